From an optimization exercise on the open Yosys and OpenROAD flow, aimed at small area; shortcuts taken in it are not production practice.
The RTL was checked by simulation tests, not by an equivalence proof against the original design.
Runs are listed by start time; runs that overlapped did not see each other's results, and the first one shown may already differ from the original design.
Not every run is shown, and edits may drop behaviour that the tests do not exercise.
The clock cells of runs 5 to 10 come from the design's own scripts or RTL, not from TritonCTS.
The clock input has no modelled driver; a real chip could not lean on it and would need a root buffer or a full tree.
Power figures rest on the tool's default switching activity, not on a simulated workload.

$ cat flow/config.mk
export PLATFORM = sky130hd
export DESIGN_NAME = rc_receiver
export DESIGN_NICKNAME = rc_receiver
export VERILOG_FILES = /design/flow/design.v
export SDC_FILE = /design/flow/constraint.sdc
export NUM_CORES = 4
export LEC_CHECK = 0
export CAP_MARGIN = 20
export CORE_MARGIN = 2
export CORE_UTILIZATION = 40
export SLEW_MARGIN = 20
$ cat flow/run.sh
#!/bin/bash
# synth_recipe.tcl (not shown) runs the flow's synth.tcl, then flattens the netlist and writes it again
# the make line also repeats each setting of config.mk as NAME=value (left out here)
make -C /OpenROAD-flow-scripts/flow DESIGN_CONFIG=/design/flow/config.mk WORK_HOME=/design/flow/orfs CLKGATE_MAP_FILE= SYNTH_SCRIPT=/design/flow/synth_recipe.tcl finish
$ cat flow/design.v
module YS_PWM#(parameter HZ= 50)(   
  input clk, rstn,
  input [7:0] val,  
  output reg out   
);
reg [32:0] clk_cnt;
localparam [32:0] clks_per_cycle = 1000/HZ*48000;  
reg [16:0] clks_high_dur;   
always @(posedge clk, negedge rstn) begin
	if (!rstn) begin clk_cnt = 0; out <= 0; end
	else if (clk_cnt < clks_per_cycle) 	begin
		clks_high_dur = 60000+val*120;   
		out <= clk_cnt<clks_high_dur ? 1 : 0;  
		clk_cnt = clk_cnt+1;
	end
	else clk_cnt=0;  
end
endmodule
module ReadRF #(parameter CLKS_PER_BIT= 4992, IDLE=300)(   
  input clk, rstn, in,												 
  output reg out_led,
  output reg [7:0] servo_out,
  output reg [7:0] esc_out
);
reg [9:0] data_all;   
reg [7:0] data_temp, data[0:4];  
reg start_bit, end_bit;
reg [4:0] data_bits_cnt;  
reg [3:0] data_cnt;  
reg [16:0] high_cnt;  
reg [32:0] clk_cnt;   
reg in_prev;
always @(posedge clk, negedge rstn) begin
	if (!rstn) begin
		clk_cnt = CLKS_PER_BIT;
		in_prev <= 1;
		data_bits_cnt = 0;   
		data_cnt = 0;			 
		servo_out <= 'h64; esc_out <= 'h64;  
		out_led <= 0;
		high_cnt = 0;
		data_all = 0;
		data[0] = 0; data[1] = 0; data[2] = 0; data[3] = 0; data[4] = 0;
		start_bit = 0; end_bit = 0;
	end
	else if (clk_cnt==0) 	begin
		clk_cnt=CLKS_PER_BIT;  
		if(in) begin
			if(high_cnt<10000) high_cnt=high_cnt+1;  
			else begin servo_out<='h64; esc_out<='h64; data_bits_cnt=0; data_cnt=0; end  
		end
		else high_cnt=0; 
		if(high_cnt>IDLE) begin
			data_cnt=0;
			data_bits_cnt=0;
		end
		else begin
			data_all[data_bits_cnt]=in;
			data_bits_cnt=data_bits_cnt+1;
			if(data_bits_cnt>=10) begin
				data_bits_cnt=0;
				{end_bit, data[data_cnt], start_bit} = data_all;
				if(start_bit || !end_bit) data[data_cnt]='h64;  
				data_cnt = data_cnt+1;
				if(data_cnt>=5) begin   
					if( data[0]=='hff && data[1]=='hff && data[2]+data[3]==data[4]) begin  
						out_led<=~out_led;  
						servo_out<=data[2];  
						esc_out<=data[3];  
					end 
					else begin  
						servo_out<='h64;  
						esc_out<='h64;
					end
					data_cnt=0;
				end
			end
		end
	end  
	else begin
		clk_cnt = clk_cnt-1;
		if(!in && high_cnt>IDLE && in!=in_prev) 	 
			clk_cnt = CLKS_PER_BIT>>1;
		in_prev<=in;
	end
end
endmodule
module rc_receiver (
  input  iCLK,        
  input  iRESETn,     
  input  rf_in,       
  output led,         
  output servo_pwm,   
  output esc_pwm      
);
wire [7:0] servo_val, esc_val;
ReadRF rf(iCLK, iRESETn, rf_in, led, servo_val, esc_val);
YS_PWM servo_pwm_gen(iCLK, iRESETn, servo_val, servo_pwm);
YS_PWM esc_pwm_gen(iCLK, iRESETn, esc_val, esc_pwm);
endmodule
$ cat flow/constraint.sdc
create_clock -name core_clock -period 20.8 [get_ports {iCLK}]
set_input_delay 4.1600 -clock core_clock [delete_from_list [all_inputs] [get_ports {iCLK}]]
set_output_delay 4.1600 -clock core_clock [all_outputs]
set_load 0.01 [all_outputs]
==> reports/metrics.json, run 1 <==
{
  "criticalPathCategory": {"value": "primary input to register"},
  "power.density_cell_area": {"value": 57.54, "unit": "nW/um^2"},
  "route.detailed.vias_per_inst": {"value": 5.392},
  "timing.clock.skew": {"value": 0.01196, "unit": "ns"},
  "yosys_warnings": {"value": 3},
  "timing_hold_violations_final": {"value": 0},
  "synth-main-ff-cell": {"value": "sky130_fd_sc_hd__dfrtp_1"},
  "num_antenna_cells": {"value": 0},
  "ys_ff_latch": {"value": 195},
  "cts_max_path_buffers": {"value": 2},
  "synth_enable_flop_cells": {"value": 0},
  "rsz0062_at_grt": {"value": "false"},
  "placed_cells": {"value": 1699},
  "post-cts-setup-buffers": {"value": 0},
  "ant_nets": {"value": 0},
  "finish.net_count": {"value": 1432},
  "tightestPinTransition": {"value": 1.005, "unit": "ns"},
  "vias": {"value": 9339},
  "final_period_minus_worst_setup_slack": {"value": 11.54, "unit": "ns"},
  "timing.final.ws_setup": {"value": 9.257, "unit": "ns"},
  "syn_to_final_growth": {"value": 9.063, "unit": "%"},
  "worst-r2r-cell-count": {"value": 25},
  "final_common_cell": {"value": "sky130_fd_sc_hd__dfrtp_1"},
  "dr.first_iter.drc_count": {"value": 742},
  "timing_max_transition_violations_final": {"value": 0},
  "fmaxAchievable": {"value": 86.64, "unit": "MHz"},
  "die_area": {"value": 32100, "unit": "um^2"},
  "area_share_of_the_leading_cell_type_in_the_synthesized_netlist": {"value": 37.52, "unit": "%"},
  "cpLargestDelayFamily": {"value": "compound AO/OA/AOI/OAI gates"},
  "setup_viol": {"value": 0},
  "power.static_leakage": {"value": 6.023, "unit": "nW"},
  "synth_area_leader": {"value": "sky130_fd_sc_hd__dfrtp_1"},
  "routedWlPerCell": {"value": 15.74, "unit": "um"},
  "critPathBufInv": {"value": 5},
  "fp.coreArea": {"value": 30430, "unit": "um^2"},
  "overflow": {"value": 0},
  "worstPathMaxFanout": {"value": 21},
  "floorplan.die.width": {"value": 179.2, "unit": "um"},
  "grt_pass1_vias": {"value": 9144},
  "floorplan.initialDensity": {"value": 40.33, "unit": "%"},
  "fp.dieH": {"value": 179.2, "unit": "um"},
  "groute.usage.overall": {"value": 18.49, "unit": "%"},
  "cts_tree": {"value": "built"},
  "place.port_buffers": {"value": 5},
  "netlist-cell-type-count": {"value": 74},
  "fin_crit_sh": {"value": 55.49, "unit": "%"},
  "setup_tns_final": {"value": 0, "unit": "ns"},
  "mostFrequentLayoutCells": {"value": "sky130_fd_sc_hd__dfrtp_1, sky130_fd_sc_hd__nor2_1, sky130_fd_sc_hd__nand2_1"},
  "cts.repair.resized": {"value": 0},
  "grt_antenna_before_repair": {"value": 0},
  "whs_path_depth": {"value": 2},
  "maxCapViolations": {"value": 0},
  "timing.critical_path.from_type": {"value": "primary input"},
  "synth-async-reset-ratio": {"value": 100.0, "unit": "%"},
  "timing.hold.worst.class": {"value": "register to register"},
  "detailedRoute.firstPassIterationCount": {"value": 5},
  "ys_top_cells_by_area": {"value": "sky130_fd_sc_hd__dfrtp_1, sky130_fd_sc_hd__ha_1, sky130_fd_sc_hd__xnor2_1"},
  "status": {"value": "no timing/DRC/antenna violations"},
  "placementRows": {"value": 64},
  "grt_max_degree": {"value": 121},
  "postCtsHoldBufs": {"value": 0},
  "proportion_of_synthesized_chip_area_in_sequential_cells": {"value": 39.87, "unit": "%"},
  "cts_inserted_buffers": {"value": 17},
  "clk_pin_slew_worst_setup_hold_paths": {"value": 0.08, "unit": "ns"},
  "crit_required": {"value": 21.18, "unit": "ns"},
  "endpoint_kind": {"value": "register"},
  "cell_count_after_synthesis": {"value": 1316},
  "finish.cell_count_without_fillers": {"value": 1732},
  "gp_routability_congestion": {"value": 0.8992},
  "top_level_ports": {"value": 6},
  "layout_cells_sized_above_1": {"value": 5.838, "unit": "%"},
  "clock_tree.root_cell": {"value": "sky130_fd_sc_hd__clkbuf_16"},
  "crit_path_top_delay_cell": {"value": "sky130_fd_sc_hd__clkdlybuf4s50_1"},
  "power.total": {"value": 770.2, "unit": "uW"},
  "worst-path-stages": {"value": 26},
  "clkLatencyLatePin": {"value": 0.44, "unit": "ns"},
  "final_util": {"value": 43.99, "unit": "%"},
  "cp_data_arrival_time": {"value": 11.92, "unit": "ns"},
  "slew-limit-headroom": {"value": 32.84, "unit": "%"},
  "mappedNetlistArea": {"value": 12270, "unit": "um^2"},
  "grt_pass1_wl": {"value": 47.02, "unit": "mm"},
  "wl": {"value": 27.26, "unit": "mm"},
  "clock_sink_count": {"value": 195},
  "drc_errors": {"value": 0},
  "postSynthAreaPerCell": {"value": 9.326, "unit": "um^2"},
  "place_ws": {"value": 8.917, "unit": "ns"},
  "htree_num_levels": {"value": 4},
  "peakVddDrop": {"value": 0.05588, "unit": "mV"},
  "dpl.hpwl": {"value": 19.44, "unit": "mm"},
  "cpPeakStageDelay": {"value": 1.00, "unit": "ns"}
}
## final cells by class
type / count / area (um^2)
Fill cell: 2962 / 17040
Multi-Input combinational cell: 1031 / 7036
Sequential cell: 195 / 4893
Tap cell: 396 / 495.5
Clock buffer: 19 / 452.9
Inverter: 65 / 244.0
Clock inverter: 13 / 137.6
Timing Repair Buffer: 13 / 126.4
## state kept, by name, summed over array words and instances, names as in the netlist, 4 cells and up
signal and cells:
rf.data_bits_cnt 5, rf.esc_out 8, rf.clk_cnt 33, servo_pwm_gen.clk_cnt 33
rf.high_cnt 17, rf.data 40, rf.servo_out 8, esc_pwm_gen.clk_cnt 33
rf.data_cnt 4, rf.data_all 10
## power by group
group | internal [mW] | total [mW] | leakage [nW] | switching (mW)
Clock | 0.176 | 0.335 | 0.291 | 0.159
Sequential | 0.388 | 0.395 | 2.50 | 0.00751
Combinational | 0.0135 | 0.0396 | 3.23 | 0.0261
Total | 0.577 | 0.770 | 6.02 | 0.193
## path summary, 6_finish.rpt
kind / endpoint / from / slack [ns]
max: rf.servo_out[2] / rf_in / 9.26
max reg2reg: rf.servo_out[2] / rf.high_cnt[7] / 13.14
max in group asynchronous: rf.in_prev / iRESETn / 15.50
min reg2reg: rf.data[0][3] / rf.data[0][3] / 0.48
min: rf.data[0][3] / rf.data[0][3] / 0.48
min in group asynchronous: esc_pwm_gen.clk_cnt[6] / iRESETn / 3.82
## worst register-to-register path, cell delays in order, from the launching register on
cell	delay (ns)
sky130_fd_sc_hd__dfrtp_1	0.46
sky130_fd_sc_hd__or4_4	0.61
sky130_fd_sc_hd__a2111o_1	0.51
sky130_fd_sc_hd__nand2_1	0.37
sky130_fd_sc_hd__and2_1	0.28
sky130_fd_sc_hd__inv_1	0.06
sky130_fd_sc_hd__ha_1	0.43
sky130_fd_sc_hd__inv_1	0.13
sky130_fd_sc_hd__or4b_2	0.71
sky130_fd_sc_hd__a211oi_1	0.22
sky130_fd_sc_hd__mux2_2	0.44
sky130_fd_sc_hd__nand2_1	0.23
sky130_fd_sc_hd__nor2_1	0.07
sky130_fd_sc_hd__a21oi_1	0.32
sky130_fd_sc_hd__inv_1	0.09
sky130_fd_sc_hd__ha_1	0.31
sky130_fd_sc_hd__a21o_1	0.18
sky130_fd_sc_hd__a21oi_1	0.18
sky130_fd_sc_hd__xnor2_1	0.24
sky130_fd_sc_hd__xnor2_1	0.17
sky130_fd_sc_hd__o211ai_1	0.11
sky130_fd_sc_hd__a21oi_1	0.20
sky130_fd_sc_hd__nand4_1	0.17
sky130_fd_sc_hd__a2111oi_4	0.41
sky130_fd_sc_hd__o2111ai_4	0.40
sky130_fd_sc_hd__o22a_1	0.30
## layer usage
| metal | up-vias | share of wire [%] | global-route usage (%) |
|---|---|---|---|
| li1 | 4621 | - | - |
| met1 | 4509 | 48 | 25.80 |
| met2 | 163 | 46 | 29.23 |
| met3 | 46 | 3.2 | 3.181 |
| met4 | 0 | 2.4 | 5.981 |
| met5 | - | 0 | 0 |
## through the flow
stage | hold WS [ns] | area (um^2)
2_1_floorplan | 0.4418 | 12370
4_1_cts | 0.4810 | 13370
5_1_grt | 0.4937 | 13390
3_5_place_dp | 0.4640 | 12770
3_3_place_gp | 0.4599 | 12770
6_report | 0.4774 | 13390
## cell usage after synthesis (all sizes together) (11+ instances only)
library cell / number
o2bb2ai: 11
nand4: 22
ha: 79
mux2: 11
nand3: 41
nor3: 41
a21oi: 79
dfrtp: 184
clkbuf: 43
and3: 13
o21ai: 88
or4: 11
nor2: 140
fa: 27
dfstp: 11
and2: 11
nor4: 21
nor2b: 15
inv: 64
or3: 15
xor2: 46
o2111ai: 11
o21bai: 12
a21o: 18
xnor2: 62
nand2: 112
## cells by family after synthesis
| family | share of synthesized area [%] |
|---|---|
| fa+ha+maj | 12.46 |
| compound gates | 15.89 |
| mux | 1.662 |
| xor+xnor | 7.707 |
| simple gates | 18.71 |
| other cells | 0.03055 |
| buf+inv | 3.670 |
| flops | 39.87 |
==> run 2: changes to the inputs <==
==> flow/design.v (replaced) <==
module YS_PWM (
  input        clk, rstn,
  input  [7:0] val_a, val_b,
  output       out_a, out_b
);
localparam [6:0] R0 = 7'b0111110;    
localparam [6:0] RX = 7'b0011111;    
reg [6:0]  r;
reg [12:0] q;
wire tick = (r == RX);
wire wrap = &{q[12:8], q[6], q[3], q[2]};
wire lo   = (q[12:9] == 4'd0);
wire mid  = (q[12:8] == 5'd2);
always @(posedge clk) begin
  if (!rstn) begin
    r <= R0; q <= 13'd8012;
  end else if (wrap) begin
    r <= R0; q <= 13'd12;
  end else begin
    r <= {r[5:0], ~(r[6] ^ r[5]) ^ tick};
    q <= q + {12'd0, tick};
  end
end
assign out_a = rstn & ~wrap & (lo | (mid & (q[7:0] < val_a)));
assign out_b = rstn & ~wrap & (lo | (mid & (q[7:0] < val_b)));
endmodule
module rc_receiver (
  input  iCLK,        
  input  iRESETn,     
  input  rf_in,       
  output led,         
  output servo_pwm,   
  output esc_pwm      
);
localparam [7:0] DEF = 8'h64;
localparam [12:0] T0 = 13'h0800, TH = 13'h0036, TX = 13'h0400;
localparam [13:0] H0 = 14'b10001001110101, H300 = 14'b11010010101010;
reg [12:0] tc;
reg        in_prev;
reg [13:0] hc;
reg        idle;       
reg [3:0]  b;          
reg [2:0]  n;          
reg [7:0]  d2, d3;     
reg        err;        
reg        bad;        
reg        cy;         
reg        m;          
reg        m64;        
reg        ld;         
reg [7:0]  servo_val, esc_val;
reg        led_r;
wire samp = (tc == TX);
wire hmax = &hc[12:0];
wire sat  = hmax & hc[13];
wire fail = rf_in & sat;                        
wire idle_new = rf_in & (idle | (hc == H300));
wire act  = samp & ~idle_new;                   
wire sum_bit = d2[0] ^ d3[0] ^ cy;
wire k64 = (b == 4'd3) | (b == 4'd6) | (b == 4'd7);    
wire data_bit = (b != 4'd0) & (b != 4'd9);
wire stop = act & (b == 4'd9);
wire e9 = err | ~rf_in;                         
wire fend = stop & (n == 3'd4);
wire ok = ~bad & ~(e9 ? m64 : m);
wire set64_2 = (stop & e9 & (n == 3'd2)) | (fend & ~ok) | (samp & fail);
wire set64_3 = (stop & e9 & (n == 3'd3)) | (fend & ~ok) | (samp & fail);
wire sh2 = act & data_bit & ((n == 3'd2) | (n == 3'd4));
wire sh3 = act & data_bit & ((n == 3'd3) | (n == 3'd4));
always @(posedge iCLK) begin
  if (!iRESETn) begin
    tc <= T0;
    in_prev <= 1'b1;
    hc <= H0;
    idle <= 1'b0;
    b <= 4'd0;
    n <= 3'd0;
    ld <= 1'b0;
    servo_val <= DEF;
    esc_val <= DEF;
    led_r <= 1'b0;
  end else begin
    ld <= samp & (fail | fend);
    if (ld) begin
      servo_val <= d2;
      esc_val <= d3;
    end
    if (!samp) begin
      tc <= (~rf_in & in_prev & idle) ? TH : {tc[11:0], ~(tc[12] ^ tc[5])};
      in_prev <= rf_in;
    end else begin
      tc <= {tc[11:0], tc[12] ^ tc[5]};
      hc <= rf_in ? (hmax ? hc : {hc[12:0], ~(hc[13] ^ hc[0])}) : H0;
      idle <= idle_new;
      if (idle_new) begin
        b <= 4'd0;
        n <= 3'd0;
      end else begin
        b <= (b == 4'd9) ? 4'd0 : b + 4'd1;
        if (b == 4'd9) n <= (n == 3'd4) ? 3'd0 : n + 3'd1;
      end
      if (fend & ok) led_r <= ~led_r;
    end
  end
end
always @(posedge iCLK) begin
  if (set64_2) d2 <= DEF;
  else if (sh2) d2 <= {(n == 3'd4) ? d2[0] : rf_in, d2[7:1]};
  if (set64_3) d3 <= DEF;
  else if (sh3) d3 <= {(n == 3'd4) ? d3[0] : rf_in, d3[7:1]};
  if (act) begin
    if (b == 4'd0) err <= rf_in;
    if (n[2:1] == 2'd0) begin
      if (b == 4'd0) bad <= (n[0] & bad) | rf_in;
      else bad <= bad | ~rf_in;
    end
    if (n == 3'd4) begin
      if (b == 4'd0) begin
        cy <= 1'b0; m <= 1'b0; m64 <= 1'b0;
      end else if (data_bit) begin
        cy <= (d2[0] & d3[0]) | (cy & (d2[0] ^ d3[0]));
        m <= m | (sum_bit ^ rf_in);
        m64 <= m64 | (sum_bit ^ k64);
      end
    end
  end
end
assign led = led_r & iRESETn;
YS_PWM pwm(.clk(iCLK), .rstn(iRESETn), .val_a(servo_val), .val_b(esc_val),
           .out_a(servo_pwm), .out_b(esc_pwm));
endmodule
==> run 2 against run 1 <==
  * Still clean
  * Via count fell by 66%
  * Die area fell by 64%
  * Critical path depth fell by 20
  * Total power decreased by 55%
  * Critical path type is now primary input to output pin
  * Largest cell class unchanged
  * Highest routed layer unchanged
==> reports/metrics.json, run 2 <==
{
  "finish.net_count": {"value": 483, "change": "was 1432"},
  "yosys_warnings": {"value": 2, "change": "was 3"},
  "whs_path_depth": {"value": 1, "change": "was 2"},
  "dominant_combinational_cell_family_by_area_after_synthesis": {"value": "simple AND/OR/NAND/NOR gates", "change": "unchanged"},
  "compound_gate_fraction_of_synth_area": {"value": 11.05, "unit": "%", "change": "was 15.89%"},
  "fillers": {"value": 1054, "change": "was 2962"},
  "grt_pass1_wl": {"value": 14.30, "unit": "mm", "change": "was 47.02 mm"},
  "clkLatencyLatePin": {"value": 0.37, "unit": "ns", "change": "was 0.44 ns"},
  "drc_errors": {"value": 0, "change": "unchanged"},
  "ys_ff_latch": {"value": 95, "change": "was 195"},
  "postCtsHoldBufs": {"value": 0, "change": "unchanged"},
  "final_period_minus_worst_setup_slack": {"value": 10.27, "unit": "ns", "change": "was 11.54 ns"},
  "dr.first_iter.drc_count": {"value": 136, "change": "was 742"},
  "dpl.hpwl": {"value": 5.834, "unit": "mm", "change": "was 19.44 mm"},
  "ant_nets": {"value": 0, "change": "unchanged"},
  "netlist-cell-type-count": {"value": 56, "change": "was 74"},
  "multiInputGateArea": {"value": 2165, "unit": "um^2", "change": "was 7036 um^2"},
  "ys_top_cells_by_area": {"value": "sky130_fd_sc_hd__dfxtp_1, sky130_fd_sc_hd__mux2i_1, sky130_fd_sc_hd__ha_1", "change": "was sky130_fd_sc_hd__dfrtp_1, sky130_fd_sc_hd__ha_1, sky130_fd_sc_hd__xnor2_1"},
  "top_regs": {"value": "hc (14), pwm.q (13), tc (13)"},
  "final_common_cell": {"value": "sky130_fd_sc_hd__dfxtp_1", "change": "was sky130_fd_sc_hd__dfrtp_1"},
  "power.density_cell_area": {"value": 74.26, "unit": "nW/um^2", "change": "was 57.54 nW/um^2"},
  "fin_crit_sh": {"value": 49.38, "unit": "%", "change": "was 55.49%"},
  "cts_inserted_buffers": {"value": 9, "change": "was 17"},
  "groute.usage.overall": {"value": 15.38, "unit": "%", "change": "was 18.49%"},
  "peakVddDrop": {"value": 0.05337, "unit": "mV", "change": "was 0.05588 mV"},
  "timing.hold.worst.class": {"value": "register to register", "change": "unchanged"},
  "worst_reg2reg_path_startpoint": {"value": "tc[0]", "change": "was rf.high_cnt[7]"},
  "htree_num_levels": {"value": 3, "change": "was 4"},
  "whs_endpoint": {"value": "pwm.r[2]", "change": "was rf.data[0][3]"},
  "wl": {"value": 8.138, "unit": "mm", "change": "was 27.26 mm"},
  "largest_register_ffs": {"value": 14, "change": "was 40"},
  "fp.coreArea": {"value": 10370, "unit": "um^2", "change": "was 30430 um^2"},
  "clk_pin_slew_worst_setup_hold_paths": {"value": 0.09, "unit": "ns", "change": "was 0.08 ns"},
  "floorplan.initialDensity": {"value": 41.28, "unit": "%", "change": "was 40.33%"},
  "fin_hold_ws": {"value": 0.4423, "unit": "ns", "change": "was 0.4774 ns"},
  "fmaxAchievable": {"value": 97.36, "unit": "MHz", "change": "was 86.64 MHz"},
  "clock_tree.root_cell": {"value": "sky130_fd_sc_hd__clkbuf_8", "change": "was sky130_fd_sc_hd__clkbuf_16"},
  "top_level_ports": {"value": 6, "change": "unchanged"},
  "regArea": {"value": 1952, "unit": "um^2", "change": "was 4893 um^2"},
  "worst-r2r-cell-count": {"value": 4, "change": "was 25"},
  "cp_data_arrival_time": {"value": 6.11, "unit": "ns", "change": "was 11.92 ns"},
  "status": {"value": "no timing/DRC/antenna violations", "change": "unchanged"},
  "syn_to_final_growth": {"value": 7.922, "unit": "%", "change": "was 9.063%"},
  "finish.cell_count_without_fillers": {"value": 600, "change": "was 1732"},
  "power.total": {"value": 343.0, "unit": "uW", "change": "was 770.2 uW"},
  "placed_cells": {"value": 584, "change": "was 1699"},
  "timing_hold_violations_final": {"value": 0, "change": "unchanged"},
  "cts_max_path_buffers": {"value": 2, "change": "unchanged"},
  "tightestPinTransition": {"value": 0.9020, "unit": "ns", "change": "was 1.005 ns"},
  "layout_cells_sized_above_1": {"value": 6.897, "unit": "%", "change": "was 5.838%"},
  "r2r-end": {"value": "m", "change": "was rf.servo_out[2]"},
  "cts_tree": {"value": "built", "change": "unchanged"},
  "mostFrequentLayoutCells": {"value": "sky130_fd_sc_hd__dfxtp_1, sky130_fd_sc_hd__nor2_1, sky130_fd_sc_hd__nand2_1", "change": "was sky130_fd_sc_hd__dfrtp_1, sky130_fd_sc_hd__nor2_1, sky130_fd_sc_hd__nand2_1"},
  "fp.dieH": {"value": 107.4, "unit": "um", "change": "was 179.2 um"},
  "routedWlPerCell": {"value": 13.56, "unit": "um", "change": "was 15.74 um"},
  "slew-limit-headroom": {"value": 39.78, "unit": "%", "change": "was 32.84%"},
  "rsz0062_at_grt": {"value": "false", "change": "unchanged"},
  "synth_most_common_cell": {"value": "sky130_fd_sc_hd__dfxtp_1", "change": "was sky130_fd_sc_hd__dfrtp_1"},
  "grt_antenna_before_repair": {"value": 0, "change": "unchanged"},
  "grt_max_degree": {"value": 33, "change": "was 121"},
  "area_share_of_the_leading_cell_type_in_the_synthesized_netlist": {"value": 42.09, "unit": "%", "change": "was 37.52%"},
  "postSynthAreaPerCell": {"value": 9.265, "unit": "um^2", "change": "was 9.326 um^2"},
  "maxCapViolations": {"value": 0, "change": "unchanged"},
  "post-cts-setup-buffers": {"value": 0, "change": "unchanged"},
  "overflow": {"value": 0, "change": "unchanged"},
  "setup_tns_final": {"value": 0, "unit": "ns", "change": "unchanged"},
  "cts.repair.resized": {"value": 0, "change": "unchanged"},
  "regToRegSetupSlack": {"value": 18.19, "unit": "ns", "change": "was 13.14 ns"},
  "floorplan.die.width": {"value": 107.4, "unit": "um", "change": "was 179.2 um"},
  "route.detailed.vias_per_inst": {"value": 5.242, "change": "was 5.392"},
  "timing_max_transition_violations_final": {"value": 0, "change": "unchanged"},
  "synthAdderAreaFrac": {"value": 6.314, "unit": "%", "change": "was 12.46%"},
  "synth_enable_flop_cells": {"value": 5, "change": "was 0"},
  "gp_routability_congestion": {"value": 0.7523, "change": "was 0.8992"},
  "num_antenna_cells": {"value": 0, "change": "unchanged"},
  "vias": {"value": 3145, "change": "was 9339"},
  "proportion_of_synthesized_chip_area_in_sequential_cells": {"value": 45.60, "unit": "%", "change": "was 39.87%"},
  "synth_area_leader": {"value": "sky130_fd_sc_hd__dfxtp_1", "change": "was sky130_fd_sc_hd__dfrtp_1"},
  "detailedRoute.firstPassIterationCount": {"value": 6, "change": "was 5"},
  "power.static_leakage": {"value": 1.819, "unit": "nW", "change": "was 6.023 nW"},
  "synth_xor_area_share": {"value": 2.660, "unit": "%", "change": "was 7.707%"},
  "holdCritStartpoint": {"value": "pwm.r[1]", "change": "was rf.data[0][3]"},
  "cell_count_after_synthesis": {"value": 462, "change": "was 1316"},
  "synth-async-reset-ratio": {"value": 0, "unit": "%", "change": "was 100.0%"},
  "worstPathMaxFanout": {"value": 32, "change": "was 21"},
  "place.port_buffers": {"value": 5, "change": "unchanged"},
  "criticalPathCategory": {"value": "primary input to output pin", "change": "was primary input to register"},
  "timing.critical_path.from_type": {"value": "primary input", "change": "unchanged"},
  "crit_required": {"value": 16.64, "unit": "ns", "change": "was 21.18 ns"},
  "setup_viol": {"value": 0, "change": "unchanged"},
  "die_area": {"value": 11540, "unit": "um^2", "change": "was 32100 um^2"},
  "synth_mux_area_share": {"value": 6.343, "unit": "%", "change": "was 1.662%"},
  "timing.clock.skew": {"value": 0.01116, "unit": "ns", "change": "was 0.01196 ns"},
  "endpoint_kind": {"value": "output pin", "change": "was register"},
  "synth_top_cells_by_count": {"value": "sky130_fd_sc_hd__dfxtp_1, sky130_fd_sc_hd__nor2_1, sky130_fd_sc_hd__nand2_1, sky130_fd_sc_hd__mux2i_1, sky130_fd_sc_hd__inv_1", "change": "was sky130_fd_sc_hd__dfrtp_1, sky130_fd_sc_hd__nor2_1, sky130_fd_sc_hd__nand2_1, sky130_fd_sc_hd__o21ai_0"},
  "mappedNetlistArea": {"value": 4280, "unit": "um^2", "change": "was 12270 um^2"},
  "grt_pass1_vias": {"value": 3035, "change": "was 9144"},
  "clock_sink_count": {"value": 95, "change": "was 195"},
  "synth-simple-area-share": {"value": 23.85, "unit": "%", "change": "was 18.71%"},
  "synth-main-ff-cell": {"value": "sky130_fd_sc_hd__dfxtp_1", "change": "was sky130_fd_sc_hd__dfrtp_1"},
  "placementRows": {"value": 37, "change": "was 64"}
}
[run 2: worst max path at each step]
stage,startpoint,endpoint,slack [ns],cells past startpoint
finish,iRESETn,esc_pwm,10.53,6
global route,iRESETn,servo_pwm,10.38,6
CTS,iRESETn,esc_pwm,10.50,6
detailed placement,iRESETn,esc_pwm,10.50,6
global placement,iRESETn,servo_pwm,10.57,6
floorplan,iRESETn,esc_pwm,11.82,4
[run 2: cell type report]
type,instances,area share (%)
multi-input combinational,322,46.86
sequential,95,42.25
tap,136,3.684
clock buffer,9,2.681
inverter,24,1.950
timing repair buffer,7,1.408
clock inverter,7,1.165
[run 2: logic make-up (layout without fill, tap and decap cells)]
kind of cell | count (synthesis) | in the layout
AO/OA/AOI/OAI | 69 | 69
XOR/XNOR | 13 | 13
adder cells (fa/ha/maj) | 21 | 21
buffers and inverters | 45 | 47
flip-flops | 95 | 95
multiplexers | 27 | 27
AND/OR/NAND/NOR | 192 | 192
[run 2: routing by layer]
metal	up-vias	routed length [um]	part of all wire (%)	global-route usage, %
li1	1624	-	-	-
met1	1478	3922	48	19.36
met2	37	3873	48	25.77
met3	6	271	3.3	4.661
met4	0	70	0.86	3.846
met5	-	0	0	0
[run 2: where the power goes]
group | total, mW | leakage, nW | switching (mW) | internal, mW
Combinational | 0.0305 | 0.955 | 0.0179 | 0.0126
Sequential | 0.202 | 0.774 | 0.00928 | 0.193
Clock | 0.111 | 0.0909 | 0.0660 | 0.0447
Total | 0.343 | 1.82 | 0.0931 | 0.250
[run 2: per-stage QoR]
step	setup WS [ns]	instance area, um^2	util (%)
CTS	10.50	4611	44.46
global route	10.38	4619	44.55
finish	10.53	4619	44.55
detailed placement	10.50	4433	42.75
floorplan	11.82	4280	-
global placement	10.57	4433	42.75
[run 2: critical path: stages]
cell and delay (ns):
sky130_fd_sc_hd__clkdlybuf4s50_1 0.45, sky130_fd_sc_hd__buf_4 0.29, sky130_fd_sc_hd__and2_1 0.35, sky130_fd_sc_hd__o21ai_0 0.14
sky130_fd_sc_hd__a21oi_1 0.15, sky130_fd_sc_hd__clkdlybuf4s50_1 0.55
==> run 3: changes to the inputs <==
==> flow/design.v (replaced) <==
module YS_PWM (
  input        clk, rstn,
  input  [7:0] val_a, val_b,
  output       out_a, out_b
);
localparam [6:0] R0 = 7'b0111110;    
localparam [6:0] RX = 7'b0011111;    
reg [6:0]  r;
reg [12:0] q;
wire tick = (r == RX);
wire wrap = &{q[12:8], q[6], q[3], q[2]};
wire lo   = (q[12:9] == 4'd0);
wire mid  = (q[12:8] == 5'd2);
always @(posedge clk) begin
  if (!rstn) begin
    r <= R0; q <= 13'd8012;
  end else if (wrap) begin
    r <= R0; q <= 13'd12;
  end else begin
    r <= {r[5:0], ~(r[6] ^ r[5]) ^ tick};
    q <= q + {12'd0, tick};
  end
end
assign out_a = rstn & ~wrap & (lo | (mid & (q[7:0] < val_a)));
assign out_b = rstn & ~wrap & (lo | (mid & (q[7:0] < val_b)));
endmodule
module rc_receiver (
  input  iCLK,        
  input  iRESETn,     
  input  rf_in,       
  output led,         
  output servo_pwm,   
  output esc_pwm      
);
localparam [7:0] DEF = 8'h64;
localparam [12:0] T0 = 13'h0800;     
localparam [12:0] TH = 13'h0036;     
localparam [8:0]  L0 = 9'd19;     
wire rst = ~iRESETn;
reg [12:0] tc;         
reg        in_prev;
reg [8:0]  lc;         
reg        idle;       
reg        sat;        
reg [3:0]  b;          
reg [2:0]  n;          
reg [7:0]  d2, d3;     
reg        err;        
reg        bad;        
reg        cy;         
reg        m;          
reg        m64;        
reg        ld;         
reg [7:0]  servo_val, esc_val;
reg        led_r;
wire [15:0] dd = {d3, d2};
wire samp  = &{~tc[11], tc[10], ~tc[9], ~tc[8], ~tc[7], ~tc[6], ~tc[5], ~tc[4], ~tc[3], ~tc[2], ~tc[1], ~tc[0]};                   
wire l300  = &{~lc[7], ~lc[5], ~lc[4], ~lc[3], ~lc[2], ~lc[0]};                   
wire esat  = &{~dd[13], ~dd[12], dd[11], ~dd[10], dd[9], ~dd[8], ~dd[6], dd[5], dd[3], dd[1], ~dd[0]};                   
wire fail  = rf_in & idle & (sat | esat);         
wire enter = rf_in & ~idle & l300;                
wire idle_new = rf_in & (idle | l300);
wire act   = samp & ~idle_new;                    
wire count = samp & rf_in & idle & ~fail;         
wire sum_bit  = d2[0] ^ d3[0] ^ cy;
wire b0 = ~|b;                                    
wire b9 = b[3] & b[0];                            
wire k64      = b[1] & (b[2] | b[0]);             
wire data_bit = ~b0 & ~b9;
wire n01 = ~n[2] & ~n[1];                         
wire n2  = n[1] & ~n[0];
wire n3  = n[1] & n[0];
wire n4  = n[2];
wire stop = act & b9;
wire e9   = err | ~rf_in;                         
wire fend = stop & n4;
wire ok   = ~bad & ~(e9 ? m64 : m);
wire set64_all = rst | samp & (fail | enter) | (fend & ~ok);
wire set64_2 = set64_all | (stop & e9 & n2);
wire set64_3 = set64_all | (stop & e9 & n3);
wire sh2 = act & data_bit & (n2 | n4);
wire sh3 = act & data_bit & (n3 | n4);
always @(posedge iCLK) begin
  if (rst) begin
    tc <= T0;
    lc <= L0;
    idle <= 1'b0;
    b <= 4'd0;
    n <= 3'd0;
    ld <= 1'b1;
    led_r <= 1'b0;
  end else begin
    ld <= samp & (fail | fend);
    if (!samp) begin
      tc <= (~rf_in & in_prev & idle) ? TH : {tc[11:0], ~(tc[12] ^ tc[5])};
      in_prev <= rf_in;
    end else begin
      tc <= {tc[11:0], tc[12] ^ tc[5]};
      lc <= rf_in ? {lc[7:0], lc[8] ^ lc[1]} : L0;
      idle <= idle_new;
      if (idle_new) begin
        b <= 4'd0;
        n <= 3'd0;
      end else begin
        b <= b9 ? 4'd0 : b + 4'd1;
        if (b9) n <= n4 ? 3'd0 : n + 3'd1;
      end
      if (fend & ok) led_r <= ~led_r;
    end
  end
end
always @(posedge iCLK) begin
  if (ld) begin
    servo_val <= d2;
    esc_val <= d3;
  end
  if (samp) sat <= fail;
  if (set64_2) d2 <= DEF;
  else if (count) d2 <= {d3[0], d2[7:1]};
  else if (sh2) d2 <= {n4 ? d2[0] : rf_in, d2[7:1]};
  if (set64_3) d3 <= DEF;
  else if (count) d3 <= {d2[0] ^ d2[3], d3[7:1]};
  else if (sh3) d3 <= {n4 ? d3[0] : rf_in, d3[7:1]};
  if (act) begin
    if (b0) err <= rf_in;
    if (n01) begin
      if (b0) bad <= (n[0] & bad) | rf_in;
      else bad <= bad | ~rf_in;
    end
    if (n4) begin
      if (b0) begin
        cy <= 1'b0; m <= 1'b0; m64 <= 1'b0;
      end else if (data_bit) begin
        cy <= (d2[0] & d3[0]) | (cy & (d2[0] ^ d3[0]));
        m <= m | (sum_bit ^ rf_in);
        m64 <= m64 | (sum_bit ^ k64);
      end
    end
  end
end
assign led = led_r & iRESETn;
YS_PWM pwm(.clk(iCLK), .rstn(iRESETn), .val_a(servo_val), .val_b(esc_val),
           .out_a(servo_pwm), .out_b(esc_pwm));
endmodule
==> flow/flow/run.sh (new file) <==
#!/bin/bash
# Layout flow: the standard layout (standard.sh, ORFS from synthesis to
# the final layout) with these changes:
#  - synthesis maps the combinational logic with an area-oriented ABC script
#    (flow/area.abc, through flow/synth.tcl) and leaves adders to ABC instead
#    of mapping them to the library's adder cells (ADDER_MAP_FILE empty);
#    neither step touches the registers, which stay the standard synthesis's;
#  - clock tree synthesis uses small clock buffers and adds no dummy loads.
# Each tool's output goes to ORFS's logs under orfs/logs/; make's own output
# goes to flow.log in the work folder.
set -euo pipefail
W=$(pwd)
export MY_ABC_SCRIPT="$W/flow/area.abc"
export FLOW_SYNTH_TCL="$W/synth_recipe.tcl"
bash standard.sh SYNTH_SCRIPT="$W/flow/synth.tcl" ADDER_MAP_FILE= \
  CTS_ARGS="-sink_clustering_enable -repair_clock_nets -dont_use_dummy_load -buf_list sky130_fd_sc_hd__clkbuf_8" \
  finish > "$W/flow.log" 2>&1
==> flow/flow/area.abc (new file) <==
strash; ifraig; dc2; dc2; dch -f; amap; topo; dnsize
==> flow/flow/synth.tcl (new file) <==
# The standard flow's synthesis script (synth_recipe.tcl, which runs ORFS's synth.tcl) with
# one change: each abc call keeps its liberty, dont_use and constraint
# arguments, but maps with flow/area.abc instead of ORFS's delay-oriented
# script. ABC only maps the combinational logic, so the registers are those
# of the standard synthesis.
proc abc {args} {
  set i [lsearch -exact $args -script]
  if {$i >= 0} {
    set args [lreplace $args [expr {$i + 1}] [expr {$i + 1}] $::env(MY_ABC_SCRIPT)]
  }
  yosys abc {*}$args
}
source $::env(FLOW_SYNTH_TCL)
==> flow/standard.sh (new file) <==
#!/bin/bash
# synth_recipe.tcl (not shown) runs the flow's synth.tcl, then flattens the netlist and writes it again
# the make line also repeats each setting of config.mk as NAME=value (left out here)
make -C /OpenROAD-flow-scripts/flow DESIGN_CONFIG=/design/flow/config.mk WORK_HOME=/design/flow/orfs CLKGATE_MAP_FILE= SYNTH_SCRIPT=/design/flow/synth_recipe.tcl "${@:-finish}"
removed: flow/run.sh
==> run 3 against run 2 <==
  * Critical endpoint unchanged
  * Non-clock buffer count is 2 lower
  * Via count decreased by 15%
  * Final area fell by 17%
  * Combinational power shrank 66%
  * Clock skew rose by 0.016 ns
  * Maximum frequency shrank 8.3%
  * Worst setup slack worse by 0.93 ns
  * Synthesized cell count fell by 16%
  * Die area down 17%
  * Still clean
  * Core utilization rose by 0.078 points
  * Final cell count decreased by 15%
==> reports/metrics.json, run 3 <==
{
  "status": {"value": "no timing/DRC/antenna violations", "change": "unchanged"},
  "routedWlPerCell": {"value": 13.28, "unit": "um", "change": "was 13.56 um"},
  "place_area": {"value": 3730, "unit": "um^2", "change": "was 4433 um^2"},
  "cts.repair.resized": {"value": 0, "change": "unchanged"},
  "final_common_cell": {"value": "sky130_fd_sc_hd__nor2_1", "change": "was sky130_fd_sc_hd__dfxtp_1"},
  "dpl.hpwl": {"value": 4.918, "unit": "mm", "change": "was 5.834 mm"},
  "synth_most_common_cell": {"value": "sky130_fd_sc_hd__nor2_1", "change": "was sky130_fd_sc_hd__dfxtp_1"},
  "grt_pass1_vias": {"value": 2514, "change": "was 3035"},
  "peakVddDrop": {"value": 0.03885, "unit": "mV", "change": "was 0.05337 mV"},
  "synth-main-ff-cell": {"value": "sky130_fd_sc_hd__dfxtp_1", "change": "unchanged"},
  "place.port_buffers": {"value": 5, "change": "unchanged"},
  "floorplan.initialDensity": {"value": 41.05, "unit": "%", "change": "was 41.28%"},
  "clock_tree.root_cell": {"value": "sky130_fd_sc_hd__clkbuf_8", "change": "unchanged"},
  "tightestPinTransition": {"value": 0.9266, "unit": "ns", "change": "was 0.9020 ns"},
  "post-cts-setup-buffers": {"value": 0, "change": "unchanged"},
  "dominant_combinational_cell_family_by_area_after_synthesis": {"value": "simple AND/OR/NAND/NOR gates", "change": "unchanged"},
  "detailedRoute.firstPassIterationCount": {"value": 5, "change": "was 6"},
  "layout_cells_sized_above_1": {"value": 2.228, "unit": "%", "change": "was 6.897%"},
  "compound_gate_fraction_of_synth_area": {"value": 16.38, "unit": "%", "change": "was 11.05%"},
  "regArea": {"value": 2052, "unit": "um^2", "change": "was 1952 um^2"},
  "clkLatencyLatePin": {"value": 0.35, "unit": "ns", "change": "was 0.37 ns"},
  "htree_num_levels": {"value": 3, "change": "unchanged"},
  "gp_routability_congestion": {"value": 0.8736, "change": "was 0.7523"},
  "synth-simple-area-share": {"value": 20.12, "unit": "%", "change": "was 23.85%"},
  "mappedNetlistArea": {"value": 3545, "unit": "um^2", "change": "was 4280 um^2"},
  "synth-async-reset-ratio": {"value": 0, "unit": "%", "change": "unchanged"},
  "setup_viol": {"value": 0, "change": "unchanged"},
  "fp.coreArea": {"value": 8636, "unit": "um^2", "change": "was 10370 um^2"},
  "final_period_minus_worst_setup_slack": {"value": 11.21, "unit": "ns", "change": "was 10.27 ns"},
  "drc_errors": {"value": 0, "change": "unchanged"},
  "synthAdderAreaFrac": {"value": 0, "unit": "%", "change": "was 6.314%"},
  "fillers": {"value": 844, "change": "was 1054"},
  "ant_nets": {"value": 0, "change": "unchanged"},
  "cts_tree": {"value": "built", "change": "unchanged"},
  "rsz0062_at_grt": {"value": "false", "change": "unchanged"},
  "worstPathMaxFanout": {"value": 21, "change": "was 32"},
  "synth_mux_area_share": {"value": 0, "unit": "%", "change": "was 6.343%"},
  "timing.hold.worst.class": {"value": "register to register", "change": "unchanged"},
  "area_share_of_the_leading_cell_type_in_the_synthesized_netlist": {"value": 38.40, "unit": "%", "change": "was 42.09%"},
  "cts_max_path_buffers": {"value": 2, "change": "unchanged"},
  "route.detailed.vias_per_inst": {"value": 5.227, "change": "was 5.242"},
  "mostFrequentLayoutCells": {"value": "sky130_fd_sc_hd__nor2_1, sky130_fd_sc_hd__dfxtp_1, sky130_fd_sc_hd__clkinv_1", "change": "was sky130_fd_sc_hd__dfxtp_1, sky130_fd_sc_hd__nor2_1, sky130_fd_sc_hd__nand2_1"},
  "vias": {"value": 2676, "change": "was 3145"},
  "grt_antenna_before_repair": {"value": 0, "change": "unchanged"},
  "clk_pin_slew_worst_setup_hold_paths": {"value": 0.09, "unit": "ns", "change": "about the same"},
  "maxCapViolations": {"value": 0, "change": "unchanged"},
  "ys_top_cells_by_area": {"value": "sky130_fd_sc_hd__dfxtp_1, sky130_fd_sc_hd__edfxtp_1, sky130_fd_sc_hd__nor2_1", "change": "was sky130_fd_sc_hd__dfxtp_1, sky130_fd_sc_hd__mux2i_1, sky130_fd_sc_hd__ha_1"},
  "timing.clock.skew": {"value": 0.02678, "unit": "ns", "change": "was 0.01116 ns"},
  "proportion_of_synthesized_chip_area_in_sequential_cells": {"value": 57.89, "unit": "%", "change": "was 45.60%"},
  "setup_tns_final": {"value": 0, "unit": "ns", "change": "unchanged"},
  "synth_area_leader": {"value": "sky130_fd_sc_hd__dfxtp_1", "change": "unchanged"},
  "crit_required": {"value": 16.64, "unit": "ns", "change": "about the same"},
  "dr.first_iter.drc_count": {"value": 150, "change": "was 136"},
  "multiInputGateArea": {"value": 1294, "unit": "um^2", "change": "was 2165 um^2"},
  "overflow": {"value": 0, "change": "unchanged"},
  "endpoint_kind": {"value": "output pin", "change": "unchanged"},
  "power.static_leakage": {"value": 1.269, "unit": "nW", "change": "was 1.819 nW"},
  "synth_top_cells_by_count": {"value": "sky130_fd_sc_hd__nor2_1, sky130_fd_sc_hd__dfxtp_1, sky130_fd_sc_hd__clkinv_1, sky130_fd_sc_hd__nand2_1, sky130_fd_sc_hd__edfxtp_1", "change": "was sky130_fd_sc_hd__dfxtp_1, sky130_fd_sc_hd__nor2_1, sky130_fd_sc_hd__nand2_1, sky130_fd_sc_hd__mux2i_1, sky130_fd_sc_hd__inv_1"},
  "slew-limit-headroom": {"value": 37.70, "unit": "%", "change": "was 39.78%"},
  "fmaxAchievable": {"value": 89.24, "unit": "MHz", "change": "was 97.36 MHz"},
  "netlist-cell-type-count": {"value": 29, "change": "was 56"},
  "cell_count_after_synthesis": {"value": 390, "change": "was 462"},
  "fp.dieH": {"value": 98.14, "unit": "um", "change": "was 107.4 um"},
  "ys_ff_latch": {"value": 91, "change": "was 95"},
  "postCtsHoldBufs": {"value": 0, "change": "unchanged"},
  "grt_max_degree": {"value": 22, "change": "was 33"},
  "fin_crit_sh": {"value": 53.87, "unit": "%", "change": "was 49.38%"},
  "finish.net_count": {"value": 409, "change": "was 483"},
  "top_level_ports": {"value": 6, "change": "unchanged"},
  "final_cell_area": {"value": 3854, "unit": "um^2", "change": "was 4619 um^2"},
  "top_regs": {"value": "pwm.q (13), tc (13), lc (9)", "change": "was hc (14), pwm.q (13), tc (13)"},
  "synth_xor_area_share": {"value": 0, "unit": "%", "change": "was 2.660%"},
  "floorplan.die.width": {"value": 98.14, "unit": "um", "change": "was 107.4 um"},
  "placementRows": {"value": 34, "change": "was 37"},
  "wl": {"value": 6.800, "unit": "mm", "change": "was 8.138 mm"},
  "cp_data_arrival_time": {"value": 7.05, "unit": "ns", "change": "was 6.11 ns"},
  "power.density_cell_area": {"value": 74.98, "unit": "nW/um^2", "change": "was 74.26 nW/um^2"},
  "cts_inserted_buffers": {"value": 9, "change": "unchanged"},
  "syn_to_final_growth": {"value": 8.719, "unit": "%", "change": "was 7.922%"},
  "postSynthAreaPerCell": {"value": 9.089, "unit": "um^2", "change": "was 9.265 um^2"},
  "criticalPathCategory": {"value": "primary input to output pin", "change": "unchanged"},
  "grt_pass1_wl": {"value": 11.84, "unit": "mm", "change": "was 14.30 mm"},
  "timing_max_transition_violations_final": {"value": 0, "change": "unchanged"},
  "timing.critical_path.from_type": {"value": "primary input", "change": "unchanged"},
  "yosys_warnings": {"value": 2, "change": "unchanged"},
  "timing_hold_violations_final": {"value": 0, "change": "unchanged"},
  "groute.usage.overall": {"value": 15.27, "unit": "%", "change": "was 15.38%"},
  "die_area": {"value": 9630, "unit": "um^2", "change": "was 11540 um^2"},
  "num_antenna_cells": {"value": 0, "change": "unchanged"},
  "clock_sink_count": {"value": 91, "change": "was 95"},
  "synth_enable_flop_cells": {"value": 23, "change": "was 5"}
}
run 3: cell types whose count changed in the layout (fill, tap and decap cells not counted), moves of 12 or more:
| cell | previous run | this run |
|---|---|---|
| sky130_fd_sc_hd__clkinv_1 | 0 | 53 |
| sky130_fd_sc_hd__mux2i_1 | 26 | 0 |
| sky130_fd_sc_hd__inv_1 | 24 | 0 |
| sky130_fd_sc_hd__dfxtp_1 | 90 | 68 |
| sky130_fd_sc_hd__ha_1 | 20 | 0 |
| sky130_fd_sc_hd__edfxtp_1 | 5 | 23 |
| sky130_fd_sc_hd__nor2_1 | 62 | 74 |
| sky130_fd_sc_hd__o211ai_1 | 13 | 1 |
run 3: logic make-up after synthesis:
family	after synthesis
buf+inv	53
simple gates	159
flops	91
compound gates	87
run 3: power by group:
part           internal (mW)  total, mW  switching [mW]
logic                0.00361     0.0103         0.00668
clock network         0.0389     0.0913          0.0525
registers              0.184      0.187         0.00284
run 3: worst max-delay path: stages:
cell                              delay [ns]
sky130_fd_sc_hd__clkdlybuf4s50_1        0.76
sky130_fd_sc_hd__clkinv_1               0.57
sky130_fd_sc_hd__nor2_1                 0.56
sky130_fd_sc_hd__clkinv_1               0.30
sky130_fd_sc_hd__nor2_1                 0.15
sky130_fd_sc_hd__clkdlybuf4s50_1        0.54
run 3: final timing paths:
path	depth (start not counted)	start	slack, ns	to
worst max register to register	7	tc[10]	16.94	d2[5]
worst min-delay path	2	tc[11]	0.42	tc[12]
worst max-delay path	6	iRESETn	9.59	esc_pwm
worst min register to register	2	tc[11]	0.42	tc[12]
run 3: metal layers:
| layer | global-route usage [%] | vias up | share of wire [%] |
|---|---|---|---|
| li1 | - | 1409 | - |
| met1 | 20.75 | 1226 | 49 |
| met2 | 24.29 | 37 | 47 |
| met3 | 2.863 | 4 | 3.5 |
| met4 | 6.006 | 0 | 0.76 |
| met5 | 0 | - | 0 |
run 3: metrics by stage:
stage / worst slack [ns] / hold slack [ns] / std cells / total power [mW] / utilization [%]
floorplan: 11.39 / 0.4002 / 390 / 0.1980 / -
global placement: 9.628 / 0.4155 / 503 / 0.2015 / 43.19
detailed placement: 9.531 / 0.4179 / 503 / 0.2016 / 43.19
CTS: 9.522 / 0.4206 / 512 / 0.2929 / 44.62
global route: 9.226 / 0.4362 / 512 / 0.3022 / 44.62
finish: 9.594 / 0.4250 / 512 / 0.2889 / 44.62
run 3: final cells by class:
cell class | instances | area share [%]
Clock buffer | 9 | 3.214
Inverter | 53 | 5.162
Multi-Input combinational cell | 246 | 33.57
Sequential cell | 91 | 53.25
Tap cell | 108 | 3.507
Timing Repair Buffer | 5 | 1.299
==> run 4: changes to the inputs <==
--- a/flow/design.v
+++ b/flow/design.v
@@ -41,7 +41,6 @@
 reg        in_prev;
 reg [8:0]  lc;         
 reg        idle;       
-reg        sat;        
 reg [3:0]  b;          
 reg [2:0]  n;          
 reg [7:0]  d2, d3;     
@@ -57,7 +56,7 @@
 wire samp  = &{~tc[11], tc[10], ~tc[9], ~tc[8], ~tc[7], ~tc[6], ~tc[5], ~tc[4], ~tc[3], ~tc[2], ~tc[1], ~tc[0]};                   
 wire l300  = &{~lc[7], ~lc[5], ~lc[4], ~lc[3], ~lc[2], ~lc[0]};                   
 wire esat  = &{~dd[13], ~dd[12], dd[11], ~dd[10], dd[9], ~dd[8], ~dd[6], dd[5], dd[3], dd[1], ~dd[0]};                   
-wire fail  = rf_in & idle & (sat | esat);         
+wire fail  = rf_in & idle & (cy | esat);          
 wire enter = rf_in & ~idle & l300;                
 wire idle_new = rf_in & (idle | l300);
 wire act   = samp & ~idle_new;                    
@@ -114,7 +113,7 @@
     servo_val <= d2;
     esc_val <= d3;
   end
-  if (samp) sat <= fail;
+  if (samp & idle_new) cy <= fail;
   if (set64_2) d2 <= DEF;
   else if (count) d2 <= {d3[0], d2[7:1]};
   else if (sh2) d2 <= {n4 ? d2[0] : rf_in, d2[7:1]};
==> flow/flow/run.sh (replaced) <==
#!/bin/bash
# Layout flow: the standard layout (standard.sh, ORFS from synthesis to
# the final layout) with these changes:
#  - synthesis maps the combinational logic with area-oriented ABC scripts
#    (flow/abc_scripts.txt, through flow/synth.tcl, keeping the smallest
#    result) and leaves adders to ABC instead of mapping them to the library's
#    adder cells (ADDER_MAP_FILE empty); neither step touches the registers,
#    which stay the standard synthesis's;
#  - clock tree synthesis uses clkbuf_8 buffers and adds no dummy loads.
# Each tool's output goes to ORFS's logs under orfs/logs/; make's own output
# goes to flow.log in the work folder.
set -euo pipefail
W=$(pwd)
export MY_ABC_SCRIPTS="$W/flow/abc_scripts.txt"
export FLOW_SYNTH_TCL="$W/synth_recipe.tcl"
bash standard.sh SYNTH_SCRIPT="$W/flow/synth.tcl" ADDER_MAP_FILE= \
  CTS_ARGS="-sink_clustering_enable -repair_clock_nets -dont_use_dummy_load -buf_list sky130_fd_sc_hd__clkbuf_8" \
  finish > "$W/flow.log" 2>&1
==> flow/flow/abc_scripts.txt (new file) <==
strash; dch -f; map -a; strash; dch -f; map -a; strash; dch -f; map -a; strash; dch -f; map -a; strash; dch -f; amap; topo
strash; dch -f; amap; strash; dch -f; amap; topo
strash; strash; dch -f; amap; strash; dch -f; amap; topo
strash; ifraig; dc2; strash; dch -f; amap; strash; dch -f; amap; strash; dch -f; amap; strash; dch -f; amap; topo
strash; dch -f; map -a; strash; dch -f; map -a; strash; dch -f; map -a; strash; dch -f; amap; topo
strash; ifraig; dc2; balance; rewrite; refactor; balance; rewrite -z; refactor -z; balance; dch; amap; topo
strash; ifraig; dc2; balance; rewrite; refactor; balance; rewrite -z; refactor -z; balance; dch -f; amap; strash; dch -f; amap; topo
strash; ifraig; dc2; strash; dch -f; amap; strash; dch -f; amap; strash; dch -f; amap; topo
strash; ifraig; dc2; dch; amap; topo
strash; &get -n; &fraig -x; &put; dc2; dch; amap; topo
strash; strash; dch -f; amap; strash; dch -f; amap; strash; dch -f; amap; topo
strash; ifraig; dc2; dch -f; amap; strash; dch -f; amap; topo; dnsize
strash; dc2; amap; topo
strash; ifraig; dc2; dch -f; amap; strash; dch -f; amap; topo
strash; ifraig; dc2; dc2; amap; topo
strash; &get -n; &fraig -x; &put; dc2; dch -f; amap; strash; dch -f; amap; topo
strash; ifraig; dc2; balance; rewrite; refactor; balance; rewrite -z; refactor -z; balance; dch -f; amap; topo
strash; ifraig; dc2; strash; dch -f; amap; strash; dch -f; amap; topo
strash; ifraig; dc2; balance; rewrite; refactor; balance; rewrite -z; refactor -z; balance; amap; topo
strash; ifraig; dc2; dc2; dch -f; amap; strash; dch -f; amap; topo
strash; ifraig; dc2; strash; dch -f; amap; strash; dch -f; amap; strash; dch -f; amap; strash; dch -f; amap; strash; dch -f; amap; topo
strash; ifraig; dc2; amap; topo
strash; &get -n; &fraig -x; &put; dc2; amap; topo
strash; strash; dch -f; amap; strash; dch -f; amap; strash; dch -f; amap; strash; dch -f; amap; strash; dch -f; amap; topo
strash; ifraig; dc2; dc2; dch -f; amap; topo; dnsize
strash; ifraig; dc2; dch -f; amap; topo; dnsize
==> flow/flow/synth.tcl (replaced) <==
# The standard flow's synthesis script (synth_recipe.tcl, which runs ORFS's synth.tcl) with
# one change: each abc call keeps its liberty, dont_use and constraint
# arguments, but maps the logic with each area-oriented ABC script in
# flow/abc_scripts.txt (one per line) and keeps the smallest result. ABC only
# maps the combinational logic, so the registers are the standard synthesis's.
proc abc {args} {
  set i [lsearch -exact $args -script]
  set libargs {}
  foreach j [lsearch -all -exact $args -liberty] {
    lappend libargs -liberty [lindex $args [expr {$j + 1}]]
  }
  set fh [open $::env(MY_ABC_SCRIPTS) r]
  set lines [split [string trim [read $fh]] "\n"]
  close $fh
  yosys design -save my_pre_abc
  set best ""
  set best_area 1e18
  set k 0
  foreach line $lines {
    incr k
    set s [file join $::env(OBJECTS_DIR) "area_$k.abc"]
    set fh [open $s w]
    puts $fh $line
    close $fh
    yosys design -load my_pre_abc
    if {[catch {yosys abc {*}[lreplace $args [expr {$i + 1}] [expr {$i + 1}] $s]}]} {
      puts "abc script $k ($line): failed"
      continue
    }
    set st [tee -q -s result.string stat {*}$libargs]
    if {[regexp {Chip area for module '[^']*': ([0-9.]+)} $st -> area]} {
      puts "abc script $k ($line): area $area"
      if {$area < $best_area} {
        set best_area $area
        set best $s
      }
    }
  }
  puts "abc script chosen: $best ($best_area)"
  yosys design -load my_pre_abc
  yosys abc {*}[lreplace $args [expr {$i + 1}] [expr {$i + 1}] $best]
}
source $::env(FLOW_SYNTH_TCL)
removed: flow/flow/area.abc
==> run 4 against run 3 <==
  * Final cell count shrank 0.98%
  * Still clean
  * Total power grew 1.1%
  * Critical path type unchanged
  * Critical path depth is the same
  * Maximum frequency grew 0.67%
==> reports/metrics.json, run 4 <==
{
  "floorplan.die.width": {"value": 97.25, "unit": "um", "change": "was 98.14 um"},
  "fp.dieH": {"value": 97.25, "unit": "um", "change": "was 98.14 um"},
  "routedWlPerCell": {"value": 12.84, "unit": "um", "change": "was 13.28 um"},
  "cpPeakStageDelay": {"value": 0.81, "unit": "ns", "change": "was 0.76 ns"},
  "synth_enable_flop_cells": {"value": 21, "change": "was 23"},
  "floorplan.initialDensity": {"value": 40.48, "unit": "%", "change": "was 41.05%"},
  "worstPathMaxFanout": {"value": 23, "change": "was 21"},
  "final_common_cell": {"value": "sky130_fd_sc_hd__dfxtp_1", "change": "was sky130_fd_sc_hd__nor2_1"},
  "ordered_list_of_cells_on_the_worst_path": {"value": "clkdlybuf4s50_1, clkinv_1, nor2_1, clkinv_1, nor2_1, clkdlybuf4s50_1", "change": "unchanged"},
  "ys_ff_latch": {"value": 90, "change": "was 91"},
  "gp_routability_congestion": {"value": 0.8104, "change": "was 0.8736"},
  "critPathBufInv": {"value": 4, "change": "unchanged"},
  "cts_inserted_buffers": {"value": 9, "change": "unchanged"},
  "vias": {"value": 2658, "change": "was 2676"},
  "die_area": {"value": 9458, "unit": "um^2", "change": "was 9630 um^2"},
  "cts_max_path_buffers": {"value": 2, "change": "unchanged"},
  "mappedNetlistArea": {"value": 3478, "unit": "um^2", "change": "was 3545 um^2"},
  "p_seq_share": {"value": 64.3, "unit": "%", "change": "was 64.8%"},
  "overflow": {"value": 0, "change": "unchanged"},
  "area_share_of_the_leading_cell_type_in_the_synthesized_netlist": {"value": 39.71, "unit": "%", "change": "was 38.40%"},
  "grt_pass1_wl": {"value": 11.46, "unit": "mm", "change": "was 11.84 mm"},
  "cpLargestDelayFamily": {"value": "buffers and inverters", "change": "unchanged"},
  "peakVddDrop": {"value": 0.02748, "unit": "mV", "change": "was 0.03885 mV"},
  "rsz0062_at_grt": {"value": "false", "change": "unchanged"},
  "mostFrequentLayoutCells": {"value": "sky130_fd_sc_hd__dfxtp_1, sky130_fd_sc_hd__nor2_1, sky130_fd_sc_hd__clkinv_1", "change": "was sky130_fd_sc_hd__nor2_1, sky130_fd_sc_hd__dfxtp_1, sky130_fd_sc_hd__clkinv_1"},
  "grt_max_degree": {"value": 24, "change": "was 22"},
  "netlist-cell-type-count": {"value": 29, "change": "unchanged"},
  "route.detailed.vias_per_inst": {"value": 5.243, "change": "was 5.227"},
  "slew-limit-headroom": {"value": 39.32, "unit": "%", "change": "was 37.70%"},
  "dr.first_iter.drc_count": {"value": 122, "change": "was 150"},
  "synth_mux_area_share": {"value": 0, "unit": "%", "change": "unchanged"},
  "p_sw_share": {"value": 22.07, "unit": "%", "change": "was 21.46%"},
  "multiInputGateArea": {"value": 1267, "unit": "um^2", "change": "was 1294 um^2"},
  "synth_most_common_cell": {"value": "sky130_fd_sc_hd__dfxtp_1", "change": "was sky130_fd_sc_hd__nor2_1"},
  "finish.net_count": {"value": 404, "change": "was 409"},
  "synthAdderAreaFrac": {"value": 0, "unit": "%", "change": "unchanged"},
  "power.density_cell_area": {"value": 76.96, "unit": "nW/um^2", "change": "was 74.98 nW/um^2"},
  "yosys_warnings": {"value": 2, "change": "unchanged"},
  "dominant_combinational_cell_family_by_area_after_synthesis": {"value": "simple AND/OR/NAND/NOR gates", "change": "unchanged"},
  "timing.final.ws_setup": {"value": 9.669, "unit": "ns", "change": "was 9.594 ns"},
  "postSynthAreaPerCell": {"value": 9.058, "unit": "um^2", "change": "was 9.089 um^2"},
  "clock_tree.root_cell": {"value": "sky130_fd_sc_hd__clkbuf_8", "change": "unchanged"},
  "dpl.hpwl": {"value": 4.752, "unit": "mm", "change": "was 4.918 mm"},
  "maxCapViolations": {"value": 0, "change": "unchanged"},
  "final_util": {"value": 44.16, "unit": "%", "change": "was 44.62%"},
  "fp.coreArea": {"value": 8593, "unit": "um^2", "change": "was 8636 um^2"},
  "setup_tns_final": {"value": 0, "unit": "ns", "change": "unchanged"},
  "ant_nets": {"value": 0, "change": "unchanged"},
  "proportion_of_synthesized_chip_area_in_sequential_cells": {"value": 57.84, "unit": "%", "change": "was 57.89%"},
  "synth-main-ff-cell": {"value": "sky130_fd_sc_hd__dfxtp_1", "change": "unchanged"},
  "endpoint_kind": {"value": "output pin", "change": "unchanged"},
  "setup_viol": {"value": 0, "change": "unchanged"},
  "syn_to_final_growth": {"value": 9.101, "unit": "%", "change": "was 8.719%"},
  "final_period_minus_worst_setup_slack": {"value": 11.13, "unit": "ns", "change": "was 11.21 ns"},
  "wl": {"value": 6.510, "unit": "mm", "change": "was 6.800 mm"},
  "timing.clock.skew": {"value": 0.02855, "unit": "ns", "change": "was 0.02678 ns"},
  "cts_tree": {"value": "built", "change": "unchanged"},
  "share_comb_of_total_power": {"value": 4.9, "unit": "%", "change": "was 3.6%"},
  "power.static_leakage": {"value": 1.274, "unit": "nW", "change": "was 1.269 nW"},
  "fin_crit_sh": {"value": 53.51, "unit": "%", "change": "was 53.87%"},
  "place_ws": {"value": 9.692, "unit": "ns", "change": "was 9.531 ns"},
  "cp_data_arrival_time": {"value": 6.97, "unit": "ns", "change": "was 7.05 ns"},
  "switching_power": {"value": 64.44, "unit": "uW", "change": "was 62.00 uW"},
  "num_antenna_cells": {"value": 0, "change": "unchanged"},
  "cts.repair.resized": {"value": 0, "change": "unchanged"},
  "criticalPathCategory": {"value": "primary input to output pin", "change": "unchanged"},
  "timing_hold_violations_final": {"value": 0, "change": "unchanged"},
  "placementRows": {"value": 34, "change": "unchanged"},
  "synth_xor_area_share": {"value": 0, "unit": "%", "change": "unchanged"},
  "cell_count_after_synthesis": {"value": 384, "change": "was 390"},
  "grt_pass1_vias": {"value": 2568, "change": "was 2514"},
  "grt_antenna_before_repair": {"value": 0, "change": "unchanged"},
  "groute.usage.overall": {"value": 14.76, "unit": "%", "change": "was 15.27%"},
  "fmaxAchievable": {"value": 89.84, "unit": "MHz", "change": "was 89.24 MHz"},
  "timing.critical_path.from_type": {"value": "primary input", "change": "unchanged"},
  "synth-simple-area-share": {"value": 19.06, "unit": "%", "change": "was 20.12%"},
  "synth_top_cells_by_count": {"value": "sky130_fd_sc_hd__dfxtp_1, sky130_fd_sc_hd__nor2_1, sky130_fd_sc_hd__clkinv_1, sky130_fd_sc_hd__nand2_1, sky130_fd_sc_hd__o21ai_0", "change": "was sky130_fd_sc_hd__nor2_1, sky130_fd_sc_hd__dfxtp_1, sky130_fd_sc_hd__clkinv_1, sky130_fd_sc_hd__nand2_1, sky130_fd_sc_hd__edfxtp_1"},
  "synth-async-reset-ratio": {"value": 0, "unit": "%", "change": "unchanged"},
  "crit_path_top_delay_cell": {"value": "sky130_fd_sc_hd__clkdlybuf4s50_1", "change": "unchanged"},
  "power.total": {"value": 292.1, "unit": "uW", "change": "was 288.9 uW"},
  "fillers": {"value": 844, "change": "unchanged"},
  "top_level_ports": {"value": 6, "change": "unchanged"},
  "p_int": {"value": 227.6, "unit": "uW", "change": "was 226.9 uW"},
  "timing_max_transition_violations_final": {"value": 0, "change": "unchanged"},
  "timing.hold.worst.class": {"value": "register to register", "change": "unchanged"},
  "top_regs": {"value": "pwm.q (13), tc (13), lc (9)", "change": "unchanged"},
  "crit_required": {"value": 16.64, "unit": "ns", "change": "about the same"},
  "postCtsHoldBufs": {"value": 0, "change": "unchanged"},
  "ys_top_cells_by_area": {"value": "sky130_fd_sc_hd__dfxtp_1, sky130_fd_sc_hd__edfxtp_1, sky130_fd_sc_hd__nor2_1", "change": "unchanged"},
  "clkPwrFrac": {"value": 30.8, "unit": "%", "change": "was 31.6%"},
  "layout_cells_sized_above_1": {"value": 2.506, "unit": "%", "change": "was 2.228%"},
  "synth_area_leader": {"value": "sky130_fd_sc_hd__dfxtp_1", "change": "unchanged"},
  "drc_errors": {"value": 0, "change": "unchanged"},
  "clk_pin_slew_worst_setup_hold_paths": {"value": 0.09, "unit": "ns", "change": "about the same"},
  "clkLatencyLatePin": {"value": 0.35, "unit": "ns", "change": "about the same"},
  "place.port_buffers": {"value": 5, "change": "unchanged"},
  "clock_sink_count": {"value": 90, "change": "was 91"},
  "tightestPinTransition": {"value": 0.9007, "unit": "ns", "change": "was 0.9266 ns"},
  "regArea": {"value": 2012, "unit": "um^2", "change": "was 2052 um^2"},
  "status": {"value": "no timing/DRC/antenna violations", "change": "unchanged"},
  "htree_num_levels": {"value": 3, "change": "unchanged"},
  "detailedRoute.firstPassIterationCount": {"value": 5, "change": "unchanged"},
  "compound_gate_fraction_of_synth_area": {"value": 17.37, "unit": "%", "change": "was 16.38%"},
  "post-cts-setup-buffers": {"value": 0, "change": "unchanged"}
}
[run 4: cell count changes in the layout (fill, tap and decap cells not counted), moves of 3 or more]
| cell | delta |
|---|---|
| sky130_fd_sc_hd__nor2b_1 | +4 |
| sky130_fd_sc_hd__or4_1 | -3 |
| sky130_fd_sc_hd__o22ai_1 | +13 |
| sky130_fd_sc_hd__nor2_1 | -13 |
| sky130_fd_sc_hd__nand3_1 | +3 |
| sky130_fd_sc_hd__o21ai_0 | +5 |
| sky130_fd_sc_hd__a22oi_1 | -11 |
| sky130_fd_sc_hd__nand2_1 | -4 |
[run 4: metal layers]
layer / GRT usage, % / vias up / wire length (um)
met3: 4.245 / 9 / 241
met2: 23.77 / 37 / 3000
met4: 5.342 / 0 / 102
li1: - / 1400 / -
met5: 0 / - / 0
met1: 19.02 / 1212 / 3166
[run 4: stage by stage]
| step | instances | hold slack [ns] | instance area [um^2] |
|---|---|---|---|
| global route | 507 | 0.4636 | 3795 |
| CTS | 507 | 0.4373 | 3795 |
| floorplan | 384 | 0.4089 | 3478 |
| global placement | 498 | 0.4215 | 3671 |
| finish | 507 | 0.4385 | 3795 |
| detailed placement | 498 | 0.4205 | 3671 |
[run 4: cell families after synthesis]
logic type | Yosys count
flip-flops | 90
buffers and inverters | 53
AO/OA/AOI/OAI | 95
AND/OR/NAND/NOR | 146
[run 4: layout make-up]
cell class              count  area share, %
clock buffers               9          3.264
well taps                 108          3.561
inverters                  53          5.242
flip-flops and latches     90          53.02
repair buffers              6          1.517
multi-input cells         241          33.40
[run 4: power groups by stage]
stage	combinational, mW	sequential, mW	clock, mW
after global routing	0.0161	0.189	0.101
after global placement	0.0139	0.192	0
after CTS	0.0143	0.188	0.0935
after floorplan	0.0105	0.191	0
final	0.0142	0.188	0.0900
after detailed placement	0.0142	0.192	0
[run 4: final timing paths]
check,start,end,slack [ns],cells past startpoint
worst min register to register,tc[11],tc[12],0.44,2
worst min-delay path,tc[11],tc[12],0.44,2
worst max register to register,tc[10],d3[5],17.21,10
worst max-delay path,iRESETn,esc_pwm,9.67,6
[run 4: worst reg2reg max path, delay by kind of cell (launching register included)]
family          cells  cell delay (ns)
compound gates      2             1.16
simple gates        4             1.09
buf+inv             4             0.88
flops               1             0.33
==> run 5: changes to the inputs <==
--- a/flow/flow/run.sh
+++ b/flow/flow/run.sh
@@ -6,13 +6,17 @@
 #    result) and leaves adders to ABC instead of mapping them to the library's
 #    adder cells (ADDER_MAP_FILE empty); neither step touches the registers,
 #    which stay the standard synthesis's;
-#  - clock tree synthesis uses clkbuf_8 buffers and adds no dummy loads.
+#  - the clock tree is rebuilt after CTS by flow/clock_tree.tcl: a few large
+#    leaf buffers driven from the clock port, one level for every flip-flop.
 # Each tool's output goes to ORFS's logs under orfs/logs/; make's own output
 # goes to flow.log in the work folder.
 set -euo pipefail
 W=$(pwd)
 export MY_ABC_SCRIPTS="$W/flow/abc_scripts.txt"
 export FLOW_SYNTH_TCL="$W/synth_recipe.tcl"
+export MY_CLK_LEAVES=3
+export MY_CLK_BUF=sky130_fd_sc_hd__clkbuf_16
 bash standard.sh SYNTH_SCRIPT="$W/flow/synth.tcl" ADDER_MAP_FILE= \
   CTS_ARGS="-sink_clustering_enable -repair_clock_nets -dont_use_dummy_load -buf_list sky130_fd_sc_hd__clkbuf_8" \
+  POST_CTS_TCL="$W/flow/clock_tree.tcl" \
   finish > "$W/flow.log" 2>&1
==> flow/flow/clock_tree.tcl (new file) <==
# Runs after ORFS's CTS step (POST_CTS_TCL): replaces TritonCTS's clock tree
# (a root buffer and leaf buffers) with MY_CLK_LEAVES leaf buffers of type
# MY_CLK_BUF, all driven straight from the clock port, each feeding the
# flip-flops of one cluster (k-means on the flip-flop locations) from the
# cluster's centre. Every flip-flop is one buffer away from the port.
set block [ord::get_db_block]
set db [ord::get_db]
set clk_net [$block findNet iCLK]
set nleaf $::env(MY_CLK_LEAVES)
set bufm [$db findMaster $::env(MY_CLK_BUF)]

set olds {}
foreach inst [$block getInsts] {
  if {[string match "clkbuf_*_iCLK" [$inst getName]]} { lappend olds $inst }
}
foreach inst $olds {
  set n [[$inst findITerm X] getNet]
  odb::dbInst_destroy $inst
  if {$n ne "NULL" && [$n getName] ne "iCLK"} { odb::dbNet_destroy $n }
}
puts "clock_tree.tcl: removed [llength $olds] CTS buffers"

set sinks {}
set xs {}
set ys {}
foreach inst [$block getInsts] {
  set it [$inst findITerm CLK]
  if {$it eq "NULL" || $it eq ""} { continue }
  set bb [$inst getBBox]
  lappend sinks $it
  lappend xs [expr {([$bb xMin] + [$bb xMax]) / 2.0}]
  lappend ys [expr {([$bb yMin] + [$bb yMax]) / 2.0}]
}
set ns [llength $sinks]
puts "clock_tree.tcl: $ns clock sinks"

# k-means, started from sinks spread along x
set order [lsort -real -indices $xs]
set cx {}
set cy {}
for {set k 0} {$k < $nleaf} {incr k} {
  set j [lindex $order [expr {int(($k + 0.5) * $ns / $nleaf)}]]
  lappend cx [lindex $xs $j]
  lappend cy [lindex $ys $j]
}
for {set iter 0} {$iter < 50} {incr iter} {
  set asg {}
  for {set i 0} {$i < $ns} {incr i} {
    set best 0
    set bd 1e30
    for {set k 0} {$k < $nleaf} {incr k} {
      set d [expr {abs([lindex $xs $i] - [lindex $cx $k]) + abs([lindex $ys $i] - [lindex $cy $k])}]
      if {$d < $bd} { set bd $d; set best $k }
    }
    lappend asg $best
  }
  set ncx {}
  set ncy {}
  for {set k 0} {$k < $nleaf} {incr k} {
    set sx 0.0; set sy 0.0; set c 0
    for {set i 0} {$i < $ns} {incr i} {
      if {[lindex $asg $i] == $k} {
        set sx [expr {$sx + [lindex $xs $i]}]
        set sy [expr {$sy + [lindex $ys $i]}]
        incr c
      }
    }
    if {$c > 0} {
      lappend ncx [expr {$sx / $c}]
      lappend ncy [expr {$sy / $c}]
    } else {
      lappend ncx [lindex $cx $k]
      lappend ncy [lindex $cy $k]
    }
  }
  set cx $ncx
  set cy $ncy
}

for {set k 0} {$k < $nleaf} {incr k} {
  set buf [odb::dbInst_create $block $bufm "myclkbuf_$k"]
  set net [odb::dbNet_create $block "myclknet_$k"]
  $net setSigType CLOCK
  [$buf findITerm A] connect $clk_net
  [$buf findITerm X] connect $net
  set c 0
  for {set i 0} {$i < $ns} {incr i} {
    if {[lindex $asg $i] == $k} {
      set it [lindex $sinks $i]
      $it disconnect
      $it connect $net
      incr c
    }
  }
  $buf setLocation [expr {int([lindex $cx $k])}] [expr {int([lindex $cy $k])}]
  $buf setPlacementStatus PLACED
  puts "clock_tree.tcl: buffer $k at ([lindex $cx $k], [lindex $cy $k]) drives $c flip-flops"
}

detailed_placement
check_placement -verbose
estimate_parasitics -placement
report_clock_skew
report_checks -path_delay min -format end
==> run 5 against run 4 <==
  * Final cell count is 1.2% lower
  * Final area shrank 1.3%
  * Global-route usage down 0.60 points
  * Sequential cell count stayed put
  * Combinational power is essentially flat
  * Maximum frequency grew 0.19%
  * Largest power group unchanged
==> reports/metrics.json, run 5 <==
{
  "top_level_ports": {"value": 6, "change": "unchanged"},
  "ant_nets": {"value": 0, "change": "unchanged"},
  "final_period_minus_worst_setup_slack": {"value": 11.11, "unit": "ns", "change": "was 11.13 ns"},
  "clk_pin_slew_worst_setup_hold_paths": {"value": 0.12, "unit": "ns", "change": "was 0.09 ns"},
  "criticalPathCategory": {"value": "primary input to output pin", "change": "unchanged"},
  "final_util": {"value": 43.59, "unit": "%", "change": "was 44.16%"},
  "placementRows": {"value": 34, "change": "unchanged"},
  "fp.coreArea": {"value": 8593, "unit": "um^2", "change": "unchanged"},
  "place.port_buffers": {"value": 5, "change": "unchanged"},
  "p_seq_share": {"value": 69.4, "unit": "%", "change": "was 64.3%"},
  "ordered_list_of_cells_on_the_worst_path": {"value": "clkdlybuf4s50_1, clkinv_1, nor2_1, clkinv_1, nor2_1, clkdlybuf4s50_1", "change": "unchanged"},
  "routedWlPerCell": {"value": 12.67, "unit": "um", "change": "was 12.84 um"},
  "postSynthAreaPerCell": {"value": 9.058, "unit": "um^2", "change": "unchanged"},
  "fin_crit_sh": {"value": 53.42, "unit": "%", "change": "was 53.51%"},
  "multiInputGateArea": {"value": 1267, "unit": "um^2", "change": "unchanged"},
  "drc_errors": {"value": 0, "change": "unchanged"},
  "gp_routability_congestion": {"value": 0.8104, "change": "unchanged"},
  "worstPathMaxFanout": {"value": 23, "change": "unchanged"},
  "mostFrequentLayoutCells": {"value": "sky130_fd_sc_hd__dfxtp_1, sky130_fd_sc_hd__nor2_1, sky130_fd_sc_hd__clkinv_1", "change": "unchanged"},
  "ys_ff_latch": {"value": 90, "change": "unchanged"},
  "fmaxAchievable": {"value": 90.01, "unit": "MHz", "change": "was 89.84 MHz"},
  "netlist-cell-type-count": {"value": 29, "change": "unchanged"},
  "vias": {"value": 2598, "change": "was 2658"},
  "p_int": {"value": 215.6, "unit": "uW", "change": "was 227.6 uW"},
  "setup_tns_final": {"value": 0, "unit": "ns", "change": "unchanged"},
  "synth_most_common_cell": {"value": "sky130_fd_sc_hd__dfxtp_1", "change": "unchanged"},
  "final_common_cell": {"value": "sky130_fd_sc_hd__dfxtp_1", "change": "unchanged"},
  "timing_hold_violations_final": {"value": 0, "change": "unchanged"},
  "timing.clock.skew": {"value": 0.02860, "unit": "ns", "change": "was 0.02855 ns"},
  "dpl.hpwl": {"value": 4.752, "unit": "mm", "change": "unchanged"},
  "finish.net_count": {"value": 398, "change": "was 404"},
  "dr.first_iter.drc_count": {"value": 142, "change": "was 122"},
  "timing_max_transition_violations_final": {"value": 0, "change": "unchanged"},
  "clkPwrFrac": {"value": 25.4, "unit": "%", "change": "was 30.8%"},
  "wl": {"value": 6.346, "unit": "mm", "change": "was 6.510 mm"},
  "tightestPinTransition": {"value": 0.9120, "unit": "ns", "change": "was 0.9007 ns"},
  "endpoint_kind": {"value": "output pin", "change": "unchanged"},
  "synth_enable_flop_cells": {"value": 21, "change": "unchanged"},
  "mappedNetlistArea": {"value": 3478, "unit": "um^2", "change": "unchanged"},
  "fp.dieH": {"value": 97.25, "unit": "um", "change": "unchanged"},
  "grt_max_degree": {"value": 36, "change": "was 24"},
  "cell_count_after_synthesis": {"value": 384, "change": "unchanged"},
  "switching_power": {"value": 55.02, "unit": "uW", "change": "was 64.44 uW"},
  "rsz0062_at_grt": {"value": "false", "change": "unchanged"},
  "synth-main-ff-cell": {"value": "sky130_fd_sc_hd__dfxtp_1", "change": "unchanged"},
  "groute.usage.overall": {"value": 14.17, "unit": "%", "change": "was 14.76%"},
  "cpPeakStageDelay": {"value": 0.81, "unit": "ns", "change": "about the same"},
  "setup_viol": {"value": 0, "change": "unchanged"},
  "ys_top_cells_by_area": {"value": "sky130_fd_sc_hd__dfxtp_1, sky130_fd_sc_hd__edfxtp_1, sky130_fd_sc_hd__nor2_1", "change": "unchanged"},
  "fillers": {"value": 842, "change": "was 844"},
  "grt_antenna_before_repair": {"value": 0, "change": "unchanged"},
  "share_comb_of_total_power": {"value": 5.2, "unit": "%", "change": "was 4.9%"},
  "yosys_warnings": {"value": 2, "change": "unchanged"},
  "power.density_cell_area": {"value": 72.24, "unit": "nW/um^2", "change": "was 76.96 nW/um^2"},
  "clock_sink_count": {"value": 90, "change": "unchanged"},
  "power.static_leakage": {"value": 1.246, "unit": "nW", "change": "was 1.274 nW"},
  "peakVddDrop": {"value": 0.04012, "unit": "mV", "change": "was 0.02748 mV"},
  "floorplan.initialDensity": {"value": 40.48, "unit": "%", "change": "unchanged"},
  "die_area": {"value": 9458, "unit": "um^2", "change": "unchanged"},
  "num_antenna_cells": {"value": 0, "change": "unchanged"},
  "status": {"value": "no timing/DRC/antenna violations", "change": "unchanged"},
  "layout_cells_sized_above_1": {"value": 1.018, "unit": "%", "change": "was 2.506%"},
  "crit_required": {"value": 16.64, "unit": "ns", "change": "about the same"},
  "cp_data_arrival_time": {"value": 6.95, "unit": "ns", "change": "was 6.97 ns"},
  "crit_path_top_delay_cell": {"value": "sky130_fd_sc_hd__clkdlybuf4s50_1", "change": "unchanged"},
  "synth_area_leader": {"value": "sky130_fd_sc_hd__dfxtp_1", "change": "unchanged"},
  "clkLatencyLatePin": {"value": 0.18, "unit": "ns", "change": "was 0.35 ns"},
  "synth_top_cells_by_count": {"value": "sky130_fd_sc_hd__dfxtp_1, sky130_fd_sc_hd__nor2_1, sky130_fd_sc_hd__clkinv_1, sky130_fd_sc_hd__nand2_1, sky130_fd_sc_hd__o21ai_0", "change": "unchanged"},
  "overflow": {"value": 0, "change": "unchanged"},
  "slew-limit-headroom": {"value": 38.56, "unit": "%", "change": "was 39.32%"},
  "area_share_of_the_leading_cell_type_in_the_synthesized_netlist": {"value": 39.71, "unit": "%", "change": "unchanged"},
  "regArea": {"value": 2012, "unit": "um^2", "change": "unchanged"},
  "grt_pass1_vias": {"value": 2510, "change": "was 2568"},
  "p_sw_share": {"value": 20.33, "unit": "%", "change": "was 22.07%"},
  "detailedRoute.firstPassIterationCount": {"value": 4, "change": "was 5"},
  "floorplan.die.width": {"value": 97.25, "unit": "um", "change": "unchanged"},
  "syn_to_final_growth": {"value": 7.698, "unit": "%", "change": "was 9.101%"},
  "timing.hold.worst.class": {"value": "register to register", "change": "unchanged"},
  "proportion_of_synthesized_chip_area_in_sequential_cells": {"value": 57.84, "unit": "%", "change": "unchanged"},
  "maxCapViolations": {"value": 0, "change": "unchanged"},
  "power.total": {"value": 270.6, "unit": "uW", "change": "was 292.1 uW"},
  "synth-async-reset-ratio": {"value": 0, "unit": "%", "change": "unchanged"},
  "route.detailed.vias_per_inst": {"value": 5.186, "change": "was 5.243"},
  "top_regs": {"value": "pwm.q (13), tc (13), lc (9)", "change": "unchanged"},
  "timing.critical_path.from_type": {"value": "primary input", "change": "unchanged"},
  "grt_pass1_wl": {"value": 11.30, "unit": "mm", "change": "was 11.46 mm"}
}
-- run 5: power by group through the flow --
stage | registers (mW) | logic (mW) | clock network (mW)
6_report | 0.188 | 0.0141 | 0.0687
3_5_place_dp | 0.192 | 0.0142 | 0
2_1_floorplan | 0.191 | 0.0105 | 0
5_1_grt | 0.189 | 0.0161 | 0.0769
3_3_place_gp | 0.192 | 0.0139 | 0
-- run 5: final timing paths --
| check | start | endpoint | slack, ns | cells after the start |
|---|---|---|---|---|
| setup reg to reg | tc[10] | d3[5] | 17.21 | 10 |
| setup / recovery | iRESETn | esc_pwm | 9.69 | 6 |
| hold / removal | tc[11] | tc[12] | 0.44 | 2 |
| hold reg to reg | tc[11] | tc[12] | 0.44 | 2 |
-- run 5: cell type report --
cell class                 instances  share of cell area [%]
timing repair buffer               6                   1.536
multi-input combinational        241                   33.83
sequential                        90                   53.71
inverter                          53                   5.311
tap                              108                   3.607
buffer                             3                   2.004
-- run 5: critical path, delay by kind of cell --
| family | cells | cell delay (ns) |
|---|---|---|
| simple gates | 2 | 0.51 |
| buf+inv | 4 | 2.28 |
-- run 5: logic make-up after synthesis --
logic type / synth area share (%)
AOI/OAI and AO/OA: 17.37
DFF: 57.84
and+or+nand+nor: 19.06
buffers and inverters: 5.719
-- run 5: metrics by stage --
| stage | hold WS, ns | setup slack, ns | cells | instance area, um^2 |
|---|---|---|---|---|
| after floorplan | 0.4089 | 11.50 | 384 | 3478 |
| final | 0.4427 | 9.690 | 501 | 3746 |
| after global routing | 0.4694 | 9.412 | 501 | 3746 |
| after detailed placement | 0.4205 | 9.692 | 498 | 3671 |
| after global placement | 0.4215 | 9.775 | 498 | 3671 |
-- run 5: layer usage --
metal | global-route usage (%) | routed length (um)
met3 | 2.518 | 157
met5 | 0 | 0
met2 | 24.04 | 2990
met4 | 4.060 | 89
met1 | 18.65 | 3108
==> run 6: changes to the inputs <==
--- a/flow/flow/run.sh
+++ b/flow/flow/run.sh
@@ -6,6 +6,7 @@
 #    result) and leaves adders to ABC instead of mapping them to the library's
 #    adder cells (ADDER_MAP_FILE empty); neither step touches the registers,
 #    which stay the standard synthesis's;
+#  - the input and output ports get buf_1 buffers;
 #  - the clock tree is rebuilt after CTS by flow/clock_tree.tcl: a few large
 #    leaf buffers driven from the clock port, one level for every flip-flop.
 # Each tool's output goes to ORFS's logs under orfs/logs/; make's own output
@@ -17,6 +18,7 @@
 export MY_CLK_LEAVES=3
 export MY_CLK_BUF=sky130_fd_sc_hd__clkbuf_16
 bash standard.sh SYNTH_SCRIPT="$W/flow/synth.tcl" ADDER_MAP_FILE= \
+  BUFFER_PORTS_ARGS="-inputs -outputs -buffer_cell sky130_fd_sc_hd__buf_1" \
   CTS_ARGS="-sink_clustering_enable -repair_clock_nets -dont_use_dummy_load -buf_list sky130_fd_sc_hd__clkbuf_8" \
   POST_CTS_TCL="$W/flow/clock_tree.tcl" \
   finish > "$W/flow.log" 2>&1
--- a/flow/flow/clock_tree.tcl
+++ b/flow/flow/clock_tree.tcl
@@ -1,7 +1,7 @@
 # Runs after ORFS's CTS step (POST_CTS_TCL): replaces TritonCTS's clock tree
 # (a root buffer and leaf buffers) with MY_CLK_LEAVES leaf buffers of type
 # MY_CLK_BUF, all driven straight from the clock port, each feeding the
-# flip-flops of one cluster (k-means on the flip-flop locations) from the
+# flip-flops of one cluster (balanced k-means on the flip-flop locations) from the
 # cluster's centre. Every flip-flop is one buffer away from the port.
 set block [ord::get_db_block]
 set db [ord::get_db]
@@ -43,16 +43,24 @@
   lappend cx [lindex $xs $j]
   lappend cy [lindex $ys $j]
 }
-for {set iter 0} {$iter < 50} {incr iter} {
-  set asg {}
+# balanced k-means: each round assigns sink-centre pairs in order of distance,
+# filling each cluster up to ceil(sinks / leaves), then moves the centres
+set cap [expr {($ns + $nleaf - 1) / $nleaf}]
+for {set iter 0} {$iter < 30} {incr iter} {
+  set pairs {}
   for {set i 0} {$i < $ns} {incr i} {
-    set best 0
-    set bd 1e30
     for {set k 0} {$k < $nleaf} {incr k} {
-      set d [expr {abs([lindex $xs $i] - [lindex $cx $k]) + abs([lindex $ys $i] - [lindex $cy $k])}]
-      if {$d < $bd} { set bd $d; set best $k }
+      lappend pairs [list [expr {abs([lindex $xs $i] - [lindex $cx $k]) + abs([lindex $ys $i] - [lindex $cy $k])}] $i $k]
     }
-    lappend asg $best
+  }
+  set pairs [lsort -real -index 0 $pairs]
+  set asg [lrepeat $ns -1]
+  set fill [lrepeat $nleaf 0]
+  foreach p $pairs {
+    lassign $p d i k
+    if {[lindex $asg $i] >= 0 || [lindex $fill $k] >= $cap} { continue }
+    lset asg $i $k
+    lset fill $k [expr {[lindex $fill $k] + 1}]
   }
   set ncx {}
   set ncy {}
--- a/flow/config.mk
+++ b/flow/config.mk
@@ -7,5 +7,5 @@
 export LEC_CHECK = 0
 export CAP_MARGIN = 20
 export CORE_MARGIN = 2
-export CORE_UTILIZATION = 40
+export CORE_UTILIZATION = 65
 export SLEW_MARGIN = 20
==> run 6 against run 5 <==
  * Wire length up 0.84%
  * Sequential cell count unchanged
  * Total power barely moved
  * Maximum frequency is 6.9% higher
  * Synthesized cell count did not move
  * First-iteration DRC count is 11% higher
  * Die area is 37% lower
  * Hold slack better by 0.0030 ns
  * Critical path type unchanged
  * Largest cell class unchanged
==> reports/metrics.json, run 6 <==
{
  "num_antenna_cells": {"value": 0, "change": "unchanged"},
  "setup_tns_final": {"value": 0, "unit": "ns", "change": "unchanged"},
  "synthAdderAreaFrac": {"value": 0, "unit": "%", "change": "unchanged"},
  "route.detailed.vias_per_inst": {"value": 5.717, "change": "was 5.186"},
  "ant_nets": {"value": 0, "change": "unchanged"},
  "gp_routability_congestion": {"value": 0.8401, "change": "was 0.8104"},
  "ys_top_cells_by_area": {"value": "sky130_fd_sc_hd__dfxtp_1, sky130_fd_sc_hd__edfxtp_1, sky130_fd_sc_hd__nor2_1", "change": "unchanged"},
  "clkPwrFrac": {"value": 25.5, "unit": "%", "change": "was 25.4%"},
  "top_regs": {"value": "pwm.q (13), tc (13), lc (9)", "change": "unchanged"},
  "p_sw_share": {"value": 20.40, "unit": "%", "change": "was 20.33%"},
  "compound_gate_fraction_of_synth_area": {"value": 17.37, "unit": "%", "change": "unchanged"},
  "clock_sink_count": {"value": 90, "change": "unchanged"},
  "top_level_ports": {"value": 6, "change": "unchanged"},
  "fmaxAchievable": {"value": 96.22, "unit": "MHz", "change": "was 90.01 MHz"},
  "synth_most_common_cell": {"value": "sky130_fd_sc_hd__dfxtp_1", "change": "unchanged"},
  "fp.dieH": {"value": 77.15, "unit": "um", "change": "was 97.25 um"},
  "maxCapViolations": {"value": 0, "change": "unchanged"},
  "critPathBufInv": {"value": 4, "change": "unchanged"},
  "finish.net_count": {"value": 398, "change": "unchanged"},
  "floorplan.die.width": {"value": 77.15, "unit": "um", "change": "was 97.25 um"},
  "grt_max_degree": {"value": 31, "change": "was 36"},
  "area_share_of_the_leading_cell_type_in_the_synthesized_netlist": {"value": 39.71, "unit": "%", "change": "unchanged"},
  "mappedNetlistArea": {"value": 3478, "unit": "um^2", "change": "unchanged"},
  "final_cell_area": {"value": 3667, "unit": "um^2", "change": "was 3746 um^2"},
  "overflow": {"value": 0, "change": "unchanged"},
  "timing_max_transition_violations_final": {"value": 0, "change": "unchanged"},
  "grt_antenna_before_repair": {"value": 0, "change": "unchanged"},
  "grt_pass1_wl": {"value": 11.24, "unit": "mm", "change": "was 11.30 mm"},
  "synth_xor_area_share": {"value": 0, "unit": "%", "change": "unchanged"},
  "synth_mux_area_share": {"value": 0, "unit": "%", "change": "unchanged"},
  "fin_crit_sh": {"value": 49.97, "unit": "%", "change": "was 53.42%"},
  "switching_power": {"value": 55.18, "unit": "uW", "change": "was 55.02 uW"},
  "timing.hold.worst.class": {"value": "register to register", "change": "unchanged"},
  "synth-simple-area-share": {"value": 19.06, "unit": "%", "change": "unchanged"},
  "p_seq_share": {"value": 69.5, "unit": "%", "change": "was 69.4%"},
  "p_int": {"value": 215.3, "unit": "uW", "change": "was 215.6 uW"},
  "die_area": {"value": 5952, "unit": "um^2", "change": "was 9458 um^2"},
  "power.static_leakage": {"value": 1.234, "unit": "nW", "change": "was 1.246 nW"},
  "clkLatencyLatePin": {"value": 0.17, "unit": "ns", "change": "was 0.18 ns"},
  "fin_hold_ws": {"value": 0.4456, "unit": "ns", "change": "was 0.4427 ns"},
  "syn_to_final_growth": {"value": 5.432, "unit": "%", "change": "was 7.698%"},
  "postSynthAreaPerCell": {"value": 9.058, "unit": "um^2", "change": "unchanged"},
  "ordered_list_of_cells_on_the_worst_path": {"value": "buf_1, clkinv_1, nor2_1, clkinv_1, nor2_1, buf_1", "change": "was clkdlybuf4s50_1, clkinv_1, nor2_1, clkinv_1, nor2_1, clkdlybuf4s50_1"},
  "worstPathMaxFanout": {"value": 23, "change": "unchanged"},
  "final_common_cell": {"value": "sky130_fd_sc_hd__dfxtp_1", "change": "unchanged"},
  "routedWlPerCell": {"value": 13.82, "unit": "um", "change": "was 12.67 um"},
  "timing.critical_path.from_type": {"value": "primary input", "change": "unchanged"},
  "placementRows": {"value": 26, "change": "was 34"},
  "groute.usage.overall": {"value": 23.33, "unit": "%", "change": "was 14.17%"},
  "synth-async-reset-ratio": {"value": 0, "unit": "%", "change": "unchanged"},
  "vias": {"value": 2647, "change": "was 2598"},
  "status": {"value": "no timing/DRC/antenna violations", "change": "unchanged"},
  "synth-main-ff-cell": {"value": "sky130_fd_sc_hd__dfxtp_1", "change": "unchanged"},
  "mostFrequentLayoutCells": {"value": "sky130_fd_sc_hd__dfxtp_1, sky130_fd_sc_hd__nor2_1, sky130_fd_sc_hd__clkinv_1", "change": "unchanged"},
  "share_comb_of_total_power": {"value": 5.1, "unit": "%", "change": "was 5.2%"},
  "final_period_minus_worst_setup_slack": {"value": 10.39, "unit": "ns", "change": "was 11.11 ns"},
  "dpl.hpwl": {"value": 4.582, "unit": "mm", "change": "was 4.752 mm"},
  "timing.clock.skew": {"value": 0.01383, "unit": "ns", "change": "was 0.02860 ns"},
  "grt_pass1_vias": {"value": 2437, "change": "was 2510"},
  "timing_hold_violations_final": {"value": 0, "change": "unchanged"},
  "regToRegSetupSlack": {"value": 16.61, "unit": "ns", "change": "was 17.21 ns"},
  "proportion_of_synthesized_chip_area_in_sequential_cells": {"value": 57.84, "unit": "%", "change": "unchanged"},
  "peakVddDrop": {"value": 0.08485, "unit": "mV", "change": "was 0.04012 mV"},
  "slew-limit-headroom": {"value": 33.36, "unit": "%", "change": "was 38.56%"},
  "setup_viol": {"value": 0, "change": "unchanged"},
  "crit_path_top_delay_cell": {"value": "sky130_fd_sc_hd__clkinv_1", "change": "was sky130_fd_sc_hd__clkdlybuf4s50_1"},
  "cp_data_arrival_time": {"value": 6.23, "unit": "ns", "change": "was 6.95 ns"},
  "layout_cells_sized_above_1": {"value": 1.018, "unit": "%", "change": "unchanged"},
  "place_area": {"value": 3592, "unit": "um^2", "change": "was 3671 um^2"},
  "cell_count_after_synthesis": {"value": 384, "change": "unchanged"},
  "detailedRoute.firstPassIterationCount": {"value": 4, "change": "unchanged"},
  "tightestPinTransition": {"value": 0.9892, "unit": "ns", "change": "was 0.9120 ns"},
  "wl": {"value": 6.399, "unit": "mm", "change": "was 6.346 mm"},
  "cpLargestDelayFamily": {"value": "buffers and inverters", "change": "unchanged"},
  "rsz0062_at_grt": {"value": "false", "change": "unchanged"},
  "drc_errors": {"value": 0, "change": "unchanged"},
  "place.port_buffers": {"value": 5, "change": "unchanged"},
  "yosys_warnings": {"value": 2, "change": "unchanged"},
  "dr.first_iter.drc_count": {"value": 157, "change": "was 142"},
  "endpoint_kind": {"value": "output pin", "change": "unchanged"},
  "cpPeakStageDelay": {"value": 0.66, "unit": "ns", "change": "was 0.81 ns"},
  "power.total": {"value": 270.5, "unit": "uW", "change": "was 270.6 uW"},
  "synth_enable_flop_cells": {"value": 21, "change": "unchanged"},
  "criticalPathCategory": {"value": "primary input to output pin", "change": "unchanged"},
  "fp.coreArea": {"value": 5140, "unit": "um^2", "change": "was 8593 um^2"},
  "dominant_combinational_cell_family_by_area_after_synthesis": {"value": "simple AND/OR/NAND/NOR gates", "change": "unchanged"},
  "clk_pin_slew_worst_setup_hold_paths": {"value": 0.11, "unit": "ns", "change": "was 0.12 ns"},
  "power.density_cell_area": {"value": 73.76, "unit": "nW/um^2", "change": "was 72.24 nW/um^2"},
  "ys_ff_latch": {"value": 90, "change": "unchanged"},
  "synth_area_leader": {"value": "sky130_fd_sc_hd__dfxtp_1", "change": "unchanged"},
  "crit_required": {"value": 16.64, "unit": "ns", "change": "about the same"},
  "synth_top_cells_by_count": {"value": "sky130_fd_sc_hd__dfxtp_1, sky130_fd_sc_hd__nor2_1, sky130_fd_sc_hd__clkinv_1, sky130_fd_sc_hd__nand2_1, sky130_fd_sc_hd__o21ai_0", "change": "unchanged"},
  "netlist-cell-type-count": {"value": 29, "change": "unchanged"},
  "floorplan.initialDensity": {"value": 67.67, "unit": "%", "change": "was 40.48%"}
}
==> run 6: cell counts after synthesis <==
Identical to the previous run, type by type.
==> run 6: tightest hold or removal path: stages (launching register included) <==
cell                       delay [ns]
sky130_fd_sc_hd__dfxtp_1         0.32
sky130_fd_sc_hd__clkinv_1        0.05
sky130_fd_sc_hd__nor3_1          0.04
==> run 6: kinds of logic (layout without fill, tap and decap cells) <==
group           after synthesis  count (layout)
simple gates                146             146
flops                        90              90
compound gates               95              95
buf+inv                      53              62
==> run 6: final cells by class <==
class	instances	area [um^2]
plain buffers	3	75.07
fillers	401	1473
inverters	53	198.9
multi-input cells	241	1267
flip-flops and latches	90	2012
well taps	70	87.58
repair buffers	6	26.28
==> run 6: metal layers <==
layer / vias up / global-route usage [%] / wire length [um]
met2: 36 / 36.70 / 2996
li1: 1382 / - / -
met3: 4 / 4.588 / 232
met4: 0 / 3.571 / 40
met1: 1225 / 34.29 / 3129
met5: - / 0 / 0
==> run 6: path summary, 6_finish.rpt <==
| path | from | to | depth (start not counted) |
|---|---|---|---|
| setup / recovery | iRESETn | esc_pwm | 6 |
| setup reg to reg | tc[10] | d2[6] | 9 |
| hold / removal | tc[8] | tc[9] | 2 |
| hold reg to reg | tc[8] | tc[9] | 2 |
==> run 6: power by group through the flow <==
stage               Clock (mW)  Combinational, mW  Sequential (mW)
finish                  0.0689             0.0137            0.188
detailed placement           0             0.0137            0.192
global route            0.0754             0.0163            0.189
floorplan                    0             0.0105            0.191
global placement             0             0.0133            0.192
==> run 6: metrics by stage <==
step                      util (%)  setup slack (ns)  instances
final                        71.35             10.41        463
after global routing         71.35             9.981        463
after detailed placement     69.89             10.40        460
after global placement       69.89             10.48        460
after floorplan                  -             11.50        384
==> run 7: changes to the inputs <==
--- a/flow/config.mk
+++ b/flow/config.mk
@@ -7,5 +7,5 @@
 export LEC_CHECK = 0
 export CAP_MARGIN = 20
 export CORE_MARGIN = 2
-export CORE_UTILIZATION = 65
+export CORE_UTILIZATION = 40
 export SLEW_MARGIN = 20
==> run 7 against run 6 <==
  * Still clean on timing, DRC and antenna
  * Combinational power hardly changed
  * Hold slack got worse by 0.0076 ns
  * Worst setup slack worse by 0.047 ns
  * Critical path type unchanged
  * Largest power group unchanged
==> reports/metrics.json, run 7 <==
{
  "maxCapViolations": {"value": 0, "change": "unchanged"},
  "r2r-end": {"value": "d2[5]", "change": "was d2[6]"},
  "top_regs": {"value": "pwm.q (13), tc (13), lc (9)", "change": "unchanged"},
  "synth_top_cells_by_count": {"value": "sky130_fd_sc_hd__dfxtp_1, sky130_fd_sc_hd__nor2_1, sky130_fd_sc_hd__clkinv_1, sky130_fd_sc_hd__nand2_1, sky130_fd_sc_hd__o21ai_0", "change": "unchanged"},
  "fillers": {"value": 849, "change": "was 401"},
  "grt_pass1_wl": {"value": 11.40, "unit": "mm", "change": "was 11.24 mm"},
  "detailedRoute.firstPassIterationCount": {"value": 4, "change": "unchanged"},
  "whs_path_depth": {"value": 2, "change": "unchanged"},
  "synth-async-reset-ratio": {"value": 0, "unit": "%", "change": "unchanged"},
  "timing.critical_path.from_type": {"value": "primary input", "change": "unchanged"},
  "grt_max_degree": {"value": 31, "change": "unchanged"},
  "num_antenna_cells": {"value": 0, "change": "unchanged"},
  "worst-r2r-cell-count": {"value": 10, "change": "was 9"},
  "final_period_minus_worst_setup_slack": {"value": 10.44, "unit": "ns", "change": "was 10.39 ns"},
  "fin_crit_sh": {"value": 50.19, "unit": "%", "change": "was 49.97%"},
  "setup_viol": {"value": 0, "change": "unchanged"},
  "holdCritStartpoint": {"value": "tc[11]", "change": "was tc[8]"},
  "fp.coreArea": {"value": 8593, "unit": "um^2", "change": "was 5140 um^2"},
  "final_common_cell": {"value": "sky130_fd_sc_hd__dfxtp_1", "change": "unchanged"},
  "power.total": {"value": 272.1, "unit": "uW", "change": "was 270.5 uW"},
  "overflow": {"value": 0, "change": "unchanged"},
  "clkLatencyLatePin": {"value": 0.17, "unit": "ns", "change": "about the same"},
  "regToRegSetupSlack": {"value": 17.13, "unit": "ns", "change": "was 16.61 ns"},
  "rsz0062_at_grt": {"value": "false", "change": "unchanged"},
  "p_sw_share": {"value": 20.82, "unit": "%", "change": "was 20.40%"},
  "drc_errors": {"value": 0, "change": "unchanged"},
  "crit_required": {"value": 16.64, "unit": "ns", "change": "about the same"},
  "wl": {"value": 6.517, "unit": "mm", "change": "was 6.399 mm"},
  "slew-limit-headroom": {"value": 37.40, "unit": "%", "change": "was 33.36%"},
  "p_seq_share": {"value": 69.0, "unit": "%", "change": "was 69.5%"},
  "worstPathMaxFanout": {"value": 23, "change": "unchanged"},
  "fmaxAchievable": {"value": 95.78, "unit": "MHz", "change": "was 96.22 MHz"},
  "groute.usage.overall": {"value": 14.38, "unit": "%", "change": "was 23.33%"},
  "mostFrequentLayoutCells": {"value": "sky130_fd_sc_hd__dfxtp_1, sky130_fd_sc_hd__nor2_1, sky130_fd_sc_hd__clkinv_1", "change": "unchanged"},
  "cp_data_arrival_time": {"value": 6.28, "unit": "ns", "change": "was 6.23 ns"},
  "vias": {"value": 2660, "change": "was 2647"},
  "yosys_warnings": {"value": 2, "change": "unchanged"},
  "top_level_ports": {"value": 6, "change": "unchanged"},
  "placed_cells": {"value": 498, "change": "was 460"},
  "ys_top_cells_by_area": {"value": "sky130_fd_sc_hd__dfxtp_1, sky130_fd_sc_hd__edfxtp_1, sky130_fd_sc_hd__nor2_1", "change": "unchanged"},
  "routedWlPerCell": {"value": 13.01, "unit": "um", "change": "was 13.82 um"},
  "dpl.hpwl": {"value": 4.812, "unit": "mm", "change": "was 4.582 mm"},
  "placementRows": {"value": 34, "change": "was 26"},
  "timing.hold.worst.class": {"value": "register to register", "change": "unchanged"},
  "ys_ff_latch": {"value": 90, "change": "unchanged"},
  "endpoint_kind": {"value": "output pin", "change": "unchanged"},
  "synth_most_common_cell": {"value": "sky130_fd_sc_hd__dfxtp_1", "change": "unchanged"},
  "setup_tns_final": {"value": 0, "unit": "ns", "change": "unchanged"},
  "peakVddDrop": {"value": 0.04128, "unit": "mV", "change": "was 0.08485 mV"},
  "timing_hold_violations_final": {"value": 0, "change": "unchanged"},
  "mappedNetlistArea": {"value": 3478, "unit": "um^2", "change": "unchanged"},
  "timing_max_transition_violations_final": {"value": 0, "change": "unchanged"},
  "floorplan.die.width": {"value": 97.25, "unit": "um", "change": "was 77.15 um"},
  "status": {"value": "no timing/DRC/antenna violations", "change": "unchanged"},
  "power.static_leakage": {"value": 1.234, "unit": "nW", "change": "unchanged"},
  "netlist-cell-type-count": {"value": 29, "change": "unchanged"},
  "layout_cells_sized_above_1": {"value": 1.018, "unit": "%", "change": "unchanged"},
  "cell_count_after_synthesis": {"value": 384, "change": "unchanged"},
  "share_comb_of_total_power": {"value": 5.1, "unit": "%", "change": "about the same"},
  "place.port_buffers": {"value": 5, "change": "unchanged"},
  "worst_reg2reg_path_startpoint": {"value": "tc[10]", "change": "unchanged"},
  "synth-main-ff-cell": {"value": "sky130_fd_sc_hd__dfxtp_1", "change": "unchanged"},
  "synth_enable_flop_cells": {"value": 21, "change": "unchanged"},
  "clkPwrFrac": {"value": 25.9, "unit": "%", "change": "was 25.5%"},
  "gp_routability_congestion": {"value": 0.8114, "change": "was 0.8401"},
  "tightestPinTransition": {"value": 0.9292, "unit": "ns", "change": "was 0.9892 ns"},
  "syn_to_final_growth": {"value": 6.798, "unit": "%", "change": "was 5.432%"},
  "dr.first_iter.drc_count": {"value": 123, "change": "was 157"},
  "fp.dieH": {"value": 97.25, "unit": "um", "change": "was 77.15 um"},
  "die_area": {"value": 9458, "unit": "um^2", "change": "was 5952 um^2"},
  "place_area": {"value": 3640, "unit": "um^2", "change": "was 3592 um^2"},
  "switching_power": {"value": 56.65, "unit": "uW", "change": "was 55.18 uW"},
  "timing.clock.skew": {"value": 0.009742, "unit": "ns", "change": "was 0.01383 ns"},
  "route.detailed.vias_per_inst": {"value": 5.309, "change": "was 5.717"},
  "p_int": {"value": 215.4, "unit": "uW", "change": "was 215.3 uW"},
  "criticalPathCategory": {"value": "primary input to output pin", "change": "unchanged"},
  "final_cell_area": {"value": 3715, "unit": "um^2", "change": "was 3667 um^2"},
  "whs_endpoint": {"value": "tc[12]", "change": "was tc[9]"},
  "power.density_cell_area": {"value": 73.24, "unit": "nW/um^2", "change": "was 73.76 nW/um^2"},
  "proportion_of_synthesized_chip_area_in_sequential_cells": {"value": 57.84, "unit": "%", "change": "unchanged"},
  "postSynthAreaPerCell": {"value": 9.058, "unit": "um^2", "change": "unchanged"},
  "floorplan.initialDensity": {"value": 40.48, "unit": "%", "change": "was 67.67%"},
  "clock_sink_count": {"value": 90, "change": "unchanged"},
  "finish.cell_count_without_fillers": {"value": 501, "change": "was 463"},
  "ant_nets": {"value": 0, "change": "unchanged"},
  "area_share_of_the_leading_cell_type_in_the_synthesized_netlist": {"value": 39.71, "unit": "%", "change": "unchanged"},
  "grt_pass1_vias": {"value": 2499, "change": "was 2437"},
  "grt_antenna_before_repair": {"value": 0, "change": "unchanged"},
  "synth_area_leader": {"value": "sky130_fd_sc_hd__dfxtp_1", "change": "unchanged"},
  "finish.net_count": {"value": 398, "change": "unchanged"},
  "clk_pin_slew_worst_setup_hold_paths": {"value": 0.11, "unit": "ns", "change": "about the same"}
}
## run 7: cell counts in the layout (fill, tap and decap cells not counted)
Identical to the previous run, type by type.
## run 7: how the worst max path moves through the flow
stage	cells after the start	endpoint	slack [ns]	start
after floorplan	4	esc_pwm	11.50	iRESETn
after global placement	6	esc_pwm	10.46	iRESETn
after detailed placement	6	servo_pwm	10.37	iRESETn
after global routing	6	servo_pwm	10.11	iRESETn
final	6	servo_pwm	10.36	iRESETn
## run 7: layout make-up
cell class | count | area (um^2) | area share, %
Multi-Input combinational cell | 241 | 1267 | 34.12
Tap cell | 108 | 135.1 | 3.638
Sequential cell | 90 | 2012 | 54.16
Inverter | 53 | 198.9 | 5.355
Buffer | 3 | 75.07 | 2.021
Timing Repair Buffer | 6 | 26.28 | 0.7073
## run 7: stage by stage
stage | utilization [%] | worst slack, ns | hold slack (ns)
global placement | 42.36 | 10.46 | 0.4232
finish | 43.23 | 10.36 | 0.4381
detailed placement | 42.36 | 10.37 | 0.4194
floorplan | - | 11.50 | 0.4089
global route | 43.23 | 10.11 | 0.4666
## run 7: per-layer routing
layer,GRT usage (%),share of wire [%],vias to the layer above
met2,24.09,47,22
met4,4.701,1.4,0
li1,-,-,1390
met1,19.28,49,1243
met3,2.014,2.1,5
met5,0,0,-
## run 7: cells by family (layout without fill, tap and decap cells)
kind of cell           Yosys count  count (layout)  share of synthesized area [%]
AOI/OAI and AO/OA               95              95                          17.37
buffers and inverters           53              62                          5.719
DFF                             90              90                          57.84
and+or+nand+nor                146             146                          19.06
## run 7: power by group through the flow
stage                     clock network, mW  logic [mW]  registers [mW]
after floorplan                           0      0.0105           0.191
after global placement                    0      0.0137           0.192
after detailed placement                  0      0.0140           0.192
after global routing                 0.0782      0.0161           0.189
final                                0.0704      0.0140           0.188
## run 7: worst max-delay path, cell delays in order
cell and delay (ns):
sky130_fd_sc_hd__buf_1 0.47, sky130_fd_sc_hd__clkinv_1 0.68, sky130_fd_sc_hd__nor2_1 0.36, sky130_fd_sc_hd__clkinv_1 0.28
sky130_fd_sc_hd__nor2_1 0.16, sky130_fd_sc_hd__buf_1 0.16
==> run 8: changes to the inputs <==
--- a/flow/config.mk
+++ b/flow/config.mk
@@ -8,4 +8,5 @@
 export CAP_MARGIN = 20
 export CORE_MARGIN = 2
 export CORE_UTILIZATION = 40
+export GPL_TIMING_DRIVEN = 0
 export SLEW_MARGIN = 20
==> run 8 against run 7 <==
  * Final cell count is 0.20% lower
  * Total power shrank 0.45%
  * Global-route usage down 0.11 points
  * Still clean
  * Register-to-register slack worse by 0.70 ns
  * Clock skew fell by 0.0032 ns
  * Maximum frequency is 1.6% lower
  * Worst setup slack got worse by 0.17 ns
  * Final area is 0.20% lower
==> reports/metrics.json, run 8 <==
{
  "slew-limit-headroom": {"value": 36.00, "unit": "%", "change": "was 37.40%"},
  "floorplan.initialDensity": {"value": 40.48, "unit": "%", "change": "unchanged"},
  "setup_tns_final": {"value": 0, "unit": "ns", "change": "unchanged"},
  "r2r-end": {"value": "d2[5]", "change": "unchanged"},
  "placed_cells": {"value": 497, "change": "was 498"},
  "timing.clock.skew": {"value": 0.006556, "unit": "ns", "change": "was 0.009742 ns"},
  "mappedNetlistArea": {"value": 3478, "unit": "um^2", "change": "unchanged"},
  "vias": {"value": 2675, "change": "was 2660"},
  "timing.final.ws_setup": {"value": 10.19, "unit": "ns", "change": "was 10.36 ns"},
  "ant_nets": {"value": 0, "change": "unchanged"},
  "regToRegSetupSlack": {"value": 16.43, "unit": "ns", "change": "was 17.13 ns"},
  "syn_to_final_growth": {"value": 6.583, "unit": "%", "change": "was 6.798%"},
  "worstPathMaxFanout": {"value": 23, "change": "unchanged"},
  "placementRows": {"value": 34, "change": "unchanged"},
  "setup_viol": {"value": 0, "change": "unchanged"},
  "top_regs": {"value": "pwm.q (13), tc (13), lc (9)", "change": "unchanged"},
  "maxCapViolations": {"value": 0, "change": "unchanged"},
  "final_util": {"value": 43.14, "unit": "%", "change": "was 43.23%"},
  "status": {"value": "no timing/DRC/antenna violations", "change": "unchanged"},
  "mostFrequentLayoutCells": {"value": "sky130_fd_sc_hd__dfxtp_1, sky130_fd_sc_hd__nor2_1, sky130_fd_sc_hd__clkinv_1", "change": "unchanged"},
  "finish.cell_count_without_fillers": {"value": 500, "change": "was 501"},
  "gp_routability_congestion": {"value": 0.8282, "change": "was 0.8114"},
  "groute.usage.overall": {"value": 14.27, "unit": "%", "change": "was 14.38%"},
  "grt_max_degree": {"value": 31, "change": "unchanged"},
  "worst-r2r-cell-count": {"value": 9, "change": "was 10"},
  "synth-async-reset-ratio": {"value": 0, "unit": "%", "change": "unchanged"},
  "yosys_warnings": {"value": 2, "change": "unchanged"},
  "timing.critical_path.from_type": {"value": "primary input", "change": "unchanged"},
  "ys_ff_latch": {"value": 90, "change": "unchanged"},
  "synth-main-ff-cell": {"value": "sky130_fd_sc_hd__dfxtp_1", "change": "unchanged"},
  "ys_top_cells_by_area": {"value": "sky130_fd_sc_hd__dfxtp_1, sky130_fd_sc_hd__edfxtp_1, sky130_fd_sc_hd__nor2_1", "change": "unchanged"},
  "floorplan.die.width": {"value": 97.25, "unit": "um", "change": "unchanged"},
  "die_area": {"value": 9458, "unit": "um^2", "change": "unchanged"},
  "power.density_cell_area": {"value": 73.06, "unit": "nW/um^2", "change": "was 73.24 nW/um^2"},
  "worst_reg2reg_path_startpoint": {"value": "tc[10]", "change": "unchanged"},
  "rsz0062_at_grt": {"value": "false", "change": "unchanged"},
  "top_level_ports": {"value": 6, "change": "unchanged"},
  "routedWlPerCell": {"value": 13.09, "unit": "um", "change": "was 13.01 um"},
  "grt_antenna_before_repair": {"value": 0, "change": "unchanged"},
  "routing_layer_with_the_top_usage_in_global_route": {"value": "met2", "change": "unchanged"},
  "cp_data_arrival_time": {"value": 6.45, "unit": "ns", "change": "was 6.28 ns"},
  "fmaxAchievable": {"value": 94.28, "unit": "MHz", "change": "was 95.78 MHz"},
  "area_share_of_the_leading_cell_type_in_the_synthesized_netlist": {"value": 39.71, "unit": "%", "change": "unchanged"},
  "clock_sink_count": {"value": 90, "change": "unchanged"},
  "num_antenna_cells": {"value": 0, "change": "unchanged"},
  "synth_top_cells_by_count": {"value": "sky130_fd_sc_hd__dfxtp_1, sky130_fd_sc_hd__nor2_1, sky130_fd_sc_hd__clkinv_1, sky130_fd_sc_hd__nand2_1, sky130_fd_sc_hd__o21ai_0", "change": "unchanged"},
  "wl": {"value": 6.544, "unit": "mm", "change": "was 6.517 mm"},
  "proportion_of_synthesized_chip_area_in_sequential_cells": {"value": 57.84, "unit": "%", "change": "unchanged"},
  "endpoint_kind": {"value": "output pin", "change": "unchanged"},
  "clk_pin_slew_worst_setup_hold_paths": {"value": 0.10, "unit": "ns", "change": "was 0.11 ns"},
  "synth_most_common_cell": {"value": "sky130_fd_sc_hd__dfxtp_1", "change": "unchanged"},
  "cell_count_after_synthesis": {"value": 384, "change": "unchanged"},
  "final_common_cell": {"value": "sky130_fd_sc_hd__dfxtp_1", "change": "unchanged"},
  "power.static_leakage": {"value": 1.229, "unit": "nW", "change": "was 1.234 nW"},
  "final_cell_area": {"value": 3707, "unit": "um^2", "change": "was 3715 um^2"},
  "route.detailed.vias_per_inst": {"value": 5.350, "change": "was 5.309"},
  "peakVddDrop": {"value": 0.04452, "unit": "mV", "change": "was 0.04128 mV"},
  "postSynthAreaPerCell": {"value": 9.058, "unit": "um^2", "change": "unchanged"},
  "place_ws": {"value": 10.08, "unit": "ns", "change": "was 10.37 ns"},
  "drc_errors": {"value": 0, "change": "unchanged"},
  "timing_hold_violations_final": {"value": 0, "change": "unchanged"},
  "fin_crit_sh": {"value": 50.99, "unit": "%", "change": "was 50.19%"},
  "whs_endpoint": {"value": "tc[12]", "change": "unchanged"},
  "whs_path_depth": {"value": 2, "change": "unchanged"},
  "fin_hold_ws": {"value": 0.4358, "unit": "ns", "change": "was 0.4381 ns"},
  "grtUsageMet3": {"value": 3.165, "unit": "%", "change": "was 2.014%"},
  "place_area": {"value": 3632, "unit": "um^2", "change": "was 3640 um^2"},
  "synth_area_leader": {"value": "sky130_fd_sc_hd__dfxtp_1", "change": "unchanged"},
  "detailedRoute.firstPassIterationCount": {"value": 4, "change": "unchanged"},
  "timing.hold.worst.class": {"value": "register to register", "change": "unchanged"},
  "met2_track_usage_gr": {"value": 23.72, "unit": "%", "change": "was 24.09%"},
  "criticalPathCategory": {"value": "primary input to output pin", "change": "unchanged"},
  "holdCritStartpoint": {"value": "tc[11]", "change": "unchanged"},
  "clkLatencyLatePin": {"value": 0.17, "unit": "ns", "change": "about the same"},
  "power.total": {"value": 270.9, "unit": "uW", "change": "was 272.1 uW"},
  "tightestPinTransition": {"value": 0.9500, "unit": "ns", "change": "was 0.9292 ns"},
  "place.port_buffers": {"value": 5, "change": "unchanged"},
  "finish.net_count": {"value": 397, "change": "was 398"},
  "fp.coreArea": {"value": 8593, "unit": "um^2", "change": "unchanged"},
  "overflow": {"value": 0, "change": "unchanged"},
  "grt.met1_usage": {"value": 18.40, "unit": "%", "change": "was 19.28%"},
  "dr.first_iter.drc_count": {"value": 182, "change": "was 123"},
  "netlist-cell-type-count": {"value": 29, "change": "unchanged"},
  "crit_required": {"value": 16.64, "unit": "ns", "change": "about the same"},
  "timing_max_transition_violations_final": {"value": 0, "change": "unchanged"},
  "grt_pass1_wl": {"value": 11.18, "unit": "mm", "change": "was 11.40 mm"},
  "layout_cells_sized_above_1": {"value": 0.7653, "unit": "%", "change": "was 1.018%"},
  "synth_enable_flop_cells": {"value": 21, "change": "unchanged"},
  "dpl.hpwl": {"value": 4.771, "unit": "mm", "change": "was 4.812 mm"},
  "fp.dieH": {"value": 97.25, "unit": "um", "change": "unchanged"},
  "grt_pass1_vias": {"value": 2466, "change": "was 2499"},
  "final_period_minus_worst_setup_slack": {"value": 10.61, "unit": "ns", "change": "was 10.44 ns"}
}
-- run 8: cell types whose count changed in the layout (fill, tap and decap cells not counted), sizes merged --
cell,change
buf,-1
-- run 8: worst max path at each step --
stage	cells past startpoint	endpoint	startpoint
2_1_floorplan	4	esc_pwm	iRESETn
3_3_place_gp	6	esc_pwm	iRESETn
3_5_place_dp	6	servo_pwm	iRESETn
5_1_grt	6	esc_pwm	iRESETn
6_report	6	servo_pwm	iRESETn
-- run 8: kinds of logic after synthesis --
group	synth area share [%]
flip-flops	57.84
AO/OA/AOI/OAI	17.37
AND/OR/NAND/NOR	19.06
buffers and inverters	5.719
-- run 8: cell type report --
| type | instances | area (um^2) |
|---|---|---|
| multi-input cells | 241 | 1267 |
| plain buffers | 3 | 75.07 |
| fillers | 850 | 4886 |
| well taps | 108 | 135.1 |
| repair buffers | 5 | 18.77 |
| inverters | 53 | 198.9 |
| flip-flops and latches | 90 | 2012 |
-- run 8: worst max-delay path: stages --
cell and delay (ns):
sky130_fd_sc_hd__buf_1 0.50, sky130_fd_sc_hd__clkinv_1 0.75, sky130_fd_sc_hd__nor2_1 0.40, sky130_fd_sc_hd__clkinv_1 0.31, sky130_fd_sc_hd__nor2_1 0.16, sky130_fd_sc_hd__buf_1 0.15
-- run 8: report_power, final --
part	total [mW]	leakage (nW)	internal [mW]	switching (mW)
clock	0.0692	0.0370	0.0268	0.0423
combinational	0.0140	0.441	0.00469	0.00927
sequential	0.188	0.751	0.184	0.00392
total	0.271	1.23	0.215	0.0555
-- run 8: metal layers --
metal | vias to the layer above | routed length (um)
li1 | 1391 | -
met1 | 1211 | 2973
met2 | 57 | 3110
met3 | 16 | 269
met4 | 0 | 191
met5 | - | 0
==> run 9: changes to the inputs <==
--- a/flow/design.v
+++ b/flow/design.v
@@ -35,17 +35,15 @@
 localparam [7:0] DEF = 8'h64;
 localparam [12:0] T0 = 13'h0800;     
 localparam [12:0] TH = 13'h0036;     
-localparam [8:0]  L0 = 9'd19;     
+localparam [8:0]  L0 = 9'd124;     
 wire rst = ~iRESETn;
 reg [12:0] tc;         
 reg        in_prev;
 reg [8:0]  lc;         
-reg        idle;       
 reg [3:0]  b;          
 reg [2:0]  n;          
 reg [7:0]  d2, d3;     
 reg        err;        
-reg        bad;        
 reg        cy;         
 reg        m;          
 reg        m64;        
@@ -54,7 +52,8 @@
 reg        led_r;
 wire [15:0] dd = {d3, d2};
 wire samp  = &{~tc[11], tc[10], ~tc[9], ~tc[8], ~tc[7], ~tc[6], ~tc[5], ~tc[4], ~tc[3], ~tc[2], ~tc[1], ~tc[0]};                   
-wire l300  = &{~lc[7], ~lc[5], ~lc[4], ~lc[3], ~lc[2], ~lc[0]};                   
+wire l300  = &{lc[8], ~lc[7], ~lc[6], ~lc[5], ~lc[4], ~lc[3], ~lc[2], ~lc[1], ~lc[0]};                   
+wire idle  = &{~lc[8], ~lc[7], ~lc[6], ~lc[5], ~lc[4], ~lc[3], ~lc[2], ~lc[0]};                   
 wire esat  = &{~dd[13], ~dd[12], dd[11], ~dd[10], dd[9], ~dd[8], ~dd[6], dd[5], dd[3], dd[1], ~dd[0]};                   
 wire fail  = rf_in & idle & (cy | esat);          
 wire enter = rf_in & ~idle & l300;                
@@ -73,7 +72,7 @@
 wire stop = act & b9;
 wire e9   = err | ~rf_in;                         
 wire fend = stop & n4;
-wire ok   = ~bad & ~(e9 ? m64 : m);
+wire ok   = ~(e9 ? m64 : m);
 wire set64_all = rst | samp & (fail | enter) | (fend & ~ok);
 wire set64_2 = set64_all | (stop & e9 & n2);
 wire set64_3 = set64_all | (stop & e9 & n3);
@@ -83,7 +82,6 @@
   if (rst) begin
     tc <= T0;
     lc <= L0;
-    idle <= 1'b0;
     b <= 4'd0;
     n <= 3'd0;
     ld <= 1'b1;
@@ -95,8 +93,7 @@
       in_prev <= rf_in;
     end else begin
       tc <= {tc[11:0], tc[12] ^ tc[5]};
-      lc <= rf_in ? {lc[7:0], lc[8] ^ lc[1]} : L0;
-      idle <= idle_new;
+      lc <= rf_in ? {lc[7:0], lc[8] ^ lc[1] ^ l300} : L0;
       if (idle_new) begin
         b <= 4'd0;
         n <= 3'd0;
@@ -123,12 +120,12 @@
   if (act) begin
     if (b0) err <= rf_in;
     if (n01) begin
-      if (b0) bad <= (n[0] & bad) | rf_in;
-      else bad <= bad | ~rf_in;
+      if (b0) m <= (n[0] & m) | rf_in;
+      else m <= m | ~rf_in;
     end
     if (n4) begin
       if (b0) begin
-        cy <= 1'b0; m <= 1'b0; m64 <= 1'b0;
+        cy <= 1'b0; m64 <= m;
       end else if (data_bit) begin
         cy <= (d2[0] & d3[0]) | (cy & (d2[0] ^ d3[0]));
         m <= m | (sum_bit ^ rf_in);
==> run 9 against run 8 <==
  * First-iteration DRC count decreased by 25%
  * Sequential power down 4%
  * Die area fell by 0.86%
==> reports/metrics.json, run 9 <==
{
  "postSynthAreaPerCell": {"value": 9.095, "unit": "um^2", "change": "was 9.058 um^2"},
  "finish.net_count": {"value": 392, "change": "was 397"},
  "ant_nets": {"value": 0, "change": "unchanged"},
  "floorplan.initialDensity": {"value": 41.53, "unit": "%", "change": "was 40.48%"},
  "timing_max_transition_violations_final": {"value": 0, "change": "unchanged"},
  "grt_antenna_before_repair": {"value": 0, "change": "unchanged"},
  "area_share_of_the_leading_cell_type_in_the_synthesized_netlist": {"value": 39.49, "unit": "%", "change": "was 39.71%"},
  "cpLargestDelayFamily": {"value": "buffers and inverters", "change": "unchanged"},
  "timing_hold_violations_final": {"value": 0, "change": "unchanged"},
  "regArea": {"value": 1962, "unit": "um^2", "change": "was 2012 um^2"},
  "timing.final.ws_setup": {"value": 10.64, "unit": "ns", "change": "was 10.19 ns"},
  "synthAdderAreaFrac": {"value": 0, "unit": "%", "change": "unchanged"},
  "finish.cell_count_without_fillers": {"value": 492, "change": "was 500"},
  "placed_cells": {"value": 489, "change": "was 497"},
  "dominant_combinational_cell_family_by_area_after_synthesis": {"value": "simple AND/OR/NAND/NOR gates", "change": "unchanged"},
  "gp_routability_congestion": {"value": 0.9353, "change": "was 0.8282"},
  "synth-async-reset-ratio": {"value": 0, "unit": "%", "change": "unchanged"},
  "placementRows": {"value": 33, "change": "was 34"},
  "cpPeakStageDelay": {"value": 0.41, "unit": "ns", "change": "was 0.75 ns"},
  "setup_viol": {"value": 0, "change": "unchanged"},
  "dpl.hpwl": {"value": 4.824, "unit": "mm", "change": "was 4.771 mm"},
  "vias": {"value": 2593, "change": "was 2675"},
  "peakVddDrop": {"value": 0.04207, "unit": "mV", "change": "was 0.04452 mV"},
  "synth_area_leader": {"value": "sky130_fd_sc_hd__dfxtp_1", "change": "unchanged"},
  "clock_sink_count": {"value": 88, "change": "was 90"},
  "worstPathMaxFanout": {"value": 16, "change": "was 23"},
  "critPathBufInv": {"value": 4, "change": "unchanged"},
  "synth-main-ff-cell": {"value": "sky130_fd_sc_hd__dfxtp_1", "change": "unchanged"},
  "power.static_leakage": {"value": 1.183, "unit": "nW", "change": "was 1.229 nW"},
  "num_antenna_cells": {"value": 0, "change": "unchanged"},
  "power.density_cell_area": {"value": 70.18, "unit": "nW/um^2", "change": "was 73.06 nW/um^2"},
  "netlist-cell-type-count": {"value": 32, "change": "was 29"},
  "power.total": {"value": 257.7, "unit": "uW", "change": "was 270.9 uW"},
  "timing.clock.skew": {"value": 0.009740, "unit": "ns", "change": "was 0.006556 ns"},
  "place.port_buffers": {"value": 5, "change": "unchanged"},
  "synth_mux_area_share": {"value": 0, "unit": "%", "change": "unchanged"},
  "mostFrequentLayoutCells": {"value": "sky130_fd_sc_hd__nor2_1, sky130_fd_sc_hd__dfxtp_1, sky130_fd_sc_hd__clkinv_1", "change": "was sky130_fd_sc_hd__dfxtp_1, sky130_fd_sc_hd__nor2_1, sky130_fd_sc_hd__clkinv_1"},
  "cp_data_arrival_time": {"value": 6.00, "unit": "ns", "change": "was 6.45 ns"},
  "fin_hold_ws": {"value": 0.4241, "unit": "ns", "change": "was 0.4358 ns"},
  "clkLatencyLatePin": {"value": 0.17, "unit": "ns", "change": "about the same"},
  "clk_pin_slew_worst_setup_hold_paths": {"value": 0.11, "unit": "ns", "change": "was 0.10 ns"},
  "maxCapViolations": {"value": 0, "change": "unchanged"},
  "synth_xor_area_share": {"value": 0, "unit": "%", "change": "unchanged"},
  "grt_pass1_wl": {"value": 11.17, "unit": "mm", "change": "was 11.18 mm"},
  "top_regs": {"value": "pwm.q (13), tc (13), lc (9)", "change": "unchanged"},
  "drc_errors": {"value": 0, "change": "unchanged"},
  "grt_max_degree": {"value": 31, "change": "unchanged"},
  "fillers": {"value": 820, "change": "was 850"},
  "syn_to_final_growth": {"value": 6.534, "unit": "%", "change": "was 6.583%"},
  "detailedRoute.firstPassIterationCount": {"value": 4, "change": "unchanged"},
  "groute.usage.overall": {"value": 14.10, "unit": "%", "change": "was 14.27%"},
  "synth_enable_flop_cells": {"value": 20, "change": "was 21"},
  "endpoint_kind": {"value": "output pin", "change": "unchanged"},
  "place_ws": {"value": 10.63, "unit": "ns", "change": "was 10.08 ns"},
  "overflow": {"value": 0, "change": "unchanged"},
  "mappedNetlistArea": {"value": 3447, "unit": "um^2", "change": "was 3478 um^2"},
  "yosys_warnings": {"value": 2, "change": "unchanged"},
  "status": {"value": "no timing/DRC/antenna violations", "change": "unchanged"},
  "criticalPathCategory": {"value": "primary input to output pin", "change": "unchanged"},
  "proportion_of_synthesized_chip_area_in_sequential_cells": {"value": 56.91, "unit": "%", "change": "was 57.84%"},
  "wl": {"value": 6.536, "unit": "mm", "change": "was 6.544 mm"},
  "layout_cells_sized_above_1": {"value": 0.7752, "unit": "%", "change": "was 0.7653%"},
  "compound_gate_fraction_of_synth_area": {"value": 18.95, "unit": "%", "change": "was 17.37%"},
  "fp.coreArea": {"value": 8299, "unit": "um^2", "change": "was 8593 um^2"},
  "synth_top_cells_by_count": {"value": "sky130_fd_sc_hd__nor2_1, sky130_fd_sc_hd__dfxtp_1, sky130_fd_sc_hd__clkinv_1, sky130_fd_sc_hd__nand2_1, sky130_fd_sc_hd__o21ai_0", "change": "was sky130_fd_sc_hd__dfxtp_1, sky130_fd_sc_hd__nor2_1, sky130_fd_sc_hd__clkinv_1, sky130_fd_sc_hd__nand2_1, sky130_fd_sc_hd__o21ai_0"},
  "timing.critical_path.from_type": {"value": "primary input", "change": "unchanged"},
  "floorplan.die.width": {"value": 96.83, "unit": "um", "change": "was 97.25 um"},
  "fp.dieH": {"value": 96.83, "unit": "um", "change": "was 97.25 um"},
  "ys_ff_latch": {"value": 88, "change": "was 90"},
  "tightestPinTransition": {"value": 0.9498, "unit": "ns", "change": "was 0.9500 ns"},
  "fin_crit_sh": {"value": 48.85, "unit": "%", "change": "was 50.99%"},
  "timing.hold.worst.class": {"value": "register to register", "change": "unchanged"},
  "die_area": {"value": 9376, "unit": "um^2", "change": "was 9458 um^2"},
  "top_level_ports": {"value": 6, "change": "unchanged"},
  "route.detailed.vias_per_inst": {"value": 5.270, "change": "was 5.350"},
  "grt_pass1_vias": {"value": 2423, "change": "was 2466"},
  "cell_count_after_synthesis": {"value": 379, "change": "was 384"},
  "synth_most_common_cell": {"value": "sky130_fd_sc_hd__nor2_1", "change": "was sky130_fd_sc_hd__dfxtp_1"},
  "multiInputGateArea": {"value": 1313, "unit": "um^2", "change": "was 1267 um^2"},
  "dr.first_iter.drc_count": {"value": 137, "change": "was 182"},
  "routedWlPerCell": {"value": 13.28, "unit": "um", "change": "was 13.09 um"},
  "rsz0062_at_grt": {"value": "false", "change": "unchanged"},
  "crit_required": {"value": 16.64, "unit": "ns", "change": "about the same"},
  "final_period_minus_worst_setup_slack": {"value": 10.16, "unit": "ns", "change": "was 10.61 ns"},
  "crit_path_top_delay_cell": {"value": "sky130_fd_sc_hd__clkinv_1", "change": "unchanged"},
  "final_common_cell": {"value": "sky130_fd_sc_hd__nor2_1", "change": "was sky130_fd_sc_hd__dfxtp_1"},
  "regToRegSetupSlack": {"value": 16.95, "unit": "ns", "change": "was 16.43 ns"},
  "fmaxAchievable": {"value": 98.42, "unit": "MHz", "change": "was 94.28 MHz"},
  "setup_tns_final": {"value": 0, "unit": "ns", "change": "unchanged"},
  "ys_top_cells_by_area": {"value": "sky130_fd_sc_hd__dfxtp_1, sky130_fd_sc_hd__edfxtp_1, sky130_fd_sc_hd__nor2_1", "change": "unchanged"},
  "slew-limit-headroom": {"value": 36.01, "unit": "%", "change": "was 36.00%"},
  "synth-simple-area-share": {"value": 19.13, "unit": "%", "change": "was 19.06%"},
  "ordered_list_of_cells_on_the_worst_path": {"value": "buf_1, clkinv_1, nor2_1, clkinv_1, nor2_1, buf_1", "change": "unchanged"}
}
==> run 9: tightest hold or removal path, stage by stage (launching register included) <==
cell,delay (ns)
sky130_fd_sc_hd__dfxtp_1,0.32
sky130_fd_sc_hd__clkinv_1,0.05
sky130_fd_sc_hd__nor2_1,0.03
==> run 9: cell families after synthesis <==
logic type / after synthesis
compound gates: 97
flops: 88
simple gates: 148
buf+inv: 46
==> run 9: routing by layer <==
layer  GRT usage (%)  up-vias  wire length, um
met3           2.168        5              215
li1                -     1366                -
met5               0        -                0
met4           4.009        0               66
met1           20.47     1187             3408
met2           21.85       35             2846
==> run 9: layout make-up <==
cell class	instances	area share, %
sequential	88	53.42
multi-input combinational	245	35.74
inverter	46	4.702
tap	105	3.578
buffer	3	2.044
timing repair buffer	5	0.5111
==> run 9: per-stage QoR <==
| step | instance area, um^2 | utilization [%] |
|---|---|---|
| after floorplan | 3447 | - |
| after global placement | 3597 | 43.34 |
| after detailed placement | 3597 | 43.34 |
| after global routing | 3672 | 44.25 |
| final | 3672 | 44.25 |
==> run 9: worst paths after layout <==
path / start / endpoint / cells after the start
max: iRESETn / servo_pwm / 6
min: tc[7] / tc[8] / 2
max reg2reg: tc[10] / d3[2] / 8
min reg2reg: tc[7] / tc[8] / 2
==> run 9: power breakdown <==
group | switching [mW] | total, mW | internal [mW]
Sequential | 0.00253 | 0.180 | 0.178
Clock | 0.0413 | 0.0680 | 0.0268
Combinational | 0.00613 | 0.00929 | 0.00316
Total | 0.0499 | 0.258 | 0.208
==> run 10: changes to the inputs <==
--- a/flow/design.v
+++ b/flow/design.v
@@ -107,16 +107,16 @@
 end
 always @(posedge iCLK) begin
   if (ld) begin
-    servo_val <= d2;
-    esc_val <= d3;
+    servo_val <= d3;
+    esc_val <= d2;
   end
   if (samp & idle_new) cy <= fail;
   if (set64_2) d2 <= DEF;
   else if (count) d2 <= {d3[0], d2[7:1]};
-  else if (sh2) d2 <= {n4 ? d2[0] : rf_in, d2[7:1]};
+  else if (sh2) d2 <= {n4 ? d3[0] : rf_in, d2[7:1]};
   if (set64_3) d3 <= DEF;
   else if (count) d3 <= {d2[0] ^ d2[3], d3[7:1]};
-  else if (sh3) d3 <= {n4 ? d3[0] : rf_in, d3[7:1]};
+  else if (sh3) d3 <= {n4 ? d2[0] : rf_in, d3[7:1]};
   if (act) begin
     if (b0) err <= rf_in;
     if (n01) begin
==> run 10 against run 9 <==
  * Combinational power up 15%
  * Clock skew up 0.0033 ns
  * Via count up 0.23%
  * Hold slack better by 0.012 ns
  * Sequential cell count unchanged
  * Wire length down 0.67%
  * Worst setup slack worse by 0.45 ns
  * Global-route usage up 1.2 points
  * First-iteration DRC count down 5.8%
  * Final area down 0.41%
  * Still clean
==> reports/metrics.json, run 10 <==
{
  "yosys_warnings": {"value": 2, "change": "unchanged"},
  "final_period_minus_worst_setup_slack": {"value": 10.61, "unit": "ns", "change": "was 10.16 ns"},
  "worst-r2r-cell-count": {"value": 9, "change": "was 8"},
  "grt_max_degree": {"value": 31, "change": "unchanged"},
  "groute.usage.overall": {"value": 15.29, "unit": "%", "change": "was 14.10%"},
  "regToRegSetupSlack": {"value": 16.97, "unit": "ns", "change": "was 16.95 ns"},
  "fp.dieH": {"value": 96.55, "unit": "um", "change": "was 96.83 um"},
  "peakVddDrop": {"value": 0.04120, "unit": "mV", "change": "was 0.04207 mV"},
  "finish.net_count": {"value": 386, "change": "was 392"},
  "dr.first_iter.drc_count": {"value": 129, "change": "was 137"},
  "power.total": {"value": 262.2, "unit": "uW", "change": "was 257.7 uW"},
  "r2r-end": {"value": "d3[7]", "change": "was d3[2]"},
  "power.density_cell_area": {"value": 71.68, "unit": "nW/um^2", "change": "was 70.18 nW/um^2"},
  "power.static_leakage": {"value": 1.203, "unit": "nW", "change": "was 1.183 nW"},
  "floorplan.initialDensity": {"value": 41.48, "unit": "%", "change": "was 41.53%"},
  "drc_errors": {"value": 0, "change": "unchanged"},
  "synth_enable_flop_cells": {"value": 20, "change": "unchanged"},
  "dpl.hpwl": {"value": 4.689, "unit": "mm", "change": "was 4.824 mm"},
  "final_cell_area": {"value": 3657, "unit": "um^2", "change": "was 3672 um^2"},
  "worst_reg2reg_path_startpoint": {"value": "tc[10]", "change": "unchanged"},
  "syn_to_final_growth": {"value": 6.757, "unit": "%", "change": "was 6.534%"},
  "vias": {"value": 2599, "change": "was 2593"},
  "floorplan.die.width": {"value": 96.55, "unit": "um", "change": "was 96.83 um"},
  "ys_top_cells_by_area": {"value": "sky130_fd_sc_hd__dfxtp_1, sky130_fd_sc_hd__edfxtp_1, sky130_fd_sc_hd__nor2_1", "change": "unchanged"},
  "top_level_ports": {"value": 6, "change": "unchanged"},
  "place.port_buffers": {"value": 5, "change": "unchanged"},
  "mappedNetlistArea": {"value": 3426, "unit": "um^2", "change": "was 3447 um^2"},
  "ys_ff_latch": {"value": 88, "change": "unchanged"},
  "crit_required": {"value": 16.64, "unit": "ns", "change": "about the same"},
  "netlist-cell-type-count": {"value": 32, "change": "unchanged"},
  "grt_pass1_vias": {"value": 2391, "change": "was 2423"},
  "grt_pass1_wl": {"value": 11.13, "unit": "mm", "change": "was 11.17 mm"},
  "slew-limit-headroom": {"value": 48.02, "unit": "%", "change": "was 36.01%"},
  "mostFrequentLayoutCells": {"value": "sky130_fd_sc_hd__dfxtp_1, sky130_fd_sc_hd__nor2_1, sky130_fd_sc_hd__clkinv_1", "change": "was sky130_fd_sc_hd__nor2_1, sky130_fd_sc_hd__dfxtp_1, sky130_fd_sc_hd__clkinv_1"},
  "timing_max_transition_violations_final": {"value": 0, "change": "unchanged"},
  "regArea": {"value": 1962, "unit": "um^2", "change": "unchanged"},
  "timing.critical_path.from_type": {"value": "primary input", "change": "unchanged"},
  "setup_viol": {"value": 0, "change": "unchanged"},
  "whs_endpoint": {"value": "tc[9]", "change": "was tc[8]"},
  "timing.hold.worst.class": {"value": "register to register", "change": "unchanged"},
  "synth_top_cells_by_count": {"value": "sky130_fd_sc_hd__dfxtp_1, sky130_fd_sc_hd__nor2_1, sky130_fd_sc_hd__clkinv_1, sky130_fd_sc_hd__nand2_1, sky130_fd_sc_hd__o21ai_0", "change": "was sky130_fd_sc_hd__nor2_1, sky130_fd_sc_hd__dfxtp_1, sky130_fd_sc_hd__clkinv_1, sky130_fd_sc_hd__nand2_1, sky130_fd_sc_hd__o21ai_0"},
  "synth-async-reset-ratio": {"value": 0, "unit": "%", "change": "unchanged"},
  "wl": {"value": 6.492, "unit": "mm", "change": "was 6.536 mm"},
  "endpoint_kind": {"value": "output pin", "change": "unchanged"},
  "area_share_of_the_leading_cell_type_in_the_synthesized_netlist": {"value": 39.74, "unit": "%", "change": "was 39.49%"},
  "placementRows": {"value": 33, "change": "unchanged"},
  "route.detailed.vias_per_inst": {"value": 5.348, "change": "was 5.270"},
  "maxCapViolations": {"value": 0, "change": "unchanged"},
  "fmaxAchievable": {"value": 94.28, "unit": "MHz", "change": "was 98.42 MHz"},
  "synth_most_common_cell": {"value": "sky130_fd_sc_hd__dfxtp_1", "change": "was sky130_fd_sc_hd__nor2_1"},
  "status": {"value": "no timing/DRC/antenna violations", "change": "unchanged"},
  "cell_count_after_synthesis": {"value": 373, "change": "was 379"},
  "fin_hold_ws": {"value": 0.4364, "unit": "ns", "change": "was 0.4241 ns"},
  "place_area": {"value": 3576, "unit": "um^2", "change": "was 3597 um^2"},
  "clk_pin_slew_worst_setup_hold_paths": {"value": 0.11, "unit": "ns", "change": "about the same"},
  "criticalPathCategory": {"value": "primary input to output pin", "change": "unchanged"},
  "synth-main-ff-cell": {"value": "sky130_fd_sc_hd__dfxtp_1", "change": "unchanged"},
  "holdCritStartpoint": {"value": "tc[8]", "change": "was tc[7]"},
  "clock_sink_count": {"value": 88, "change": "unchanged"},
  "ant_nets": {"value": 0, "change": "unchanged"},
  "gp_routability_congestion": {"value": 0.8187, "change": "was 0.9353"},
  "num_antenna_cells": {"value": 0, "change": "unchanged"},
  "synth_area_leader": {"value": "sky130_fd_sc_hd__dfxtp_1", "change": "unchanged"},
  "setup_tns_final": {"value": 0, "unit": "ns", "change": "unchanged"},
  "overflow": {"value": 0, "change": "unchanged"},
  "timing_hold_violations_final": {"value": 0, "change": "unchanged"},
  "grt_antenna_before_repair": {"value": 0, "change": "unchanged"},
  "clkLatencyLatePin": {"value": 0.18, "unit": "ns", "change": "was 0.17 ns"},
  "cp_data_arrival_time": {"value": 6.45, "unit": "ns", "change": "was 6.00 ns"},
  "fin_crit_sh": {"value": 50.99, "unit": "%", "change": "was 48.85%"},
  "timing.clock.skew": {"value": 0.01308, "unit": "ns", "change": "was 0.009740 ns"},
  "routedWlPerCell": {"value": 13.36, "unit": "um", "change": "was 13.28 um"},
  "fillers": {"value": 822, "change": "was 820"},
  "tightestPinTransition": {"value": 0.7768, "unit": "ns", "change": "was 0.9498 ns"},
  "multiInputGateArea": {"value": 1301, "unit": "um^2", "change": "was 1313 um^2"},
  "postSynthAreaPerCell": {"value": 9.184, "unit": "um^2", "change": "was 9.095 um^2"},
  "whs_path_depth": {"value": 2, "change": "unchanged"},
  "proportion_of_synthesized_chip_area_in_sequential_cells": {"value": 57.27, "unit": "%", "change": "was 56.91%"},
  "final_common_cell": {"value": "sky130_fd_sc_hd__dfxtp_1", "change": "was sky130_fd_sc_hd__nor2_1"},
  "detailedRoute.firstPassIterationCount": {"value": 4, "change": "unchanged"},
  "top_regs": {"value": "pwm.q (13), tc (13), lc (9)", "change": "unchanged"},
  "rsz0062_at_grt": {"value": "false", "change": "unchanged"},
  "layout_cells_sized_above_1": {"value": 1.050, "unit": "%", "change": "was 0.7752%"},
  "die_area": {"value": 9321, "unit": "um^2", "change": "was 9376 um^2"},
  "worstPathMaxFanout": {"value": 19, "change": "was 16"},
  "fp.coreArea": {"value": 8258, "unit": "um^2", "change": "was 8299 um^2"}
}
==> run 10: cell types whose count changed after synthesis, sizes merged, moves of 5 or more <==
cell	before	now
or2	6	1
nand3	10	4
nor2	73	58
a221o	6	0
nand2	26	40
o221a	0	6
nor3	11	16
o21ai	26	21
a22oi	16	6
==> run 10: report_power, final <==
group / internal (mW) / switching [mW] / total [mW]
Sequential: 0.178 / 0.00278 / 0.181
Clock: 0.0269 / 0.0436 / 0.0705
Combinational: 0.00369 / 0.00701 / 0.0107
==> run 10: critical path, cell delays in order <==
cell,delay (ns)
sky130_fd_sc_hd__buf_1,0.44
sky130_fd_sc_hd__clkinv_1,0.60
sky130_fd_sc_hd__nor2_1,0.58
sky130_fd_sc_hd__clkinv_1,0.34
sky130_fd_sc_hd__nor2_1,0.16
sky130_fd_sc_hd__buf_1,0.16
==> run 10: logic make-up after synthesis <==
group                  count (synthesis)  synth area share [%]
buffers and inverters                 45                 4.931
AND/OR/NAND/NOR                      146                 18.99
AO/OA/AOI/OAI                         94                 18.81
flip-flops                            88                 57.27
==> run 10: worst max-delay path by stage <==
stage	startpoint	cells after the start	slack, ns	end
detailed placement	iRESETn	6	10.13	servo_pwm
finish	iRESETn	6	10.19	servo_pwm
global placement	iRESETn	6	10.16	esc_pwm
global route	iRESETn	6	9.89	servo_pwm
floorplan	iRESETn	4	11.42	esc_pwm
==> run 10: stage by stage <==
step | util [%] | instances | setup slack [ns]
after floorplan | - | 373 | 11.42
after global placement | 43.30 | 483 | 10.16
after detailed placement | 43.30 | 483 | 10.13
after global routing | 44.29 | 486 | 9.894
final | 44.29 | 486 | 10.19
==> run 10: layout make-up <==
type | count | share of cell area [%]
buffer | 3 | 2.053
inverter | 45 | 4.619
multi-input combinational | 240 | 35.58
sequential | 88 | 53.64
tap | 105 | 3.592
timing repair buffer | 5 | 0.5132
==> run 10: routing by layer <==
metal | track usage (%) | vias to the layer above | part of all wire, %
met5 | 0 | - | 0
met3 | 3.103 | 8 | 2.6
met1 | 21.25 | 1171 | 52
met2 | 24.59 | 50 | 45
li1 | - | 1370 | -
met4 | 3.638 | 0 | 0.71

re-timing with driven ports:
The flow's constraints put no driver on any port. The routed layouts listed below were extracted and timed again, unchanged, in two steps. Step 1 (the two cells are an assumption about what drives the block):
set clk [get_ports {iCLK}]
set_driving_cell -lib_cell sky130_fd_sc_hd__clkbuf_16 $clk
set_driving_cell -lib_cell sky130_fd_sc_hd__buf_2 [delete_from_list [all_inputs] $clk]
Step 2, shift: input delay + t, output delay - t, t = (earliest + latest rising clock arrival at the registers) / 2. This alone moves slack from input paths to output paths. a / b / c = no drivers / after step 1 / after step 2; a / b = the first two.
run	shift t [ns]	setup slack, ns	hold slack, ns	worst setup path at the end	pins driven straight from the clock port
run 1	0.488	9.257 / 9.286 / 8.798	0.477 / 0.477 / 0.477	input to register	1
run 2	0.394	10.529 / 10.507 / 10.507	0.442 / 0.442 / 0.442	input to output	1
run 3	0.365	9.594 / 9.567 / 9.567	0.425 / 0.425 / 0.425	input to output	1
run 4	0.367	9.669 / 9.646 / 9.646	0.438 / 0.438 / 0.438	input to output	1
run 5	0.231	9.690 / 9.667 / 9.667	0.443 / 0.443 / 0.443	input to output	3
run 6	0.231	10.407 / 10.381 / 10.381	0.446 / 0.446 / 0.446	input to output	3
run 7	0.231	10.360 / 10.334 / 10.334	0.438 / 0.438 / 0.438	input to output	3
run 8	0.230	10.193 / 10.167 / 10.167	0.436 / 0.436 / 0.436	input to output	3
run 9	0.229	10.640 / 10.616 / 10.616	0.424 / 0.424 / 0.424	input to output	3
run 10	0.232	10.193 / 10.166 / 10.166	0.436 / 0.436 / 0.436	input to output	3
After both steps every run listed still meets setup and hold. For run 1, which loses most, drivers alone change the setup slack by +0.029 ns; drivers and shift together by -0.459 ns.
